Source: an optimization exercise on an open RTL-to-GDS flow (aim: small area). Production flows keep margins and buffers that such runs may drop.
Where RTL was checked, it was by simulation tests only, not by an equivalence proof against the original.
Runs are listed by start time; runs that overlapped did not see each other's results, and the first one shown may already differ from the original design.
Some runs may be left out. An edit can pass the tests and still lose a function that they never use.
The RTL of runs 2, 7 and 8 was laid out without a check of its function.

--- design/flow/run.sh ---
#!/bin/bash
# synth_recipe.tcl (not shown) runs the flow's synth.tcl, then flattens the netlist and writes it again
# the make line also repeats each setting of config.mk as NAME=value (left out here)
make -C /OpenROAD-flow-scripts/flow DESIGN_CONFIG=/design/flow/config.mk WORK_HOME=/design/flow/orfs CLKGATE_MAP_FILE= SYNTH_SCRIPT=/design/flow/synth_recipe.tcl finish
--- design/flow/config.mk ---
export PLATFORM = sky130hd
export DESIGN_NAME = Cajero
export DESIGN_NICKNAME = Cajero
export VERILOG_FILES = /design/flow/design.v
export SDC_FILE = /design/flow/constraint.sdc
export NUM_CORES = 4
export LEC_CHECK = 0
export CAP_MARGIN = 20
export CORE_MARGIN = 2
export CORE_UTILIZATION = 40
export PLACE_DENSITY = 0.6
export SLEW_MARGIN = 20
--- design/flow/constraint.sdc ---
create_clock -name core_clock -period 6.0 [get_ports {CLK}]
set_input_delay 1.2000 -clock core_clock [delete_from_list [all_inputs] [get_ports {CLK}]]
set_output_delay 1.2000 -clock core_clock [all_outputs]
set_load 0.01 [all_outputs]
--- design/flow/design.v ---
module Cajero (
    input CLK,
    input RESET,
    input TARJETA_RECIBIDA,
    input [15:0] PIN_CORRECTO, 
    input [3:0] DIGITO,
    input DIGITO_STB,
    input TIPO_TRANS,
    input [31:0] MONTO,
    input MONTO_STB,
    input [63:0] BALANCE_INICIAL,
    output reg [63:0] BALANCE_ACTUALIZADO,
    output reg BALANCE_STB,
    output reg ENTREGAR_DINERO,
    output reg FONDOS_INSUFICIENTES,
    output reg PIN_INCORRECTO,
    output reg ADVERTENCIA,
    output reg BLOQUEO
    );
    reg [1:0] intentos_fallidos;
    reg [15:0] PIN_ACTUAL;
    reg [2:0] estado;
    reg [1:0] cantidad_digitos;
    localparam ESPERANDO_TARJETA      = 3'b000,  
               INGRESANDO_PIN         = 3'b001,  
               ANALIZANDO_PIN         = 3'b010,  
               DETERMINAR_TRANSACCION = 3'b011,  
               PROCESANDO_DEPOSITO    = 3'b100,  
               PROCESANDO_RETIRO      = 3'b101,  
               FIN                    = 3'b110,  
               BLOQUEADO              = 3'b111;  
    always @(posedge CLK) begin
        if (!RESET) begin  
            estado                  <= ESPERANDO_TARJETA;
	        cantidad_digitos        <= 0;
	        PIN_ACTUAL              <= 0;
	        intentos_fallidos       <= 0;
            PIN_INCORRECTO          <= 0;
            ADVERTENCIA             <= 0;
            BLOQUEO                 <= 0;
            BALANCE_STB             <= 0;
            FONDOS_INSUFICIENTES    <= 0;
            ENTREGAR_DINERO         <= 0;
            BALANCE_ACTUALIZADO     <= 0;
        end else begin  
            case (estado)
		        ESPERANDO_TARJETA: begin
    		        if (TARJETA_RECIBIDA) begin
        		        estado <= INGRESANDO_PIN;
    		        end else begin
        		        estado <= ESPERANDO_TARJETA;
    	            end
		        end
                INGRESANDO_PIN: begin
                    if (intentos_fallidos == 2'd1) begin
                        PIN_INCORRECTO <= 1;
                    end else if (intentos_fallidos == 2'd2) begin
                        ADVERTENCIA <= 1;
                        PIN_INCORRECTO <= 0;
                    end else if (intentos_fallidos == 2'd3) begin
                        ADVERTENCIA <= 0;
                        BLOQUEO <= 1;
                        estado <= BLOQUEADO;
                    end else begin
                        ADVERTENCIA <= 0;
                    end
                    if (DIGITO_STB && (intentos_fallidos < 3)) begin
                        case (cantidad_digitos) 
                            2'b00: begin
                                PIN_ACTUAL[15:12] <= DIGITO;
                                cantidad_digitos <= cantidad_digitos + 1;
                            end
                            2'b01: begin
                                PIN_ACTUAL[11:8] <= DIGITO;
                                cantidad_digitos <= cantidad_digitos + 1;
                            end
                            2'b10: begin
                                PIN_ACTUAL[7:4] <= DIGITO;
                                cantidad_digitos <= cantidad_digitos + 1;
                            end
                            2'b11: begin
                                PIN_ACTUAL[3:0] <= DIGITO;
                                cantidad_digitos <= 0;
                                estado <= ANALIZANDO_PIN;
                            end
                        endcase
                    end else if (intentos_fallidos < 3) begin
                        estado <= INGRESANDO_PIN;
                    end
                end
                ANALIZANDO_PIN: begin
                    if (PIN_ACTUAL != PIN_CORRECTO) begin
                        intentos_fallidos <= intentos_fallidos + 1;
                        estado <= INGRESANDO_PIN;
                        if (intentos_fallidos < 3) begin
                            estado <= INGRESANDO_PIN;
                        end else begin
                            estado <= BLOQUEADO;
                        end
                    end else begin
                        estado <= DETERMINAR_TRANSACCION;
                    end
                end
                DETERMINAR_TRANSACCION: begin
                    if (TIPO_TRANS == 0) begin
                       estado <= PROCESANDO_DEPOSITO;
                    end else if (TIPO_TRANS == 1) begin
                       estado <= PROCESANDO_RETIRO;
                    end else begin
                       estado <= ESPERANDO_TARJETA;
                    end
                end
                PROCESANDO_DEPOSITO: begin
                    if (MONTO_STB) begin
                        BALANCE_ACTUALIZADO <= BALANCE_INICIAL + MONTO;
                        BALANCE_STB <= 1;
                        estado <= FIN;
                    end else begin
                        estado <= PROCESANDO_DEPOSITO;
                    end
                end
                PROCESANDO_RETIRO: begin
                    if (MONTO_STB) begin
                        if (MONTO > BALANCE_ACTUALIZADO) begin
                            FONDOS_INSUFICIENTES <= 1;
                            BALANCE_STB <= 1;
                            estado <= FIN;
                        end else begin
                            BALANCE_ACTUALIZADO  <= BALANCE_ACTUALIZADO - MONTO;
                            BALANCE_STB <= 1;
                            ENTREGAR_DINERO <= 1;
                            estado <= FIN;
                        end
                    end else begin
                        estado <= PROCESANDO_RETIRO;
                    end
                end
                FIN: begin
                    if (BALANCE_STB) begin
                        cantidad_digitos        <= 0;
                        intentos_fallidos       <= 0;
                        PIN_ACTUAL              <= 0;
                        estado                  <= ESPERANDO_TARJETA;
                        ADVERTENCIA             <= 0;
                        BLOQUEO                 <= 0;
                        BALANCE_STB             <= 0;
                        ENTREGAR_DINERO         <= 0;
                        PIN_INCORRECTO          <= 0;
                        FONDOS_INSUFICIENTES    <= 0;
                    end else begin
                        estado <= FIN;
                    end
                end
                BLOQUEADO: begin
                    if (!RESET) begin
                        estado <= ESPERANDO_TARJETA;
                    end else begin
                    	estado <= BLOQUEADO;
                    end 
                end
            endcase
        end
    end
endmodule
==> results of run 1 <==
## cells by family (layout without fill, tap and decap cells)
kind of cell	Yosys count	after routing
compound gates	442	442
buf+inv	128	281
xor+xnor	83	83
flops	93	93
fa+ha+maj	74	74
simple gates	517	517
mux	10	10
## placed cells by master, fill, tap and decap left out, types with 39 or more instances in the layout
cell,count
nor2_1,141
inv_1,58
ha_1,72
xnor2_1,44
dfxtp_1,93
clkdlybuf4s50_1,191
a21oi_1,134
nand2_1,120
nor3_1,39
xor2_1,39
o21ai_0,89
## layer usage
layer	wire length (microns)	vias up	GRT usage (%)	share of wire, %
met1	15600	5109	35.8	45
met4	775	0	8.02	2.2
met2	16000	399	43.9	46
li1	-	5329	-	-
met5	0	-	0	0
met3	2290	49	3.91	6.6
## flip-flops by register name (all words and copies together), names as in the netlist
signal and flops:
BALANCE_ACTUALIZADO 64, PIN_ACTUAL 16, estado 3, cantidad_digitos 2
intentos_fallidos 2, ADVERTENCIA 1, BALANCE_STB 1, BLOQUEO 1
ENTREGAR_DINERO 1, FONDOS_INSUFICIENTES 1, PIN_INCORRECTO 1
## worst max path at each step
stage | start | end | cells past startpoint
floorplan | MONTO[0] | BALANCE_ACTUALIZADO[44] | 12
global placement | MONTO[0] | BALANCE_ACTUALIZADO[46] | 14
detailed placement | MONTO[0] | BALANCE_ACTUALIZADO[46] | 14
CTS | MONTO[0] | BALANCE_ACTUALIZADO[46] | 14
global route | MONTO[0] | BALANCE_ACTUALIZADO[46] | 14
finish | MONTO[0] | BALANCE_ACTUALIZADO[46] | 14
## worst register-to-register path, cell delays in order (launching register included)
cell and delay [ns]:
dfxtp_1 0.34, inv_1 0.06, ha_1 0.20, inv_1 0.07, fa_1 0.22, a21o_1 0.14
a21oi_1 0.10, o311ai_2 0.38, o21ai_2 0.14, a211oi_4 0.58, o21a_2 0.83, buf_4 0.33
o21ai_0 0.10, a21oi_1 0.14, nor2_1 0.06
## metrics by stage
| step | worst slack (ns) | instance area (sq um) | std cells | hold WS, ns | util, % |
|---|---|---|---|---|---|
| after global routing | 0.966 | 12100 | 1819 | 0.521 | 51.4 |
| after detailed placement | 0.848 | 11800 | 1803 | 0.485 | 50.0 |
| after CTS | 1.22 | 12100 | 1819 | 0.504 | 51.4 |
| final | 1.21 | 12100 | 1819 | 0.502 | 51.4 |
| after floorplan | 2.05 | 9640 | 1347 | 0.473 | - |
| after global placement | 0.865 | 11800 | 1803 | 0.479 | 50.0 |
## area by class of cell
class,count,area (sq um)
Clock buffer,9,225
Clock inverter,7,91.3
Fill cell,2496,11400
Inverter,59,221
Multi-Input combinational cell,1126,7270
Sequential cell,93,1860
Tap cell,319,399
Timing Repair Buffer,206,2020
==> results.json, run 1 <==
{
  "die_area_sq_um": 25400,
  "synth-main-ff-cell": "dfxtp_1",
  "worstPathArrival_ns": 5.10,
  "clkTransAtPathRegs_ns": 0.08,
  "slowest_delay_ns": 0.53,
  "crit_required_ns": 6.31,
  "crit_path_top_delay_cell": "or4_1",
  "vias": 10886,
  "gp_congestion": 0.929,
  "skew_ns": 0.0162,
  "avgRoutedWirePerCell_microns": 19.1,
  "reg2reg_depth": 14,
  "reg2reg_slack_ns": 2.19,
  "tightest_slew_ns": 0.921,
  "cts.sinks": 93,
  "cts.path.max_buffers": 2,
  "cts_made_buffers": 9,
  "ios": 192,
  "synthesis.nets": 1543,
  "drtAntennaViolNets": 0,
  "antenna_cells": 0,
  "worst-path-buf-inv": 3,
  "slew_viol_final": 0,
  "drt_iter0_drc": 971,
  "synth_compound_area_share_pct": 30.3,
  "syn_area_sq_um": 9640,
  "crit_top_cell": "o31a_1",
  "tns_ns": 0,
  "synth_top_family_by_area": "compound AO/OA/AOI/OAI gates",
  "antenna_found_initial": 0,
  "route.detailed.drc": 0,
  "hold_path.startpoint": "BALANCE_ACTUALIZADO[0]",
  "start_util_pct": 41.0,
  "startpoint_type": "input port",
  "layout_min_cycle_time_ns": 4.79,
  "rows": 56,
  "cts_resized": 0,
  "grt_use_total_pct": 26.5,
  "synth-seq-cells": 93,
  "syn_to_final_growth_pct": 25.5,
  "grt_pass1_vias": 10354,
  "via_per_inst": 5.98,
  "yosysWarnings": 1,
  "root_buffer": "clkbuf_16",
  "hp-class": "reg -> reg",
  "synth_common_cells": "nor2_1 (142), a21oi_1 (134), nand2_1 (120)",
  "r2r_start": "BALANCE_ACTUALIZADO[0]",
  "min_to": "BALANCE_ACTUALIZADO[0]",
  "yosysMostFrequentCell": "nor2_1",
  "fin_nets": 1691,
  "synthAdderAreaFrac_pct": 9.76,
  "tritoncts": "built",
  "path_class": "in -> reg",
  "synth_enable_flop_cells": 0,
  "grt_setup_unrepaired": "false",
  "muxShareOfSynthArea_pct": 1.04,
  "seq_area_frac_synth_pct": 19.3,
  "core-area_sq_um": 23500,
  "synth_xor_area_share_pct": 7.54,
  "yosys.area_share.simple_pct": 26.7,
  "fmax_mhz": 209,
  "post-cts-setup-buffers": 0,
  "endpoint_kind": "register",
  "path_cells": "clkdlybuf4s50_1 > ha_1 > inv_1 > fa_1 > nor2b_1 > o31a_1 > a41o_1 > o21ai_1 > o31ai_2 > a41oi_2 > buf_4 > or4_1 > a21oi_1 > o31a_1",
  "max_cap_viol_count": 0,
  "port_buffers": 191,
  "r2r_end": "BALANCE_ACTUALIZADO[15]",
  "postSynthCellCount": 1347,
  "crit_family": "compound AO/OA/AOI/OAI gates",
  "setup_violations": 0,
  "h-tree-depth": 3,
  "hold_buffers": 0,
  "clk-insertion-delay-late_ns": 0.36,
  "grt_pass1_wl_mm": 55.1,
  "min_period_over_period_pct": 79.8,
  "drt-total-wl_mm": 34.7,
  "yosysTopAreaCellShare_pct": 19.3,
  "synth.distinct_cells": 85,
  "synth_area_leaders": "dfxtp_1 (19%), ha_1 (9.3%), a21oi_1 (7.0%), nor2_1 (5.5%), nand2_1 (4.7%)",
  "cp_max_fo": 24,
  "die_w_microns": 159,
  "drt-pass1-iter-count": 5,
  "synth_async_sr_flop_share_pct": 0,
  "die_h_microns": 159,
  "drive_gt1_share_pct": 4.60,
  "grt-ovfl-total": 0,
  "yosysTopAreaCell": "dfxtp_1",
  "grt_max_degree": 64,
  "avgSynthCellArea_sq_um": 7.16,
  "relSlewSlack_pct": 38.6,
  "dp_hpwl_mm": 26.6,
  "outcome": "no timing/DRC/antenna violations",
  "whs_path_depth": 2,
  "final-hold-violation-count": 0
}
Power of run 1 is not shown: the default activity estimate is doubtful for this run.
==> run 2: changes to the inputs <==
==> design/flow/design.v (replaced) <==
module Cajero (
    input CLK,
    input RESET,
    input TARJETA_RECIBIDA,
    input [15:0] PIN_CORRECTO,
    input [3:0] DIGITO,
    input DIGITO_STB,
    input TIPO_TRANS,
    input [31:0] MONTO,
    input MONTO_STB,
    input [63:0] BALANCE_INICIAL,
    output reg [63:0] BALANCE_ACTUALIZADO,
    output BALANCE_STB,
    output ENTREGAR_DINERO,
    output FONDOS_INSUFICIENTES,
    output reg PIN_INCORRECTO,
    output reg ADVERTENCIA,
    output BLOQUEO
    );
    localparam ESP = 3'd0, ING = 3'd1, ANA = 3'd2, DET = 3'd3,
               DEP = 3'd4, RET = 3'd5, FIN = 3'd6, BLQ = 3'd7;
    reg [2:0]  estado;
    reg [1:0]  cnt;         
    reg [1:0]  intentos;
    reg [15:0] pin;
    wire s_ing = (estado == ING);
    wire s_fin = (estado == FIN);
    wire md    = (estado == DEP) & MONTO_STB;
    wire mw    = (estado == RET) & MONTO_STB;
    assign BALANCE_STB          = s_fin;
    assign ENTREGAR_DINERO      = s_fin & cnt[0];
    assign FONDOS_INSUFICIENTES = s_fin & cnt[1];
    assign BLOQUEO              = (estado == BLQ);
    wire [63:0] x  = md ? BALANCE_INICIAL : BALANCE_ACTUALIZADO;
    wire [31:0] b  = {32{md}} & MONTO | {32{mw}} & ~MONTO;
    wire        ci = mw;
    wire [31:0] ap = x[31:0] ^ b;
    wire [31:0] ag = x[31:0] & b;
    wire [32:0] cc;
    assign cc[0] = ci;
    wire [31:0] g0 = {ag[31:1], ag[0] | (ap[0] & ci)};
    wire bg1 = g0[1] | (ap[1] & g0[0]);
    wire bp1 = ap[1] & ap[0];
    wire bg2 = g0[3] | (ap[3] & g0[2]);
    wire bp2 = ap[3] & ap[2];
    wire bg3 = g0[5] | (ap[5] & g0[4]);
    wire bp3 = ap[5] & ap[4];
    wire bg4 = g0[7] | (ap[7] & g0[6]);
    wire bp4 = ap[7] & ap[6];
    wire bg5 = g0[9] | (ap[9] & g0[8]);
    wire bp5 = ap[9] & ap[8];
    wire bg6 = g0[11] | (ap[11] & g0[10]);
    wire bp6 = ap[11] & ap[10];
    wire bg7 = g0[13] | (ap[13] & g0[12]);
    wire bp7 = ap[13] & ap[12];
    wire bg8 = g0[15] | (ap[15] & g0[14]);
    wire bp8 = ap[15] & ap[14];
    wire bg9 = g0[17] | (ap[17] & g0[16]);
    wire bp9 = ap[17] & ap[16];
    wire bg10 = g0[19] | (ap[19] & g0[18]);
    wire bp10 = ap[19] & ap[18];
    wire bg11 = g0[21] | (ap[21] & g0[20]);
    wire bp11 = ap[21] & ap[20];
    wire bg12 = g0[23] | (ap[23] & g0[22]);
    wire bp12 = ap[23] & ap[22];
    wire bg13 = g0[25] | (ap[25] & g0[24]);
    wire bp13 = ap[25] & ap[24];
    wire bg14 = g0[27] | (ap[27] & g0[26]);
    wire bp14 = ap[27] & ap[26];
    wire bg15 = g0[29] | (ap[29] & g0[28]);
    wire bp15 = ap[29] & ap[28];
    wire bg16 = g0[31] | (ap[31] & g0[30]);
    wire bp16 = ap[31] & ap[30];
    wire bg17 = bg2 | (bp2 & bg1);
    wire bp17 = bp2 & bp1;
    wire bg18 = bg4 | (bp4 & bg3);
    wire bp18 = bp4 & bp3;
    wire bg19 = bg6 | (bp6 & bg5);
    wire bp19 = bp6 & bp5;
    wire bg20 = bg8 | (bp8 & bg7);
    wire bp20 = bp8 & bp7;
    wire bg21 = bg10 | (bp10 & bg9);
    wire bp21 = bp10 & bp9;
    wire bg22 = bg12 | (bp12 & bg11);
    wire bp22 = bp12 & bp11;
    wire bg23 = bg14 | (bp14 & bg13);
    wire bp23 = bp14 & bp13;
    wire bg24 = bg16 | (bp16 & bg15);
    wire bp24 = bp16 & bp15;
    wire bg25 = bg18 | (bp18 & bg17);
    wire bp25 = bp18 & bp17;
    wire bg26 = bg20 | (bp20 & bg19);
    wire bp26 = bp20 & bp19;
    wire bg27 = bg22 | (bp22 & bg21);
    wire bp27 = bp22 & bp21;
    wire bg28 = bg24 | (bp24 & bg23);
    wire bp28 = bp24 & bp23;
    wire bg29 = bg26 | (bp26 & bg25);
    wire bp29 = bp26 & bp25;
    wire bg30 = bg28 | (bp28 & bg27);
    wire bp30 = bp28 & bp27;
    wire bg31 = bg30 | (bp30 & bg29);
    wire bp31 = bp30 & bp29;
    wire bg32 = bg27 | (bp27 & bg29);
    wire bp32 = bp27 & bp29;
    wire bg33 = bg19 | (bp19 & bg25);
    wire bp33 = bp19 & bp25;
    wire bg34 = bg21 | (bp21 & bg29);
    wire bp34 = bp21 & bp29;
    wire bg35 = bg23 | (bp23 & bg32);
    wire bp35 = bp23 & bp32;
    wire bg36 = bg3 | (bp3 & bg17);
    wire bp36 = bp3 & bp17;
    wire bg37 = bg5 | (bp5 & bg25);
    wire bp37 = bp5 & bp25;
    wire bg38 = bg7 | (bp7 & bg33);
    wire bp38 = bp7 & bp33;
    wire bg39 = bg9 | (bp9 & bg29);
    wire bp39 = bp9 & bp29;
    wire bg40 = bg11 | (bp11 & bg34);
    wire bp40 = bp11 & bp34;
    wire bg41 = bg13 | (bp13 & bg32);
    wire bp41 = bp13 & bp32;
    wire bg42 = bg15 | (bp15 & bg35);
    wire bp42 = bp15 & bp35;
    wire bg43 = g0[2] | (ap[2] & bg1);
    wire bp43 = ap[2] & bp1;
    wire bg44 = g0[4] | (ap[4] & bg17);
    wire bp44 = ap[4] & bp17;
    wire bg45 = g0[6] | (ap[6] & bg36);
    wire bp45 = ap[6] & bp36;
    wire bg46 = g0[8] | (ap[8] & bg25);
    wire bp46 = ap[8] & bp25;
    wire bg47 = g0[10] | (ap[10] & bg37);
    wire bp47 = ap[10] & bp37;
    wire bg48 = g0[12] | (ap[12] & bg33);
    wire bp48 = ap[12] & bp33;
    wire bg49 = g0[14] | (ap[14] & bg38);
    wire bp49 = ap[14] & bp38;
    wire bg50 = g0[16] | (ap[16] & bg29);
    wire bp50 = ap[16] & bp29;
    wire bg51 = g0[18] | (ap[18] & bg39);
    wire bp51 = ap[18] & bp39;
    wire bg52 = g0[20] | (ap[20] & bg34);
    wire bp52 = ap[20] & bp34;
    wire bg53 = g0[22] | (ap[22] & bg40);
    wire bp53 = ap[22] & bp40;
    wire bg54 = g0[24] | (ap[24] & bg32);
    wire bp54 = ap[24] & bp32;
    wire bg55 = g0[26] | (ap[26] & bg41);
    wire bp55 = ap[26] & bp41;
    wire bg56 = g0[28] | (ap[28] & bg35);
    wire bp56 = ap[28] & bp35;
    wire bg57 = g0[30] | (ap[30] & bg42);
    wire bp57 = ap[30] & bp42;
    assign cc[1] = g0[0];
    assign cc[2] = bg1;
    assign cc[3] = bg43;
    assign cc[4] = bg17;
    assign cc[5] = bg44;
    assign cc[6] = bg36;
    assign cc[7] = bg45;
    assign cc[8] = bg25;
    assign cc[9] = bg46;
    assign cc[10] = bg37;
    assign cc[11] = bg47;
    assign cc[12] = bg33;
    assign cc[13] = bg48;
    assign cc[14] = bg38;
    assign cc[15] = bg49;
    assign cc[16] = bg29;
    assign cc[17] = bg50;
    assign cc[18] = bg39;
    assign cc[19] = bg51;
    assign cc[20] = bg34;
    assign cc[21] = bg52;
    assign cc[22] = bg40;
    assign cc[23] = bg53;
    assign cc[24] = bg32;
    assign cc[25] = bg54;
    assign cc[26] = bg41;
    assign cc[27] = bg55;
    assign cc[28] = bg35;
    assign cc[29] = bg56;
    assign cc[30] = bg42;
    assign cc[31] = bg57;
    assign cc[32] = bg31;
    wire [31:0] slo = ap ^ cc[31:0];
    wire        c   = cc[32];
    wire [31:0] y = x[63:32] ^ {32{~md}};    
    wire [32:0] t;
    assign t[0] = 1'b1;
    genvar k;
    generate for (k = 0; k < 32; k = k + 1) begin : pf
        assign t[k+1] = t[k] & y[k];
    end endgenerate
    wire        hi_zero = t[32] & ~md;       
    wire        flip = md ? c : (mw & ~c & ~hi_zero);
    wire [31:0] shi = x[63:32] ^ ({32{flip}} & t[31:0]);
    wire        refused = mw & ~c & hi_zero;
    wire [63:0] nbal = {shi, refused ? BALANCE_ACTUALIZADO[31:0] : slo};
    wire dig = s_ing & DIGITO_STB & ~(&intentos);
    always @(posedge CLK) begin
        if (!RESET) begin
            estado <= ESP;
            cnt <= 0;
            intentos <= 0;
            PIN_INCORRECTO <= 0;
            ADVERTENCIA <= 0;
            BALANCE_ACTUALIZADO <= 0;
        end else begin
            BALANCE_ACTUALIZADO <= nbal;
            if (dig) pin <= {pin[11:0], DIGITO};
            if (s_ing) begin
                PIN_INCORRECTO <= (intentos == 2'd1);
                ADVERTENCIA    <= (intentos == 2'd2);
            end
            case (estado)
                ESP: if (TARJETA_RECIBIDA) estado <= ING;
                ING: begin
                    if (&intentos) estado <= BLQ;
                    else if (DIGITO_STB) begin
                        cnt <= cnt + 2'd1;
                        if (&cnt) estado <= ANA;
                    end
                end
                ANA: begin
                    if (pin != PIN_CORRECTO) begin
                        intentos <= intentos + 2'd1;
                        estado <= ING;
                    end else
                        estado <= DET;
                end
                DET: estado <= TIPO_TRANS ? RET : DEP;
                DEP: if (MONTO_STB) estado <= FIN;
                RET: if (MONTO_STB) begin
                    estado <= FIN;
                    cnt <= refused ? 2'b10 : 2'b01;
                end
                FIN: begin
                    estado <= ESP;
                    cnt <= 0;
                    intentos <= 0;
                    PIN_INCORRECTO <= 0;
                    ADVERTENCIA <= 0;
                end
                BLQ: ;
            endcase
        end
    end
endmodule
==> run 2 against run 1 <==
  * Critical endpoint is now BALANCE_ACTUALIZADO[31]
  * Still clean
  * Clock-buffer cell count did not move
  * Die area fell by 28%
  * Global-route usage fell by 3.0 points
  * Clock skew fell by 0.0073 ns
  * Flip-flop and latch count fell by 4
  * Critical path type unchanged
  * Synthesized area fell by 28%
  * First-iteration DRC count fell by 64%
  * Sequential share of layout area rose by 5.1 points
  * Highest routed layer unchanged
  * Non-clock buffer count rose by 11
  * Wire length fell by 39%
  * Cell count fell by 30%
==> results.json, run 2 <==
{
  "outcome": "no timing/DRC/antenna violations",
  "die_w_microns": 136,
  "synth_common_cells": "nand2_1 (138), dfxtp_1 (73), nor2_1 (71)",
  "synth_async_sr_flop_share_pct": 0,
  "drt_iter0_drc": 351,
  "port_buffers": 191,
  "layout_min_cycle_time_ns": 5.34,
  "ios": 192,
  "regArea_sq_um": 1940,
  "yosysTopAreaCellShare_pct": 21.1,
  "drive_gt1_share_pct": 6.29,
  "clkTransAtPathRegs_ns": 0.08,
  "cts.sinks": 89,
  "yosysTopAreaCell": "dfxtp_1",
  "path_class": "in -> reg",
  "fmax_mhz": 187,
  "dp_hpwl_mm": 15.8,
  "cts_resized": 0,
  "n_fill_cell": 1691,
  "synthAdderAreaFrac_pct": 11.1,
  "root_buffer": "clkbuf_16",
  "muxShareOfSynthArea_pct": 4.68,
  "cts_made_buffers": 9,
  "yosys.area_share.simple_pct": 20.5,
  "reg_top3": "BALANCE_ACTUALIZADO (64), pin (16), estado (3)",
  "slew_viol_final": 0,
  "avgSynthCellArea_sq_um": 8.03,
  "skew_ns": 0.00894,
  "multi_input_area_sq_um": 4640,
  "top_register": "BALANCE_ACTUALIZADO",
  "gp_congestion": 0.863,
  "via_per_inst": 5.31,
  "fin_nets": 1218,
  "final_cell_mix": "clkdlybuf4s50_1 (191), nand2_1 (138), dfxtp_1 (73), nor2_1 (71), inv_1 (54)",
  "slowest_delay_ns": 0.57,
  "grt_pass1_wl_mm": 34.6,
  "drtAntennaViolNets": 0,
  "synthesis.nets": 1036,
  "crit_path_top_delay_cell": "nor4bb_4",
  "antenna_found_initial": 0,
  "synth-seq-cells": 89,
  "die_area_sq_um": 18400,
  "max_cap_viol_count": 0,
  "drt-pass1-iter-count": 5,
  "tritoncts": "built",
  "tns_ns": 0,
  "synth_area_leaders": "dfxtp_1 (21%), nand2_1 (7.5%), edfxtp_1 (6.9%), ha_1 (6.1%), fa_1 (4.9%)",
  "grt_setup_unrepaired": "false",
  "grt-ovfl-total": 0,
  "avgRoutedWirePerCell_microns": 16.5,
  "vias": 6766,
  "yosysWarnings": 1,
  "synth_compound_area_share_pct": 22.0,
  "clk-insertion-delay-late_ns": 0.35,
  "path_cells": "clkdlybuf4s50_1 > nor4bb_4 > buf_4 > nand2_1 > nand2_1 > fa_1 > inv_1 > fa_1 > nor2b_1 > o31a_1 > o41ai_1 > buf_4 > a21boi_0 > or2_2 > a21boi_0 > o21bai_1 > a21oi_1 > fa_1 > xnor2_1 > nand2_1 > a21oi_1",
  "relSlewSlack_pct": 32.9,
  "crit_family": "simple AND/OR/NAND/NOR gates",
  "worstPathArrival_ns": 5.63,
  "synth.distinct_cells": 71,
  "final-hold-violation-count": 0,
  "syn_area_sq_um": 6930,
  "synth_top_family_by_area": "compound AO/OA/AOI/OAI gates",
  "final_common_cell": "clkdlybuf4s50_1",
  "hold_buffers": 0,
  "largest_register_ffs": 64,
  "endpoint_kind": "register",
  "synth_xor_area_share_pct": 7.84,
  "grt_max_degree": 44,
  "syn_to_final_growth_pct": 37.1,
  "antenna_cells": 0,
  "postSynthCellCount": 863,
  "tightest_slew_ns": 1.00,
  "h-tree-depth": 3,
  "grt_use_total_pct": 23.6,
  "core-area_sq_um": 17100,
  "cp_max_fo": 9,
  "start_util_pct": 40.5,
  "worst-path-buf-inv": 4,
  "crit_required_ns": 6.29,
  "synth-main-ff-cell": "dfxtp_1",
  "route.detailed.drc": 0,
  "yosysMostFrequentCell": "nand2_1",
  "startpoint_type": "input port",
  "min_period_over_period_pct": 89.0,
  "cts.path.max_buffers": 2,
  "die_h_microns": 136,
  "post-cts-setup-buffers": 0,
  "hp-class": "reg -> reg",
  "grt_pass1_vias": 6727,
  "synth_enable_flop_cells": 16,
  "rows": 48,
  "drt-total-wl_mm": 21.1,
  "seq_area_frac_synth_pct": 28.0,
  "setup_violations": 0
}
-- run 2: worst paths after layout --
| check | startpoint | endpoint | slack (ns) | cells after the start |
|---|---|---|---|---|
| setup reg to reg | estado[1] | BALANCE_ACTUALIZADO[18] | 1.35 | 18 |
| hold reg to reg | BALANCE_ACTUALIZADO[9] | BALANCE_ACTUALIZADO[9] | 0.47 | 2 |
| setup / recovery | MONTO_STB | BALANCE_ACTUALIZADO[31] | 0.66 | 21 |
| hold / removal | BALANCE_ACTUALIZADO[9] | BALANCE_ACTUALIZADO[9] | 0.47 | 2 |
-- run 2: cell type report --
type	count	area share, %
Timing Repair Buffer	217	22.4
Inverter	55	2.17
Clock inverter	7	0.764
Tap cell	225	2.96
Multi-Input combinational cell	673	48.8
Clock buffer	9	2.37
Sequential cell	89	20.4
-- run 2: logic make-up (layout without fill, tap and decap cells) --
| group | count (synthesis) | in the layout |
|---|---|---|
| muxes | 32 | 32 |
| xor gates and xnor gates | 62 | 62 |
| DFF | 89 | 89 |
| buffers and inverters | 101 | 288 |
| adders and majority gates | 51 | 51 |
| AOI/OAI and AO/OA | 217 | 217 |
| and+or+nand+nor | 311 | 311 |
-- run 2: worst min-delay path, delay by kind of cell, from the launching register on --
kind	cells	cell delay (ns)
flops	1	0.33
compound gates	1	0.05
simple gates	1	0.06
-- run 2: metrics by stage --
step                      setup WS, ns  utilization (%)  cell area, sq um  hold WS [ns]  std cells
after floorplan                  0.306                -              6930         0.447        863
after global placement           0.370             53.7              9200         0.451       1259
after detailed placement         0.310             53.7              9200         0.455       1259
after CTS                        0.642             55.5              9490         0.473       1275
after global routing             0.226             55.5              9500         0.484       1275
final                            0.659             55.5              9500         0.471       1275
-- run 2: per-layer routing --
| layer | vias to the layer above | track usage (%) | share of wire [%] | routed length, microns |
|---|---|---|---|---|
| li1 | 3436 | - | - | - |
| met1 | 3143 | 33.2 | 49 | 10300 |
| met2 | 169 | 37.7 | 45 | 9400 |
| met3 | 18 | 3.48 | 5.0 | 1050 |
| met4 | 0 | 6.54 | 1.5 | 325 |
| met5 | - | 0 | 0 | 0 |
Power of run 2 is not shown: the default activity estimate is doubtful for this run.
==> run 3: changes to the inputs <==
==> design/flow/design.v (replaced) <==
module Cajero (
    input CLK,
    input RESET,
    input TARJETA_RECIBIDA,
    input [15:0] PIN_CORRECTO,
    input [3:0] DIGITO,
    input DIGITO_STB,
    input TIPO_TRANS,
    input [31:0] MONTO,
    input MONTO_STB,
    input [63:0] BALANCE_INICIAL,
    output reg [63:0] BALANCE_ACTUALIZADO,
    output BALANCE_STB,
    output ENTREGAR_DINERO,
    output FONDOS_INSUFICIENTES,
    output reg PIN_INCORRECTO,
    output reg ADVERTENCIA,
    output BLOQUEO
    );
    localparam ESP = 3'd0, ING = 3'd1, ANA = 3'd2, DET = 3'd3,
               DEP = 3'd4, RET = 3'd5, FIN = 3'd6, BLQ = 3'd7;
    reg [2:0]  estado;
    reg [1:0]  cnt;         
    reg [1:0]  intentos;
    reg [15:0] pin;
    wire s_ing = (estado == ING);
    wire s_fin = (estado == FIN);
    wire md    = RESET & (estado == DEP) & MONTO_STB;
    wire mw    = RESET & (estado == RET) & MONTO_STB;
    wire hold  = RESET & ~md;
    assign BALANCE_STB          = s_fin;
    assign ENTREGAR_DINERO      = s_fin & cnt[0];
    assign FONDOS_INSUFICIENTES = s_fin & cnt[1];
    assign BLOQUEO              = (estado == BLQ);
    wire [63:0] x  = {64{md}} & BALANCE_INICIAL | {64{hold}} & BALANCE_ACTUALIZADO;
    wire [31:0] b  = {32{md}} & MONTO | {32{mw}} & ~MONTO;
    wire        ci = mw;
    wire [31:0] y = x[63:32] ^ {32{~md}};    
    wire [31:0] ap = x[31:0] ^ b;
    wire [31:0] ag = x[31:0] & b;
    wire q1 = ag[1] | (ap[1] & (ag[0] | (ap[0] & ci)));
    wire q2 = ap[1] & ap[0];
    wire q3 = ag[3] | (ap[3] & ag[2]);
    wire q4 = ap[3] & ap[2];
    wire q5 = ag[5] | (ap[5] & ag[4]);
    wire q6 = ap[5] & ap[4];
    wire q7 = ag[7] | (ap[7] & ag[6]);
    wire q8 = ap[7] & ap[6];
    wire q9 = ag[9] | (ap[9] & ag[8]);
    wire q10 = ap[9] & ap[8];
    wire q11 = ag[11] | (ap[11] & ag[10]);
    wire q12 = ap[11] & ap[10];
    wire q13 = ag[13] | (ap[13] & ag[12]);
    wire q14 = ap[13] & ap[12];
    wire q15 = ag[15] | (ap[15] & ag[14]);
    wire q16 = ap[15] & ap[14];
    wire q17 = ag[17] | (ap[17] & ag[16]);
    wire q18 = ap[17] & ap[16];
    wire q19 = ag[19] | (ap[19] & ag[18]);
    wire q20 = ap[19] & ap[18];
    wire q21 = ag[21] | (ap[21] & ag[20]);
    wire q22 = ap[21] & ap[20];
    wire q23 = ag[23] | (ap[23] & ag[22]);
    wire q24 = ap[23] & ap[22];
    wire q25 = ag[25] | (ap[25] & ag[24]);
    wire q26 = ap[25] & ap[24];
    wire q27 = ag[27] | (ap[27] & ag[26]);
    wire q28 = ap[27] & ap[26];
    wire q29 = ag[29] | (ap[29] & ag[28]);
    wire q30 = ap[29] & ap[28];
    wire q31 = ag[31] | (ap[31] & ag[30]);
    wire q32 = ap[31] & ap[30];
    wire q33 = q3 | (q4 & q1);
    wire q34 = q4 & q2;
    wire q35 = q7 | (q8 & q5);
    wire q36 = q8 & q6;
    wire q37 = q11 | (q12 & q9);
    wire q38 = q12 & q10;
    wire q39 = q15 | (q16 & q13);
    wire q40 = q16 & q14;
    wire q41 = q19 | (q20 & q17);
    wire q42 = q20 & q18;
    wire q43 = q23 | (q24 & q21);
    wire q44 = q24 & q22;
    wire q45 = q27 | (q28 & q25);
    wire q46 = q28 & q26;
    wire q47 = q31 | (q32 & q29);
    wire q48 = q32 & q30;
    wire q49 = q35 | (q36 & q33);
    wire q50 = q36 & q34;
    wire q51 = q39 | (q40 & q37);
    wire q52 = q40 & q38;
    wire q53 = q43 | (q44 & q41);
    wire q54 = q44 & q42;
    wire q55 = q47 | (q48 & q45);
    wire q56 = q48 & q46;
    wire q57 = q51 | (q52 & q49);
    wire q58 = q52 & q50;
    wire q59 = q55 | (q56 & q53);
    wire q60 = q56 & q54;
    wire q61 = q59 | (q60 & q57);
    wire q62 = q60 & q58;
    wire q63 = q53 | (q54 & q57);
    wire q64 = q54 & q58;
    wire q65 = q37 | (q38 & q49);
    wire q66 = q38 & q50;
    wire q67 = q41 | (q42 & q57);
    wire q68 = q42 & q58;
    wire q69 = q45 | (q46 & q63);
    wire q70 = q46 & q64;
    wire q71 = q5 | (q6 & q33);
    wire q72 = q6 & q34;
    wire q73 = q9 | (q10 & q49);
    wire q74 = q10 & q50;
    wire q75 = q13 | (q14 & q65);
    wire q76 = q14 & q66;
    wire q77 = q17 | (q18 & q57);
    wire q78 = q18 & q58;
    wire q79 = q21 | (q22 & q67);
    wire q80 = q22 & q68;
    wire q81 = q25 | (q26 & q63);
    wire q82 = q26 & q64;
    wire q83 = q29 | (q30 & q69);
    wire q84 = q30 & q70;
    wire q85 = ag[2] | (ap[2] & q1);
    wire q86 = ap[2] & q2;
    wire q87 = ag[4] | (ap[4] & q33);
    wire q88 = ap[4] & q34;
    wire q89 = ag[6] | (ap[6] & q71);
    wire q90 = ap[6] & q72;
    wire q91 = ag[8] | (ap[8] & q49);
    wire q92 = ap[8] & q50;
    wire q93 = ag[10] | (ap[10] & q73);
    wire q94 = ap[10] & q74;
    wire q95 = ag[12] | (ap[12] & q65);
    wire q96 = ap[12] & q66;
    wire q97 = ag[14] | (ap[14] & q75);
    wire q98 = ap[14] & q76;
    wire q99 = ag[16] | (ap[16] & q57);
    wire q100 = ap[16] & q58;
    wire q101 = ag[18] | (ap[18] & q77);
    wire q102 = ap[18] & q78;
    wire q103 = ag[20] | (ap[20] & q67);
    wire q104 = ap[20] & q68;
    wire q105 = ag[22] | (ap[22] & q79);
    wire q106 = ap[22] & q80;
    wire q107 = ag[24] | (ap[24] & q63);
    wire q108 = ap[24] & q64;
    wire q109 = ag[26] | (ap[26] & q81);
    wire q110 = ap[26] & q82;
    wire q111 = ag[28] | (ap[28] & q69);
    wire q112 = ap[28] & q70;
    wire q113 = ag[30] | (ap[30] & q83);
    wire q114 = ap[30] & q84;
    wire [32:0] cc = {q61, q113, q83, q111, q69, q109, q81, q107, q63, q105, q79, q103, q67, q101, q77, q99, q57, q97, q75, q95, q65, q93, q73, q91, q49, q89, q71, q87, q33, q85, q1, (ag[0] | (ap[0] & ci)), ci};
    wire [31:0] slo = ap ^ cc[31:0];
    wire        c   = cc[32];
    wire q115 = y[1] & y[0];
    wire q116 = y[3] & y[2];
    wire q117 = y[5] & y[4];
    wire q118 = y[7] & y[6];
    wire q119 = y[9] & y[8];
    wire q120 = y[11] & y[10];
    wire q121 = y[13] & y[12];
    wire q122 = y[15] & y[14];
    wire q123 = y[17] & y[16];
    wire q124 = y[19] & y[18];
    wire q125 = y[21] & y[20];
    wire q126 = y[23] & y[22];
    wire q127 = y[25] & y[24];
    wire q128 = y[27] & y[26];
    wire q129 = y[29] & y[28];
    wire q130 = y[31] & y[30];
    wire q131 = q116 & q115;
    wire q132 = q118 & q117;
    wire q133 = q120 & q119;
    wire q134 = q122 & q121;
    wire q135 = q124 & q123;
    wire q136 = q126 & q125;
    wire q137 = q128 & q127;
    wire q138 = q130 & q129;
    wire q139 = q132 & q131;
    wire q140 = q134 & q133;
    wire q141 = q136 & q135;
    wire q142 = q138 & q137;
    wire q143 = q140 & q139;
    wire q144 = q142 & q141;
    wire q145 = q144 & q143;
    wire q146 = q141 & q143;
    wire q147 = q133 & q139;
    wire q148 = q135 & q143;
    wire q149 = q137 & q146;
    wire q150 = q117 & q131;
    wire q151 = q119 & q139;
    wire q152 = q121 & q147;
    wire q153 = q123 & q143;
    wire q154 = q125 & q148;
    wire q155 = q127 & q146;
    wire q156 = q129 & q149;
    wire q157 = y[2] & q115;
    wire q158 = y[4] & q131;
    wire q159 = y[6] & q150;
    wire q160 = y[8] & q139;
    wire q161 = y[10] & q151;
    wire q162 = y[12] & q147;
    wire q163 = y[14] & q152;
    wire q164 = y[16] & q143;
    wire q165 = y[18] & q153;
    wire q166 = y[20] & q148;
    wire q167 = y[22] & q154;
    wire q168 = y[24] & q146;
    wire q169 = y[26] & q155;
    wire q170 = y[28] & q149;
    wire q171 = y[30] & q156;
    wire [32:0] t = {q145, q171, q156, q170, q149, q169, q155, q168, q146, q167, q154, q166, q148, q165, q153, q164, q143, q163, q152, q162, q147, q161, q151, q160, q139, q159, q150, q158, q131, q157, q115, y[0], 1'b1};
    wire        hi_zero = t[32] & ~md;       
    wire        flip = md ? c : (mw & ~c & ~hi_zero);
    wire [31:0] shi = x[63:32] ^ ({32{flip}} & t[31:0]);
    wire        refused = mw & ~c & hi_zero;
    wire [63:0] nbal = {shi, refused ? BALANCE_ACTUALIZADO[31:0] : slo};
    wire dig = s_ing & DIGITO_STB & ~(&intentos);
    always @(posedge CLK) BALANCE_ACTUALIZADO <= nbal;
    always @(posedge CLK) begin
        if (!RESET) begin
            estado <= ESP;
            cnt <= 0;
            intentos <= 0;
            PIN_INCORRECTO <= 0;
            ADVERTENCIA <= 0;
        end else begin
            if (dig) pin <= {pin[11:0], DIGITO};
            if (s_ing) begin
                PIN_INCORRECTO <= (intentos == 2'd1);
                ADVERTENCIA    <= (intentos == 2'd2);
            end
            case (estado)
                ESP: if (TARJETA_RECIBIDA) estado <= ING;
                ING: begin
                    if (&intentos) estado <= BLQ;
                    else if (DIGITO_STB) begin
                        cnt <= cnt + 2'd1;
                        if (&cnt) estado <= ANA;
                    end
                end
                ANA: begin
                    if (pin != PIN_CORRECTO) begin
                        intentos <= intentos + 2'd1;
                        estado <= ING;
                    end else
                        estado <= DET;
                end
                DET: estado <= TIPO_TRANS ? RET : DEP;
                DEP: if (MONTO_STB) estado <= FIN;
                RET: if (MONTO_STB) begin
                    estado <= FIN;
                    cnt <= refused ? 2'b10 : 2'b01;
                end
                FIN: begin
                    estado <= ESP;
                    cnt <= 0;
                    intentos <= 0;
                    PIN_INCORRECTO <= 0;
                    ADVERTENCIA <= 0;
                end
                BLQ: ;
            endcase
        end
    end
endmodule
==> design/flow/flow/run.sh (new file) <==
#!/bin/bash
# Standard ORFS layout (standard.sh, unchanged synthesis), except that the
# port buffers are the smallest buffer instead of the resizer's default choice.
set -euo pipefail
bash standard.sh finish \
  BUFFER_PORTS_ARGS="-buffer_cell sky130_fd_sc_hd__buf_1" \
  > standard_flow.log 2>&1
==> design/flow/standard.sh (new file) <==
#!/bin/bash
# synth_recipe.tcl (not shown) runs the flow's synth.tcl, then flattens the netlist and writes it again
# the make line also repeats each setting of config.mk as NAME=value (left out here)
make -C /OpenROAD-flow-scripts/flow DESIGN_CONFIG=/design/flow/config.mk WORK_HOME=/design/flow/orfs CLKGATE_MAP_FILE= SYNTH_SCRIPT=/design/flow/synth_recipe.tcl "${@:-finish}"
--- a/design/flow/config.mk
+++ b/design/flow/config.mk
@@ -5,6 +5,7 @@
 export SDC_FILE = /design/flow/constraint.sdc
 export NUM_CORES = 4
 export LEC_CHECK = 0
+export ABC_AREA = 1
 export CAP_MARGIN = 20
 export CORE_MARGIN = 2
 export CORE_UTILIZATION = 40
removed: design/flow/run.sh
==> run 3 against run 2 <==
  * Register-to-register slack improved by 0.39 ns
  * Still clean
  * Clock skew increased by 0.0017 ns
  * Critical path type unchanged
  * Flip-flop and latch count unchanged
  * Worst hold slack got worse by 0.0012 ns
  * Global-route usage decreased by 3.9 points
==> results.json, run 3 <==
{
  "worstPathArrival_ns": 4.95,
  "synth_enable_flop_cells": 48,
  "finish.instance_area_sq_um": 7770,
  "tightest_slew_ns": 0.649,
  "reg2reg_depth": 26,
  "r2r_end": "BALANCE_ACTUALIZADO[31]",
  "tns_ns": 0,
  "largest_register_ffs": 64,
  "final_cell_mix": "nand2_1 (268), buf_1 (191), inv_1 (105), o21ai_0 (66), nor2_1 (51)",
  "avgRoutedWirePerCell_microns": 13.3,
  "postSynthCellCount": 866,
  "cts.path.max_buffers": 2,
  "slowest_delay_ns": 0.44,
  "muxShareOfSynthArea_pct": 0,
  "cp_max_fo": 18,
  "placed_cell_area_sq_um": 7460,
  "synth-main-ff-cell": "edfxtp_1",
  "avgSynthCellArea_sq_um": 7.60,
  "grt_setup_unrepaired": "false",
  "die_area_sq_um": 17500,
  "worst-path-buf-inv": 6,
  "gp_congestion": 0.917,
  "hp-class": "reg -> reg",
  "fin_nets": 1219,
  "syn_area_sq_um": 6590,
  "crit_required_ns": 6.12,
  "hold_buffers": 0,
  "start_util_pct": 41.2,
  "vias": 6147,
  "grt-ovfl-total": 0,
  "antenna_found_initial": 0,
  "grt_use_total_pct": 19.6,
  "grt_pass1_vias": 5878,
  "yosysTopAreaCellShare_pct": 21.9,
  "slew_viol_final": 0,
  "skew_ns": 0.0106,
  "crit_family": "simple AND/OR/NAND/NOR gates",
  "hold_path.startpoint": "pin[9]",
  "post-cts-setup-buffers": 0,
  "synth_top_family_by_area": "simple AND/OR/NAND/NOR gates",
  "whs_path_depth": 0,
  "crit_top_cell": "nand2_1",
  "ios": 192,
  "path_class": "in -> reg",
  "min_period_over_period_pct": 80.6,
  "synth_area_leaders": "edfxtp_1 (22%), nand2_1 (15%), dfxtp_1 (12%), ha_1 (6.5%), inv_1 (6.0%)",
  "cts.sinks": 89,
  "syn_to_final_growth_pct": 18.0,
  "synthesis.nets": 1039,
  "h-tree-depth": 3,
  "synth-seq-cells": 89,
  "drt_iter0_drc": 354,
  "die_h_microns": 132,
  "synth_common_cells": "nand2_1 (268), inv_1 (105), o21ai_0 (66)",
  "port_buffers": 191,
  "drtAntennaViolNets": 0,
  "tritoncts": "built",
  "yosysMostFrequentCell": "nand2_1",
  "r2r_start": "estado[1]",
  "min_to": "pin[13]",
  "die_w_microns": 132,
  "synth_xor_area_share_pct": 3.86,
  "synth_async_sr_flop_share_pct": 0,
  "seq_area_frac_synth_pct": 34.4,
  "drive_gt1_share_pct": 4.28,
  "root_buffer": "clkbuf_16",
  "outcome": "no timing/DRC/antenna violations",
  "fmax_mhz": 207,
  "clkTransAtPathRegs_ns": 0.08,
  "relSlewSlack_pct": 56.7,
  "cts_resized": 0,
  "yosys.area_share.simple_pct": 28.0,
  "reg2reg_slack_ns": 1.74,
  "route.detailed.drc": 0,
  "max_cap_viol_count": 0,
  "startpoint_type": "input port",
  "grt_pass1_wl_mm": 27.9,
  "setup_violations": 0,
  "synth_compound_area_share_pct": 13.0,
  "final-hold-violation-count": 0,
  "layout_min_cycle_time_ns": 4.83,
  "reg_top3": "BALANCE_ACTUALIZADO (64), pin (16), estado (3)",
  "yosysWarnings": 1,
  "dp_hpwl_mm": 12.6,
  "clk-insertion-delay-late_ns": 0.36,
  "endpoint_kind": "register",
  "antenna_cells": 0,
  "synthAdderAreaFrac_pct": 11.6,
  "yosysTopAreaCell": "edfxtp_1",
  "crit_path_top_delay_cell": "fa_1",
  "drt-total-wl_mm": 16.9,
  "rows": 46,
  "drt-pass1-iter-count": 5,
  "final_common_cell": "nand2_1",
  "top_register": "BALANCE_ACTUALIZADO",
  "core-area_sq_um": 16000,
  "synth.distinct_cells": 44,
  "cts_made_buffers": 9,
  "via_per_inst": 4.85,
  "grt_max_degree": 64
}
-- run 3: changes by cell type after synthesis, sizes merged, moves of 33 or more --
cell	previous run	this run
a21oi	53	20
inv	55	107
nand2	139	273
o21ai	34	67
-- run 3: per-layer routing --
layer  global-route usage [%]  routed length, microns
met5                        0                       0
met4                     6.57                     269
met3                     3.15                     789
met2                     32.5                    7850
met1                     26.2                    7980
-- run 3: cells by family after synthesis --
| group | count (synthesis) |
|---|---|
| buffers and inverters | 139 |
| AOI/OAI and AO/OA | 140 |
| xor gates and xnor gates | 29 |
| adders and majority gates | 51 |
| and+or+nand+nor | 418 |
| DFF | 89 |
-- run 3: how the worst max path moves through the flow --
stage	start	endpoint	slack (ns)	cells past startpoint
floorplan	RESET	BALANCE_ACTUALIZADO[0]	0.85	23
global placement	MONTO_STB	BALANCE_ACTUALIZADO[31]	0.87	27
detailed placement	MONTO_STB	BALANCE_ACTUALIZADO[31]	0.73	27
CTS	MONTO_STB	BALANCE_ACTUALIZADO[31]	1.11	27
global route	MONTO_STB	BALANCE_ACTUALIZADO[31]	0.74	27
finish	MONTO_STB	BALANCE_ACTUALIZADO[31]	1.17	27
-- run 3: final cells by class --
cell class	instances	area [sq um]
tap	216	270
multi-input combinational	638	3730
inverter	108	408
fill	1677	8230
timing repair buffer	200	785
clock inverter	7	83.8
sequential	89	2260
clock buffer	9	225
-- run 3: stage by stage --
stage	setup slack, ns	utilization [%]	std cells	hold WS [ns]
finish	1.17	48.6	1267	0.470
global route	0.737	48.6	1267	0.493
CTS	1.11	48.6	1267	0.472
detailed placement	0.729	46.6	1251	0.456
global placement	0.869	46.6	1251	0.449
floorplan	0.847	-	866	0.442
Power of run 3 is not shown: the default activity estimate is doubtful for this run.
==> run 4: changes to the inputs <==
==> design/flow/flow/run.sh (replaced) <==
#!/bin/bash
# The standard ORFS layout (standard.sh) with two changes:
#  - synthesis maps logic with flow/abc.script (see flow/abc_override.tcl);
#  - port buffers are sky130_fd_sc_hd__buf_1 instead of the resizer's default pick.
set -euo pipefail
W=$PWD
{ head -n 1 synth_recipe.tcl; cat flow/abc_override.tcl; tail -n +2 synth_recipe.tcl; } > synth_custom.tcl
export CUSTOM_ABC_SCRIPT=$W/flow/abc.script
bash standard.sh finish \
  SYNTH_SCRIPT=$W/synth_custom.tcl \
  BUFFER_PORTS_ARGS="-buffer_cell sky130_fd_sc_hd__buf_1" \
  > standard_flow.log 2>&1
==> design/flow/flow/abc.script (new file) <==
strash
&get -n
&fraig -x
&put
scorr
dc2
strash
&get -n
&dch -f
&nf -R 1000 -p
&put
==> design/flow/flow/abc_override.tcl (new file) <==
# Same synthesis as synth_recipe.tcl, except that the ABC call uses flow/abc.script
# (an area-recovering mapping) instead of the ORFS script; registers are mapped
# before ABC runs, so they are the standard synthesis's.
proc abc {args} {
  set i [lsearch -exact $args -script]
  if { $i >= 0 } {
    set args [lreplace $args [expr {$i + 1}] [expr {$i + 1}] $::env(CUSTOM_ABC_SCRIPT)]
  }
  yosys abc {*}$args
}
--- a/design/flow/config.mk
+++ b/design/flow/config.mk
@@ -5,7 +5,6 @@
 export SDC_FILE = /design/flow/constraint.sdc
 export NUM_CORES = 4
 export LEC_CHECK = 0
-export ABC_AREA = 1
 export CAP_MARGIN = 20
 export CORE_MARGIN = 2
 export CORE_UTILIZATION = 40
==> run 4 against run 3 <==
  * The layout now fails its checks (setup timing)
  * Wire length decreased by 0.54%
  * Clock-buffer cell count up 5
  * Worst setup slack worse by 2.1 ns
  * Sequential share of layout area fell by 2.0 points
  * Global-route usage grew 2.5 points
  * Critical path depth grew 14
  * Critical endpoint is now BALANCE_ACTUALIZADO[21]
  * Largest cell class unchanged
==> results.json, run 4 <==
{
  "final_common_cell": "buf_1",
  "pre_cts_ws_ns": -1.79,
  "yosysTopAreaCell": "edfxtp_1",
  "dp_hpwl_mm": 11.9,
  "outcome": "failed layout checks",
  "yosysMostFrequentCell": "nand2_1",
  "n_fill_cell": 1216,
  "tightest_slew_ns": 0.643,
  "slew_viol_final": 0,
  "yosysWarnings": 1,
  "drive_gt1_share_pct": 22.9,
  "final-hold-violation-count": 0,
  "drt_iter0_drc": 402,
  "tritoncts": "built",
  "reg2reg_depth": 45,
  "start_util_pct": 40.5,
  "core-area_sq_um": 13800,
  "path_class": "in -> reg",
  "max_cap_viol_count": 0,
  "crit_required_ns": 6.10,
  "fmax_mhz": 145,
  "min_to": "pin[15]",
  "synth.distinct_cells": 40,
  "final_cell_mix": "buf_1 (189), buf_4 (126), nand2_1 (56), edfxtp_1 (48), o21ai_0 (43)",
  "worstPathArrival_ns": 7.01,
  "reg_top3": "BALANCE_ACTUALIZADO (64), pin (16), estado (3)",
  "crit_family": "buffers and inverters",
  "endpoint_kind": "register",
  "die_h_microns": 122,
  "route.detailed.drc": 0,
  "synth_async_sr_flop_share_pct": 0,
  "grt_pass1_wl_mm": 26.2,
  "drt-total-wl_mm": 16.8,
  "synth_common_cells": "nand2_1 (62), edfxtp_1 (48), o21ai_0 (47)",
  "yosysTopAreaCellShare_pct": 25.8,
  "largest_register_ffs": 64,
  "syn_to_final_growth_pct": 49.5,
  "die_area_sq_um": 14900,
  "synth_area_leaders": "edfxtp_1 (26%), dfxtp_1 (15%), ha_1 (7.6%), fa_1 (6.1%), xor2_1 (5.6%)",
  "seq_area_frac_synth_pct": 40.5,
  "top_register": "BALANCE_ACTUALIZADO",
  "worst_slack_ns": -0.916,
  "synth-seq-cells": 89,
  "cts_made_buffers": 9,
  "setup_violations": 24,
  "regArea_sq_um": 2260,
  "grt_use_total_pct": 22.1,
  "crit_top_cell": "buf_4",
  "synth-main-ff-cell": "edfxtp_1",
  "clk-insertion-delay-late_ns": 0.35,
  "holdWs_ns": 0.467,
  "relSlewSlack_pct": 56.6,
  "r2r_start": "estado[1]",
  "reg2reg_slack_ns": -0.40,
  "avgRoutedWirePerCell_microns": 15.3,
  "multi_input_area_sq_um": 3510,
  "grt_pass1_vias": 5613,
  "placed_cell_area_sq_um": 7310,
  "vias": 5689,
  "port_buffers": 191,
  "antenna_found_initial": 1,
  "drtAntennaViolNets": 0,
  "synthesis.nets": 739,
  "die_w_microns": 122,
  "cp_max_fo": 2,
  "ios": 192,
  "finish.instance_area_sq_um": 8350,
  "min_period_over_period_pct": 115,
  "hold_path.startpoint": "pin[11]",
  "via_per_inst": 5.17,
  "cts.sinks": 89,
  "gp_congestion": 0.843,
  "startpoint_type": "input port",
  "root_buffer": "clkbuf_16",
  "so_faults": "setup timing",
  "slowest_delay_ns": 0.36,
  "hp-class": "reg -> reg",
  "skew_ns": 0.0101,
  "crit_path_top_delay_cell": "or3_4",
  "crit_cells": 41,
  "clkTransAtPathRegs_ns": 0.07,
  "layout_min_cycle_time_ns": 6.92,
  "grt-ovfl-total": 0,
  "drt-pass1-iter-count": 5,
  "synth_enable_flop_cells": 48,
  "antenna_cells": 0,
  "rows": 43,
  "grt_max_degree": 55,
  "whs_path_depth": 0,
  "grt_setup_unrepaired": "true",
  "worst-path-buf-inv": 18,
  "h-tree-depth": 3,
  "cts.path.max_buffers": 2,
  "r2r_end": "BALANCE_ACTUALIZADO[55]",
  "avgSynthCellArea_sq_um": 9.87,
  "fin_nets": 1088,
  "postSynthCellCount": 566,
  "syn_area_sq_um": 5580
}
## run 4: cell types whose count changed after synthesis, moves of 22 or more
| cell | change |
|---|---|
| nand2_1 | -206 |
| inv_1 | -105 |
| a22oi_1 | +34 |
| nand3b_1 | -31 |
| clkinv_1 | +22 |
| nand3_1 | -22 |
## run 4: how the worst max path moves through the flow
stage                      from  slack, ns                 endpoint
after floorplan           RESET      -2.81  BALANCE_ACTUALIZADO[55]
after global placement    RESET      -1.58  BALANCE_ACTUALIZADO[55]
after detailed placement  RESET      -1.79  BALANCE_ACTUALIZADO[55]
after CTS                 RESET      -0.90  BALANCE_ACTUALIZADO[55]
after global routing      RESET      -1.35  BALANCE_ACTUALIZADO[55]
final                     RESET      -0.92  BALANCE_ACTUALIZADO[21]
## run 4: cell families (layout without fill, tap and decap cells)
family / count (synthesis) / count (layout) / synth area share, %
adders and majority gates: 51 / 51 / 13.7
xor gates and xnor gates: 62 / 62 / 9.72
and+or+nand+nor: 161 / 161 / 13.2
AOI/OAI and AO/OA: 178 / 178 / 20.9
buffers and inverters: 23 / 377 / 1.55
DFF: 89 / 89 / 40.5
muxes: 2 / 2 / 0.359
## run 4: what timing repair did
item                                    in CTS  in global routing
gates resized for setup                     44                 14
hold buffers                                 0                  0
pin swaps                                   37                 13
endpoints found under the setup margin      57                 63
gates cloned                                 0                  0
buffers inserted                            54                 10
## run 4: stage by stage
stage	utilization [%]	std cells	TNS [ns]
floorplan	-	566	-135.29
global placement	53.1	1020	-30.81
detailed placement	53.1	1020	-42.96
CTS	59.6	1090	-14.25
global route	60.6	1100	-23.22
finish	60.6	1100	-14.09
## run 4: worst register-to-register path: cells and delay by family, from the launching register on
family | cells | cell delay, ns
simple gates | 25 | 3.00
xor+xnor | 1 | 0.15
flops | 1 | 0.30
compound gates | 14 | 1.90
fa+ha+maj | 2 | 0.60
buf+inv | 3 | 0.36
## run 4: cell type report
type / instances / share of cell area, %
Clock buffer: 14 / 3.42
Clock inverter: 2 / 0.420
Inverter: 23 / 1.05
Multi-Input combinational cell: 454 / 42.0
Sequential cell: 89 / 27.1
Tap cell: 180 / 2.70
Timing Repair Buffer: 338 / 23.3
## run 4: metal layers
metal	up-vias	global-route usage, %	part of all wire [%]
met4	0	8.33	1.8
met5	-	0	0
met2	167	37.0	48
met3	20	5.38	7.2
met1	2719	27.6	43
li1	2783	-	-
Power of run 4 is not shown: the default activity estimate is doubtful for this run.
==> run 5: changes to the inputs <==
==> design/flow/flow/abc.script (replaced) <==
strash
&get -n
&fraig -x
&put
scorr
dc2
strash
&get -n
&dch -f
&nf -R 20 -p
&put
==> run 5 against run 4 <==
  * The layout still fails its checks (setup timing)
  * Clock-buffer cell count decreased by 5
  * Worst setup slack got worse by 0.28 ns
  * Final area fell by 4.3%
  * Clock skew down 0.0041 ns
  * Cell count shrank 3.6%
  * Synthesized area grew 1.2%
==> results.json, run 5 <==
{
  "outcome": "failed layout checks",
  "so_faults": "setup timing",
  "crit_end": "BALANCE_ACTUALIZADO[62]",
  "crit_path_top_delay_cell": "or4_4",
  "grt_setup_unrepaired": "true",
  "relSlewSlack_pct": 49.6,
  "seq_area_frac_synth_pct": 40.0,
  "yosysTopAreaCellShare_pct": 25.5,
  "final-hold-violation-count": 0,
  "grt_pass1_wl_mm": 25.5,
  "drtAntennaViolNets": 0,
  "synth.distinct_cells": 48,
  "synth_enable_flop_cells": 48,
  "drt_iter0_drc": 398,
  "via_per_inst": 5.25,
  "synth_async_sr_flop_share_pct": 0,
  "h-tree-depth": 3,
  "synth-seq-cells": 89,
  "max_cap_viol_count": 0,
  "grt-ovfl-total": 0,
  "yosysWarnings": 1,
  "drive_gt1_share_pct": 18.5,
  "startpoint": "RESET",
  "synthesis.nets": 742,
  "final_cell_mix": "buf_1 (189), buf_4 (89), nand2_1 (61), o21ai_0 (50), edfxtp_1 (48)",
  "antenna_cells": 0,
  "dp.cells": 1023,
  "crit_required_ns": 6.23,
  "final_common_cell": "buf_1",
  "setup_violations": 22,
  "avgSynthCellArea_sq_um": 9.93,
  "r2r_start": "estado[1]",
  "tns_ns": -15.96,
  "endpoint_kind": "register",
  "fmax_mhz": 139,
  "worstPathArrival_ns": 7.43,
  "min_period_over_period_pct": 120,
  "rows": 43,
  "root_buffer": "clkbuf_16",
  "antenna_found_initial": 0,
  "fin_nets": 1048,
  "drt-pass1-iter-count": 7,
  "synth_common_cells": "nand2_1 (64), o21ai_0 (54), edfxtp_1 (48)",
  "ios": 192,
  "r2r_end": "BALANCE_ACTUALIZADO[62]",
  "hold_buffers": 0,
  "postSynthCellCount": 569,
  "grt_use_total_pct": 21.5,
  "core-area_sq_um": 13800,
  "synth-main-ff-cell": "edfxtp_1",
  "cp_max_fo": 2,
  "clkTransAtPathRegs_ns": 0.07,
  "start_util_pct": 40.9,
  "cts.path.max_buffers": 2,
  "die_w_microns": 123,
  "yosysTopAreaCell": "edfxtp_1",
  "layout_min_cycle_time_ns": 7.20,
  "grt_pass1_vias": 5481,
  "tightest_slew_ns": 0.755,
  "slew_viol_final": 0,
  "reg2reg_slack_ns": -0.70,
  "pre_cts_ws_ns": -2.11,
  "finish.instance_area_sq_um": 7990,
  "startpoint_type": "input port",
  "layout.cells.non_filler": 1060,
  "cts_made_buffers": 9,
  "synth_area_leaders": "edfxtp_1 (26%), dfxtp_1 (15%), ha_1 (7.5%), fa_1 (6.0%), xor2_1 (5.6%)",
  "path_class": "in -> reg",
  "reg2reg_depth": 33,
  "worst_slack_ns": -1.20,
  "reg_top3": "BALANCE_ACTUALIZADO (64), pin (16), estado (3)",
  "vias": 5570,
  "yosysMostFrequentCell": "nand2_1",
  "grt_max_degree": 71,
  "gp_congestion": 0.843,
  "top_register": "BALANCE_ACTUALIZADO",
  "route.detailed.drc": 0,
  "syn_to_final_growth_pct": 41.5,
  "syn_area_sq_um": 5650,
  "drt-total-wl_mm": 16.5,
  "largest_register_ffs": 64,
  "die_h_microns": 123,
  "cts.sinks": 89,
  "hp-class": "reg -> reg",
  "placed_cell_area_sq_um": 7360,
  "die_area_sq_um": 15100,
  "port_buffers": 191,
  "clk-insertion-delay-late_ns": 0.35,
  "avgRoutedWirePerCell_microns": 15.6,
  "tritoncts": "built",
  "n_fill_cell": 1242,
  "slowest_delay_ns": 0.45,
  "dp_hpwl_mm": 11.9,
  "skew_ns": 0.00605
}
run 5: worst min path at each step:
stage                     cells after the start  slack (ns)      end  startpoint
after floorplan                               0        0.43  pin[15]     pin[11]
after global placement                        0        0.45  pin[15]     pin[11]
after detailed placement                      0        0.46   pin[5]      pin[1]
after CTS                                     0        0.48   pin[5]      pin[1]
after global routing                          0        0.48  pin[15]     pin[11]
final                                         0        0.48  pin[15]     pin[11]
run 5: routing by layer:
metal | track usage, % | up-vias | share of wire (%)
met5 | 0 | - | 0
met4 | 6.68 | 0 | 1.7
met3 | 4.74 | 18 | 7.1
met2 | 36.2 | 174 | 48
met1 | 27.7 | 2645 | 43
li1 | - | 2733 | -
run 5: what timing repair did:
item                       CTS  global route
resized for setup           28            15
gates cloned                 0             2
buffers inserted            12            10
pin swaps                   18             7
hold endpoints to repair     0             0
setup endpoints to repair   72            66
run 5: critical path: cells and delay by family:
kind,cells,cell delay (ns)
AO/OA/AOI/OAI,16,2.56
XOR/XNOR,1,0.13
adder cells (fa/ha/maj),2,0.60
buffers and inverters,3,0.29
AND/OR/NAND/NOR,11,2.62
run 5: final cells by class:
type / count / area (sq um) / area share [%]
tap: 180 / 225 / 2.82
multi-input combinational: 452 / 3520 / 44.0
timing repair buffer: 295 / 1610 / 20.1
clock inverter: 7 / 46.3 / 0.579
sequential: 89 / 2260 / 28.3
clock buffer: 9 / 225 / 2.82
inverter: 28 / 106 / 1.33
run 5: cells by family (layout without fill, tap and decap cells):
group,Yosys count,in the layout,share of synthesized area (%)
compound gates,187,187,22.0
xor+xnor,62,62,9.61
fa+ha+maj,51,51,13.6
buf+inv,28,339,1.86
flops,89,89,40.0
mux,2,2,0.354
simple gates,150,150,12.6
run 5: metrics by stage:
| step | utilization [%] | hold WS [ns] |
|---|---|---|
| after floorplan | - | 0.435 |
| final | 57.8 | 0.477 |
| after global placement | 53.2 | 0.446 |
| after global routing | 57.8 | 0.478 |
| after CTS | 56.6 | 0.477 |
| after detailed placement | 53.2 | 0.461 |
Power of run 5 is not shown: the default activity estimate is doubtful for this run.
==> run 6: changes to the inputs <==
==> design/flow/flow/abc.script (replaced) <==
strash
&get -n
&dch
&nf -p
&put
==> run 6 against run 5 <==
  * The run now finishes clean
  * Register-to-register slack improved by 1.9 ns
  * Clock skew increased by 0.00070 ns
  * Maximum frequency is 39% higher
  * Die area rose by 2.9%
  * Flip-flop and latch count unchanged
  * Worst setup slack better by 2.0 ns
  * Via count decreased by 4.4%
  * Core utilization down 7.4 points
  * First-iteration DRC count decreased by 27%
  * Synthesized cell count is 3.9% higher
  * Clock-buffer cell count is the same
  * Critical path type unchanged
==> results.json, run 6 <==
{
  "h-tree-depth": 3,
  "final_cell_mix": "buf_1 (191), nand2_1 (77), edfxtp_1 (48), dfxtp_1 (41), xor2_1 (40)",
  "grt_use_total_pct": 20.6,
  "grt_max_degree": 97,
  "ios": 192,
  "drive_gt1_share_pct": 3.95,
  "cts.sinks": 89,
  "clk-insertion-delay-late_ns": 0.34,
  "rows": 44,
  "use_met2_pct": 34.1,
  "fin_nets": 978,
  "synth-main-ff-cell": "edfxtp_1",
  "grt_most_used_layer": "met2",
  "synth.distinct_cells": 47,
  "vias": 5324,
  "gp_congestion": 0.922,
  "root_buffer": "clkbuf_16",
  "fmax_mhz": 193,
  "grtUsageMet1_pct": 26.0,
  "grt-ovfl-total": 0,
  "tightest_slew_ns": 0.852,
  "synthesis.nets": 764,
  "via_per_inst": 5.36,
  "cts_resized": 0,
  "outcome": "no timing/DRC/antenna violations",
  "skew_ns": 0.00675,
  "yosysWarnings": 1,
  "dp_hpwl_mm": 12.0,
  "cts.path.max_buffers": 2,
  "startpoint_type": "input port",
  "slew_viol_final": 0,
  "r2r_end": "BALANCE_ACTUALIZADO[30]",
  "port_buffers": 191,
  "relSlewSlack_pct": 43.0,
  "core-area_sq_um": 14400,
  "postSynthCellCount": 591,
  "syn_to_final_growth_pct": 24.3,
  "drt-pass1-iter-count": 5,
  "synth-seq-cells": 89,
  "drtAntennaViolNets": 0,
  "top_register": "BALANCE_ACTUALIZADO",
  "tns_ns": 0,
  "drt_iter0_drc": 292,
  "reg2reg_depth": 15,
  "met3_usage_pct": 5.37,
  "crit_required_ns": 6.28,
  "hold_path.startpoint": "pin[7]",
  "hp-class": "reg -> reg",
  "grt_pass1_vias": 5319,
  "cts_made_buffers": 9,
  "drt-total-wl_mm": 16.0,
  "yosysTopAreaCell": "edfxtp_1",
  "grt_setup_unrepaired": "false",
  "start_util_pct": 40.5,
  "avgRoutedWirePerCell_microns": 16.1,
  "r2r_start": "estado[2]",
  "worstPathArrival_ns": 5.45,
  "synth_enable_flop_cells": 48,
  "antenna_found_initial": 0,
  "n_fill_cell": 1388,
  "clkTransAtPathRegs_ns": 0.07,
  "whs_path_depth": 0,
  "min_period_over_period_pct": 86.2,
  "final_common_cell": "buf_1",
  "final-hold-violation-count": 0,
  "max_cap_viol_count": 0,
  "die_h_microns": 125,
  "synth_common_cells": "nand2_1 (77), edfxtp_1 (48), dfxtp_1 (41)",
  "setup_violations": 0,
  "path_class": "in -> reg",
  "die_w_microns": 125,
  "cp_max_fo": 96,
  "antenna_cells": 0,
  "synth_async_sr_flop_share_pct": 0,
  "endpoint_kind": "register",
  "largest_register_ffs": 64,
  "reg_top3": "BALANCE_ACTUALIZADO (64), pin (16), estado (3)",
  "die_area_sq_um": 15500,
  "yosysTopAreaCellShare_pct": 24.8,
  "route.detailed.drc": 0,
  "tritoncts": "built",
  "hold_buffers": 0,
  "yosysMostFrequentCell": "nand2_1",
  "reg2reg_slack_ns": 1.20,
  "post-cts-setup-buffers": 0,
  "layout_min_cycle_time_ns": 5.17,
  "synth_area_leaders": "edfxtp_1 (25%), dfxtp_1 (14%), ha_1 (7.3%), xor2_1 (6.0%), fa_1 (5.8%)",
  "grt_pass1_wl_mm": 26.0,
  "min_to": "pin[11]",
  "syn_area_sq_um": 5820,
  "avgSynthCellArea_sq_um": 9.84,
  "seq_area_frac_synth_pct": 38.9
}
## run 6: changes by cell type after synthesis, moves of 6 or more
| cell | previous run | this run |
|---|---|---|
| nor2_1 | 39 | 33 |
| o21ai_0 | 54 | 38 |
| a2bb2oi_1 | 0 | 11 |
| nand3_1 | 5 | 12 |
| o211ai_1 | 3 | 10 |
| nand2_1 | 64 | 77 |
| nand3b_1 | 2 | 9 |
| nor2b_1 | 3 | 14 |
| a21oi_1 | 30 | 24 |
## run 6: worst max-delay path, cell delays in order
cell and delay (ns):
buf_1 0.34, clkinv_1 0.28, a21oi_4 0.21, buf_12 0.37
a22o_1 0.19, ha_1 0.26, a21oi_1 0.21, nand2_1 0.12
a21oi_1 0.22, or4b_1 0.15, nand2_1 0.19, a221oi_1 0.46
nand2b_1 0.14, o22ai_2 0.44, buf_4 0.29, nor2b_1 0.19
xnor2_1 0.14
## run 6: area by class of cell
class                   count  area (sq um)  area share, %
multi-input cells         479          3500           48.3
flip-flops and latches     89          2260           31.3
repair buffers            203           832           11.5
well taps                 184           230           3.18
clock buffers               9           225           3.11
clock inverters             7           101           1.40
inverters                  23          86.3           1.19
## run 6: worst max-delay path by stage
stage                                   end  slack, ns  cells past startpoint  start
floorplan            BALANCE_ACTUALIZADO[0]       0.06                     14  RESET
global placement    BALANCE_ACTUALIZADO[30]       0.60                     16  RESET
detailed placement  BALANCE_ACTUALIZADO[30]       0.46                     16  RESET
CTS                 BALANCE_ACTUALIZADO[56]       0.81                     17  RESET
global route        BALANCE_ACTUALIZADO[56]       0.33                     18  RESET
finish              BALANCE_ACTUALIZADO[56]       0.83                     17  RESET
## run 6: metal layers
metal | vias up | part of all wire (%)
met3 | 28 | 6.6
met5 | - | 0
met1 | 2463 | 43
met2 | 180 | 47
li1 | 2653 | -
met4 | 0 | 2.7
## run 6: kinds of logic after synthesis
group	Yosys count	synth area share (%)
and+or+nand+nor	184	15.1
xor gates and xnor gates	63	9.48
adders and majority gates	51	13.2
DFF	89	38.9
AOI/OAI and AO/OA	181	21.8
buffers and inverters	23	1.48
## run 6: stage by stage
step	setup WS, ns	instance area, sq um	hold slack [ns]	utilization [%]	std cells
floorplan	0.0633	5840	0.447	-	591
global placement	0.601	6910	0.450	48.1	978
detailed placement	0.461	6910	0.455	48.1	978
CTS	0.813	7230	0.471	50.3	994
global route	0.328	7230	0.492	50.3	994
finish	0.828	7230	0.469	50.3	994
Power of run 6 is not shown: the default activity estimate is doubtful for this run.
==> run 7: changes to the inputs <==
--- a/design/flow/design.v
+++ b/design/flow/design.v
@@ -156,63 +156,37 @@
     wire [31:0] slo = ap ^ cc[31:0];
     wire        c   = cc[32];
     wire q115 = y[1] & y[0];
-    wire q116 = y[3] & y[2];
-    wire q117 = y[5] & y[4];
-    wire q118 = y[7] & y[6];
-    wire q119 = y[9] & y[8];
-    wire q120 = y[11] & y[10];
-    wire q121 = y[13] & y[12];
-    wire q122 = y[15] & y[14];
-    wire q123 = y[17] & y[16];
-    wire q124 = y[19] & y[18];
-    wire q125 = y[21] & y[20];
-    wire q126 = y[23] & y[22];
-    wire q127 = y[25] & y[24];
-    wire q128 = y[27] & y[26];
-    wire q129 = y[29] & y[28];
-    wire q130 = y[31] & y[30];
-    wire q131 = q116 & q115;
-    wire q132 = q118 & q117;
-    wire q133 = q120 & q119;
-    wire q134 = q122 & q121;
-    wire q135 = q124 & q123;
-    wire q136 = q126 & q125;
-    wire q137 = q128 & q127;
-    wire q138 = q130 & q129;
-    wire q139 = q132 & q131;
-    wire q140 = q134 & q133;
-    wire q141 = q136 & q135;
-    wire q142 = q138 & q137;
-    wire q143 = q140 & q139;
-    wire q144 = q142 & q141;
-    wire q145 = q144 & q143;
-    wire q146 = q141 & q143;
-    wire q147 = q133 & q139;
-    wire q148 = q135 & q143;
-    wire q149 = q137 & q146;
-    wire q150 = q117 & q131;
-    wire q151 = q119 & q139;
-    wire q152 = q121 & q147;
-    wire q153 = q123 & q143;
-    wire q154 = q125 & q148;
-    wire q155 = q127 & q146;
-    wire q156 = q129 & q149;
-    wire q157 = y[2] & q115;
-    wire q158 = y[4] & q131;
-    wire q159 = y[6] & q150;
-    wire q160 = y[8] & q139;
-    wire q161 = y[10] & q151;
-    wire q162 = y[12] & q147;
-    wire q163 = y[14] & q152;
-    wire q164 = y[16] & q143;
-    wire q165 = y[18] & q153;
-    wire q166 = y[20] & q148;
-    wire q167 = y[22] & q154;
-    wire q168 = y[24] & q146;
-    wire q169 = y[26] & q155;
-    wire q170 = y[28] & q149;
-    wire q171 = y[30] & q156;
-    wire [32:0] t = {q145, q171, q156, q170, q149, q169, q155, q168, q146, q167, q154, q166, q148, q165, q153, q164, q143, q163, q152, q162, q147, q161, q151, q160, q139, q159, q150, q158, q131, q157, q115, y[0], 1'b1};
+    wire q116 = y[2] & q115;
+    wire q117 = y[3] & q116;
+    wire q118 = y[4] & q117;
+    wire q119 = y[5] & q118;
+    wire q120 = y[6] & q119;
+    wire q121 = y[7] & q120;
+    wire q122 = y[8] & q121;
+    wire q123 = y[9] & q122;
+    wire q124 = y[10] & q123;
+    wire q125 = y[11] & q124;
+    wire q126 = y[12] & q125;
+    wire q127 = y[13] & q126;
+    wire q128 = y[14] & q127;
+    wire q129 = y[15] & q128;
+    wire q130 = y[16] & q129;
+    wire q131 = y[17] & q130;
+    wire q132 = y[18] & q131;
+    wire q133 = y[19] & q132;
+    wire q134 = y[20] & q133;
+    wire q135 = y[21] & q134;
+    wire q136 = y[22] & q135;
+    wire q137 = y[23] & q136;
+    wire q138 = y[24] & q137;
+    wire q139 = y[25] & q138;
+    wire q140 = y[26] & q139;
+    wire q141 = y[27] & q140;
+    wire q142 = y[28] & q141;
+    wire q143 = y[29] & q142;
+    wire q144 = y[30] & q143;
+    wire q145 = y[31] & q144;
+    wire [32:0] t = {q145, q144, q143, q142, q141, q140, q139, q138, q137, q136, q135, q134, q133, q132, q131, q130, q129, q128, q127, q126, q125, q124, q123, q122, q121, q120, q119, q118, q117, q116, q115, y[0], 1'b1};
     wire        hi_zero = t[32] & ~md;       
     wire        flip = md ? c : (mw & ~c & ~hi_zero);
     wire [31:0] shi = x[63:32] ^ ({32{flip}} & t[31:0]);
==> run 7 against run 6 <==
  * The layout now fails its checks (setup timing)
  * Clock-buffer cell count rose by 1
  * Sequential share of layout area decreased by 3.1 points
  * Synthesized area decreased by 3.9%
  * Synthesized cell count is 6.1% lower
  * Worst hold slack better by 0.0075 ns
  * Core utilization is 7.9 points higher
  * Clock skew grew 0.0044 ns
  * Via count up 3.6%
  * Register-to-register slack worse by 1.5 ns
  * Non-clock buffer count increased by 84
  * Critical path depth is 5 higher
  * First-iteration DRC count grew 7.5%
  * Critical endpoint is now BALANCE_ACTUALIZADO[28]
==> results.json, run 7 <==
{
  "ios": 192,
  "antenna_found_initial": 0,
  "grt_pass1_wl_mm": 25.6,
  "so_faults": "setup timing",
  "postSynthCellCount": 555,
  "slowest_delay_ns": 0.55,
  "endpoint_kind": "register",
  "grt-ovfl-total": 0,
  "synth_area_leaders": "edfxtp_1 (26%), dfxtp_1 (15%), ha_1 (7.6%), fa_1 (6.1%), a22oi_1 (5.9%)",
  "final-hold-violation-count": 0,
  "synth-main-ff-cell": "edfxtp_1",
  "h-tree-depth": 3,
  "synthesis.nets": 728,
  "tns_ns": -26.35,
  "cts.sinks": 89,
  "layout.cells.non_filler": 1038,
  "rows": 43,
  "die_w_microns": 122,
  "largest_register_ffs": 64,
  "grt_setup_unrepaired": "true",
  "dp_hpwl_mm": 11.6,
  "die_h_microns": 122,
  "path_class": "in -> reg",
  "drt-pass1-iter-count": 5,
  "synth_common_cells": "nand2_1 (69), o21ai_0 (58), edfxtp_1 (48)",
  "drtAntennaViolNets": 0,
  "seq_area_frac_synth_pct": 40.5,
  "slew_viol_final": 0,
  "yosysWarnings": 1,
  "port_buffers": 191,
  "setup_violations": 66,
  "holdWs_ns": 0.477,
  "hp-class": "reg -> reg",
  "crit_family": "simple AND/OR/NAND/NOR gates",
  "top_layer_used": "met4",
  "worst-path-buf-inv": 5,
  "layout_min_cycle_time_ns": 6.48,
  "startpoint_type": "input port",
  "cp_max_fo": 9,
  "clkTransAtPathRegs_ns": 0.06,
  "cts_made_buffers": 9,
  "r2r_start": "estado[2]",
  "syn_area_sq_um": 5590,
  "synth.distinct_cells": 40,
  "path_cells": "buf_8 > clkinv_4 > o211a_1 > nor4b_2 > buf_4 > nand4b_1 > or3_1 > nand3b_1 > or3_4 > nand3b_1 > or3_4 > nand3b_1 > or3_4 > nand3b_1 > or3_4 > nand3b_1 > or3_1 > nand3b_1 > or3_4 > or4b_4 > buf_4 > buf_8",
  "yosysMostFrequentCell": "nand2_1",
  "wl_met3_mm": 1.14,
  "gp_congestion": 0.856,
  "grt_max_degree": 55,
  "fin_nets": 1026,
  "synth-seq-cells": 89,
  "avgSynthCellArea_sq_um": 10.1,
  "synth_enable_flop_cells": 48,
  "max_cap_viol_count": 0,
  "drt_iter0_drc": 314,
  "outcome": "failed layout checks",
  "met1Wirelength_mm": 7.11,
  "drive_gt1_share_pct": 18.6,
  "root_buffer": "clkbuf_16",
  "crit_path_top_delay_cell": "or4b_4",
  "reg2reg_depth": 21,
  "min_to": "pin[12]",
  "drt-total-wl_mm": 16.2,
  "yosysTopAreaCell": "edfxtp_1",
  "relSlewSlack_pct": 51.8,
  "start_util_pct": 40.6,
  "hold_path.startpoint": "pin[8]",
  "final_cell_mix": "buf_1 (189), buf_4 (74), nand2_1 (68), o21ai_0 (54), edfxtp_1 (48)",
  "reg2reg_slack_ns": -0.26,
  "die_area_sq_um": 14900,
  "skew_ns": 0.0111,
  "clk-insertion-delay-late_ns": 0.35,
  "core-area_sq_um": 13800,
  "reg_top3": "BALANCE_ACTUALIZADO (64), pin (16), estado (3)",
  "route.detailed.drc": 0,
  "yosysTopAreaCellShare_pct": 25.8,
  "placed_cell_area_sq_um": 7160,
  "via_per_inst": 5.31,
  "tritoncts": "built",
  "hold_buffers": 0,
  "dp.cells": 996,
  "syn_to_final_growth_pct": 43.6,
  "fmax_mhz": 154,
  "worstPathArrival_ns": 6.59,
  "final_common_cell": "buf_1",
  "finish.instance_area_sq_um": 8030,
  "grt_pass1_vias": 5496,
  "dr_wl_met2_mm": 7.63,
  "cts.path.max_buffers": 2,
  "tightest_slew_ns": 0.722,
  "r2r_end": "BALANCE_ACTUALIZADO[28]",
  "avgRoutedWirePerCell_microns": 15.6,
  "worst_slack_ns": -0.475,
  "vias": 5515,
  "synth_async_sr_flop_share_pct": 0,
  "min_period_over_period_pct": 108,
  "top_register": "BALANCE_ACTUALIZADO",
  "whs_path_depth": 0,
  "crit_required_ns": 6.11,
  "grt_use_total_pct": 21.7,
  "antenna_cells": 0,
  "crit_top_cell": "nand3b_1"
}
run 7: changes by cell type after synthesis, sizes merged, moves of 4 or more:
cell     before  now
o21ai        38   58
or3           2   15
clkinv       23   11
nor2b        14    3
a2bb2oi      11    1
xnor2        23   33
xor2         40   30
a22oi        36   44
nand2        77   69
o211ai       10    2
nor3b         3    8
a21o          7    3
run 7: how the worst max path moves through the flow:
stage | endpoint | slack, ns | from | cells after the start
2_1_floorplan | BALANCE_ACTUALIZADO[0] | -1.16 | RESET | 17
3_3_place_gp | cnt[0] | -0.84 | MONTO_STB | 23
3_5_place_dp | cnt[0] | -0.91 | MONTO_STB | 23
4_1_cts | BALANCE_ACTUALIZADO[22] | -0.47 | MONTO_STB | 22
5_1_grt | BALANCE_ACTUALIZADO[49] | -0.68 | MONTO_STB | 26
6_report | BALANCE_ACTUALIZADO[28] | -0.48 | MONTO_STB | 22
run 7: layout make-up:
class,instances,area (sq um)
clock inverter,6,35.0
timing repair buffer,287,1610
fill,1254,5740
multi-input combinational,455,3620
sequential,89,2260
tap,180,225
clock buffer,10,229
inverter,11,46.3
run 7: cell families after synthesis:
kind of cell | share of synthesized area, %
flops | 40.5
simple gates | 14.2
fa+ha+maj | 13.7
compound gates | 20.5
mux | 0.537
buf+inv | 0.738
xor+xnor | 9.87
run 7: metrics by stage:
stage / utilization [%] / setup WS, ns
5_1_grt: 58.3 / -0.682
3_5_place_dp: 52.0 / -0.908
3_3_place_gp: 52.0 / -0.837
6_report: 58.3 / -0.475
4_1_cts: 56.4 / -0.469
2_1_floorplan: - / -1.16
run 7: repair_timing:
action / CTS / global route
pin swaps: 9 / 33
setup endpoints to repair: 66 / 69
cloned: 5 / 0
resized for setup: 44 / 51
endpoints found under the hold margin: 0 / 0
buffers inserted: 14 / 10
run 7: routing by layer:
layer / track usage (%) / vias up
li1: - / 2686
met4: 8.55 / 0
met3: 4.18 / 22
met5: 0 / -
met2: 35.2 / 208
met1: 28.5 / 2599
Power of run 7 is not shown: the default activity estimate is doubtful for this run.
==> run 8: changes to the inputs <==
==> design/flow/design.v (replaced) <==
module Cajero (
    input CLK,
    input RESET,
    input TARJETA_RECIBIDA,
    input [15:0] PIN_CORRECTO,
    input [3:0] DIGITO,
    input DIGITO_STB,
    input TIPO_TRANS,
    input [31:0] MONTO,
    input MONTO_STB,
    input [63:0] BALANCE_INICIAL,
    output reg [63:0] BALANCE_ACTUALIZADO,
    output BALANCE_STB,
    output ENTREGAR_DINERO,
    output FONDOS_INSUFICIENTES,
    output reg PIN_INCORRECTO,
    output reg ADVERTENCIA,
    output BLOQUEO
    );
    localparam ESP = 3'd0, ING = 3'd1, ANA = 3'd2, DET = 3'd3,
               DEP = 3'd4, RET = 3'd5, FIN = 3'd6, BLQ = 3'd7;
    reg [2:0]  estado;
    reg [1:0]  cnt;         
    reg [1:0]  intentos;
    reg [15:0] pin;
    wire s_ing = (estado == ING);
    wire s_fin = (estado == FIN);
    wire md    = RESET & (estado == DEP) & MONTO_STB;
    wire mw    = RESET & (estado == RET) & MONTO_STB;
    wire hold  = RESET & ~md;
    assign BALANCE_STB          = s_fin;
    assign ENTREGAR_DINERO      = s_fin & cnt[0];
    assign FONDOS_INSUFICIENTES = s_fin & cnt[1];
    assign BLOQUEO              = (estado == BLQ);
    wire [63:0] x  = {64{md}} & BALANCE_INICIAL | {64{hold}} & BALANCE_ACTUALIZADO;
    wire [31:0] b  = {32{md}} & MONTO | {32{mw}} & ~MONTO;
    wire        ci = mw;
    wire [31:0] y = x[63:32] ^ {32{~md}};    
    wire [31:0] ap = x[31:0] ^ b;
    wire [31:0] ag = x[31:0] & b;
    wire q1 = ag[1] | (ap[1] & (ag[0] | (ap[0] & ci)));
    wire q2 = ap[1] & ap[0];
    wire q3 = ag[3] | (ap[3] & ag[2]);
    wire q4 = ap[3] & ap[2];
    wire q5 = ag[5] | (ap[5] & ag[4]);
    wire q6 = ap[5] & ap[4];
    wire q7 = ag[7] | (ap[7] & ag[6]);
    wire q8 = ap[7] & ap[6];
    wire q9 = ag[9] | (ap[9] & ag[8]);
    wire q10 = ap[9] & ap[8];
    wire q11 = ag[11] | (ap[11] & ag[10]);
    wire q12 = ap[11] & ap[10];
    wire q13 = ag[13] | (ap[13] & ag[12]);
    wire q14 = ap[13] & ap[12];
    wire q15 = ag[15] | (ap[15] & ag[14]);
    wire q16 = ap[15] & ap[14];
    wire q17 = ag[17] | (ap[17] & ag[16]);
    wire q18 = ap[17] & ap[16];
    wire q19 = ag[19] | (ap[19] & ag[18]);
    wire q20 = ap[19] & ap[18];
    wire q21 = ag[21] | (ap[21] & ag[20]);
    wire q22 = ap[21] & ap[20];
    wire q23 = ag[23] | (ap[23] & ag[22]);
    wire q24 = ap[23] & ap[22];
    wire q25 = ag[25] | (ap[25] & ag[24]);
    wire q26 = ap[25] & ap[24];
    wire q27 = ag[27] | (ap[27] & ag[26]);
    wire q28 = ap[27] & ap[26];
    wire q29 = ag[29] | (ap[29] & ag[28]);
    wire q30 = ap[29] & ap[28];
    wire q31 = ag[31] | (ap[31] & ag[30]);
    wire q32 = ap[31] & ap[30];
    wire q33 = ag[2] | (ap[2] & q1);
    wire q34 = ap[2] & q2;
    wire q35 = q3 | (q4 & q1);
    wire q36 = q4 & q2;
    wire q37 = ag[6] | (ap[6] & q5);
    wire q38 = ap[6] & q6;
    wire q39 = q7 | (q8 & q5);
    wire q40 = q8 & q6;
    wire q41 = ag[10] | (ap[10] & q9);
    wire q42 = ap[10] & q10;
    wire q43 = q11 | (q12 & q9);
    wire q44 = q12 & q10;
    wire q45 = ag[14] | (ap[14] & q13);
    wire q46 = ap[14] & q14;
    wire q47 = q15 | (q16 & q13);
    wire q48 = q16 & q14;
    wire q49 = ag[18] | (ap[18] & q17);
    wire q50 = ap[18] & q18;
    wire q51 = q19 | (q20 & q17);
    wire q52 = q20 & q18;
    wire q53 = ag[22] | (ap[22] & q21);
    wire q54 = ap[22] & q22;
    wire q55 = q23 | (q24 & q21);
    wire q56 = q24 & q22;
    wire q57 = ag[26] | (ap[26] & q25);
    wire q58 = ap[26] & q26;
    wire q59 = q27 | (q28 & q25);
    wire q60 = q28 & q26;
    wire q61 = ag[30] | (ap[30] & q29);
    wire q62 = ap[30] & q30;
    wire q63 = q31 | (q32 & q29);
    wire q64 = q32 & q30;
    wire q65 = ag[4] | (ap[4] & q35);
    wire q66 = ap[4] & q36;
    wire q67 = q5 | (q6 & q35);
    wire q68 = q6 & q36;
    wire q69 = q37 | (q38 & q35);
    wire q70 = q38 & q36;
    wire q71 = q39 | (q40 & q35);
    wire q72 = q40 & q36;
    wire q73 = ag[12] | (ap[12] & q43);
    wire q74 = ap[12] & q44;
    wire q75 = q13 | (q14 & q43);
    wire q76 = q14 & q44;
    wire q77 = q45 | (q46 & q43);
    wire q78 = q46 & q44;
    wire q79 = q47 | (q48 & q43);
    wire q80 = q48 & q44;
    wire q81 = ag[20] | (ap[20] & q51);
    wire q82 = ap[20] & q52;
    wire q83 = q21 | (q22 & q51);
    wire q84 = q22 & q52;
    wire q85 = q53 | (q54 & q51);
    wire q86 = q54 & q52;
    wire q87 = q55 | (q56 & q51);
    wire q88 = q56 & q52;
    wire q89 = ag[28] | (ap[28] & q59);
    wire q90 = ap[28] & q60;
    wire q91 = q29 | (q30 & q59);
    wire q92 = q30 & q60;
    wire q93 = q61 | (q62 & q59);
    wire q94 = q62 & q60;
    wire q95 = q63 | (q64 & q59);
    wire q96 = q64 & q60;
    wire q97 = ag[8] | (ap[8] & q71);
    wire q98 = ap[8] & q72;
    wire q99 = q9 | (q10 & q71);
    wire q100 = q10 & q72;
    wire q101 = q41 | (q42 & q71);
    wire q102 = q42 & q72;
    wire q103 = q43 | (q44 & q71);
    wire q104 = q44 & q72;
    wire q105 = q73 | (q74 & q71);
    wire q106 = q74 & q72;
    wire q107 = q75 | (q76 & q71);
    wire q108 = q76 & q72;
    wire q109 = q77 | (q78 & q71);
    wire q110 = q78 & q72;
    wire q111 = q79 | (q80 & q71);
    wire q112 = q80 & q72;
    wire q113 = ag[24] | (ap[24] & q87);
    wire q114 = ap[24] & q88;
    wire q115 = q25 | (q26 & q87);
    wire q116 = q26 & q88;
    wire q117 = q57 | (q58 & q87);
    wire q118 = q58 & q88;
    wire q119 = q59 | (q60 & q87);
    wire q120 = q60 & q88;
    wire q121 = q89 | (q90 & q87);
    wire q122 = q90 & q88;
    wire q123 = q91 | (q92 & q87);
    wire q124 = q92 & q88;
    wire q125 = q93 | (q94 & q87);
    wire q126 = q94 & q88;
    wire q127 = q95 | (q96 & q87);
    wire q128 = q96 & q88;
    wire q129 = ag[16] | (ap[16] & q111);
    wire q130 = ap[16] & q112;
    wire q131 = q17 | (q18 & q111);
    wire q132 = q18 & q112;
    wire q133 = q49 | (q50 & q111);
    wire q134 = q50 & q112;
    wire q135 = q51 | (q52 & q111);
    wire q136 = q52 & q112;
    wire q137 = q81 | (q82 & q111);
    wire q138 = q82 & q112;
    wire q139 = q83 | (q84 & q111);
    wire q140 = q84 & q112;
    wire q141 = q85 | (q86 & q111);
    wire q142 = q86 & q112;
    wire q143 = q87 | (q88 & q111);
    wire q144 = q88 & q112;
    wire q145 = q113 | (q114 & q111);
    wire q146 = q114 & q112;
    wire q147 = q115 | (q116 & q111);
    wire q148 = q116 & q112;
    wire q149 = q117 | (q118 & q111);
    wire q150 = q118 & q112;
    wire q151 = q119 | (q120 & q111);
    wire q152 = q120 & q112;
    wire q153 = q121 | (q122 & q111);
    wire q154 = q122 & q112;
    wire q155 = q123 | (q124 & q111);
    wire q156 = q124 & q112;
    wire q157 = q125 | (q126 & q111);
    wire q158 = q126 & q112;
    wire q159 = q127 | (q128 & q111);
    wire q160 = q128 & q112;
    wire [32:0] cc = {q159, q157, q155, q153, q151, q149, q147, q145, q143, q141, q139, q137, q135, q133, q131, q129, q111, q109, q107, q105, q103, q101, q99, q97, q71, q69, q67, q65, q35, q33, q1, (ag[0] | (ap[0] & ci)), ci};
    wire [31:0] slo = ap ^ cc[31:0];
    wire        c   = cc[32];
    wire q161 = y[1] & y[0];
    wire q162 = y[3] & y[2];
    wire q163 = y[5] & y[4];
    wire q164 = y[7] & y[6];
    wire q165 = y[9] & y[8];
    wire q166 = y[11] & y[10];
    wire q167 = y[13] & y[12];
    wire q168 = y[15] & y[14];
    wire q169 = y[17] & y[16];
    wire q170 = y[19] & y[18];
    wire q171 = y[21] & y[20];
    wire q172 = y[23] & y[22];
    wire q173 = y[25] & y[24];
    wire q174 = y[27] & y[26];
    wire q175 = y[29] & y[28];
    wire q176 = y[31] & y[30];
    wire q177 = y[2] & q161;
    wire q178 = q162 & q161;
    wire q179 = y[6] & q163;
    wire q180 = q164 & q163;
    wire q181 = y[10] & q165;
    wire q182 = q166 & q165;
    wire q183 = y[14] & q167;
    wire q184 = q168 & q167;
    wire q185 = y[18] & q169;
    wire q186 = q170 & q169;
    wire q187 = y[22] & q171;
    wire q188 = q172 & q171;
    wire q189 = y[26] & q173;
    wire q190 = q174 & q173;
    wire q191 = y[30] & q175;
    wire q192 = q176 & q175;
    wire q193 = y[4] & q178;
    wire q194 = q163 & q178;
    wire q195 = q179 & q178;
    wire q196 = q180 & q178;
    wire q197 = y[12] & q182;
    wire q198 = q167 & q182;
    wire q199 = q183 & q182;
    wire q200 = q184 & q182;
    wire q201 = y[20] & q186;
    wire q202 = q171 & q186;
    wire q203 = q187 & q186;
    wire q204 = q188 & q186;
    wire q205 = y[28] & q190;
    wire q206 = q175 & q190;
    wire q207 = q191 & q190;
    wire q208 = q192 & q190;
    wire q209 = y[8] & q196;
    wire q210 = q165 & q196;
    wire q211 = q181 & q196;
    wire q212 = q182 & q196;
    wire q213 = q197 & q196;
    wire q214 = q198 & q196;
    wire q215 = q199 & q196;
    wire q216 = q200 & q196;
    wire q217 = y[24] & q204;
    wire q218 = q173 & q204;
    wire q219 = q189 & q204;
    wire q220 = q190 & q204;
    wire q221 = q205 & q204;
    wire q222 = q206 & q204;
    wire q223 = q207 & q204;
    wire q224 = q208 & q204;
    wire q225 = y[16] & q216;
    wire q226 = q169 & q216;
    wire q227 = q185 & q216;
    wire q228 = q186 & q216;
    wire q229 = q201 & q216;
    wire q230 = q202 & q216;
    wire q231 = q203 & q216;
    wire q232 = q204 & q216;
    wire q233 = q217 & q216;
    wire q234 = q218 & q216;
    wire q235 = q219 & q216;
    wire q236 = q220 & q216;
    wire q237 = q221 & q216;
    wire q238 = q222 & q216;
    wire q239 = q223 & q216;
    wire q240 = q224 & q216;
    wire [32:0] t = {q240, q239, q238, q237, q236, q235, q234, q233, q232, q231, q230, q229, q228, q227, q226, q225, q216, q215, q214, q213, q212, q211, q210, q209, q196, q195, q194, q193, q178, q177, q161, y[0], 1'b1};
    wire        hi_zero = t[32] & ~md;       
    wire        flip = md ? c : (mw & ~c & ~hi_zero);
    wire [31:0] shi = x[63:32] ^ ({32{flip}} & t[31:0]);
    wire        refused = mw & ~c & hi_zero;
    wire [63:0] nbal = {shi, refused ? BALANCE_ACTUALIZADO[31:0] : slo};
    wire dig = s_ing & DIGITO_STB & ~(&intentos);
    always @(posedge CLK) BALANCE_ACTUALIZADO <= nbal;
    always @(posedge CLK) begin
        if (!RESET) begin
            estado <= ESP;
            cnt <= 0;
            intentos <= 0;
            PIN_INCORRECTO <= 0;
            ADVERTENCIA <= 0;
        end else begin
            if (dig) pin <= {pin[11:0], DIGITO};
            if (s_ing) begin
                PIN_INCORRECTO <= (intentos == 2'd1);
                ADVERTENCIA    <= (intentos == 2'd2);
            end
            case (estado)
                ESP: if (TARJETA_RECIBIDA) estado <= ING;
                ING: begin
                    if (&intentos) estado <= BLQ;
                    else if (DIGITO_STB) begin
                        cnt <= cnt + 2'd1;
                        if (&cnt) estado <= ANA;
                    end
                end
                ANA: begin
                    if (pin != PIN_CORRECTO) begin
                        intentos <= intentos + 2'd1;
                        estado <= ING;
                    end else
                        estado <= DET;
                end
                DET: estado <= TIPO_TRANS ? RET : DEP;
                DEP: if (MONTO_STB) estado <= FIN;
                RET: if (MONTO_STB) begin
                    estado <= FIN;
                    cnt <= refused ? 2'b10 : 2'b01;
                end
                FIN: begin
                    estado <= ESP;
                    cnt <= 0;
                    intentos <= 0;
                    PIN_INCORRECTO <= 0;
                    ADVERTENCIA <= 0;
                end
                BLQ: ;
            endcase
        end
    end
endmodule
==> run 8 against run 7 <==
  * Now clean on timing, DRC and antenna
  * Die area rose by 1.0%
  * Worst setup slack gained 1.0 ns
  * Non-clock buffer count decreased by 87
==> results.json, run 8 <==
{
  "skew_ns": 0.00873,
  "die_h_microns": 123,
  "cts_made_buffers": 9,
  "die_area_sq_um": 15100,
  "syn_to_final_growth_pct": 24.0,
  "clk-insertion-delay-late_ns": 0.35,
  "endpoint_kind": "register",
  "tightest_slew_ns": 0.755,
  "fmax_mhz": 184,
  "reg2reg_slack_ns": 0.74,
  "rows": 43,
  "top_register": "BALANCE_ACTUALIZADO",
  "antenna_found_initial": 0,
  "vias": 5400,
  "avgRoutedWirePerCell_microns": 16.2,
  "h-tree-depth": 3,
  "gp_congestion": 0.864,
  "min_period_over_period_pct": 90.7,
  "postSynthCellCount": 578,
  "slew_viol_final": 0,
  "drt-pass1-iter-count": 7,
  "grt_pass1_wl_mm": 24.6,
  "worst-path-buf-inv": 3,
  "slowest_delay_ns": 0.58,
  "fin_nets": 951,
  "crit_family": "compound AO/OA/AOI/OAI gates",
  "hold_buffers": 0,
  "drt-total-wl_mm": 15.8,
  "path_cells": "buf_1 > clkinv_1 > a21oi_4 > a22oi_1 > fa_1 > clkinv_1 > fa_1 > a211o_1 > a41o_1 > a31oi_1 > o31ai_1 > a21oi_1 > o31a_1 > nor2b_1 > a21oi_2 > a221oi_1 > xnor2_1",
  "yosysTopAreaCellShare_pct": 25.5,
  "startpoint_type": "input port",
  "syn_area_sq_um": 5650,
  "grt_pass1_vias": 5169,
  "cts.path.max_buffers": 2,
  "post-cts-setup-buffers": 0,
  "grt_use_total_pct": 20.5,
  "drive_gt1_share_pct": 3.40,
  "core-area_sq_um": 13800,
  "hp-class": "reg -> reg",
  "crit_end": "BALANCE_ACTUALIZADO[33]",
  "relSlewSlack_pct": 49.5,
  "outcome": "no timing/DRC/antenna violations",
  "die_w_microns": 123,
  "clkTransAtPathRegs_ns": 0.06,
  "port_buffers": 191,
  "synth_enable_flop_cells": 48,
  "synth.distinct_cells": 47,
  "ios": 192,
  "route.detailed.drc": 0,
  "tns_ns": 0,
  "antenna_cells": 0,
  "r2r_end": "BALANCE_ACTUALIZADO[33]",
  "reg_top3": "BALANCE_ACTUALIZADO (64), pin (16), estado (3)",
  "final_common_cell": "buf_1",
  "startpoint": "RESET",
  "start_util_pct": 40.9,
  "grt-ovfl-total": 0,
  "reg2reg_depth": 16,
  "via_per_inst": 5.54,
  "crit_cells": 17,
  "r2r_start": "estado[2]",
  "synth_area_leaders": "edfxtp_1 (26%), dfxtp_1 (15%), ha_1 (7.5%), xnor2_1 (5.9%), xor2_1 (5.6%)",
  "cts.sinks": 89,
  "yosysWarnings": 1,
  "root_buffer": "clkbuf_16",
  "final_cell_mix": "buf_1 (191), nand2_1 (65), edfxtp_1 (48), dfxtp_1 (41), o21ai_0 (41)",
  "cts_resized": 0,
  "tritoncts": "built",
  "grt_setup_unrepaired": "false",
  "drtAntennaViolNets": 0,
  "synth_async_sr_flop_share_pct": 0,
  "avgSynthCellArea_sq_um": 9.78,
  "max_cap_viol_count": 0,
  "synthesis.nets": 740,
  "synth-main-ff-cell": "edfxtp_1",
  "crit_required_ns": 6.23,
  "path_class": "in -> reg",
  "synth_common_cells": "nand2_1 (65), edfxtp_1 (48), dfxtp_1 (41), o21ai_0 (41), a22oi_1 (39)",
  "setup_violations": 0,
  "cp_max_fo": 13,
  "yosysTopAreaCell": "edfxtp_1",
  "largest_register_ffs": 64,
  "grt_max_degree": 70,
  "worstPathArrival_ns": 5.68,
  "layout_min_cycle_time_ns": 5.44,
  "final-hold-violation-count": 0,
  "synth-seq-cells": 89,
  "dp_hpwl_mm": 11.5,
  "drt_iter0_drc": 416,
  "yosysMostFrequentCell": "nand2_1",
  "crit_path_top_delay_cell": "o31ai_1",
  "seq_area_frac_synth_pct": 40.0
}
[run 8: cell count changes after synthesis, moves of 7 or more]
| cell | change |
|---|---|
| a21o_1 | +7 |
| a221oi_1 | +7 |
| or3_1 | -13 |
| fa_1 | -11 |
| nor3b_1 | -7 |
| clkinv_1 | +9 |
| o21ai_0 | -17 |
| o2bb2ai_1 | +8 |
[run 8: cell type report]
type / count / area, sq um
clock buffer: 10 / 229
fill: 1341 / 6820
sequential: 89 / 2260
clock inverter: 6 / 81.3
inverter: 20 / 75.1
multi-input combinational: 469 / 3350
tap: 180 / 225
timing repair buffer: 200 / 785
[run 8: cells by family (layout without fill, tap and decap cells)]
kind of cell | after synthesis | after routing | share of synthesized area (%)
multiplexers | 1 | 1 | 0.177
buffers and inverters | 20 | 236 | 1.33
adder cells (fa/ha/maj) | 40 | 40 | 9.65
AND/OR/NAND/NOR | 165 | 165 | 14.1
XOR/XNOR | 74 | 74 | 11.5
AO/OA/AOI/OAI | 189 | 189 | 23.3
flip-flops | 89 | 89 | 40.0
[run 8: metrics by stage]
stage	util (%)	instances	hold slack (ns)	setup WS (ns)	cell area [sq um]
2_1_floorplan	-	578	0.447	0.0484	5670
3_3_place_gp	48.4	958	0.455	0.305	6690
3_5_place_dp	48.4	958	0.464	0.227	6700
4_1_cts	50.7	974	0.479	0.578	7010
5_1_grt	50.7	974	0.486	0.0605	7010
6_report	50.7	974	0.479	0.556	7010
[run 8: how the worst min path moves through the flow]
stage,start,end,slack (ns),cells past startpoint
after global routing,pin[1],pin[5],0.49,0
after detailed placement,pin[9],pin[13],0.46,0
after CTS,pin[9],pin[13],0.48,0
after global placement,pin[9],pin[13],0.46,0
after floorplan,pin[8],pin[12],0.45,0
final,pin[9],pin[13],0.48,0
[run 8: worst register-to-register path, delay by kind of cell (launching register included)]
kind / cells / cell delay [ns]
buffers and inverters: 1 / 0.38
XOR/XNOR: 1 / 0.17
AND/OR/NAND/NOR: 4 / 1.24
AO/OA/AOI/OAI: 9 / 2.58
flip-flops: 1 / 0.52
adder cells (fa/ha/maj): 1 / 0.25
[run 8: per-layer routing]
metal  global-route usage, %  part of all wire [%]
met3                    4.14                   6.1
met4                    8.48                   1.7
met2                    33.5                    48
met1                    26.5                    45
met5                       0                     0
Power of run 8 is not shown: the default activity estimate is doubtful for this run.
==> run 9: changes to the inputs <==
--- a/design/flow/design.v
+++ b/design/flow/design.v
@@ -21,7 +21,7 @@
                DEP = 3'd4, RET = 3'd5, FIN = 3'd6, BLQ = 3'd7;
     reg [2:0]  estado;
     reg [1:0]  cnt;         
-    reg [1:0]  intentos;
+    reg        pend;        
     reg [15:0] pin;
     wire s_ing = (estado == ING);
     wire s_fin = (estado == FIN);
@@ -287,25 +287,27 @@
     wire [31:0] shi = x[63:32] ^ ({32{flip}} & t[31:0]);
     wire        refused = mw & ~c & hi_zero;
     wire [63:0] nbal = {shi, refused ? BALANCE_ACTUALIZADO[31:0] : slo};
-    wire dig = s_ing & DIGITO_STB & ~(&intentos);
+    wire lock = pend & ADVERTENCIA;    
+    wire dig  = s_ing & DIGITO_STB & ~lock;
     always @(posedge CLK) BALANCE_ACTUALIZADO <= nbal;
     always @(posedge CLK) begin
         if (!RESET) begin
             estado <= ESP;
             cnt <= 0;
-            intentos <= 0;
+            pend <= 0;
             PIN_INCORRECTO <= 0;
             ADVERTENCIA <= 0;
         end else begin
             if (dig) pin <= {pin[11:0], DIGITO};
-            if (s_ing) begin
-                PIN_INCORRECTO <= (intentos == 2'd1);
-                ADVERTENCIA    <= (intentos == 2'd2);
-            end
             case (estado)
                 ESP: if (TARJETA_RECIBIDA) estado <= ING;
                 ING: begin
-                    if (&intentos) estado <= BLQ;
+                    pend <= 0;
+                    if (pend) begin
+                        PIN_INCORRECTO <= ~PIN_INCORRECTO & ~ADVERTENCIA;
+                        ADVERTENCIA    <= PIN_INCORRECTO;
+                    end
+                    if (lock) estado <= BLQ;
                     else if (DIGITO_STB) begin
                         cnt <= cnt + 2'd1;
                         if (&cnt) estado <= ANA;
@@ -313,7 +315,7 @@
                 end
                 ANA: begin
                     if (pin != PIN_CORRECTO) begin
-                        intentos <= intentos + 2'd1;
+                        pend <= 1;
                         estado <= ING;
                     end else
                         estado <= DET;
@@ -327,7 +329,6 @@
                 FIN: begin
                     estado <= ESP;
                     cnt <= 0;
-                    intentos <= 0;
                     PIN_INCORRECTO <= 0;
                     ADVERTENCIA <= 0;
                 end
--- a/design/flow/config.mk
+++ b/design/flow/config.mk
@@ -7,6 +7,7 @@
 export LEC_CHECK = 0
 export CAP_MARGIN = 20
 export CORE_MARGIN = 2
-export CORE_UTILIZATION = 40
-export PLACE_DENSITY = 0.6
+export CORE_UTILIZATION = 60
+export CTS_BUF_LIST = sky130_fd_sc_hd__clkbuf_8
+export PLACE_DENSITY = 0.75
 export SLEW_MARGIN = 20
==> run 9 against run 8 <==
  * Wire length shrank 7.2%
  * Synthesized cell count shrank 0.52%
  * Register-to-register slack is essentially flat
  * Critical path depth grew 2
  * First-iteration DRC count shrank 26%
  * Global-route usage grew 8.0 points
  * Die area shrank 33%
  * Clock-buffer cell count shrank 1
  * Cell count shrank 7.1%
  * Worst setup slack gained 0.038 ns
  * Largest cell class unchanged
  * Highest routed layer unchanged
==> results.json, run 9 <==
{
  "postSynthCellCount": 575,
  "h-tree-depth": 3,
  "drive_gt1_share_pct": 4.03,
  "synth_async_sr_flop_share_pct": 0,
  "final_common_cell": "buf_1",
  "final-hold-violation-count": 0,
  "avgSynthCellArea_sq_um": 9.78,
  "synth.distinct_cells": 50,
  "crit_path_top_delay_cell": "fa_1",
  "layout_min_cycle_time_ns": 5.41,
  "post-cts-setup-buffers": 0,
  "fmax_mhz": 185,
  "tritoncts": "built",
  "max_cap_viol_count": 0,
  "antenna_found_initial": 0,
  "ios": 192,
  "endpoint_kind": "register",
  "grt_setup_unrepaired": "false",
  "route.detailed.drc": 0,
  "grt_use_total_pct": 28.6,
  "cts.sinks": 88,
  "yosysTopAreaCell": "edfxtp_1",
  "cts.path.max_buffers": 2,
  "antenna_cells": 0,
  "cts_resized": 0,
  "cts_made_buffers": 9,
  "tns_ns": 0,
  "reg_top3": "BALANCE_ACTUALIZADO (64), pin (16), estado (3)",
  "top_register": "BALANCE_ACTUALIZADO",
  "avgRoutedWirePerCell_microns": 16.2,
  "core-area_sq_um": 9150,
  "synth_enable_flop_cells": 48,
  "start_util_pct": 61.4,
  "hp-class": "reg -> reg",
  "grt_pass1_wl_mm": 23.4,
  "drt-pass1-iter-count": 5,
  "die_area_sq_um": 10200,
  "outcome": "no timing/DRC/antenna violations",
  "dp_hpwl_mm": 10.7,
  "drtAntennaViolNets": 0,
  "final_cell_mix": "buf_1 (191), nand2_1 (62), xnor2_1 (54), edfxtp_1 (48), o21ai_0 (42)",
  "fin_nets": 948,
  "path_class": "in -> reg",
  "syn_area_sq_um": 5620,
  "worstPathArrival_ns": 5.70,
  "cp_max_fo": 19,
  "path_cells": "buf_1 > nand2_1 > nor2_4 > a22oi_1 > fa_1 > clkinv_1 > fa_1 > a211o_1 > a41o_1 > a31oi_1 > o21bai_1 > a21oi_1 > clkinv_1 > a21oi_1 > nor2b_1 > a21oi_2 > buf_4 > nor4b_1 > xnor2_1",
  "clk-insertion-delay-late_ns": 0.36,
  "grt_pass1_vias": 5062,
  "largest_register_ffs": 64,
  "synthesis.nets": 734,
  "slew_viol_final": 0,
  "synth_area_leaders": "edfxtp_1 (26%), dfxtp_1 (14%), xnor2_1 (8.4%), ha_1 (6.9%), a22oi_1 (5.2%)",
  "drt_iter0_drc": 306,
  "crit_required_ns": 6.30,
  "relSlewSlack_pct": 43.1,
  "yosysMostFrequentCell": "nand2_1",
  "yosysWarnings": 1,
  "synth-main-ff-cell": "edfxtp_1",
  "root_buffer": "clkbuf_8",
  "die_w_microns": 101,
  "rows": 35,
  "min_period_over_period_pct": 90.1,
  "grt-ovfl-total": 0,
  "grt_max_degree": 86,
  "slowest_delay_ns": 0.44,
  "syn_to_final_growth_pct": 20.9,
  "tightest_slew_ns": 0.853,
  "die_h_microns": 101,
  "synth_common_cells": "nand2_1 (62), xnor2_1 (54), edfxtp_1 (48)",
  "clkTransAtPathRegs_ns": 0.10,
  "port_buffers": 191,
  "gp_congestion": 0.883,
  "seq_area_frac_synth_pct": 39.9,
  "yosysTopAreaCellShare_pct": 25.6,
  "startpoint_type": "input port",
  "synth-seq-cells": 88,
  "hold_buffers": 0,
  "drt-total-wl_mm": 14.7,
  "vias": 5354,
  "via_per_inst": 5.92,
  "skew_ns": 0.0141,
  "setup_violations": 0
}
==> run 9: changes by cell type after synthesis, moves of 4 or more <==
cell	delta
nor3b_1	+4
xor2_1	-15
xnor2_1	+16
o2bb2ai_1	-4
a21oi_1	+5
a2bb2oi_1	+5
a221oi_1	-4
nand3_1	-6
nand4b_1	-5
nor4b_1	+4
nor3_1	+5
==> run 9: area by class of cell <==
class	instances	area, sq um
Timing Repair Buffer	203	807
Fill cell	711	2360
Sequential cell	88	2240
Tap cell	111	139
Clock buffer	9	124
Multi-Input combinational cell	470	3350
Clock inverter	7	70.1
Inverter	17	65.1
==> run 9: final timing paths <==
check             startpoint                       to  slack [ns]  cells past startpoint
setup reg to reg   estado[2]  BALANCE_ACTUALIZADO[59]        0.74                     18
setup / recovery   MONTO_STB  BALANCE_ACTUALIZADO[59]        0.59                     19
hold reg to reg      pin[11]                  pin[15]        0.47                      0
hold / removal       pin[11]                  pin[15]        0.47                      0
==> run 9: critical path: cells and delay by family <==
kind	cells	cell delay [ns]
buffers and inverters	4	0.67
XOR/XNOR	1	0.17
adder cells (fa/ha/maj)	2	0.65
AO/OA/AOI/OAI	8	2.07
AND/OR/NAND/NOR	4	0.94
==> run 9: cell families (layout without fill, tap and decap cells) <==
group | Yosys count | after routing | share of synthesized area (%)
flops | 88 | 88 | 39.9
xor+xnor | 75 | 75 | 11.7
buf+inv | 17 | 236 | 1.14
fa+ha+maj | 37 | 37 | 9.04
compound gates | 191 | 191 | 23.4
simple gates | 167 | 167 | 14.8
==> run 9: through the flow <==
stage / std cells / worst slack, ns / area, sq um / hold WS, ns / utilization, %
6_report: 905 / 0.594 / 6800 / 0.467 / 74.3
2_1_floorplan: 575 / 0.0714 / 5650 / 0.447 / -
3_3_place_gp: 889 / 0.417 / 6600 / 0.450 / 72.1
4_1_cts: 905 / 0.621 / 6790 / 0.468 / 74.2
5_1_grt: 905 / 0.198 / 6800 / 0.482 / 74.3
3_5_place_dp: 889 / 0.264 / 6600 / 0.457 / 72.1
==> run 9: per-layer routing <==
layer	track usage, %	vias up	share of wire [%]
met1	38.3	2477	42
met5	0	-	0
met3	4.79	15	7.4
met4	7.48	0	0.97
li1	-	2629	-
met2	48.0	233	49
Power of run 9 is not shown: the default activity estimate is doubtful for this run.
==> run 10: changes to the inputs <==
--- a/design/flow/config.mk
+++ b/design/flow/config.mk
@@ -9,5 +9,6 @@
 export CORE_MARGIN = 2
 export CORE_UTILIZATION = 60
 export CTS_BUF_LIST = sky130_fd_sc_hd__clkbuf_8
+export GPL_TIMING_DRIVEN = 0
 export PLACE_DENSITY = 0.75
 export SLEW_MARGIN = 20
==> run 10 against run 9 <==
  * Still clean on timing, DRC and antenna
  * First-iteration DRC count increased by 3.9%
  * Via count increased by 0.64%
  * Synthesized cell count unchanged
  * Worst hold slack improved by 0.011 ns
  * Final area increased by 1.8%
  * Wire length increased by 0.90%
  * Cell count unchanged
  * Non-clock buffer count decreased by 1
  * Sequential share of layout area decreased by 0.57 points
  * Clock-buffer cell count unchanged
  * Critical endpoint is now BALANCE_ACTUALIZADO[60]
  * Largest cell class unchanged
==> results.json, run 10 <==
{
  "seq_area_frac_synth_pct": 39.9,
  "hold_buffers": 0,
  "dp.cells": 885,
  "drt_iter0_drc": 318,
  "start_util_pct": 61.4,
  "final-hold-violation-count": 0,
  "rows": 35,
  "yosysTopAreaCell": "edfxtp_1",
  "gp_congestion": 0.894,
  "port_buffers": 191,
  "outcome": "no timing/DRC/antenna violations",
  "synth_async_sr_flop_share_pct": 0,
  "final_common_cell": "buf_1",
  "clkTransAtPathRegs_ns": 0.10,
  "antenna_found_initial": 0,
  "grt_use_total_pct": 28.5,
  "vias": 5388,
  "min_period_over_period_pct": 95.6,
  "antenna_cells": 0,
  "skew_ns": 0.0130,
  "yosysMostFrequentCell": "nand2_1",
  "cts.sinks": 88,
  "clk-insertion-delay-late_ns": 0.37,
  "synth.distinct_cells": 50,
  "path_cells": "buf_1 > nand2_1 > nor2_4 > buf_12 > buf_16 > a22oi_1 > fa_1 > clkinv_1 > fa_1 > a211o_1 > a41o_1 > a31oi_2 > o21bai_1 > a21oi_2 > clkinv_1 > a21oi_1 > nor2_1 > a21oi_2 > nor3_1 > xnor2_1",
  "path_class": "in -> reg",
  "hp-class": "reg -> reg",
  "core-area_sq_um": 9150,
  "relSlewSlack_pct": 42.4,
  "h-tree-depth": 3,
  "fmax_mhz": 174,
  "layout.cells.non_filler": 905,
  "grt_pass1_wl_mm": 23.2,
  "route.detailed.drc": 0,
  "drt-total-wl_mm": 14.8,
  "crit_required_ns": 6.25,
  "syn_to_final_growth_pct": 23.0,
  "cts_made_buffers": 9,
  "drive_gt1_share_pct": 4.53,
  "yosysTopAreaCellShare_pct": 25.6,
  "yosysWarnings": 1,
  "synth_enable_flop_cells": 48,
  "dp_hpwl_mm": 10.7,
  "fin_nets": 948,
  "synth_area_leaders": "edfxtp_1 (26%), dfxtp_1 (14%), xnor2_1 (8.4%), ha_1 (6.9%), a22oi_1 (5.2%)",
  "synth_common_cells": "nand2_1 (62), xnor2_1 (54), edfxtp_1 (48)",
  "avgRoutedWirePerCell_microns": 16.4,
  "grt-ovfl-total": 0,
  "cp_max_fo": 32,
  "max_cap_viol_count": 0,
  "top_register": "BALANCE_ACTUALIZADO",
  "postSynthCellCount": 575,
  "syn_area_sq_um": 5620,
  "synth-main-ff-cell": "edfxtp_1",
  "tightest_slew_ns": 0.864,
  "synthesis.nets": 734,
  "slew_viol_final": 0,
  "root_buffer": "clkbuf_8",
  "slowest_delay_ns": 0.70,
  "ios": 192,
  "worstPathArrival_ns": 5.98,
  "grt_max_degree": 39,
  "via_per_inst": 5.95,
  "tritoncts": "built",
  "synth-seq-cells": 88,
  "drtAntennaViolNets": 0,
  "largest_register_ffs": 64,
  "endpoint_kind": "register",
  "n_fill_cell": 711,
  "crit_path_top_delay_cell": "a21oi_2",
  "grt_pass1_vias": 5099,
  "layout_min_cycle_time_ns": 5.74,
  "grt_setup_unrepaired": "true",
  "drt-pass1-iter-count": 5,
  "die_h_microns": 101,
  "startpoint_type": "input port",
  "setup_violations": 0,
  "final_cell_mix": "buf_1 (191), nand2_1 (62), xnor2_1 (54), edfxtp_1 (48), o21ai_0 (42)",
  "avgSynthCellArea_sq_um": 9.78,
  "die_w_microns": 101,
  "cts.path.max_buffers": 2,
  "reg_top3": "BALANCE_ACTUALIZADO (64), pin (16), estado (3)",
  "die_area_sq_um": 10200
}
[run 10: cell counts after synthesis]
No cell type changed its count.
[run 10: cell families after synthesis]
family	synth area share, %
AO/OA/AOI/OAI	23.4
buffers and inverters	1.14
XOR/XNOR	11.7
adder cells (fa/ha/maj)	9.04
flip-flops	39.9
AND/OR/NAND/NOR	14.8
[run 10: worst paths after layout]
kind	start	endpoint	slack [ns]	cells after the start
hold reg to reg	pin[1]	pin[5]	0.48	0
hold / removal	pin[1]	pin[5]	0.48	0
setup / recovery	RESET	BALANCE_ACTUALIZADO[60]	0.26	20
setup reg to reg	estado[2]	BALANCE_ACTUALIZADO[60]	0.60	18
[run 10: repair_timing]
action	CTS	global route
buffers inserted	3	0
setup endpoints to repair	60	66
gates cloned	0	1
pin swaps	1	1
resized for setup	1	4
[run 10: layer usage]
metal  global-route usage [%]  vias to the layer above  share of wire, %
met2                     49.4                      202                49
met4                     7.80                        0               1.5
met5                        0                        -                 0
met1                     35.8                     2524                42
li1                         -                     2644                 -
met3                     6.24                       18               7.5
[run 10: per-stage QoR]
step / setup TNS [ns] / instance area [sq um] / worst slack (ns) / util, % / hold WS (ns)
floorplan: 0 / 5650 / 0.0714 / - / 0.447
global placement: -121.49 / 6500 / -1.80 / 71.0 / 0.449
detailed placement: -35.29 / 6680 / -0.680 / 73.0 / 0.457
CTS: 0 / 6890 / 0.0215 / 75.2 / 0.480
global route: -0.243 / 6920 / -0.0384 / 75.6 / 0.487
finish: 0 / 6920 / 0.262 / 75.6 / 0.478
[run 10: area by class of cell]
class                      count  area [sq um]  share of cell area [%]
clock buffer                   9           124                    1.79
inverter                      17          77.6                    1.12
clock inverter                 7          53.8                   0.778
multi-input combinational    471          3370                    48.8
timing repair buffer         202           908                    13.1
sequential                    88          2240                    32.4
tap                          111           139                    2.01
[run 10: critical path, delay by kind of cell]
| kind | cells | cell delay (ns) |
|---|---|---|
| compound gates | 8 | 2.53 |
| buf+inv | 5 | 0.81 |
| fa+ha+maj | 2 | 0.65 |
| simple gates | 4 | 0.60 |
| xor+xnor | 1 | 0.17 |
Power of run 10 is not shown: the default activity estimate is doubtful for this run.
==> run 11: changes to the inputs <==
--- a/design/flow/config.mk
+++ b/design/flow/config.mk
@@ -9,6 +9,7 @@
 export CORE_MARGIN = 2
 export CORE_UTILIZATION = 60
 export CTS_BUF_LIST = sky130_fd_sc_hd__clkbuf_8
-export GPL_TIMING_DRIVEN = 0
+export CTS_CLUSTER_DIAMETER = 100
+export CTS_CLUSTER_SIZE = 30
 export PLACE_DENSITY = 0.75
 export SLEW_MARGIN = 20
==> run 11 against run 10 <==
  * Cell count unchanged
  * Largest cell class unchanged
  * Maximum frequency is 6.1% higher
  * Clock skew increased by 0.0011 ns
  * Synthesized cell count unchanged
  * Die area is the same
  * Non-clock buffer count rose by 1
  * Synthesized area is the same
==> results.json, run 11 <==
{
  "die_h_microns": 101,
  "crit_family": "compound AO/OA/AOI/OAI gates",
  "tns_ns": 0,
  "grt_pass1_wl_mm": 23.4,
  "worst_slack_ns": 0.594,
  "layout_min_cycle_time_ns": 5.41,
  "hp-class": "reg -> reg",
  "r2r_start": "estado[2]",
  "avgSynthCellArea_sq_um": 9.78,
  "reg2reg_slack_ns": 0.74,
  "root_buffer": "clkbuf_8",
  "outcome": "no timing/DRC/antenna violations",
  "min_period_over_period_pct": 90.1,
  "grt_pass1_vias": 5062,
  "startpoint": "MONTO_STB",
  "hold_buffers": 0,
  "gp_congestion": 0.883,
  "start_util_pct": 61.4,
  "synth.distinct_cells": 50,
  "path_cells": "buf_1 > nand2_1 > nor2_4 > a22oi_1 > fa_1 > clkinv_1 > fa_1 > a211o_1 > a41o_1 > a31oi_1 > o21bai_1 > a21oi_1 > clkinv_1 > a21oi_1 > nor2b_1 > a21oi_2 > buf_4 > nor4b_1 > xnor2_1",
  "reg2reg_depth": 18,
  "vias": 5354,
  "worstPathArrival_ns": 5.70,
  "clk-insertion-delay-late_ns": 0.36,
  "synth_area_leaders": "edfxtp_1 (26%), dfxtp_1 (14%), xnor2_1 (8.4%), ha_1 (6.9%), a22oi_1 (5.2%)",
  "min_to": "pin[15]",
  "fmax_mhz": 185,
  "final_common_cell": "buf_1",
  "core-area_sq_um": 9150,
  "yosysTopAreaCellShare_pct": 25.6,
  "fin_nets": 948,
  "holdWs_ns": 0.467,
  "slew_viol_final": 0,
  "drtAntennaViolNets": 0,
  "synth_async_sr_flop_share_pct": 0,
  "slowest_delay_ns": 0.44,
  "grt_use_total_pct": 28.6,
  "die_w_microns": 101,
  "cts_made_buffers": 9,
  "relSlewSlack_pct": 43.1,
  "cts.sinks": 88,
  "grt-ovfl-total": 0,
  "synthesis.nets": 734,
  "clkTransAtPathRegs_ns": 0.10,
  "post-cts-setup-buffers": 0,
  "hold_path.startpoint": "pin[11]",
  "seq_area_frac_synth_pct": 39.9,
  "yosysTopAreaCell": "edfxtp_1",
  "grt_setup_unrepaired": "false",
  "crit_path_top_delay_cell": "fa_1",
  "pre_cts_ws_ns": 0.264,
  "synth_common_cells": "nand2_1 (62), xnor2_1 (54), edfxtp_1 (48)",
  "dp_hpwl_mm": 10.7,
  "h-tree-depth": 3,
  "synth-main-ff-cell": "edfxtp_1",
  "port_buffers": 191,
  "drive_gt1_share_pct": 4.03,
  "endpoint_kind": "register",
  "tightest_slew_ns": 0.853,
  "worst-path-buf-inv": 4,
  "drt-total-wl_mm": 14.7,
  "r2r_end": "BALANCE_ACTUALIZADO[59]",
  "cp_max_fo": 19,
  "grt_max_degree": 86,
  "ios": 192,
  "avgRoutedWirePerCell_microns": 16.2,
  "drt-pass1-iter-count": 5,
  "cts.path.max_buffers": 2,
  "largest_register_ffs": 64,
  "yosysWarnings": 1,
  "yosysMostFrequentCell": "nand2_1",
  "rows": 35,
  "drt_iter0_drc": 306,
  "crit_required_ns": 6.30,
  "synth-seq-cells": 88,
  "syn_to_final_growth_pct": 20.9,
  "syn_area_sq_um": 5620,
  "route.detailed.drc": 0,
  "max_cap_viol_count": 0,
  "antenna_found_initial": 0,
  "postSynthCellCount": 575,
  "final_cell_mix": "buf_1 (191), nand2_1 (62), xnor2_1 (54), edfxtp_1 (48), o21ai_0 (42)",
  "final-hold-violation-count": 0,
  "reg_top3": "BALANCE_ACTUALIZADO (64), pin (16), estado (3)",
  "path_class": "in -> reg",
  "skew_ns": 0.0141,
  "top_register": "BALANCE_ACTUALIZADO",
  "whs_path_depth": 0,
  "die_area_sq_um": 10200,
  "via_per_inst": 5.92,
  "tritoncts": "built",
  "layout.cells.non_filler": 905,
  "cts_resized": 0,
  "startpoint_type": "input port",
  "antenna_cells": 0,
  "synth_enable_flop_cells": 48,
  "dp.cells": 889,
  "setup_violations": 0
}
run 11: metrics by stage:
step / util [%] / area, sq um
2_1_floorplan: - / 5650
3_3_place_gp: 72.1 / 6600
3_5_place_dp: 72.1 / 6600
4_1_cts: 74.2 / 6790
5_1_grt: 74.3 / 6800
6_report: 74.3 / 6800
run 11: logic make-up after synthesis:
| family | synth area share [%] |
|---|---|
| compound gates | 23.4 |
| xor+xnor | 11.7 |
| fa+ha+maj | 9.04 |
| buf+inv | 1.14 |
| flops | 39.9 |
| simple gates | 14.8 |
run 11: worst max-delay path by stage:
stage | end | slack (ns) | depth (start not counted)
finish | BALANCE_ACTUALIZADO[59] | 0.59 | 19
global route | BALANCE_ACTUALIZADO[59] | 0.20 | 18
CTS | BALANCE_ACTUALIZADO[59] | 0.62 | 19
detailed placement | BALANCE_ACTUALIZADO[59] | 0.26 | 19
global placement | BALANCE_ACTUALIZADO[47] | 0.42 | 19
floorplan | BALANCE_ACTUALIZADO[47] | 0.07 | 17
run 11: area by class of cell:
cell class	instances	area, sq um
clock buffer	9	124
timing repair buffer	203	807
sequential	88	2240
tap	111	139
clock inverter	7	70.1
fill	711	2360
inverter	17	65.1
multi-input combinational	470	3350
run 11: per-layer routing:
metal / vias up / GRT usage, % / wire [microns]
li1: 2629 / - / -
met1: 2477 / 38.3 / 6230
met2: 233 / 48.0 / 7220
met3: 15 / 4.79 / 1090
met4: 0 / 7.48 / 142
met5: - / 0 / 0
Power of run 11 is not shown: the default activity estimate is doubtful for this run.
==> run 12: changes to the inputs <==
==> design/flow/flow/run.sh (replaced) <==
#!/bin/bash
# The standard ORFS layout (standard.sh) with these changes:
#  - synthesis maps logic with flow/abc.script (see flow/abc_override.tcl);
#  - port buffers are sky130_fd_sc_hd__buf_1 instead of the resizer's default pick;
#  - clock tree synthesis uses clkbuf_8 buffers and inserts no dummy loads.
set -euo pipefail
W=$PWD
{ head -n 1 synth_recipe.tcl; cat flow/abc_override.tcl; tail -n +2 synth_recipe.tcl; } > synth_custom.tcl
export CUSTOM_ABC_SCRIPT=$W/flow/abc.script
bash standard.sh finish \
  SYNTH_SCRIPT=$W/synth_custom.tcl \
  BUFFER_PORTS_ARGS="-buffer_cell sky130_fd_sc_hd__buf_1" \
  CTS_ARGS="-sink_clustering_enable -repair_clock_nets -buf_list sky130_fd_sc_hd__clkbuf_8 -dont_use_dummy_load" \
  > standard_flow.log 2>&1
--- a/design/flow/config.mk
+++ b/design/flow/config.mk
@@ -9,7 +9,5 @@
 export CORE_MARGIN = 2
 export CORE_UTILIZATION = 60
 export CTS_BUF_LIST = sky130_fd_sc_hd__clkbuf_8
-export CTS_CLUSTER_DIAMETER = 100
-export CTS_CLUSTER_SIZE = 30
 export PLACE_DENSITY = 0.75
 export SLEW_MARGIN = 20
==> run 12 against run 11 <==
  * Worst hold slack got worse by 0.017 ns
  * Via count fell by 0.58%
  * Clock-buffer cell count did not move
  * Highest routed layer unchanged
  * Synthesized area did not move
  * Worst setup slack improved by 0.00084 ns
  * Cell count fell by 0.77%
==> results.json, run 12 <==
{
  "via_per_inst": 5.93,
  "hold_buffers": 0,
  "setup_violations": 0,
  "skew_ns": 0.0277,
  "route.detailed.drc": 0,
  "core-area_sq_um": 9150,
  "syn_to_final_growth_pct": 19.7,
  "yosysTopAreaCell": "edfxtp_1",
  "synth_common_cells": "nand2_1 (62), xnor2_1 (54), edfxtp_1 (48)",
  "max_cap_viol_count": 0,
  "post-cts-setup-buffers": 0,
  "h-tree-depth": 3,
  "drtAntennaViolNets": 0,
  "grt-ovfl-total": 0,
  "ios": 192,
  "largest_register_ffs": 64,
  "synthesis.nets": 734,
  "slew_viol_final": 0,
  "cts_resized": 0,
  "cts.path.max_buffers": 2,
  "worstPathArrival_ns": 5.68,
  "dp_hpwl_mm": 10.7,
  "tns_ns": 0,
  "rows": 35,
  "tightest_slew_ns": 0.838,
  "seq_area_frac_synth_pct": 39.9,
  "cts_made_buffers": 9,
  "synth_enable_flop_cells": 48,
  "avgSynthCellArea_sq_um": 9.78,
  "grt_pass1_wl_mm": 23.4,
  "dp.cells": 889,
  "yosysTopAreaCellShare_pct": 25.6,
  "grt_max_degree": 86,
  "antenna_found_initial": 0,
  "vias": 5323,
  "die_w_microns": 101,
  "syn_area_sq_um": 5620,
  "gp_congestion": 0.883,
  "antenna_cells": 0,
  "top_register": "BALANCE_ACTUALIZADO",
  "start_util_pct": 61.4,
  "hp-class": "reg -> reg",
  "crit_required_ns": 6.28,
  "die_area_sq_um": 10200,
  "final_common_cell": "buf_1",
  "synth-main-ff-cell": "edfxtp_1",
  "final_cell_mix": "buf_1 (191), nand2_1 (62), xnor2_1 (54), edfxtp_1 (48), o21ai_0 (42)",
  "layout.cells.non_filler": 898,
  "reg_top3": "BALANCE_ACTUALIZADO (64), pin (16), estado (3)",
  "port_buffers": 191,
  "startpoint_type": "input port",
  "outcome": "no timing/DRC/antenna violations",
  "drt-total-wl_mm": 14.5,
  "grt_setup_unrepaired": "false",
  "min_period_over_period_pct": 90.1,
  "tritoncts": "built",
  "die_h_microns": 101,
  "path_class": "in -> reg",
  "fmax_mhz": 185,
  "drt_iter0_drc": 353,
  "root_buffer": "clkbuf_8",
  "synth_async_sr_flop_share_pct": 0,
  "synth-seq-cells": 88,
  "layout_min_cycle_time_ns": 5.41,
  "synth.distinct_cells": 50,
  "cts.sinks": 88,
  "postSynthCellCount": 575,
  "n_fill_cell": 729,
  "final-hold-violation-count": 0,
  "grt_use_total_pct": 28.4,
  "yosysWarnings": 1,
  "fin_nets": 948,
  "cp_max_fo": 19,
  "relSlewSlack_pct": 43.5,
  "drive_gt1_share_pct": 3.30,
  "synth_area_leaders": "edfxtp_1 (26%), dfxtp_1 (14%), xnor2_1 (8.4%), ha_1 (6.9%), a22oi_1 (5.2%)",
  "drt-pass1-iter-count": 6,
  "grt_pass1_vias": 5089,
  "yosysMostFrequentCell": "nand2_1",
  "endpoint_kind": "register",
  "clk-insertion-delay-late_ns": 0.35,
  "avgRoutedWirePerCell_microns": 16.2,
  "clkTransAtPathRegs_ns": 0.10
}
## run 12: cell counts after synthesis
Identical to the previous run, type by type.
## run 12: area by class of cell
class	count	area [sq um]	share of cell area [%]
Multi-Input combinational cell	470	3350	49.8
Sequential cell	88	2240	33.3
Timing Repair Buffer	203	807	12.0
Tap cell	111	139	2.06
Clock buffer	9	124	1.84
Inverter	17	65.1	0.967
## run 12: kinds of logic (layout without fill, tap and decap cells)
logic type	Yosys count	after routing	share of synthesized area (%)
adders and majority gates	37	37	9.04
and+or+nand+nor	167	167	14.8
xor gates and xnor gates	75	75	11.7
DFF	88	88	39.9
buffers and inverters	17	229	1.14
AOI/OAI and AO/OA	191	191	23.4
## run 12: layer usage
layer / wire length, microns / vias to the layer above / track usage [%]
li1: - / 2623 / -
met1: 6310 / 2462 / 37.6
met2: 7090 / 223 / 48.4
met3: 987 / 15 / 5.34
met4: 146 / 0 / 6.22
met5: 0 / - / 0
## run 12: worst max-delay path, stage by stage
cell,delay (ns)
buf_1,0.17
nand2_1,0.20
nor2_4,0.10
a22oi_1,0.24
fa_1,0.21
clkinv_1,0.08
fa_1,0.44
a211o_1,0.28
a41o_1,0.29
a31oi_1,0.35
o21bai_1,0.22
a21oi_1,0.30
clkinv_1,0.19
a21oi_1,0.25
nor2b_1,0.23
a21oi_2,0.13
buf_4,0.23
nor4b_1,0.41
xnor2_1,0.17
## run 12: stage by stage
step	setup slack, ns	area (sq um)	hold WS [ns]	utilization, %
floorplan	0.0714	5650	0.447	-
global placement	0.417	6600	0.450	72.1
finish	0.594	6730	0.451	73.5
global route	0.182	6730	0.466	73.5
CTS	0.613	6720	0.454	73.4
detailed placement	0.264	6600	0.457	72.1
## run 12: final timing paths
check             from                       to  slack (ns)  depth (start not counted)
max          MONTO_STB  BALANCE_ACTUALIZADO[59]        0.59                         19
min            pin[11]                  pin[15]        0.45                          0
max reg2reg  estado[2]  BALANCE_ACTUALIZADO[59]        0.73                         18
min reg2reg    pin[11]                  pin[15]        0.45                          0
Power of run 12 is not shown: the default activity estimate is doubtful for this run.
==> run 13: changes to the inputs <==
--- a/design/flow/flow/run.sh
+++ b/design/flow/flow/run.sh
@@ -10,5 +10,5 @@
 bash standard.sh finish \
   SYNTH_SCRIPT=$W/synth_custom.tcl \
   BUFFER_PORTS_ARGS="-buffer_cell sky130_fd_sc_hd__buf_1" \
-  CTS_ARGS="-sink_clustering_enable -repair_clock_nets -buf_list sky130_fd_sc_hd__clkbuf_8 -dont_use_dummy_load" \
+  CTS_ARGS="-sink_clustering_enable -repair_clock_nets -buf_list {sky130_fd_sc_hd__clkbuf_4 sky130_fd_sc_hd__clkbuf_8} -sink_clustering_size 10 -dont_use_dummy_load" \
   > standard_flow.log 2>&1
==> run 13 against run 12 <==
  * Sequential share of layout area unchanged
  * Core utilization unchanged
  * Wire length unchanged
  * Worst setup slack unchanged
  * First-iteration DRC count unchanged
  * Cell count unchanged
  * Synthesized cell count unchanged
  * Clock-buffer cell count unchanged
  * Register-to-register slack about the same
  * Die area unchanged
  * Worst hold slack unchanged
  * Final area unchanged
  * Critical path type unchanged
  * Critical endpoint unchanged
  * Highest routed layer unchanged
==> results.json, run 13 <==
{
  "outcome": "no timing/DRC/antenna violations",
  "reg_top3": "BALANCE_ACTUALIZADO (64), pin (16), estado (3)",
  "postSynthCellCount": 575,
  "path_class": "in -> reg",
  "clk-insertion-delay-late_ns": 0.35,
  "slew_viol_final": 0,
  "antenna_cells": 0,
  "yosysTopAreaCell": "edfxtp_1",
  "gp_congestion": 0.883,
  "grt_use_total_pct": 28.4,
  "cts_made_buffers": 9,
  "die_w_microns": 101,
  "synth-seq-cells": 88,
  "final-hold-violation-count": 0,
  "via_per_inst": 5.93,
  "die_h_microns": 101,
  "yosysTopAreaCellShare_pct": 25.6,
  "drt_iter0_drc": 353,
  "start_util_pct": 61.4,
  "yosysWarnings": 1,
  "tritoncts": "built",
  "avgSynthCellArea_sq_um": 9.78,
  "h-tree-depth": 3,
  "drive_gt1_share_pct": 3.30,
  "drt-pass1-iter-count": 6,
  "skew_ns": 0.0277,
  "final_common_cell": "buf_1",
  "ios": 192,
  "min_period_over_period_pct": 90.1,
  "hold_buffers": 0,
  "cp_max_fo": 19,
  "n_fill_cell": 729,
  "max_cap_viol_count": 0,
  "seq_area_frac_synth_pct": 39.9,
  "yosysMostFrequentCell": "nand2_1",
  "startpoint_type": "input port",
  "endpoint_kind": "register",
  "clkTransAtPathRegs_ns": 0.10,
  "cts_resized": 0,
  "synth_common_cells": "nand2_1 (62), xnor2_1 (54), edfxtp_1 (48)",
  "syn_area_sq_um": 5620,
  "largest_register_ffs": 64,
  "synth.distinct_cells": 50,
  "setup_violations": 0,
  "antenna_found_initial": 0,
  "core-area_sq_um": 9150,
  "grt-ovfl-total": 0,
  "cts.sinks": 88,
  "grt_pass1_vias": 5089,
  "vias": 5323,
  "drt-total-wl_mm": 14.5,
  "avgRoutedWirePerCell_microns": 16.2,
  "rows": 35,
  "synth-main-ff-cell": "edfxtp_1",
  "grt_setup_unrepaired": "false",
  "route.detailed.drc": 0,
  "synthesis.nets": 734,
  "grt_pass1_wl_mm": 23.4,
  "drtAntennaViolNets": 0,
  "synth_async_sr_flop_share_pct": 0,
  "tightest_slew_ns": 0.838,
  "synth_area_leaders": "edfxtp_1 (26%), dfxtp_1 (14%), xnor2_1 (8.4%), ha_1 (6.9%), a22oi_1 (5.2%)",
  "hp-class": "reg -> reg",
  "tns_ns": 0,
  "layout_min_cycle_time_ns": 5.41,
  "relSlewSlack_pct": 43.5,
  "synth_enable_flop_cells": 48,
  "grt_max_degree": 86,
  "post-cts-setup-buffers": 0,
  "port_buffers": 191,
  "worstPathArrival_ns": 5.68,
  "crit_required_ns": 6.28,
  "top_register": "BALANCE_ACTUALIZADO",
  "final_cell_mix": "buf_1 (191), nand2_1 (62), xnor2_1 (54), edfxtp_1 (48), o21ai_0 (42)",
  "syn_to_final_growth_pct": 19.7,
  "root_buffer": "clkbuf_8",
  "die_area_sq_um": 10200,
  "dp_hpwl_mm": 10.7,
  "cts.path.max_buffers": 2,
  "fin_nets": 948,
  "fmax_mhz": 185
}
run 13: cell counts after synthesis:
Identical to the previous run, type by type.
run 13: critical path, cell delays in order:
cell	delay (ns)
buf_1	0.17
nand2_1	0.20
nor2_4	0.10
a22oi_1	0.24
fa_1	0.21
clkinv_1	0.08
fa_1	0.44
a211o_1	0.28
a41o_1	0.29
a31oi_1	0.35
o21bai_1	0.22
a21oi_1	0.30
clkinv_1	0.19
a21oi_1	0.25
nor2b_1	0.23
a21oi_2	0.13
buf_4	0.23
nor4b_1	0.41
xnor2_1	0.17
run 13: area by class of cell:
class	count	area, sq um	area share [%]
clock buffer	9	124	1.84
timing repair buffer	203	807	12.0
multi-input combinational	470	3350	49.8
sequential	88	2240	33.3
inverter	17	65.1	0.967
tap	111	139	2.06
run 13: cell families after synthesis:
kind of cell | synth area share, %
adder cells (fa/ha/maj) | 9.04
flip-flops | 39.9
XOR/XNOR | 11.7
AO/OA/AOI/OAI | 23.4
buffers and inverters | 1.14
AND/OR/NAND/NOR | 14.8
run 13: per-stage QoR:
| stage | utilization [%] | cells | area (sq um) | hold slack, ns | setup slack, ns |
|---|---|---|---|---|---|
| after CTS | 73.4 | 898 | 6720 | 0.454 | 0.613 |
| after floorplan | - | 575 | 5650 | 0.447 | 0.0714 |
| after global placement | 72.1 | 889 | 6600 | 0.450 | 0.417 |
| final | 73.5 | 898 | 6730 | 0.451 | 0.594 |
| after detailed placement | 72.1 | 889 | 6600 | 0.457 | 0.264 |
| after global routing | 73.5 | 898 | 6730 | 0.466 | 0.182 |
run 13: final timing paths:
path,cells after the start,slack (ns),end,from
max,19,0.59,BALANCE_ACTUALIZADO[59],MONTO_STB
min,0,0.45,pin[15],pin[11]
max reg2reg,18,0.73,BALANCE_ACTUALIZADO[59],estado[2]
min reg2reg,0,0.45,pin[15],pin[11]
run 13: layer usage:
layer / share of wire [%] / track usage, % / vias to the layer above / wire length [microns]
li1: - / - / 2623 / -
met1: 43 / 37.6 / 2462 / 6310
met2: 49 / 48.4 / 223 / 7090
met3: 6.8 / 5.34 / 15 / 987
met4: 1.0 / 6.22 / 0 / 146
met5: 0 / 0 / - / 0
Power of run 13 is not shown: the default activity estimate is doubtful for this run.
==> run 14: changes to the inputs <==
--- a/design/flow/flow/run.sh
+++ b/design/flow/flow/run.sh
@@ -10,5 +10,5 @@
 bash standard.sh finish \
   SYNTH_SCRIPT=$W/synth_custom.tcl \
   BUFFER_PORTS_ARGS="-buffer_cell sky130_fd_sc_hd__buf_1" \
-  CTS_ARGS="-sink_clustering_enable -repair_clock_nets -buf_list {sky130_fd_sc_hd__clkbuf_4 sky130_fd_sc_hd__clkbuf_8} -sink_clustering_size 10 -dont_use_dummy_load" \
+  CTS_ARGS="-sink_clustering_enable -repair_clock_nets -buf_list sky130_fd_sc_hd__clkbuf_8 -dont_use_dummy_load" \
   > standard_flow.log 2>&1
==> design/flow/flow/abc.script (replaced) <==
strash
&get -n
&dch
&nf -p -R 20
&put
==> run 14 against run 13 <==
  * Still clean on timing, DRC and antenna
  * First-iteration DRC count is 38% lower
  * Final area fell by 0.93%
  * Critical path depth stayed put
  * Synthesized area fell by 1.2%
  * Global-route usage grew 0.64 points
  * Critical endpoint is now BALANCE_ACTUALIZADO[53]
  * Highest routed layer unchanged
==> results.json, run 14 <==
{
  "postSynthCellCount": 566,
  "grt_pass1_vias": 5038,
  "synth.distinct_cells": 50,
  "min_to": "ADVERTENCIA",
  "regArea_sq_um": 2240,
  "startpoint_type": "input port",
  "dp_hpwl_mm": 10.9,
  "clk-insertion-delay-late_ns": 0.36,
  "synth_async_sr_flop_share_pct": 0,
  "die_h_microns": 100,
  "r2r_start": "estado[2]",
  "syn_area_sq_um": 5560,
  "grtUsageMet1_pct": 38.4,
  "hold_buffers": 0,
  "post-cts-setup-buffers": 0,
  "grt_pass1_wl_mm": 23.5,
  "antenna_found_initial": 0,
  "synth-seq-cells": 88,
  "reg2reg_depth": 18,
  "yosysMostFrequentCell": "nand2_1",
  "avgRoutedWirePerCell_microns": 16.1,
  "outcome": "no timing/DRC/antenna violations",
  "seq_area_frac_synth_pct": 40.4,
  "cts_resized": 0,
  "fmax_mhz": 184,
  "reg_top3": "BALANCE_ACTUALIZADO (64), pin (16), estado (3)",
  "drt_iter0_drc": 218,
  "met3_usage_pct": 4.04,
  "hp-class": "reg -> reg",
  "cp_max_fo": 17,
  "h-tree-depth": 3,
  "grt_max_degree": 55,
  "yosysTopAreaCellShare_pct": 25.9,
  "worst_slack_ns": 0.563,
  "via_per_inst": 5.92,
  "port_buffers": 191,
  "min_period_over_period_pct": 90.6,
  "synth_area_leaders": "edfxtp_1 (26%), dfxtp_1 (14%), ha_1 (7.0%), a22oi_1 (5.9%), xnor2_1 (5.8%)",
  "pre_cts_ws_ns": 0.186,
  "vias": 5259,
  "final_cell_mix": "buf_1 (191), nand2_1 (62), edfxtp_1 (48), a22oi_1 (44), dfxtp_1 (40)",
  "drt-pass1-iter-count": 5,
  "skew_ns": 0.0268,
  "cts.sinks": 88,
  "grt-ovfl-total": 0,
  "top_register": "BALANCE_ACTUALIZADO",
  "use_met2_pct": 49.2,
  "grt_most_used_layer": "met2",
  "yosysWarnings": 1,
  "clkTransAtPathRegs_ns": 0.08,
  "drive_gt1_share_pct": 3.60,
  "largest_register_ffs": 64,
  "whs_path_depth": 2,
  "post-route-util_pct": 73.2,
  "grt_setup_unrepaired": "false",
  "gp_congestion": 0.893,
  "drtAntennaViolNets": 0,
  "multi_input_area_sq_um": 3280,
  "tightest_slew_ns": 0.846,
  "r2r_end": "BALANCE_ACTUALIZADO[53]",
  "final-hold-violation-count": 0,
  "layout_min_cycle_time_ns": 5.44,
  "die_w_microns": 100,
  "setup_violations": 0,
  "rows": 35,
  "grt_use_total_pct": 29.0,
  "max_cap_viol_count": 0,
  "synth_enable_flop_cells": 48,
  "yosysTopAreaCell": "edfxtp_1",
  "root_buffer": "clkbuf_8",
  "route.detailed.drc": 0,
  "reg2reg_slack_ns": 0.70,
  "start_util_pct": 61.0,
  "path_class": "in -> reg",
  "slew_viol_final": 0,
  "core-area_sq_um": 9110,
  "crit_required_ns": 6.24,
  "tns_ns": 0,
  "avgSynthCellArea_sq_um": 9.82,
  "holdWs_ns": 0.481,
  "ios": 192,
  "cts_made_buffers": 9,
  "syn_to_final_growth_pct": 19.9,
  "endpoint_kind": "register",
  "hold_path.startpoint": "ADVERTENCIA",
  "n_fill_cell": 726,
  "fin_nets": 939,
  "synthesis.nets": 725,
  "antenna_cells": 0,
  "cts.path.max_buffers": 2,
  "synth_common_cells": "nand2_1 (62), edfxtp_1 (48), a22oi_1 (44)",
  "drt-total-wl_mm": 14.4,
  "relSlewSlack_pct": 43.6,
  "tritoncts": "built",
  "synth-main-ff-cell": "edfxtp_1",
  "final_common_cell": "buf_1",
  "die_area_sq_um": 10000,
  "worstPathArrival_ns": 5.68
}
==> run 14: worst max-delay path: stages <==
cell and delay, ns:
buf_1 0.12, nand2_1 0.18, o21a_4 0.29, a22oi_1 0.21, fa_2 0.24, clkinv_1 0.08, fa_1 0.45, a211o_1 0.26
o21ai_0 0.15, o21ai_1 0.17, a31oi_1 0.41, o31ai_2 0.15, a31o_1 0.32, a41oi_1 0.32, nor2b_1 0.21, a21o_2 0.37
nand3b_1 0.18, nand2b_1 0.20, xor2_1 0.15
==> run 14: cell type report <==
| type | instances | area share, % |
|---|---|---|
| Sequential cell | 88 | 33.6 |
| Tap cell | 111 | 2.08 |
| Clock buffer | 9 | 1.86 |
| Timing Repair Buffer | 203 | 12.1 |
| Inverter | 19 | 1.07 |
| Multi-Input combinational cell | 459 | 49.2 |
==> run 14: cells by family (layout without fill, tap and decap cells) <==
| kind of cell | count (synthesis) | after routing | synth area share, % |
|---|---|---|---|
| flops | 88 | 88 | 40.4 |
| xor+xnor | 74 | 74 | 11.7 |
| buf+inv | 19 | 231 | 1.28 |
| simple gates | 159 | 159 | 13.7 |
| compound gates | 189 | 189 | 23.9 |
| fa+ha+maj | 37 | 37 | 9.14 |
==> run 14: stage by stage <==
| stage | std cells | instance area (sq um) |
|---|---|---|
| CTS | 889 | 6660 |
| global route | 889 | 6660 |
| detailed placement | 880 | 6530 |
| finish | 889 | 6660 |
| global placement | 880 | 6530 |
| floorplan | 566 | 5580 |
==> run 14: layer usage <==
metal	share of wire, %	vias to the layer above
met1	42	2431
met4	2.0	0
met5	0	-
li1	-	2576
met2	48	230
met3	8.0	22
==> run 14: how the worst max path moves through the flow <==
stage | from | to | slack [ns] | cells after the start
2_1_floorplan | RESET | BALANCE_ACTUALIZADO[43] | 0.01 | 18
4_1_cts | MONTO_STB | BALANCE_ACTUALIZADO[53] | 0.55 | 19
3_3_place_gp | MONTO_STB | BALANCE_ACTUALIZADO[59] | 0.35 | 19
5_1_grt | MONTO_STB | BALANCE_ACTUALIZADO[53] | 0.1 | 19
3_5_place_dp | MONTO_STB | BALANCE_ACTUALIZADO[53] | 0.19 | 19
6_report | MONTO_STB | BALANCE_ACTUALIZADO[53] | 0.56 | 19
Power of run 14 is not shown: the default activity estimate is doubtful for this run.
==> run 15: changes to the inputs <==
==> design/flow/flow/abc.script (replaced) <==
strash
&get -n
&dch
&nf -p -R 30
&put
--- a/design/flow/config.mk
+++ b/design/flow/config.mk
@@ -5,9 +5,9 @@
 export SDC_FILE = /design/flow/constraint.sdc
 export NUM_CORES = 4
 export LEC_CHECK = 0
-export CAP_MARGIN = 20
+export CAP_MARGIN = 0
 export CORE_MARGIN = 2
 export CORE_UTILIZATION = 60
 export CTS_BUF_LIST = sky130_fd_sc_hd__clkbuf_8
 export PLACE_DENSITY = 0.75
-export SLEW_MARGIN = 20
+export SLEW_MARGIN = 0
==> run 15 against run 14 <==
  * Synthesized area shrank 0.74%
  * Still clean on timing, DRC and antenna
  * Register-to-register slack gained 0.16 ns
  * Final area decreased by 0.66%
  * Die area fell by 0.72%
  * Worst hold slack got worse by 0.0048 ns
  * Critical path type unchanged
  * Wire length shrank 1.2%
  * Maximum frequency is 2.7% higher
  * Clock skew down 0.0011 ns
==> results.json, run 15 <==
{
  "die_area_sq_um": 9980,
  "synth.distinct_cells": 45,
  "root_buffer": "clkbuf_8",
  "synth_enable_flop_cells": 48,
  "tightest_slew_ns": 1.17,
  "worst-path-buf-inv": 3,
  "worstPathArrival_ns": 5.52,
  "drt-pass1-iter-count": 4,
  "drt_iter0_drc": 287,
  "fin_nets": 937,
  "outcome": "no timing/DRC/antenna violations",
  "top_register": "BALANCE_ACTUALIZADO",
  "pre_cts_ws_ns": 0.358,
  "clkTransAtPathRegs_ns": 0.09,
  "cts_resized": 0,
  "cp_max_fo": 11,
  "die_h_microns": 99.9,
  "relSlewSlack_pct": 21.4,
  "synth-main-ff-cell": "edfxtp_1",
  "start_util_pct": 62.6,
  "startpoint_type": "input port",
  "cts_made_buffers": 9,
  "setup_violations": 0,
  "port_buffers": 191,
  "yosysTopAreaCellShare_pct": 26.1,
  "grt_setup_unrepaired": "false",
  "synth-seq-cells": 88,
  "layout_min_cycle_time_ns": 5.30,
  "avgSynthCellArea_sq_um": 9.76,
  "seq_area_frac_synth_pct": 40.7,
  "antenna_cells": 0,
  "fmax_mhz": 189,
  "crit_path_top_delay_cell": "fa_1",
  "drtAntennaViolNets": 0,
  "synth_async_sr_flop_share_pct": 0,
  "h-tree-depth": 3,
  "yosysWarnings": 1,
  "drive_gt1_share_pct": 3.48,
  "synth_common_cells": "nand2_1 (67), edfxtp_1 (48), a22oi_1 (45)",
  "skew_ns": 0.0257,
  "avgRoutedWirePerCell_microns": 16.0,
  "route.detailed.drc": 0,
  "yosysMostFrequentCell": "nand2_1",
  "crit_family": "compound AO/OA/AOI/OAI gates",
  "final_cell_mix": "buf_1 (191), nand2_1 (67), edfxtp_1 (48), a22oi_1 (45), o21ai_0 (41)",
  "holdWs_ns": 0.476,
  "cts.sinks": 88,
  "gp_congestion": 0.886,
  "drt-total-wl_mm": 14.2,
  "post-route-util_pct": 75.2,
  "grt_max_degree": 98,
  "tritoncts": "built",
  "grt_use_total_pct": 27.8,
  "dp_hpwl_mm": 10.6,
  "grt_pass1_wl_mm": 22.5,
  "hp-class": "reg -> reg",
  "via_per_inst": 5.88,
  "ios": 192,
  "hold_buffers": 0,
  "tns_ns": 0,
  "min_period_over_period_pct": 88.3,
  "path_cells": "buf_1 > nand2_1 > o21a_4 > a22oi_1 > fa_1 > clkinv_1 > fa_1 > a211o_1 > o21ai_0 > o21ai_1 > a31oi_1 > o31ai_2 > a21oi_1 > buf_4 > nor2_1 > nor3b_1 > a22o_2 > nor2b_1 > o211ai_1 > xor2_1",
  "syn_to_final_growth_pct": 20.0,
  "syn_area_sq_um": 5520,
  "postSynthCellCount": 565,
  "vias": 5202,
  "slew_viol_final": 0,
  "grt-ovfl-total": 0,
  "grt_pass1_vias": 4915,
  "slowest_delay_ns": 0.45,
  "largest_register_ffs": 64,
  "synthesis.nets": 724,
  "antenna_found_initial": 0,
  "worst_slack_ns": 0.703,
  "endpoint_kind": "register",
  "final_common_cell": "buf_1",
  "clk-insertion-delay-late_ns": 0.36,
  "reg_top3": "BALANCE_ACTUALIZADO (64), pin (16), estado (3)",
  "core-area_sq_um": 8810,
  "crit_required_ns": 6.23,
  "crit_top_cell": "fa_1",
  "cts.path.max_buffers": 2,
  "path_class": "in -> reg",
  "synth_area_leaders": "edfxtp_1 (26%), dfxtp_1 (15%), ha_1 (7.0%), xor2_1 (6.4%), a22oi_1 (6.1%)",
  "yosysTopAreaCell": "edfxtp_1",
  "max_cap_viol_count": 0,
  "die_w_microns": 99.9,
  "final-hold-violation-count": 0,
  "post-cts-setup-buffers": 0,
  "rows": 34
}
run 15: changes by cell type after synthesis, sizes merged, moves of 3 or more:
cell	before	now
nor3	10	7
o21ai	38	42
nand2	62	67
xor2	37	40
run 15: kinds of logic after synthesis:
| family | count (synthesis) | synth area share (%) |
|---|---|---|
| buffers and inverters | 18 | 1.22 |
| AO/OA/AOI/OAI | 188 | 23.6 |
| XOR/XNOR | 75 | 11.9 |
| adder cells (fa/ha/maj) | 37 | 9.21 |
| flip-flops | 88 | 40.7 |
| AND/OR/NAND/NOR | 159 | 13.4 |
run 15: routing by layer:
layer  wire (microns)  global-route usage (%)  up-vias
li1                 -                       -     2575
met1             5850                    35.0     2396
met2             7120                    49.2      217
met3              972                    4.46       14
met4              235                    9.06        0
met5                0                       0        -
run 15: layout make-up:
type | count | area [sq um]
flip-flops and latches | 88 | 2240
well taps | 108 | 135
clock buffers | 9 | 124
repair buffers | 202 | 812
fillers | 659 | 2190
inverters | 18 | 67.6
multi-input cells | 459 | 3240
run 15: path summary, 6_finish.rpt:
check             from                 endpoint  slack (ns)  cells after the start
max          MONTO_STB  BALANCE_ACTUALIZADO[63]        0.70                     20
min            pin[11]                  pin[15]        0.48                      0
max reg2reg  estado[2]  BALANCE_ACTUALIZADO[63]        0.86                     19
min reg2reg    pin[11]                  pin[15]        0.48                      0
run 15: per-stage QoR:
stage / instance area [sq um] / cells
after floorplan: 5540 / 565
after global placement: 6500 / 875
after detailed placement: 6500 / 875
after CTS: 6620 / 884
after global routing: 6620 / 884
final: 6620 / 884
Power of run 15 is not shown: the default activity estimate is doubtful for this run.
==> run 16: changes to the inputs <==
==> design/flow/flow/abc.script (replaced) <==
strash
&get -n
&dch
&nf -p -R 40
&put
--- a/design/flow/config.mk
+++ b/design/flow/config.mk
@@ -5,9 +5,9 @@
 export SDC_FILE = /design/flow/constraint.sdc
 export NUM_CORES = 4
 export LEC_CHECK = 0
-export CAP_MARGIN = 0
+export CAP_MARGIN = 20
 export CORE_MARGIN = 2
 export CORE_UTILIZATION = 60
 export CTS_BUF_LIST = sky130_fd_sc_hd__clkbuf_8
 export PLACE_DENSITY = 0.75
-export SLEW_MARGIN = 0
+export SLEW_MARGIN = 20
==> run 16 against run 15 <==
  * Still clean on timing, DRC and antenna
  * Sequential share of layout area decreased by 0.22 points
  * Final area increased by 0.66%
  * Worst setup slack got worse by 0.22 ns
  * Via count decreased by 0.63%
  * Synthesized area decreased by 0.48%
  * Synthesized cell count unchanged
  * First-iteration DRC count decreased by 11%
  * Non-clock buffer count decreased by 4
  * Worst hold slack improved by 0.011 ns
==> results.json, run 16 <==
{
  "outcome": "no timing/DRC/antenna violations",
  "yosysWarnings": 1,
  "final_cell_mix": "buf_1 (191), nand2_1 (72), edfxtp_1 (48), a22oi_1 (43)",
  "ios": 192,
  "reg_top3": "BALANCE_ACTUALIZADO (64), pin (16), estado (3)",
  "fmax_mhz": 181,
  "crit_path_top_delay_cell": "a2111oi_1",
  "synthAdderAreaFrac_pct": 9.25,
  "avgRoutedWirePerCell_microns": 15.8,
  "yosys.area_share.simple_pct": 13.3,
  "yosysTopAreaCell": "edfxtp_1",
  "h-tree-depth": 3,
  "muxShareOfSynthArea_pct": 0,
  "worst_slack_ns": 0.485,
  "drt_iter0_drc": 254,
  "slowest_delay_ns": 0.46,
  "slew_viol_final": 0,
  "grt_use_total_pct": 27.9,
  "max_cap_viol_count": 0,
  "hp-class": "reg -> reg",
  "grt_pass1_vias": 4853,
  "die_area_sq_um": 9930,
  "endpoint_kind": "register",
  "layout_min_cycle_time_ns": 5.52,
  "die_h_microns": 99.6,
  "yosysTopAreaCellShare_pct": 26.3,
  "hold_path.startpoint": "pin[6]",
  "drive_gt1_share_pct": 4.40,
  "syn_to_final_growth_pct": 21.4,
  "antenna_cells": 0,
  "min_period_over_period_pct": 91.9,
  "grt_setup_unrepaired": "false",
  "start_util_pct": 62.3,
  "vias": 5169,
  "synth_area_leaders": "edfxtp_1 (26%), dfxtp_1 (15%), ha_1 (7.1%), xnor2_1 (6.4%), a22oi_1 (5.9%)",
  "startpoint_type": "input port",
  "syn_area_sq_um": 5490,
  "top_register": "BALANCE_ACTUALIZADO",
  "grt_max_degree": 61,
  "r2r_start": "estado[2]",
  "grt_pass1_wl_mm": 22.4,
  "relSlewSlack_pct": 47.4,
  "drt-total-wl_mm": 13.9,
  "synth.distinct_cells": 50,
  "seq_area_frac_synth_pct": 40.8,
  "synth_enable_flop_cells": 48,
  "skew_ns": 0.0337,
  "clk-insertion-delay-late_ns": 0.36,
  "port_buffers": 191,
  "synth_compound_area_share_pct": 23.5,
  "post-route-util_pct": 75.7,
  "synth_async_sr_flop_share_pct": 0,
  "root_buffer": "clkbuf_8",
  "worstPathArrival_ns": 5.73,
  "n_fill_cell": 687,
  "crit_required_ns": 6.21,
  "final-hold-violation-count": 0,
  "synth-seq-cells": 88,
  "path_cells": "buf_1 > nand2_8 > o31a_2 > buf_12 > a22o_1 > ha_1 > a21oi_1 > nor2_1 > a211oi_1 > nor2_1 > a211oi_1 > nor2_1 > a211oi_1 > o21a_1 > nor2b_2 > nand2_1 > o21ai_4 > nand4_1 > a2111oi_1 > xnor2_1",
  "synth_top_family_by_area": "compound AO/OA/AOI/OAI gates",
  "synth_xor_area_share_pct": 12.0,
  "gp_congestion": 0.909,
  "cts.path.max_buffers": 2,
  "rows": 34,
  "die_w_microns": 99.6,
  "fin_nets": 933,
  "largest_register_ffs": 64,
  "tritoncts": "built",
  "route.detailed.drc": 0,
  "multi_input_area_sq_um": 3300,
  "yosysMostFrequentCell": "nand2_1",
  "via_per_inst": 5.87,
  "core-area_sq_um": 8810,
  "drtAntennaViolNets": 0,
  "finish.instance_area_sq_um": 6660,
  "setup_violations": 0,
  "avgSynthCellArea_sq_um": 9.72,
  "tightest_slew_ns": 0.789,
  "clkTransAtPathRegs_ns": 0.10,
  "grt-ovfl-total": 0,
  "antenna_found_initial": 0,
  "cts_made_buffers": 9,
  "postSynthCellCount": 565,
  "dp_hpwl_mm": 10.3,
  "final_common_cell": "buf_1",
  "path_class": "in -> reg",
  "synth-main-ff-cell": "edfxtp_1",
  "regArea_sq_um": 2240,
  "cts.sinks": 88,
  "pre_cts_ws_ns": 0.107,
  "cp_max_fo": 49,
  "drt-pass1-iter-count": 5,
  "startpoint": "MONTO_STB",
  "holdWs_ns": 0.487,
  "synth_common_cells": "nand2_1 (74), edfxtp_1 (48), o21ai_0 (44)",
  "synthesis.nets": 724,
  "placed_cell_area_sq_um": 6530
}
## run 16: worst max-delay path: cells and delay by family
kind,cells,cell delay (ns)
compound gates,9,2.63
simple gates,7,0.96
buf+inv,2,0.45
fa+ha+maj,1,0.34
xor+xnor,1,0.12
## run 16: stage by stage
stage | TNS, ns | std cells
6_report | 0 | 880
5_1_grt | 0 | 880
4_1_cts | 0 | 880
3_5_place_dp | 0 | 871
3_3_place_gp | 0 | 871
2_1_floorplan | -35.23 | 565
## run 16: logic make-up after synthesis
kind of cell,count (synthesis)
AOI/OAI and AO/OA,186
xor gates and xnor gates,75
adders and majority gates,37
buffers and inverters,17
DFF,88
and+or+nand+nor,162
## run 16: metal layers
layer | track usage (%) | wire (microns) | vias up
li1 | - | - | 2550
met2 | 47.1 | 6590 | 216
met1 | 36.8 | 5970 | 2388
met5 | 0 | 0 | -
met3 | 5.69 | 1170 | 15
met4 | 7.90 | 178 | 0
## run 16: area by class of cell
type	count	area share, %
tap	108	2.03
timing repair buffer	198	11.9
sequential	88	33.6
inverter	17	0.976
clock buffer	9	1.86
multi-input combinational	460	49.6
## run 16: path summary, 6_finish.rpt
kind | endpoint | slack (ns) | cells past startpoint
worst max register to register | BALANCE_ACTUALIZADO[63] | 0.82 | 20
worst max-delay path | BALANCE_ACTUALIZADO[63] | 0.48 | 20
worst min register to register | pin[10] | 0.49 | 0
worst min-delay path | pin[10] | 0.49 | 0
## run 16: repair_timing
action | 4_1_cts | 5_1_grt
setup buffers | 0 | 0
gates resized for setup | 0 | 1
hold buffers | 0 | 0
setup endpoints to repair | 0 | 1
Power of run 16 is not shown: the default activity estimate is doubtful for this run.
==> run 17: changes to the inputs <==
==> design/flow/flow/abc.script (replaced) <==
strash
&get -n
&dch
&nf -p -R 30
&put
==> run 17 against run 16 <==
  * Synthesized cell count unchanged
  * Worst setup slack better by 0.22 ns
  * Core utilization down 0.43 points
  * Sequential share of layout area up 0.19 points
  * Synthesized area up 0.48%
  * Non-clock buffer count up 4
  * Die area up 0.46%
  * Wire length up 1.8%
  * Critical path type unchanged
  * Largest cell class unchanged
==> results.json, run 17 <==
{
  "synth_enable_flop_cells": 48,
  "skew_ns": 0.0236,
  "tritoncts": "built",
  "grt_use_total_pct": 27.8,
  "setup_violations": 0,
  "synth_top_family_by_area": "compound AO/OA/AOI/OAI gates",
  "grt_max_degree": 98,
  "outcome": "no timing/DRC/antenna violations",
  "drive_gt1_share_pct": 3.48,
  "cts_made_buffers": 9,
  "post-cts-setup-buffers": 0,
  "hold_buffers": 0,
  "drt-pass1-iter-count": 5,
  "tightest_slew_ns": 0.775,
  "syn_area_sq_um": 5520,
  "cts.path.max_buffers": 2,
  "seq_area_frac_synth_pct": 40.7,
  "drt-total-wl_mm": 14.2,
  "crit_family": "compound AO/OA/AOI/OAI gates",
  "synth-seq-cells": 88,
  "startpoint_type": "input port",
  "largest_register_ffs": 64,
  "die_h_microns": 99.9,
  "max_cap_viol_count": 0,
  "synthesis.nets": 724,
  "cts.sinks": 88,
  "min_period_over_period_pct": 88.3,
  "final_common_cell": "buf_1",
  "yosysTopAreaCellShare_pct": 26.1,
  "antenna_found_initial": 0,
  "fin_nets": 937,
  "slew_viol_final": 0,
  "worst-path-buf-inv": 3,
  "start_util_pct": 62.6,
  "ios": 192,
  "tns_ns": 0,
  "antenna_cells": 0,
  "root_buffer": "clkbuf_8",
  "synth_common_cells": "nand2_1 (67), edfxtp_1 (48), a22oi_1 (45)",
  "yosysMostFrequentCell": "nand2_1",
  "postSynthCellCount": 565,
  "die_area_sq_um": 9980,
  "endpoint_kind": "register",
  "path_cells": "buf_1 > nand2_1 > nor2_4 > a22oi_1 > fa_1 > clkinv_1 > fa_1 > a211o_1 > o21ai_0 > o21ai_1 > a31oi_1 > o31ai_2 > a21oi_1 > buf_4 > o31ai_2 > nor2b_1 > a21boi_0 > o21ai_0 > xor2_1",
  "yosys.area_share.simple_pct": 13.4,
  "clk-insertion-delay-late_ns": 0.36,
  "synth.distinct_cells": 45,
  "syn_to_final_growth_pct": 20.1,
  "via_per_inst": 5.88,
  "fmax_mhz": 189,
  "gp_congestion": 0.886,
  "yosysTopAreaCell": "edfxtp_1",
  "grt_pass1_vias": 4915,
  "route.detailed.drc": 0,
  "port_buffers": 191,
  "reg_top3": "BALANCE_ACTUALIZADO (64), pin (16), estado (3)",
  "grt_setup_unrepaired": "false",
  "worstPathArrival_ns": 5.38,
  "rows": 34,
  "synth_async_sr_flop_share_pct": 0,
  "synth_xor_area_share_pct": 11.9,
  "path_class": "in -> reg",
  "core-area_sq_um": 8810,
  "cp_max_fo": 17,
  "crit_required_ns": 6.09,
  "synth-main-ff-cell": "edfxtp_1",
  "top_register": "BALANCE_ACTUALIZADO",
  "drtAntennaViolNets": 0,
  "synth_area_leaders": "edfxtp_1 (26%), dfxtp_1 (15%), ha_1 (7.0%), xor2_1 (6.4%), a22oi_1 (6.1%)",
  "avgSynthCellArea_sq_um": 9.76,
  "die_w_microns": 99.9,
  "hp-class": "reg -> reg",
  "dp_hpwl_mm": 10.6,
  "yosysWarnings": 1,
  "synthAdderAreaFrac_pct": 9.21,
  "cts_resized": 0,
  "vias": 5198,
  "synth_compound_area_share_pct": 23.6,
  "final_cell_mix": "buf_1 (191), nand2_1 (67), edfxtp_1 (48), a22oi_1 (45), o21ai_0 (41)",
  "slowest_delay_ns": 0.42,
  "grt_pass1_wl_mm": 22.5,
  "grt-ovfl-total": 0,
  "final-hold-violation-count": 0,
  "h-tree-depth": 3,
  "drt_iter0_drc": 296,
  "clkTransAtPathRegs_ns": 0.09,
  "relSlewSlack_pct": 48.3,
  "avgRoutedWirePerCell_microns": 16.0,
  "crit_path_top_delay_cell": "nor2_4",
  "layout_min_cycle_time_ns": 5.30,
  "muxShareOfSynthArea_pct": 0
}
==> run 17: metrics by stage <==
stage                     hold WS, ns  util, %  setup WS (ns)  instances  area, sq um
after floorplan                 0.447        -        0.00633        565         5540
after global placement          0.451     73.8          0.487        875         6500
after detailed placement        0.466     73.8          0.358        875         6500
after CTS                       0.482     75.2          0.714        884         6620
after global routing            0.479     75.2          0.243        884         6630
final                           0.478     75.2          0.702        884         6630
==> run 17: path summary, 6_finish.rpt <==
path         startpoint                 endpoint  slack, ns  depth (start not counted)
min             pin[11]                  pin[15]       0.48                          0
max reg2reg   estado[2]  BALANCE_ACTUALIZADO[63]       0.85                         19
max           MONTO_STB  BALANCE_ACTUALIZADO[30]       0.70                         19
min reg2reg     pin[11]                  pin[15]       0.48                          0
==> run 17: area by class of cell <==
type	count	area [sq um]
multi-input cells	459	3250
flip-flops and latches	88	2240
fillers	658	2180
repair buffers	202	812
well taps	108	135
clock buffers	9	124
inverters	18	67.6
==> run 17: logic make-up after synthesis <==
logic type / after synthesis
AOI/OAI and AO/OA: 188
and+or+nand+nor: 159
DFF: 88
xor gates and xnor gates: 75
adders and majority gates: 37
buffers and inverters: 18
==> run 17: layer usage <==
layer / global-route usage (%) / wire, microns / vias up
li1: - / - / 2568
met1: 35.0 / 5810 / 2390
met2: 49.2 / 7170 / 227
met3: 4.46 / 969 / 13
met4: 9.06 / 210 / 0
met5: 0 / 0 / -
Power of run 17 is not shown: the default activity estimate is doubtful for this run.
==> run 18: changes to the inputs <==
--- a/design/flow/design.v
+++ b/design/flow/design.v
@@ -13,25 +13,28 @@
     output BALANCE_STB,
     output ENTREGAR_DINERO,
     output FONDOS_INSUFICIENTES,
-    output reg PIN_INCORRECTO,
-    output reg ADVERTENCIA,
+    output PIN_INCORRECTO,
+    output ADVERTENCIA,
     output BLOQUEO
     );
     localparam ESP = 3'd0, ING = 3'd1, ANA = 3'd2, DET = 3'd3,
-               DEP = 3'd4, RET = 3'd5, FIN = 3'd6, BLQ = 3'd7;
+               DEP = 3'd4, RET = 3'd5, FIN = 3'd6, ING1 = 3'd7;
     reg [2:0]  estado;
     reg [1:0]  cnt;         
-    reg        pend;        
+    reg        f1, f2;      
     reg [15:0] pin;
-    wire s_ing = (estado == ING);
-    wire s_fin = (estado == FIN);
-    wire md    = RESET & (estado == DEP) & MONTO_STB;
-    wire mw    = RESET & (estado == RET) & MONTO_STB;
-    wire hold  = RESET & ~md;
+    wire s_fin  = (estado == FIN);
+    wire s_ing1 = (estado == ING1);
+    wire s_ing  = (estado == ING) | s_ing1;
+    wire md     = RESET & (estado == DEP) & MONTO_STB;
+    wire mw     = RESET & (estado == RET) & MONTO_STB;
+    wire hold   = RESET & ~md;
     assign BALANCE_STB          = s_fin;
     assign ENTREGAR_DINERO      = s_fin & cnt[0];
     assign FONDOS_INSUFICIENTES = s_fin & cnt[1];
-    assign BLOQUEO              = (estado == BLQ);
+    assign PIN_INCORRECTO       = f1 & ~f2;
+    assign ADVERTENCIA          = f2 & ~f1;
+    assign BLOQUEO              = f1 & f2;
     wire [63:0] x  = {64{md}} & BALANCE_INICIAL | {64{hold}} & BALANCE_ACTUALIZADO;
     wire [31:0] b  = {32{md}} & MONTO | {32{mw}} & ~MONTO;
     wire        ci = mw;
@@ -287,39 +290,34 @@
     wire [31:0] shi = x[63:32] ^ ({32{flip}} & t[31:0]);
     wire        refused = mw & ~c & hi_zero;
     wire [63:0] nbal = {shi, refused ? BALANCE_ACTUALIZADO[31:0] : slo};
-    wire lock = pend & ADVERTENCIA;    
+    wire lock = s_ing1 & f2;                 
     wire dig  = s_ing & DIGITO_STB & ~lock;
     always @(posedge CLK) BALANCE_ACTUALIZADO <= nbal;
     always @(posedge CLK) begin
         if (!RESET) begin
             estado <= ESP;
             cnt <= 0;
-            pend <= 0;
-            PIN_INCORRECTO <= 0;
-            ADVERTENCIA <= 0;
+            f1 <= 0;
+            f2 <= 0;
         end else begin
             if (dig) pin <= {pin[11:0], DIGITO};
             case (estado)
-                ESP: if (TARJETA_RECIBIDA) estado <= ING;
-                ING: begin
-                    pend <= 0;
-                    if (pend) begin
-                        PIN_INCORRECTO <= ~PIN_INCORRECTO & ~ADVERTENCIA;
-                        ADVERTENCIA    <= PIN_INCORRECTO;
+                ESP: if (TARJETA_RECIBIDA & ~(f1 & f2)) estado <= ING;
+                ING, ING1: begin
+                    if (s_ing1) begin
+                        f1 <= ~f1;
+                        f2 <= f1 | f2;
                     end
-                    if (lock) estado <= BLQ;
-                    else if (DIGITO_STB) begin
-                        cnt <= cnt + 2'd1;
-                        if (&cnt) estado <= ANA;
-                    end
-                end
-                ANA: begin
-                    if (pin != PIN_CORRECTO) begin
-                        pend <= 1;
+                    if (lock) estado <= ESP;
+                    else begin
                         estado <= ING;
-                    end else
-                        estado <= DET;
+                        if (DIGITO_STB) begin
+                            cnt <= cnt + 2'd1;
+                            if (&cnt) estado <= ANA;
+                        end
+                    end
                 end
+                ANA: estado <= (pin != PIN_CORRECTO) ? ING1 : DET;
                 DET: estado <= TIPO_TRANS ? RET : DEP;
                 DEP: if (MONTO_STB) estado <= FIN;
                 RET: if (MONTO_STB) begin
@@ -329,10 +327,9 @@
                 FIN: begin
                     estado <= ESP;
                     cnt <= 0;
-                    PIN_INCORRECTO <= 0;
-                    ADVERTENCIA <= 0;
+                    f1 <= 0;
+                    f2 <= 0;
                 end
-                BLQ: ;
             endcase
         end
     end
==> run 18 against run 17 <==
  * Critical endpoint is now BALANCE_ACTUALIZADO[51]
  * Final area down 1.2%
  * First-iteration DRC count is 9.5% lower
  * Flip-flop and latch count shrank 1
  * Worst setup slack worse by 0.16 ns
  * Critical path depth is 2 lower
  * Core utilization fell by 0.56 points
  * Synthesized area down 1.5%
  * Register-to-register slack worse by 0.26 ns
  * Die area down 1.4%
==> results.json, run 18 <==
{
  "outcome": "no timing/DRC/antenna violations",
  "root_buffer": "clkbuf_8",
  "clk-insertion-delay-late_ns": 0.35,
  "die_h_microns": 99.2,
  "worst-path-buf-inv": 2,
  "yosysMostFrequentCell": "nand2_1",
  "port_buffers": 191,
  "core-area_sq_um": 8760,
  "synth_common_cells": "nand2_1 (73), xnor2_1 (49), edfxtp_1 (48)",
  "relSlewSlack_pct": 50.9,
  "final_common_cell": "buf_1",
  "antenna_cells": 0,
  "synth-seq-cells": 87,
  "yosysTopAreaCellShare_pct": 26.5,
  "avgSynthCellArea_sq_um": 9.75,
  "ios": 192,
  "h-tree-depth": 3,
  "drt_iter0_drc": 268,
  "tritoncts": "built",
  "tns_ns": 0,
  "yosysTopAreaCell": "edfxtp_1",
  "antenna_found_initial": 0,
  "final_cell_mix": "buf_1 (191), nand2_1 (73), xnor2_1 (49), edfxtp_1 (48), a22oi_1 (45)",
  "grt_max_degree": 96,
  "rows": 34,
  "grt_use_total_pct": 28.2,
  "fin_nets": 926,
  "worst_slack_ns": 0.546,
  "cp_max_fo": 46,
  "synth-main-ff-cell": "edfxtp_1",
  "synth_area_leaders": "edfxtp_1 (27%), dfxtp_1 (14%), xnor2_1 (7.9%), ha_1 (7.1%), a22oi_1 (6.2%)",
  "reg_top3": "BALANCE_ACTUALIZADO (64), pin (16), estado (3)",
  "vias": 5149,
  "skew_ns": 0.0324,
  "route.detailed.drc": 0,
  "top_register": "BALANCE_ACTUALIZADO",
  "die_w_microns": 99.2,
  "cts.path.max_buffers": 2,
  "postSynthCellCount": 557,
  "crit_family": "compound AO/OA/AOI/OAI gates",
  "n_fill_cell": 697,
  "post-route-util_pct": 74.7,
  "pre_cts_ws_ns": 0.208,
  "yosysWarnings": 1,
  "startpoint_type": "input port",
  "layout_min_cycle_time_ns": 5.45,
  "grt_pass1_wl_mm": 23.0,
  "endpoint_kind": "register",
  "hold_buffers": 0,
  "setup_violations": 0,
  "synth.distinct_cells": 45,
  "slowest_delay_ns": 0.65,
  "max_cap_viol_count": 0,
  "synth_async_sr_flop_share_pct": 0,
  "dp_hpwl_mm": 10.4,
  "post-cts-setup-buffers": 0,
  "syn_to_final_growth_pct": 20.5,
  "grt_setup_unrepaired": "false",
  "slew_viol_final": 0,
  "crit_path_top_delay_cell": "a2111oi_0",
  "largest_register_ffs": 64,
  "die_area_sq_um": 9830,
  "cts_resized": 0,
  "start_util_pct": 62.0,
  "drtAntennaViolNets": 0,
  "seq_area_frac_synth_pct": 40.9,
  "drt-total-wl_mm": 13.9,
  "grt_pass1_vias": 4906,
  "hp-class": "reg -> reg",
  "min_period_over_period_pct": 90.9,
  "fmax_mhz": 183,
  "clkTransAtPathRegs_ns": 0.10,
  "cts.sinks": 87,
  "worstPathArrival_ns": 5.68,
  "gp_congestion": 0.919,
  "synthesis.nets": 716,
  "tightest_slew_ns": 0.734,
  "path_cells": "buf_1 > and3_4 > buf_4 > a22o_1 > ha_1 > a211o_1 > o21ai_1 > o21ai_2 > a31oi_2 > o31ai_2 > a31oi_2 > o31a_1 > nand2b_1 > o22a_4 > a2111oi_0 > nand2_1 > xor2_1",
  "grt-ovfl-total": 0,
  "drive_gt1_share_pct": 3.66,
  "final-hold-violation-count": 0,
  "synth_enable_flop_cells": 48,
  "drt-pass1-iter-count": 5,
  "crit_top_cell": "a31oi_2",
  "via_per_inst": 5.90,
  "syn_area_sq_um": 5430,
  "cts_made_buffers": 9,
  "crit_required_ns": 6.23,
  "avgRoutedWirePerCell_microns": 15.9,
  "path_class": "in -> reg"
}
[run 18: cell count changes after synthesis, moves of 4 or more]
| cell | previous run | this run |
|---|---|---|
| xnor2_1 | 35 | 49 |
| nand3_1 | 14 | 7 |
| a211oi_1 | 8 | 4 |
| xor2_1 | 40 | 25 |
| nand2_1 | 67 | 73 |
| a21oi_1 | 27 | 31 |
| nand4_1 | 9 | 5 |
[run 18: path summary, 6_finish.rpt]
kind | start | cells after the start | slack, ns | end
worst max-delay path | RESET | 17 | 0.55 | BALANCE_ACTUALIZADO[51]
worst min-delay path | pin[11] | 0 | 0.48 | pin[15]
worst max register to register | estado[2] | 17 | 0.59 | BALANCE_ACTUALIZADO[51]
worst min register to register | pin[11] | 0 | 0.48 | pin[15]
[run 18: cell type report]
class / count / area (sq um) / area share, %
multi-input cells: 451 / 3200 / 48.9
flip-flops and latches: 87 / 2220 / 34.0
repair buffers: 199 / 790 / 12.1
well taps: 108 / 135 / 2.06
clock buffers: 9 / 124 / 1.89
inverters: 19 / 72.6 / 1.11
[run 18: layer usage]
| metal | GRT usage, % | up-vias | wire (microns) |
|---|---|---|---|
| met1 | 38.7 | 2401 | 5950 |
| met3 | 4.36 | 10 | 1140 |
| met5 | 0 | - | 0 |
| met4 | 6.74 | 0 | 104 |
| met2 | 47.5 | 212 | 6710 |
| li1 | - | 2526 | - |
[run 18: kinds of logic after synthesis]
family | count (synthesis) | share of synthesized area [%]
adders and majority gates | 37 | 9.35
muxes | 1 | 0.184
buffers and inverters | 19 | 1.31
AOI/OAI and AO/OA | 194 | 24.3
xor gates and xnor gates | 74 | 11.9
and+or+nand+nor | 145 | 12.0
DFF | 87 | 40.9
[run 18: metrics by stage]
step	hold WS, ns	cells	instance area [sq um]
6_report	0.484	873	6550
3_5_place_dp	0.457	864	6410
5_1_grt	0.506	873	6550
4_1_cts	0.482	873	6540
2_1_floorplan	0.449	557	5480
3_3_place_gp	0.454	864	6410
[run 18: worst register-to-register path, delay by kind of cell, from the launching register on]
family / cells / cell delay [ns]
DFF: 1 / 0.53
xor gates and xnor gates: 1 / 0.17
AOI/OAI and AO/OA: 10 / 2.67
buffers and inverters: 1 / 0.45
and+or+nand+nor: 4 / 1.23
adders and majority gates: 1 / 0.24
Power of run 18 is not shown: the default activity estimate is doubtful for this run.
==> run 19: changes to the inputs <==
--- a/design/flow/flow/run.sh
+++ b/design/flow/flow/run.sh
@@ -2,6 +2,7 @@
 # The standard ORFS layout (standard.sh) with these changes:
 #  - synthesis maps logic with flow/abc.script (see flow/abc_override.tcl);
 #  - port buffers are sky130_fd_sc_hd__buf_1 instead of the resizer's default pick;
+#  - floorplan removes synthesis buffers instead of an early pre-placement timing repair;
 #  - clock tree synthesis uses clkbuf_8 buffers and inserts no dummy loads.
 set -euo pipefail
 W=$PWD
@@ -10,5 +11,6 @@
 bash standard.sh finish \
   SYNTH_SCRIPT=$W/synth_custom.tcl \
   BUFFER_PORTS_ARGS="-buffer_cell sky130_fd_sc_hd__buf_1" \
+  REMOVE_ABC_BUFFERS=1 \
   CTS_ARGS="-sink_clustering_enable -repair_clock_nets -buf_list sky130_fd_sc_hd__clkbuf_8 -dont_use_dummy_load" \
   > standard_flow.log 2>&1
==> run 19 against run 18 <==
  * Wire length increased by 1.3%
  * Clock skew decreased by 0.0080 ns
  * Die area unchanged
  * Flip-flop and latch count unchanged
  * Core utilization decreased by 0.24 points
  * Still clean on timing, DRC and antenna
  * Worst setup slack improved by 0.067 ns
==> results.json, run 19 <==
{
  "vias": 5175,
  "final_cell_mix": "buf_1 (191), nand2_1 (73), xnor2_1 (49), edfxtp_1 (48), a22oi_1 (45)",
  "route.detailed.drc": 0,
  "via_per_inst": 5.92,
  "cp_max_fo": 11,
  "avgSynthCellArea_sq_um": 9.75,
  "port_buffers": 191,
  "start_util_pct": 62.0,
  "slowest_delay_ns": 0.44,
  "drt-total-wl_mm": 14.1,
  "synth_area_leaders": "edfxtp_1 (27%), dfxtp_1 (14%), xnor2_1 (7.9%), ha_1 (7.1%), a22oi_1 (6.2%)",
  "tightest_slew_ns": 0.872,
  "drtAntennaViolNets": 0,
  "synth_enable_flop_cells": 48,
  "grt-ovfl-total": 0,
  "drive_gt1_share_pct": 3.13,
  "slew_viol_final": 0,
  "drt-pass1-iter-count": 4,
  "fmax_mhz": 186,
  "outcome": "no timing/DRC/antenna violations",
  "worst-path-buf-inv": 4,
  "core-area_sq_um": 8760,
  "synth.distinct_cells": 45,
  "grt_setup_unrepaired": "false",
  "grt_max_degree": 88,
  "yosysTopAreaCellShare_pct": 26.5,
  "clkTransAtPathRegs_ns": 0.09,
  "die_area_sq_um": 9830,
  "yosysTopAreaCell": "edfxtp_1",
  "tritoncts": "built",
  "path_cells": "buf_1 > clkinv_1 > a21oi_4 > a22oi_1 > fa_1 > clkinv_1 > fa_1 > a211o_1 > o21ai_0 > o21ai_0 > a31oi_1 > o31ai_2 > a31oi_2 > o31a_1 > o22a_1 > buf_4 > nor3b_1 > nand2_1 > xor2_1",
  "syn_area_sq_um": 5430,
  "final_common_cell": "buf_1",
  "grt_use_total_pct": 28.8,
  "path_class": "in -> reg",
  "root_buffer": "clkbuf_8",
  "h-tree-depth": 3,
  "postSynthCellCount": 557,
  "seq_area_frac_synth_pct": 40.9,
  "layout_min_cycle_time_ns": 5.39,
  "hp-class": "reg -> reg",
  "synth_async_sr_flop_share_pct": 0,
  "regArea_sq_um": 2220,
  "relSlewSlack_pct": 41.9,
  "multi_input_area_sq_um": 3190,
  "ios": 192,
  "drt_iter0_drc": 241,
  "synth-main-ff-cell": "edfxtp_1",
  "die_h_microns": 99.2,
  "min_period_over_period_pct": 89.8,
  "reg_top3": "BALANCE_ACTUALIZADO (64), pin (16), estado (3)",
  "skew_ns": 0.0245,
  "antenna_found_initial": 0,
  "largest_register_ffs": 64,
  "yosysMostFrequentCell": "nand2_1",
  "synth-seq-cells": 87,
  "setup_violations": 0,
  "worstPathArrival_ns": 5.61,
  "endpoint_kind": "register",
  "top_register": "BALANCE_ACTUALIZADO",
  "max_cap_viol_count": 0,
  "finish.instance_area_sq_um": 6520,
  "n_fill_cell": 671,
  "crit_required_ns": 6.22,
  "rows": 34,
  "synth_common_cells": "nand2_1 (73), xnor2_1 (49), edfxtp_1 (48)",
  "cts_made_buffers": 9,
  "cts.sinks": 87,
  "dp_hpwl_mm": 10.5,
  "clk-insertion-delay-late_ns": 0.36,
  "die_w_microns": 99.2,
  "fin_nets": 927,
  "grt_pass1_wl_mm": 22.7,
  "holdWs_ns": 0.472,
  "gp_congestion": 0.951,
  "avgRoutedWirePerCell_microns": 16.1,
  "cts.path.max_buffers": 2,
  "antenna_cells": 0,
  "final-hold-violation-count": 0,
  "syn_to_final_growth_pct": 20.1,
  "crit_family": "compound AO/OA/AOI/OAI gates",
  "crit_path_top_delay_cell": "o31ai_2",
  "placed_cell_area_sq_um": 6380,
  "grt_pass1_vias": 4819,
  "startpoint_type": "input port",
  "yosysWarnings": 1
}
run 19: cell counts after synthesis:
Identical to the previous run, type by type.
run 19: path summary, 6_finish.rpt:
| check | from | endpoint | slack (ns) | depth (start not counted) |
|---|---|---|---|---|
| setup / recovery | RESET | BALANCE_ACTUALIZADO[39] | 0.61 | 19 |
| hold / removal | pin[1] | pin[5] | 0.47 | 0 |
| setup reg to reg | estado[2] | BALANCE_ACTUALIZADO[29] | 0.66 | 18 |
| hold reg to reg | pin[1] | pin[5] | 0.47 | 0 |
run 19: cell type report:
cell class	count	share of cell area (%)
tap	108	2.07
clock buffer	9	1.90
sequential	87	34.1
multi-input combinational	451	48.8
inverter	19	1.09
timing repair buffer	200	12.0
run 19: repair_timing:
action / CTS / global route
hold buffers: 0 / 0
resized for setup: 0 / 5
endpoints found under the setup margin: 0 / 9
setup buffers: 0 / 0
run 19: cell families (layout without fill, tap and decap cells):
logic type	Yosys count	count (layout)	synth area share (%)
flip-flops	87	87	40.9
AND/OR/NAND/NOR	145	145	12.0
adder cells (fa/ha/maj)	37	37	9.35
XOR/XNOR	74	74	11.9
buffers and inverters	19	228	1.31
AO/OA/AOI/OAI	194	194	24.3
multiplexers	1	1	0.184
run 19: metrics by stage:
stage / utilization, % / setup TNS (ns) / setup slack, ns / cells
2_1_floorplan: - / -242.81 / -3.04 / 557
3_3_place_gp: 72.8 / 0 / 0.309 / 865
3_5_place_dp: 72.8 / 0 / 0.146 / 865
4_1_cts: 74.2 / 0 / 0.465 / 874
5_1_grt: 74.4 / 0 / 0.0440 / 874
6_report: 74.4 / 0 / 0.613 / 874
run 19: worst reg2reg max path: cells and delay by family, from the launching register on:
family,cells,cell delay (ns)
fa+ha+maj,2,0.71
simple gates,2,0.74
flops,1,0.52
compound gates,11,2.78
buf+inv,2,0.25
xor+xnor,1,0.08
run 19: layer usage:
layer	vias to the layer above	share of wire, %	GRT usage (%)	routed length (microns)
met4	0	1.8	9.27	250
met2	227	47	47.5	6640
met1	2398	43	38.7	6000
li1	2528	-	-	-
met5	-	0	0	0
met3	22	8.5	5.34	1190
Power of run 19 is not shown: the default activity estimate is doubtful for this run.
==> run 20: changes to the inputs <==
--- a/design/flow/config.mk
+++ b/design/flow/config.mk
@@ -7,7 +7,7 @@
 export LEC_CHECK = 0
 export CAP_MARGIN = 20
 export CORE_MARGIN = 2
-export CORE_UTILIZATION = 60
+export CORE_UTILIZATION = 50
 export CTS_BUF_LIST = sky130_fd_sc_hd__clkbuf_8
-export PLACE_DENSITY = 0.75
+export PLACE_DENSITY = 0.65
 export SLEW_MARGIN = 20
==> run 20 against run 19 <==
  * Flip-flop and latch count unchanged
  * Largest cell class unchanged
  * Synthesized cell count unchanged
  * Critical path depth did not move
  * Via count is 1.1% lower
  * Clock skew rose by 0.0051 ns
==> results.json, run 20 <==
{
  "outcome": "no timing/DRC/antenna violations",
  "antenna_cells": 0,
  "min_period_over_period_pct": 90.5,
  "skew_ns": 0.0295,
  "rows": 38,
  "crit_required_ns": 6.10,
  "core-area_sq_um": 10700,
  "port_buffers": 191,
  "h-tree-depth": 3,
  "yosysMostFrequentCell": "nand2_1",
  "cts.sinks": 87,
  "synth-main-ff-cell": "edfxtp_1",
  "grt-ovfl-total": 0,
  "startpoint": "MONTO_STB",
  "root_buffer": "clkbuf_8",
  "syn_to_final_growth_pct": 21.4,
  "final_cell_mix": "buf_1 (191), nand2_1 (73), xnor2_1 (49), edfxtp_1 (48)",
  "cp_max_fo": 10,
  "r2r_end": "BALANCE_ACTUALIZADO[30]",
  "largest_register_ffs": 64,
  "drt_iter0_drc": 326,
  "reg2reg_depth": 18,
  "antenna_found_initial": 0,
  "final-hold-violation-count": 0,
  "synth_common_cells": "nand2_1 (73), xnor2_1 (49), edfxtp_1 (48)",
  "r2r_start": "estado[2]",
  "layout_min_cycle_time_ns": 5.43,
  "cts.path.max_buffers": 2,
  "synth_enable_flop_cells": 48,
  "drt-pass1-iter-count": 5,
  "drive_gt1_share_pct": 3.51,
  "setup_violations": 0,
  "fmax_mhz": 184,
  "postSynthCellCount": 557,
  "final_common_cell": "buf_1",
  "reg_top3": "BALANCE_ACTUALIZADO (64), pin (16), estado (3)",
  "cts_made_buffers": 9,
  "synth.distinct_cells": 45,
  "grt_pass1_wl_mm": 22.4,
  "die_area_sq_um": 11700,
  "regArea_sq_um": 2220,
  "whs_path_depth": 0,
  "hold_buffers": 0,
  "dp.cells": 901,
  "avgRoutedWirePerCell_microns": 15.4,
  "yosysTopAreaCellShare_pct": 26.5,
  "die_w_microns": 108,
  "hp-class": "reg -> reg",
  "min_to": "pin[13]",
  "holdWs_ns": 0.485,
  "via_per_inst": 5.63,
  "grt_max_degree": 66,
  "gp_congestion": 0.809,
  "slew_viol_final": 0,
  "start_util_pct": 50.8,
  "syn_area_sq_um": 5430,
  "worstPathArrival_ns": 5.53,
  "clkTransAtPathRegs_ns": 0.10,
  "tightest_slew_ns": 0.752,
  "vias": 5120,
  "startpoint_type": "input port",
  "grt_pass1_vias": 4874,
  "synth-seq-cells": 87,
  "relSlewSlack_pct": 49.7,
  "synth_async_sr_flop_share_pct": 0,
  "yosysTopAreaCell": "edfxtp_1",
  "clk-insertion-delay-late_ns": 0.37,
  "yosysWarnings": 1,
  "top_register": "BALANCE_ACTUALIZADO",
  "endpoint_kind": "register",
  "die_h_microns": 108,
  "path_class": "in -> reg",
  "synth_area_leaders": "edfxtp_1 (27%), dfxtp_1 (14%), xnor2_1 (7.9%), ha_1 (7.1%), a22oi_1 (6.2%)",
  "reg2reg_slack_ns": 0.72,
  "drt-total-wl_mm": 14.0,
  "grt_setup_unrepaired": "false",
  "fin_nets": 931,
  "max_cap_viol_count": 0,
  "route.detailed.drc": 0,
  "hold_path.startpoint": "pin[9]",
  "tritoncts": "built",
  "seq_area_frac_synth_pct": 40.9,
  "avgSynthCellArea_sq_um": 9.75,
  "grt_use_total_pct": 24.1,
  "dp_hpwl_mm": 10.5,
  "post-cts-setup-buffers": 0,
  "n_fill_cell": 972,
  "layout.cells.non_filler": 910,
  "multi_input_area_sq_um": 3170,
  "ios": 192,
  "drtAntennaViolNets": 0
}
==> run 20: cell counts after synthesis <==
Identical to the previous run, type by type.
==> run 20: worst max path at each step <==
| stage | end | slack (ns) |
|---|---|---|
| after floorplan | cnt[1] | -3.04 |
| after global placement | BALANCE_ACTUALIZADO[51] | 0.36 |
| after detailed placement | BALANCE_ACTUALIZADO[29] | 0.18 |
| after CTS | BALANCE_ACTUALIZADO[30] | 0.51 |
| after global routing | BALANCE_ACTUALIZADO[30] | 0.09 |
| final | BALANCE_ACTUALIZADO[29] | 0.57 |
==> run 20: routing by layer <==
layer | share of wire, % | wire, microns | vias to the layer above | GRT usage (%)
li1 | - | - | 2529 | -
met1 | 44 | 6110 | 2394 | 29.7
met2 | 48 | 6780 | 182 | 42.4
met3 | 6.9 | 975 | 15 | 4.94
met4 | 1.2 | 170 | 0 | 7.14
met5 | 0 | 0 | - | 0
==> run 20: final cells by class <==
type                    count  area share (%)
clock buffers               9            1.88
repair buffers            204            12.5
flip-flops and latches     87            33.7
well taps                 140            2.66
multi-input cells         451            48.1
inverters                  19            1.08
==> run 20: critical path, cell delays in order <==
cell	delay [ns]
buf_1	0.15
and3_4	0.24
a22oi_1	0.24
fa_1	0.22
clkinv_1	0.09
fa_1	0.47
a211o_1	0.28
o21ai_0	0.14
o21ai_0	0.23
a31oi_1	0.39
o31ai_1	0.21
a31oi_1	0.28
buf_4	0.17
o21ai_0	0.22
nor2b_1	0.23
a21boi_0	0.38
clkinv_1	0.12
a21oi_1	0.19
xnor2_1	0.08
==> run 20: metrics by stage <==
stage / setup slack (ns) / util [%] / setup TNS, ns / area, sq um
2_1_floorplan: -3.04 / - / -242.81 / 5430
3_3_place_gp: 0.356 / 60.4 / 0 / 6460
3_5_place_dp: 0.176 / 60.4 / 0 / 6460
4_1_cts: 0.506 / 61.5 / 0 / 6580
5_1_grt: 0.0859 / 61.6 / 0 / 6590
6_report: 0.568 / 61.6 / 0 / 6590
==> run 20: cells by family after synthesis <==
group	after synthesis	synth area share, %
DFF	87	40.9
adders and majority gates	37	9.35
buffers and inverters	19	1.31
AOI/OAI and AO/OA	194	24.3
and+or+nand+nor	145	12.0
xor gates and xnor gates	74	11.9
muxes	1	0.184
==> run 20: repair_timing <==
action | in CTS | in global routing
hold endpoints to repair | 0 | 0
resized for setup | 0 | 1
endpoints found under the setup margin | 0 | 1
Power of run 20 is not shown: the default activity estimate is doubtful for this run.
==> run 21: changes to the inputs <==
--- a/design/flow/config.mk
+++ b/design/flow/config.mk
@@ -7,7 +7,7 @@
 export LEC_CHECK = 0
 export CAP_MARGIN = 20
 export CORE_MARGIN = 2
-export CORE_UTILIZATION = 50
+export CORE_UTILIZATION = 68
 export CTS_BUF_LIST = sky130_fd_sc_hd__clkbuf_8
-export PLACE_DENSITY = 0.65
+export PLACE_DENSITY = 0.8
 export SLEW_MARGIN = 20
==> run 21 against run 20 <==
  * Die area down 26%
  * Flip-flop and latch count is the same
  * Still clean
  * Wire length increased by 1.4%
  * Highest routed layer unchanged
  * Sequential share of layout area up 0.32 points
  * Critical path type unchanged
==> results.json, run 21 <==
{
  "outcome": "no timing/DRC/antenna violations",
  "synth_top_family_by_area": "compound AO/OA/AOI/OAI gates",
  "regArea_sq_um": 2220,
  "synth_area_leaders": "edfxtp_1 (27%), dfxtp_1 (14%), xnor2_1 (7.9%), ha_1 (7.1%), a22oi_1 (6.2%)",
  "holdWs_ns": 0.483,
  "die_w_microns": 93.4,
  "synth-seq-cells": 87,
  "synth_xor_area_share_pct": 11.9,
  "path_class": "in -> reg",
  "synth.distinct_cells": 45,
  "route.detailed.drc": 0,
  "syn_area_sq_um": 5430,
  "via_per_inst": 6.09,
  "grt_max_degree": 96,
  "antenna_cells": 0,
  "yosysTopAreaCell": "edfxtp_1",
  "slew_viol_final": 0,
  "crit_required_ns": 6.22,
  "avgSynthCellArea_sq_um": 9.75,
  "vias": 5288,
  "seq_area_frac_synth_pct": 40.9,
  "layout_min_cycle_time_ns": 5.71,
  "tritoncts": "built",
  "cts.path.max_buffers": 2,
  "start_util_pct": 70.3,
  "dp_hpwl_mm": 10.5,
  "syn_to_final_growth_pct": 20.2,
  "hp-class": "reg -> reg",
  "n_fill_cell": 512,
  "top_register": "BALANCE_ACTUALIZADO",
  "drt-pass1-iter-count": 5,
  "yosysWarnings": 1,
  "skew_ns": 0.0280,
  "tightest_slew_ns": 0.718,
  "fin_nets": 927,
  "yosysMostFrequentCell": "nand2_1",
  "root_buffer": "clkbuf_8",
  "grt_pass1_vias": 4960,
  "drtAntennaViolNets": 0,
  "pre_cts_ws_ns": -0.117,
  "yosys.area_share.simple_pct": 12.0,
  "die_area_sq_um": 8720,
  "die_h_microns": 93.4,
  "synth_compound_area_share_pct": 24.3,
  "grt_setup_unrepaired": "false",
  "cp_max_fo": 17,
  "min_period_over_period_pct": 95.2,
  "tns_ns": 0,
  "endpoint_kind": "register",
  "postSynthCellCount": 557,
  "cts_made_buffers": 9,
  "core-area_sq_um": 7730,
  "relSlewSlack_pct": 52.0,
  "startpoint_type": "input port",
  "reg_top3": "BALANCE_ACTUALIZADO (64), pin (16), estado (3)",
  "drt_iter0_drc": 323,
  "synth-main-ff-cell": "edfxtp_1",
  "grt_pass1_wl_mm": 22.4,
  "synth_async_sr_flop_share_pct": 0,
  "synthAdderAreaFrac_pct": 9.35,
  "grt_use_total_pct": 32.3,
  "rows": 32,
  "grt-ovfl-total": 0,
  "final_cell_mix": "buf_1 (191), nand2_1 (73), xnor2_1 (49), edfxtp_1 (48)",
  "layout.cells.non_filler": 868,
  "clkTransAtPathRegs_ns": 0.10,
  "largest_register_ffs": 64,
  "final-hold-violation-count": 0,
  "synth_enable_flop_cells": 48,
  "max_cap_viol_count": 0,
  "final_common_cell": "buf_1",
  "synth_common_cells": "nand2_1 (73), xnor2_1 (49), edfxtp_1 (48)",
  "yosysTopAreaCellShare_pct": 26.5,
  "gp_congestion": 0.921,
  "path_cells": "buf_1 > and3_4 > a21oi_1 > fa_1 > clkinv_1 > fa_1 > a211o_1 > o21ai_0 > o21ai_0 > a31oi_2 > o31ai_2 > a31oi_2 > o31a_1 > o22a_1 > buf_4 > nor3b_1 > nand2_1 > xor2_1",
  "post-cts-setup-buffers": 0,
  "crit_path_top_delay_cell": "o21ai_0",
  "worst_slack_ns": 0.289,
  "ios": 192,
  "clk-insertion-delay-late_ns": 0.37,
  "h-tree-depth": 3,
  "muxShareOfSynthArea_pct": 0.184,
  "setup_violations": 0,
  "cts.sinks": 87,
  "drive_gt1_share_pct": 3.26,
  "avgRoutedWirePerCell_microns": 16.4,
  "port_buffers": 191,
  "slowest_delay_ns": 0.53,
  "antenna_found_initial": 0,
  "dp.cells": 859,
  "worstPathArrival_ns": 5.93,
  "drt-total-wl_mm": 14.2,
  "fmax_mhz": 175,
  "multi_input_area_sq_um": 3190
}
## run 21: final cells by class
class	count	area share (%)
inverters	19	1.09
multi-input cells	451	48.8
flip-flops and latches	87	34.0
well taps	102	1.95
repair buffers	200	12.2
clock buffers	9	1.90
## run 21: worst paths after layout
path | cells past startpoint | end | slack (ns) | from
setup / recovery | 18 | BALANCE_ACTUALIZADO[39] | 0.29 | RESET
hold / removal | 0 | pin[14] | 0.48 | pin[10]
setup reg to reg | 18 | BALANCE_ACTUALIZADO[39] | 0.47 | estado[2]
hold reg to reg | 0 | pin[14] | 0.48 | pin[10]
## run 21: logic make-up after synthesis
logic type	Yosys count
adders and majority gates	37
DFF	87
muxes	1
and+or+nand+nor	145
buffers and inverters	19
AOI/OAI and AO/OA	194
xor gates and xnor gates	74
## run 21: repair_timing
item                                    CTS  global route
resized for setup                         0             5
hold buffers                              0             0
endpoints found under the setup margin    0            25
endpoints found under the hold margin     0             0
## run 21: routing by layer
layer / vias to the layer above / global-route usage, % / wire [microns]
li1: 2527 / - / -
met3: 26 / 5.80 / 1220
met1: 2460 / 40.9 / 5730
met4: 0 / 14.7 / 313
met2: 275 / 54.0 / 6970
met5: - / 0 / 0
## run 21: stage by stage
step / util, % / cell area [sq um]
after CTS: 84.1 / 6500
after floorplan: - / 5430
after global placement: 82.5 / 6380
final: 84.5 / 6530
after global routing: 84.5 / 6530
after detailed placement: 82.5 / 6380
## run 21: worst max-delay path: cells and delay by family
family | cells | cell delay (ns)
XOR/XNOR | 1 | 0.16
adder cells (fa/ha/maj) | 2 | 0.64
AO/OA/AOI/OAI | 9 | 2.58
AND/OR/NAND/NOR | 3 | 0.82
buffers and inverters | 3 | 0.55
Power of run 21 is not shown: the default activity estimate is doubtful for this run.
==> run 22: changes to the inputs <==
--- a/design/flow/design.v
+++ b/design/flow/design.v
@@ -10,31 +10,24 @@
     input MONTO_STB,
     input [63:0] BALANCE_INICIAL,
     output reg [63:0] BALANCE_ACTUALIZADO,
-    output BALANCE_STB,
-    output ENTREGAR_DINERO,
-    output FONDOS_INSUFICIENTES,
-    output PIN_INCORRECTO,
-    output ADVERTENCIA,
-    output BLOQUEO
+    output reg BALANCE_STB,
+    output reg ENTREGAR_DINERO,
+    output reg FONDOS_INSUFICIENTES,
+    output reg PIN_INCORRECTO,
+    output reg ADVERTENCIA,
+    output reg BLOQUEO
     );
     localparam ESP = 3'd0, ING = 3'd1, ANA = 3'd2, DET = 3'd3,
-               DEP = 3'd4, RET = 3'd5, FIN = 3'd6, ING1 = 3'd7;
+               DEP = 3'd4, RET = 3'd5, ING1 = 3'd7;
     reg [2:0]  estado;
     reg [1:0]  cnt;         
-    reg        f1, f2;      
     reg [15:0] pin;
-    wire s_fin  = (estado == FIN);
+    wire s_esp  = (estado == ESP);
     wire s_ing1 = (estado == ING1);
     wire s_ing  = (estado == ING) | s_ing1;
     wire md     = RESET & (estado == DEP) & MONTO_STB;
     wire mw     = RESET & (estado == RET) & MONTO_STB;
     wire hold   = RESET & ~md;
-    assign BALANCE_STB          = s_fin;
-    assign ENTREGAR_DINERO      = s_fin & cnt[0];
-    assign FONDOS_INSUFICIENTES = s_fin & cnt[1];
-    assign PIN_INCORRECTO       = f1 & ~f2;
-    assign ADVERTENCIA          = f2 & ~f1;
-    assign BLOQUEO              = f1 & f2;
     wire [63:0] x  = {64{md}} & BALANCE_INICIAL | {64{hold}} & BALANCE_ACTUALIZADO;
     wire [31:0] b  = {32{md}} & MONTO | {32{mw}} & ~MONTO;
     wire        ci = mw;
@@ -290,26 +283,36 @@
     wire [31:0] shi = x[63:32] ^ ({32{flip}} & t[31:0]);
     wire        refused = mw & ~c & hi_zero;
     wire [63:0] nbal = {shi, refused ? BALANCE_ACTUALIZADO[31:0] : slo};
-    wire lock = s_ing1 & f2;                 
+    wire lock = s_ing1 & ADVERTENCIA;        
     wire dig  = s_ing & DIGITO_STB & ~lock;
     always @(posedge CLK) BALANCE_ACTUALIZADO <= nbal;
     always @(posedge CLK) begin
+        BALANCE_STB          <= md | mw;
+        ENTREGAR_DINERO      <= mw & ~refused;
+        FONDOS_INSUFICIENTES <= refused;
         if (!RESET) begin
             estado <= ESP;
             cnt <= 0;
-            f1 <= 0;
-            f2 <= 0;
+            PIN_INCORRECTO <= 0;
+            ADVERTENCIA <= 0;
+            BLOQUEO <= 0;
         end else begin
             if (dig) pin <= {pin[11:0], DIGITO};
             case (estado)
-                ESP: if (TARJETA_RECIBIDA & ~(f1 & f2)) estado <= ING;
+                ESP: begin
+                    PIN_INCORRECTO <= 0;
+                    ADVERTENCIA <= 0;
+                    if (TARJETA_RECIBIDA & ~BALANCE_STB & ~BLOQUEO) estado <= ING;
+                end
                 ING, ING1: begin
                     if (s_ing1) begin
-                        f1 <= ~f1;
-                        f2 <= f1 | f2;
+                        PIN_INCORRECTO <= ~PIN_INCORRECTO & ~ADVERTENCIA;
+                        ADVERTENCIA    <= PIN_INCORRECTO;
                     end
-                    if (lock) estado <= ESP;
-                    else begin
+                    if (lock) begin
+                        estado <= ESP;
+                        BLOQUEO <= 1;
+                    end else begin
                         estado <= ING;
                         if (DIGITO_STB) begin
                             cnt <= cnt + 2'd1;
@@ -319,17 +322,8 @@
                 end
                 ANA: estado <= (pin != PIN_CORRECTO) ? ING1 : DET;
                 DET: estado <= TIPO_TRANS ? RET : DEP;
-                DEP: if (MONTO_STB) estado <= FIN;
-                RET: if (MONTO_STB) begin
-                    estado <= FIN;
-                    cnt <= refused ? 2'b10 : 2'b01;
-                end
-                FIN: begin
-                    estado <= ESP;
-                    cnt <= 0;
-                    f1 <= 0;
-                    f2 <= 0;
-                end
+                DEP, RET: if (MONTO_STB) estado <= ESP;
+                default: estado <= ESP;
             endcase
         end
     end
--- a/design/flow/config.mk
+++ b/design/flow/config.mk
@@ -7,7 +7,7 @@
 export LEC_CHECK = 0
 export CAP_MARGIN = 20
 export CORE_MARGIN = 2
-export CORE_UTILIZATION = 68
+export CORE_UTILIZATION = 60
 export CTS_BUF_LIST = sky130_fd_sc_hd__clkbuf_8
-export PLACE_DENSITY = 0.8
+export PLACE_DENSITY = 0.75
 export SLEW_MARGIN = 20
==> run 22 against run 21 <==
  * Flip-flop and latch count rose by 4
  * Core utilization fell by 11 points
  * Still clean
  * Non-clock buffer count rose by 4
  * Global-route usage fell by 3.6 points
==> results.json, run 22 <==
{
  "outcome": "no timing/DRC/antenna violations",
  "crit_required_ns": 6.27,
  "endpoint_kind": "register",
  "tritoncts": "built",
  "drt-pass1-iter-count": 7,
  "dp_hpwl_mm": 10.6,
  "grt_use_total_pct": 28.7,
  "max_cap_viol_count": 0,
  "fin_nets": 948,
  "slew_viol_final": 0,
  "hold_buffers": 0,
  "fmax_mhz": 180,
  "tightest_slew_ns": 0.941,
  "synth_common_cells": "nand2_1 (64), xnor2_1 (52), o21ai_0 (50)",
  "vias": 5288,
  "yosysWarnings": 1,
  "r2r_start": "estado[2]",
  "synth_compound_area_share_pct": 23.1,
  "final_cell_mix": "buf_1 (191), nand2_1 (64), xnor2_1 (52), o21ai_0 (50), edfxtp_1 (48)",
  "rows": 35,
  "seq_area_frac_synth_pct": 41.2,
  "clk-insertion-delay-late_ns": 0.36,
  "startpoint_type": "input port",
  "grt_pass1_vias": 5031,
  "drt-total-wl_mm": 14.7,
  "setup_violations": 0,
  "cp_max_fo": 12,
  "multi_input_area_sq_um": 3230,
  "hp-class": "reg -> reg",
  "synth_area_leaders": "edfxtp_1 (26%), dfxtp_1 (15%), xnor2_1 (8.2%), ha_1 (6.9%), a22o_1 (4.7%)",
  "cts_made_buffers": 9,
  "yosys.area_share.simple_pct": 13.6,
  "start_util_pct": 61.0,
  "ios": 192,
  "layout_min_cycle_time_ns": 5.55,
  "cts_resized": 0,
  "synth-seq-cells": 91,
  "drtAntennaViolNets": 0,
  "root_buffer": "clkbuf_8",
  "yosysTopAreaCell": "edfxtp_1",
  "yosysMostFrequentCell": "nand2_1",
  "muxShareOfSynthArea_pct": 0.179,
  "cts.sinks": 91,
  "min_period_over_period_pct": 92.5,
  "hold_path.startpoint": "pin[10]",
  "synth_xor_area_share_pct": 11.4,
  "synth_top_family_by_area": "compound AO/OA/AOI/OAI gates",
  "grt-ovfl-total": 0,
  "grt_max_degree": 83,
  "final-hold-violation-count": 0,
  "regArea_sq_um": 2300,
  "reg_top3": "BALANCE_ACTUALIZADO (64), pin (16), estado (3)",
  "h-tree-depth": 3,
  "startpoint": "MONTO_STB",
  "post-cts-setup-buffers": 0,
  "core-area_sq_um": 9150,
  "top_register": "BALANCE_ACTUALIZADO",
  "avgSynthCellArea_sq_um": 9.73,
  "avgRoutedWirePerCell_microns": 16.4,
  "synth-main-ff-cell": "edfxtp_1",
  "synthAdderAreaFrac_pct": 9.10,
  "placed_cell_area_sq_um": 6580,
  "relSlewSlack_pct": 37.2,
  "route.detailed.drc": 0,
  "finish.instance_area_sq_um": 6710,
  "drt_iter0_drc": 311,
  "die_w_microns": 100,
  "largest_register_ffs": 64,
  "postSynthCellCount": 574,
  "drive_gt1_share_pct": 3.18,
  "antenna_found_initial": 0,
  "cts.path.max_buffers": 2,
  "syn_to_final_growth_pct": 20.2,
  "grt_setup_unrepaired": "false",
  "yosysTopAreaCellShare_pct": 25.8,
  "grt_pass1_wl_mm": 23.1,
  "n_fill_cell": 720,
  "synth.distinct_cells": 50,
  "worstPathArrival_ns": 5.82,
  "die_h_microns": 100,
  "die_area_sq_um": 10100,
  "syn_area_sq_um": 5580,
  "skew_ns": 0.0211,
  "synth_async_sr_flop_share_pct": 0,
  "port_buffers": 191,
  "gp_congestion": 0.960,
  "final_common_cell": "buf_1",
  "path_class": "in -> reg",
  "antenna_cells": 0,
  "clkTransAtPathRegs_ns": 0.09,
  "synth_enable_flop_cells": 48,
  "via_per_inst": 5.89
}
==> run 22: cell count changes after synthesis, moves of 5 or more <==
cell,delta
nor4_1,+5
nor2_1,+13
nor3_1,+9
nand2_1,-9
o2bb2ai_1,+5
a22oi_1,-10
o21ai_0,+5
==> run 22: through the flow <==
stage	std cells	setup slack [ns]	hold WS, ns	setup TNS (ns)	utilization, %
global route	898	0.0288	0.494	0	73.3
finish	898	0.452	0.479	0	73.3
floorplan	574	-2.61	0.428	-197.57	-
CTS	898	0.462	0.477	0	73.3
detailed placement	889	0.122	0.458	0	71.9
global placement	889	0.323	0.440	0	71.9
==> run 22: path summary, 6_finish.rpt <==
check / end / slack (ns) / cells past startpoint
worst max-delay path: BALANCE_ACTUALIZADO[39] / 0.45 / 20
worst min-delay path: pin[14] / 0.48 / 0
worst max register to register: BALANCE_ACTUALIZADO[39] / 1.00 / 19
worst min register to register: pin[14] / 0.48 / 0
==> run 22: logic make-up after synthesis <==
logic type	Yosys count
compound gates	188
xor+xnor	73
fa+ha+maj	37
buf+inv	20
flops	91
mux	1
simple gates	164
==> run 22: layout make-up <==
class	count	area share (%)
multi-input cells	463	48.1
clock buffers	9	1.85
well taps	111	2.07
repair buffers	204	12.5
flip-flops and latches	91	34.3
inverters	20	1.12
==> run 22: worst max-delay path: stages <==
cell	delay, ns
buf_1	0.23
clkinv_1	0.17
nor4_1	0.50
nand2_1	0.23
buf_4	0.22
nor2_1	0.09
a21o_1	0.11
ha_1	0.23
a211o_1	0.28
o21ai_0	0.18
o21ba_1	0.30
o31ai_2	0.14
a21oi_1	0.35
nor3_1	0.11
nor4_1	0.33
nand3_1	0.16
o22a_1	0.26
buf_4	0.20
nor4b_1	0.34
xnor2_1	0.17
==> run 22: per-layer routing <==
| metal | track usage [%] | wire [microns] |
|---|---|---|
| met1 | 38.8 | 6710 |
| met2 | 46.4 | 6850 |
| met3 | 5.13 | 902 |
| met4 | 10.4 | 243 |
| met5 | 0 | 0 |
Power of run 22 is not shown: the default activity estimate is doubtful for this run.

## re-timing with driven ports
In the flow no input, the clock included, has a driving cell. The finished layouts below were timed again as built, in two steps. Step 1, drivers: a clkbuf_16 drives CLK and a buf_2 each remaining input, both assumed. Step 2 adds t to the input delays and takes it off the output delays; t is the mean of the earliest and latest rising clock arrival at the registers after step 1. Input paths then give back, and output paths get back, about the clock's delay inside the block. Slacks: ideal ports / drivers / drivers and shift; pairs: ideal ports / drivers.
run	t, ns	setup slack, ns	worst setup path after step 2	worst data-port slew with drivers (ns)
run 1	0.404	1.214 / 1.237 / 0.833	input to register	0.05
run 2	0.392	0.659 / 0.675 / 0.283	input to register	0.07
run 3	0.392	1.167 / 1.185 / 0.793	input to register	0.06
run 4	0.383	-0.916 / -0.936 / -1.319	input to register	0.07
run 5	0.385	-1.195 / -1.213 / -1.598	input to register	0.06
run 6	0.381	0.828 / 0.844 / 0.464	input to register	0.07
run 7	0.386	-0.475 / -0.503 / -0.889	input to register	0.06
run 8	0.383	0.556 / 0.569 / 0.187	input to register	0.05
run 9	0.390	0.594 / 0.604 / 0.214	input to register	0.05
run 10	0.397	0.262 / 0.275 / -0.122	input to register	0.06
run 11	0.390	0.594 / 0.604 / 0.214	input to register	0.05
run 12	0.374	0.594 / 0.605 / 0.230	input to register	0.05
run 13	0.374	0.594 / 0.605 / 0.230	input to register	0.05
run 14	0.383	0.563 / 0.575 / 0.193	input to register	0.05
run 15	0.386	0.703 / 0.705 / 0.319	input to register	0.06
run 16	0.377	0.485 / 0.493 / 0.116	input to register	0.06
run 17	0.386	0.702 / 0.704 / 0.319	input to register	0.06
run 18	0.369	0.546 / 0.542 / 0.173	input to register	0.06
run 19	0.380	0.613 / 0.614 / 0.234	input to register	0.06
run 20	0.388	0.568 / 0.578 / 0.190	input to register	0.07
run 21	0.390	0.289 / 0.287 / -0.103	input to register	0.05
run 22	0.381	0.452 / 0.460 / 0.079	input to register	0.05
Met with ideal ports but missed after step 2: setup timing in run 10 and run 21. The setup slack of run 7, which loses most, moves by -0.028 ns with the drivers and by -0.414 ns with both steps.
